What follows belongs to an exercise in optimizing a design on an open flow for small area, a short achievable clock period and few clock cycles; a production flow would make more cautious choices. RTL that was checked went through simulation tests only; none was proved equivalent to the original. Order is by start time. A run may have started before the one above it ended, and the first run may already hold edits. Not every run is shown, and edits may drop behaviour that the tests do not exercise. Only the layout flow was run in runs 2 to 4, 7, 9 and 10; the RTL was not checked for function there. No activity file was given, so power comes from the tool's default toggle rates.

==> flow/design.v <==
module ALU(
    input  [31:0] A, B,
    input  [3:0]  ALUControl,
    output reg [31:0] Result,
    output Zero,
    output Less,
    output LessU
);
    assign Zero  = (Result == 32'b0);
    assign Less  = ($signed(A) < $signed(B));
    assign LessU = (A < B);
    always @(*) begin
        case (ALUControl)
            4'b0010: Result = A + B;                      
            4'b0110: Result = A - B;                      
            4'b0000: Result = A & B;                      
            4'b0001: Result = A | B;                      
            4'b0011: Result = A ^ B;                      
            4'b0100: Result = A << B[4:0];                
            4'b0101: Result = A >> B[4:0];                
            4'b0111: Result = $signed(A) >>> B[4:0];      
            4'b1000: Result = {31'b0, Less};              
            4'b1001: Result = {31'b0, LessU};             
            default: Result = 32'b0;
        endcase
    end
endmodule
module Control_Unit(
    input  [6:0] opcode,
    input  [2:0] funct3,
    input  [6:0] funct7,
    output reg RegWrite,
    output reg ALUSrc,
    output reg [1:0] ALUSrcA,
    output reg MemWrite,
    output reg MemRead,
    output reg [1:0] ResultSrc,
    output reg Branch,
    output reg Jump,
    output reg JumpReg,
    output reg [3:0] ALUControl,
    output reg [2:0] ImmSrc
);
    always @(*) begin
        RegWrite   = 1'b0;
        ALUSrc     = 1'b0;
        ALUSrcA    = 2'b00;
        MemWrite   = 1'b0;
        MemRead    = 1'b0;
        ResultSrc  = 2'b00;
        Branch     = 1'b0;
        Jump       = 1'b0;
        JumpReg    = 1'b0;
        ALUControl = 4'b0010;
        ImmSrc     = 3'b000;
        case (opcode)
            7'b0110011: begin  
                RegWrite = 1'b1;
                case ({funct7, funct3})
                    10'b0000000_000: ALUControl = 4'b0010;  
                    10'b0100000_000: ALUControl = 4'b0110;  
                    10'b0000000_111: ALUControl = 4'b0000;  
                    10'b0000000_110: ALUControl = 4'b0001;  
                    10'b0000000_100: ALUControl = 4'b0011;  
                    10'b0000000_001: ALUControl = 4'b0100;  
                    10'b0000000_101: ALUControl = 4'b0101;  
                    10'b0100000_101: ALUControl = 4'b0111;  
                    10'b0000000_010: ALUControl = 4'b1000;  
                    10'b0000000_011: ALUControl = 4'b1001;  
                    default:         ALUControl = 4'b0000;
                endcase
            end
            7'b0010011: begin  
                RegWrite = 1'b1;
                ALUSrc   = 1'b1;
                case (funct3)
                    3'b000: ALUControl = 4'b0010;  
                    3'b111: ALUControl = 4'b0000;  
                    3'b110: ALUControl = 4'b0001;  
                    3'b100: ALUControl = 4'b0011;  
                    3'b001: ALUControl = 4'b0100;  
                    3'b101: ALUControl = (funct7 == 7'b0000000) ? 4'b0101 : 4'b0111;  
                    3'b010: ALUControl = 4'b1000;  
                    3'b011: ALUControl = 4'b1001;  
                    default: ALUControl = 4'b0000;
                endcase
            end
            7'b0000011: begin  
                RegWrite  = 1'b1;
                ALUSrc    = 1'b1;
                MemRead   = 1'b1;
                ResultSrc = 2'b01;
            end
            7'b0100011: begin  
                ALUSrc   = 1'b1;
                MemWrite = 1'b1;
                ImmSrc   = 3'b001;
            end
            7'b1100011: begin  
                Branch     = 1'b1;
                ALUControl = 4'b0110;
                ImmSrc     = 3'b010;
            end
            7'b0110111: begin  
                RegWrite = 1'b1;
                ALUSrc   = 1'b1;
                ALUSrcA  = 2'b10;
                ImmSrc   = 3'b011;
            end
            7'b0010111: begin  
                RegWrite = 1'b1;
                ALUSrc   = 1'b1;
                ALUSrcA  = 2'b01;
                ImmSrc   = 3'b011;
            end
            7'b1101111: begin  
                RegWrite  = 1'b1;
                ResultSrc = 2'b10;
                Jump      = 1'b1;
                ImmSrc    = 3'b100;
            end
            7'b1100111: begin  
                RegWrite  = 1'b1;
                ALUSrc    = 1'b1;
                ResultSrc = 2'b10;
                Jump      = 1'b1;
                JumpReg   = 1'b1;
            end
            default: ;
        endcase
    end
endmodule
module Extend(In, ImmSrc, Imm_Ext);
    input  [31:0] In;
    input  [2:0]  ImmSrc;
    output reg [31:0] Imm_Ext;
    always @(*) begin
        case (ImmSrc)
            3'b000: Imm_Ext = {{20{In[31]}}, In[31:20]};                                 
            3'b001: Imm_Ext = {{20{In[31]}}, In[31:25], In[11:7]};                       
            3'b010: Imm_Ext = {{19{In[31]}}, In[31], In[7], In[30:25], In[11:8], 1'b0};  
            3'b011: Imm_Ext = {In[31:12], 12'b0};                                        
            3'b100: Imm_Ext = {{11{In[31]}}, In[31], In[19:12], In[20], In[30:21], 1'b0};  
            default: Imm_Ext = 32'h00000000;
        endcase
    end
endmodule
module Register_file(clk, WE3, WD3, A1, A2, A3, RD1, RD2);
    input clk, WE3;
    input  [4:0]  A1, A2, A3;
    input  [31:0] WD3;
    output [31:0] RD1, RD2;
    reg [31:0] Register [1:31];
    always @(posedge clk) begin
        if (WE3 & (A3 != 5'h00))
            Register[A3] <= WD3;
    end
    assign RD1 = (A1 == 5'h00) ? 32'd0 :
                 (WE3 && (A3 == A1)) ? WD3 : Register[A1];
    assign RD2 = (A2 == 5'h00) ? 32'd0 :
                 (WE3 && (A3 == A2)) ? WD3 : Register[A2];
endmodule
module Hazard_unit(
    input  [4:0] Rs1_D, Rs2_D,
    input  [4:0] Rs1_E, Rs2_E, Rd_E,
    input        MemReadE, PCSrcE,
    input        RegWriteM, RegWriteW,
    input  [4:0] Rd_M, Rd_W,
    output reg [1:0] ForwardAE,
    output reg [1:0] ForwardBE,
    output StallF, StallD, FlushD, FlushE
);
    wire lwStall = MemReadE && (Rd_E != 5'h00) && ((Rd_E == Rs1_D) || (Rd_E == Rs2_D));
    assign StallF = lwStall;
    assign StallD = lwStall;
    assign FlushD = PCSrcE;
    assign FlushE = lwStall | PCSrcE;
    always @(*) begin
        if (RegWriteM && (Rd_M != 5'h00) && (Rd_M == Rs1_E))
            ForwardAE = 2'b10;
        else if (RegWriteW && (Rd_W != 5'h00) && (Rd_W == Rs1_E))
            ForwardAE = 2'b01;
        else
            ForwardAE = 2'b00;
        if (RegWriteM && (Rd_M != 5'h00) && (Rd_M == Rs2_E))
            ForwardBE = 2'b10;
        else if (RegWriteW && (Rd_W != 5'h00) && (Rd_W == Rs2_E))
            ForwardBE = 2'b01;
        else
            ForwardBE = 2'b00;
    end
endmodule
module Branch_Jump_Control(
    input Branch, Jump,
    input Zero, Less, LessU,
    input [2:0] funct3,
    output reg PCSrc
);
    always @(*) begin
        PCSrc = 1'b0;
        if (Jump)
            PCSrc = 1'b1;
        else if (Branch) begin
            case (funct3)
                3'b000: PCSrc = Zero;     
                3'b001: PCSrc = ~Zero;    
                3'b100: PCSrc = Less;     
                3'b101: PCSrc = ~Less;    
                3'b110: PCSrc = LessU;    
                3'b111: PCSrc = ~LessU;   
                default: PCSrc = 1'b0;
            endcase
        end
    end
endmodule
module RV32I_Processor(
    input         clk,
    input         rst,
    output [31:0] imem_addr,
    input  [31:0] imem_rdata,
    output [31:0] dmem_addr,
    output [31:0] dmem_wdata,
    output        dmem_we,
    input  [31:0] dmem_rdata
);
    localparam [31:0] NOP = 32'h00000013;
    reg  [31:0] PCF;
    wire [31:0] PCPlus4F = PCF + 32'd4;
    wire [31:0] PCTargetE;
    wire PCSrcE;
    wire StallF, StallD, FlushD, FlushE;
    always @(posedge clk or posedge rst) begin
        if (rst)
            PCF <= 32'h00000000;
        else if (!StallF)
            PCF <= PCSrcE ? PCTargetE : PCPlus4F;
    end
    assign imem_addr = PCF;
    reg [31:0] InstrD, PCD, PCPlus4D;
    always @(posedge clk or posedge rst) begin
        if (rst) begin
            InstrD   <= NOP;
            PCD      <= 32'h0;
            PCPlus4D <= 32'h0;
        end else if (FlushD) begin
            InstrD   <= NOP;
            PCD      <= 32'h0;
            PCPlus4D <= 32'h0;
        end else if (!StallD) begin
            InstrD   <= imem_rdata;
            PCD      <= PCF;
            PCPlus4D <= PCPlus4F;
        end
    end
    wire RegWriteD, ALUSrcD, MemWriteD, MemReadD, BranchD, JumpD, JumpRegD;
    wire [1:0] ALUSrcAD, ResultSrcD;
    wire [3:0] ALUControlD;
    wire [2:0] ImmSrcD;
    wire [31:0] RD1D, RD2D, ImmExtD;
    wire [4:0] Rs1D = InstrD[19:15];
    wire [4:0] Rs2D = InstrD[24:20];
    wire [4:0] RdD  = InstrD[11:7];
    wire        RegWriteW;
    wire [4:0]  RdW;
    wire [31:0] ResultW;
    Control_Unit control (
        .opcode(InstrD[6:0]),
        .funct3(InstrD[14:12]),
        .funct7(InstrD[31:25]),
        .RegWrite(RegWriteD),
        .ALUSrc(ALUSrcD),
        .ALUSrcA(ALUSrcAD),
        .MemWrite(MemWriteD),
        .MemRead(MemReadD),
        .ResultSrc(ResultSrcD),
        .Branch(BranchD),
        .Jump(JumpD),
        .JumpReg(JumpRegD),
        .ALUControl(ALUControlD),
        .ImmSrc(ImmSrcD)
    );
    Register_file rf (
        .clk(clk),
        .WE3(RegWriteW),
        .WD3(ResultW),
        .A1(Rs1D),
        .A2(Rs2D),
        .A3(RdW),
        .RD1(RD1D),
        .RD2(RD2D)
    );
    Extend extension (
        .In(InstrD),
        .ImmSrc(ImmSrcD),
        .Imm_Ext(ImmExtD)
    );
    reg RegWriteE, ALUSrcE, MemWriteE, MemReadE, BranchE, JumpE, JumpRegE;
    reg [1:0] ALUSrcAE, ResultSrcE;
    reg [3:0] ALUControlE;
    reg [31:0] RD1E, RD2E, ImmExtE, PCE, PCPlus4E;
    reg [4:0] Rs1E, Rs2E, RdE;
    reg [2:0] funct3E;
    always @(posedge clk or posedge rst) begin
        if (rst) begin
            RegWriteE   <= 1'b0;
            ALUSrcE     <= 1'b0;
            MemWriteE   <= 1'b0;
            MemReadE    <= 1'b0;
            BranchE     <= 1'b0;
            JumpE       <= 1'b0;
            JumpRegE    <= 1'b0;
            ALUSrcAE    <= 2'b00;
            ResultSrcE  <= 2'b00;
            ALUControlE <= 4'b0000;
            RD1E        <= 32'h0;
            RD2E        <= 32'h0;
            ImmExtE     <= 32'h0;
            PCE         <= 32'h0;
            PCPlus4E    <= 32'h0;
            Rs1E        <= 5'h0;
            Rs2E        <= 5'h0;
            RdE         <= 5'h0;
            funct3E     <= 3'b000;
        end else if (FlushE) begin
            RegWriteE   <= 1'b0;
            ALUSrcE     <= 1'b0;
            MemWriteE   <= 1'b0;
            MemReadE    <= 1'b0;
            BranchE     <= 1'b0;
            JumpE       <= 1'b0;
            JumpRegE    <= 1'b0;
            ALUSrcAE    <= 2'b00;
            ResultSrcE  <= 2'b00;
            ALUControlE <= 4'b0000;
            RD1E        <= 32'h0;
            RD2E        <= 32'h0;
            ImmExtE     <= 32'h0;
            PCE         <= 32'h0;
            PCPlus4E    <= 32'h0;
            Rs1E        <= 5'h0;
            Rs2E        <= 5'h0;
            RdE         <= 5'h0;
            funct3E     <= 3'b000;
        end else begin
            RegWriteE   <= RegWriteD;
            ALUSrcE     <= ALUSrcD;
            MemWriteE   <= MemWriteD;
            MemReadE    <= MemReadD;
            BranchE     <= BranchD;
            JumpE       <= JumpD;
            JumpRegE    <= JumpRegD;
            ALUSrcAE    <= ALUSrcAD;
            ResultSrcE  <= ResultSrcD;
            ALUControlE <= ALUControlD;
            RD1E        <= RD1D;
            RD2E        <= RD2D;
            ImmExtE     <= ImmExtD;
            PCE         <= PCD;
            PCPlus4E    <= PCPlus4D;
            Rs1E        <= Rs1D;
            Rs2E        <= Rs2D;
            RdE         <= RdD;
            funct3E     <= InstrD[14:12];
        end
    end
    wire [1:0] ForwardAE, ForwardBE;
    reg  [31:0] ALUResultM;
    reg         RegWriteM;
    reg  [4:0]  RdM;
    wire [31:0] FwdAE = (ForwardAE == 2'b10) ? ALUResultM :
                        (ForwardAE == 2'b01) ? ResultW : RD1E;
    wire [31:0] FwdBE = (ForwardBE == 2'b10) ? ALUResultM :
                        (ForwardBE == 2'b01) ? ResultW : RD2E;
    wire [31:0] SrcAE = (ALUSrcAE == 2'b01) ? PCE :
                        (ALUSrcAE == 2'b10) ? 32'h0 : FwdAE;
    wire [31:0] SrcBE = ALUSrcE ? ImmExtE : FwdBE;
    wire [31:0] ALUResultE;
    wire ZeroE, LessE, LessUE;
    ALU alu (
        .A(SrcAE),
        .B(SrcBE),
        .ALUControl(ALUControlE),
        .Result(ALUResultE),
        .Zero(ZeroE),
        .Less(LessE),
        .LessU(LessUE)
    );
    Branch_Jump_Control branch_jump_control (
        .Branch(BranchE),
        .Jump(JumpE),
        .Zero(ZeroE),
        .Less(LessE),
        .LessU(LessUE),
        .funct3(funct3E),
        .PCSrc(PCSrcE)
    );
    assign PCTargetE = JumpRegE ? ((FwdAE + ImmExtE) & 32'hFFFFFFFE) : (PCE + ImmExtE);
    Hazard_unit hazard_unit_inst (
        .Rs1_D(Rs1D),
        .Rs2_D(Rs2D),
        .Rs1_E(Rs1E),
        .Rs2_E(Rs2E),
        .Rd_E(RdE),
        .MemReadE(MemReadE),
        .PCSrcE(PCSrcE),
        .RegWriteM(RegWriteM),
        .RegWriteW(RegWriteW),
        .Rd_M(RdM),
        .Rd_W(RdW),
        .ForwardAE(ForwardAE),
        .ForwardBE(ForwardBE),
        .StallF(StallF),
        .StallD(StallD),
        .FlushD(FlushD),
        .FlushE(FlushE)
    );
    reg        MemWriteM;
    reg [1:0]  ResultSrcM;
    reg [31:0] WriteDataM, PCPlus4M;
    always @(posedge clk or posedge rst) begin
        if (rst) begin
            RegWriteM  <= 1'b0;
            MemWriteM  <= 1'b0;
            ResultSrcM <= 2'b00;
            ALUResultM <= 32'h0;
            WriteDataM <= 32'h0;
            PCPlus4M   <= 32'h0;
            RdM        <= 5'h0;
        end else begin
            RegWriteM  <= RegWriteE;
            MemWriteM  <= MemWriteE;
            ResultSrcM <= ResultSrcE;
            ALUResultM <= ALUResultE;
            WriteDataM <= FwdBE;
            PCPlus4M   <= PCPlus4E;
            RdM        <= RdE;
        end
    end
    assign dmem_addr  = ALUResultM;
    assign dmem_wdata = WriteDataM;
    assign dmem_we    = MemWriteM;
    reg        RegWriteWr;
    reg [1:0]  ResultSrcW;
    reg [31:0] ALUResultW, ReadDataW, PCPlus4W;
    reg [4:0]  RdWr;
    always @(posedge clk or posedge rst) begin
        if (rst) begin
            RegWriteWr <= 1'b0;
            ResultSrcW <= 2'b00;
            ALUResultW <= 32'h0;
            ReadDataW  <= 32'h0;
            PCPlus4W   <= 32'h0;
            RdWr       <= 5'h0;
        end else begin
            RegWriteWr <= RegWriteM;
            ResultSrcW <= ResultSrcM;
            ALUResultW <= ALUResultM;
            ReadDataW  <= dmem_rdata;
            PCPlus4W   <= PCPlus4M;
            RdWr       <= RdM;
        end
    end
    assign RegWriteW = RegWriteWr;
    assign RdW       = RdWr;
    assign ResultW   = (ResultSrcW == 2'b01) ? ReadDataW :
                       (ResultSrcW == 2'b10) ? PCPlus4W : ALUResultW;
endmodule
==> flow/run.sh <==
#!/bin/bash
# synth_recipe.tcl (not shown) runs the flow's synth.tcl, then flattens the netlist and writes it again
# the make line also repeats each setting of config.mk as NAME=value (left out here)
make -C /OpenROAD-flow-scripts/flow DESIGN_CONFIG=/design/flow/config.mk WORK_HOME=/design/flow/orfs CLKGATE_MAP_FILE= SYNTH_SCRIPT=/design/flow/synth_recipe.tcl finish
==> flow/config.mk <==
export PLATFORM = sky130hd
export DESIGN_NAME = RV32I_Processor
export DESIGN_NICKNAME = RV32I_Processor
export VERILOG_FILES = /design/flow/design.v
export SDC_FILE = /design/flow/constraint.sdc
export NUM_CORES = 4
export LEC_CHECK = 0
export CAP_MARGIN = 20
export CORE_MARGIN = 2
export CORE_UTILIZATION = 40
export PLACE_DENSITY = 0.6
export SLEW_MARGIN = 20
==> flow/constraint.sdc <==
create_clock -name core_clock -period 11.0 [get_ports {clk}]
set_input_delay 2.2000 -clock core_clock [delete_from_list [all_inputs] [get_ports {clk}]]
set_output_delay 2.2000 -clock core_clock [all_outputs]
set_load 0.01 [all_outputs]
==> notes.md, run 1 <==
The number of slew-limit violations in the final report is 0. The average detailed-routed wire length per instance is between 30 and 40 µm. For this run, the detailed router's first-pass iteration total came to 7. The layout overhead on the synthesized area came out at 14.2%. In the synthesized netlist the dominant register cell turns out to be sky130_fd_sc_hd__edfxtp_1. The largest area contributor in the netlist is sky130_fd_sc_hd__edfxtp_1. The share of post-route cells with drive strength above 1 came out at around 19%. The number of global-route vias before repair came out at roughly 57k. The areal power density over the cells is around 210 nW/µm². The data required time at the worst endpoint is ~12 ns. The final-report hold violation count was 0. For this run, design rule violations remaining after detail routing come to 0. The post-synthesis cell count is 6132. The proportion of register bits with asynchronous set or reset after synthesis is 34.6%. The clock sink total is between 1.5k and 2k. The post-layout utilization of the core is between 40 and 50%. At the pin with the least slew margin, the transition time is ~1.3 ns.

The startpoint identified for the worst hold timing path is PCPlus4E[21]. Entering global routing, the biggest net connects between 150 and 200 pins. The number of hold-repair buffers added at the cts stage came out at 0.

The post-CTS clock slew at the launch and capture registers of the worst setup and hold paths is 0.06 ns. The area of the die came out at 204000 µm². The hold-critical path depth is 0.

The total of warnings raised by yosys came out at 7. The endpoint of the most critical register-to-register path is PCF[7]. The overall via count from detail_route is 59.0k. The number of gates resized after cts is 0.

The number of clock buffers inserted by TritonCTS came out at about 170. The worst relative slew slack came out at ~12%. The worst IR drop on VDD is roughly 0.18 mV. The depth of the worst register-to-register path is 25. The share of the yosys chip area belonging to registers is between 50% and 60%. The later pin in the worst-skew pair is clocked with a latency of around 0.84 ns. Of all nets on the critical path, the largest fanout is roughly 50. The final net count is roughly 6.5k. The count of endpoints failing setup in the final report came out at 0.

The reported leakage power is 32.5 nW. Data on the critical path arrives at its endpoint at 11.16 ns. The kind of start point of the critical path is a flip-flop. Static timing analysis puts the maximum clock frequency at roughly 0.096 GHz. The number of flip-flops under the largest register name is 992. The post-detailed-route count of antenna-violating nets came out at 0. The total length of routed wires is around 320000 µm. The weighted congestion reported at the end of routability-driven placement came out at ~1.

The first-pass GRT wire length is ~450000 µm. The number of antenna violations at the first check in global routing was 20. The number of placement rows came out at between 150 and 200.

The count of H-tree levels built during CTS is 4. Across the run, the number of max-cap violations was 0. The fraction of post-synthesis cell area in the top cell type by area is between 30% and 40%. Each instance of the synthesized netlist takes up on average between 10 and 15 µm². Counting I/O delays and the setup requirement, the final critical path takes between 10 and 15 ns. The total grt overflow is 0.

For this run, the total global-route usage over all layers was measured as between 30 and 40%. The detail-routed via count per cell is 6.52. The worst setup skew after layout came out at between 0.05 and 0.06 ns.

The sum of negative setup slack is 0 ns. Setup repair after global routing left no endpoint under its margin. The cell area after synthesis is 80000 µm². In this run the post-CTS setup repair buffer count came out at 0.

Counting flops per register, the top entry is rf.Register. The reg-to-reg setup timing slack came out at 0.54 ns. After layout, the worst path uses 95.1% of the clock period. Overall power consumption after layout is estimated at 19.1 mW. The count of buffers from port buffering came out at between 150 and 200. Synthesis inferred roughly 1.5k register bits.

The worst hold path terminates at PCPlus4M[21]. The initial cell density of the core came out at 40.1%. The buffer cell driving the clock tree root is sky130_fd_sc_hd__clkbuf_16. The critical path in this run is classified as flip-flop to flip-flop. By area the synthesized netlist is led by sky130_fd_sc_hd__edfxtp_1 (37%), sky130_fd_sc_hd__dfrtp_1 (16%), sky130_fd_sc_hd__mux4_2 (14%). The number of distinct library cells after synthesis came out at around 100. The startpoint of the lowest-slack register-to-register path is RdWr[3]. The number of violations reported at the end of detailed-routing iteration 0 is slightly below 9k.

The die extent in x came out at around 450 µm. STA classifies the critical path endpoint as a flip-flop. Measured along the y axis, the die boundary spans approximately 450 µm. In this run the worst hold path is classified as flip-flop to flip-flop.

The run finished with no timing, DRC or antenna violations. The TritonCTS clock tree is yes. The number of ports placed on the die boundary came out at 163. Counting the fill cells in the layout gives approximately 18k. Yosys mapped a number of flops with a built-in enable equal to 992. The clock passes through at most 3 buffers. The detailed placer's ending HPWL came out at 213000 µm. The floorplan core area came out at around 200000 µm².
==> cells by family after synthesis <==
logic type,count (synthesis),synth area share [%]
adders and majority gates,166,2.63
AOI/OAI and AO/OA,1403,11.9
muxes,894,19.3
xor gates and xnor gates,113,1.24
DFF,1517,53.7
and+or+nand+nor,1430,8.25
buffers and inverters,609,3.02
==> cell usage after synthesis, drive strengths merged, types with 46 or more instances <==
| cell | count |
|---|---|
| nand3 | 125 |
| nor3 | 91 |
| xnor2 | 74 |
| dfrtp | 522 |
| nand2 | 405 |
| nor2 | 468 |
| clkbuf | 306 |
| edfxtp | 992 |
| ha | 162 |
| and2 | 95 |
| o21ai | 244 |
| mux4 | 514 |
| a21oi | 320 |
| mux2i | 352 |
| a31oi | 60 |
| o211ai | 46 |
| buf | 150 |
| inv | 152 |
| a211oi | 275 |
| a22oi | 72 |
| and3 | 46 |
==> through the flow <==
stage	setup WS, ns	instances	hold WS, ns	cell area (µm²)
3_5_place_dp	0.979	8721	0.335	85700
2_1_floorplan	1.67	6132	0.331	80000
5_1_grt	0.369	9033	0.348	91300
4_1_cts	0.933	9024	0.345	91200
6_report	0.541	9050	0.340	91300
3_3_place_gp	1.18	8720	0.331	85700
==> per-layer routing <==
| layer | wire [µm] | share of wire, % | up-vias | GRT usage [%] |
|---|---|---|---|---|
| met5 | 15 | 0.0047 | - | 0 |
| met4 | 20900 | 6.5 | 2 | 17.5 |
| met3 | 30900 | 9.6 | 787 | 6.53 |
| li1 | - | - | 24200 | - |
| met2 | 146000 | 46 | 3626 | 47.7 |
| met1 | 123000 | 38 | 30300 | 41.0 |
==> final cells by class <==
class,instances,area (µm²),share of cell area [%]
clock buffers,225,4610,5.04
well taps,2656,3320,3.64
multi-input cells,4006,35400,38.7
flip-flops and latches,1517,43000,47.1
repair buffers,390,3460,3.79
clock inverters,78,932,1.02
diodes,25,62.6,0.0685
inverters,153,578,0.633
==> worst max-delay path, cell delays in order (launching register included) <==
cell                        delay [ns]
sky130_fd_sc_hd__dfrtp_1          0.53
sky130_fd_sc_hd__or3_1            0.64
sky130_fd_sc_hd__o311ai_2         0.51
sky130_fd_sc_hd__nor2_4           0.06
sky130_fd_sc_hd__buf_4            0.32
sky130_fd_sc_hd__mux2i_1          0.72
sky130_fd_sc_hd__o21ai_0          0.22
sky130_fd_sc_hd__mux2_2           0.39
sky130_fd_sc_hd__ha_1             0.44
sky130_fd_sc_hd__or4_1            0.55
sky130_fd_sc_hd__o31ai_1          0.47
sky130_fd_sc_hd__a221o_1          0.56
sky130_fd_sc_hd__nand3_1          0.18
sky130_fd_sc_hd__a2111oi_0        0.66
sky130_fd_sc_hd__nor2_1           0.12
sky130_fd_sc_hd__a21oi_1          0.42
sky130_fd_sc_hd__a2111oi_0        0.22
sky130_fd_sc_hd__or3_1            0.35
sky130_fd_sc_hd__or4_1            0.52
sky130_fd_sc_hd__nor4_1           0.27
sky130_fd_sc_hd__nand3_1          0.33
sky130_fd_sc_hd__a221o_1          0.47
sky130_fd_sc_hd__or2_4            0.49
sky130_fd_sc_hd__buf_4            0.33
sky130_fd_sc_hd__o211a_1          0.15
sky130_fd_sc_hd__o32ai_1          0.32
==> layout by cell type (no fill, tap or decap), drive strengths merged, types with 39 or more instances in the layout <==
cell type      netlist  routed
a2111oi             39      39
a211oi             275     275
a21o                43      43
a21oi              320     320
a22oi               72      72
a31oi               60      60
and2                95      95
and3                46      46
buf                150     228
clkbuf             306     225
clkdlybuf4s50        0     162
clkinv               1      52
dfrtp              522     522
edfxtp             992     992
ha                 162     162
inv                152     160
mux2i              352     352
mux4               514     514
nand2              405     405
nand2b              44      44
nand3              125     125
nor2               468     468
nor3                91      91
o211ai              46      46
o21ai              244     244
xnor2               74      74
xor2                39      39
==> worst max path at each step <==
stage / start / end / depth (start not counted)
4_1_cts: RdWr[3] / PCF[7] / 25
3_3_place_gp: RdWr[3] / PCF[7] / 25
5_1_grt: RdWr[3] / PCF[7] / 25
6_report: RdWr[3] / PCF[7] / 25
2_1_floorplan: rst / ALUControlE[0] / 1
3_5_place_dp: RdWr[3] / PCF[7] / 25
==> report_power, final <==
group | total (mW) | switching, mW | leakage (nW) | internal, mW
registers | 8.08 | 0.859 | 15.2 | 7.22
logic | 5.39 | 3.62 | 14.5 | 1.77
clock network | 5.67 | 2.42 | 2.70 | 3.25
total | 19.1 | 6.90 | 32.5 | 12.2
Testbench counts, summed over its fixed seeds: cycles 67,204.
==> inputs of run 2 (changes only) <==
==> flow/design.v (replaced) <==
module ALU(
    input  [31:0] A, B,
    input         Sub, Add, Xor, Or, And, ShiftL, ShiftR, Sra, Slt, Sltu,
    output [31:0] Result,
    output        Eq, Lt, Ltu
);
    wire [31:0] Bx  = Sub ? ~B : B;
    wire [32:0] Sum = {1'b0, A} + {1'b0, Bx} + {32'd0, Sub};
    assign Ltu = ~Sum[32];
    assign Lt  = (A[31] ^ B[31]) ? A[31] : Sum[31];
    assign Eq  = (A == B);
    function [31:0] rev(input [31:0] x);
        integer i;
        for (i = 0; i < 32; i = i + 1) rev[i] = x[31 - i];
    endfunction
    wire [31:0] ShIn  = ShiftL ? rev(A) : A;
    wire        Fill  = Sra & A[31] & ~ShiftL;
    wire [32:0] ShTmp = $signed({Fill, ShIn}) >>> B[4:0];
    wire [31:0] ShOut = ShiftL ? rev(ShTmp[31:0]) : ShTmp[31:0];
    assign Result = ({32{Add}} & Sum[31:0]) |
                    ({32{Xor}} & (A ^ B)) |
                    ({32{Or}}  & (A | B)) |
                    ({32{And}} & (A & B)) |
                    ({32{ShiftL | ShiftR}} & ShOut) |
                    {31'd0, (Slt & Lt) | (Sltu & Ltu)};
endmodule
module Control_Unit(
    input  [6:0] opcode,
    output isR, isI, isLoad, isStore, isBranch, isLUI, isAUIPC, isJAL, isJALR
);
    assign isR      = (opcode == 7'b0110011);
    assign isI      = (opcode == 7'b0010011);
    assign isLoad   = (opcode == 7'b0000011);
    assign isStore  = (opcode == 7'b0100011);
    assign isBranch = (opcode == 7'b1100011);
    assign isLUI    = (opcode == 7'b0110111);
    assign isAUIPC  = (opcode == 7'b0010111);
    assign isJAL    = (opcode == 7'b1101111);
    assign isJALR   = (opcode == 7'b1100111);
endmodule
module Extend(In, Imm_Ext);
    input  [31:0] In;
    output reg [31:0] Imm_Ext;
    wire [6:0] op = In[6:0];
    always @(*) begin
        case (op)
            7'b0100011: Imm_Ext = {{20{In[31]}}, In[31:25], In[11:7]};                       
            7'b1100011: Imm_Ext = {{19{In[31]}}, In[31], In[7], In[30:25], In[11:8], 1'b0};  
            7'b0110111,
            7'b0010111: Imm_Ext = {In[31:12], 12'b0};                                        
            7'b1101111: Imm_Ext = {{11{In[31]}}, In[31], In[19:12], In[20], In[30:21], 1'b0};  
            default:    Imm_Ext = {{20{In[31]}}, In[31:20]};                                 
        endcase
    end
endmodule
module Register_file(clk, WE3, WD3, A1, A2, A3, RD1, RD2);
    input clk, WE3;
    input  [4:0]  A1, A2, A3;
    input  [31:0] WD3;
    output [31:0] RD1, RD2;
    reg [31:0] Register [1:31];
    always @(posedge clk) begin
        if (WE3 & (A3 != 5'h00))
            Register[A3] <= WD3;
    end
    assign RD1 = Register[A1];
    assign RD2 = Register[A2];
endmodule
module Hazard_unit(
    input  [4:0] Rs1_D, Rs2_D,
    input  [4:0] Rs1_E, Rs2_E, Rd_E,
    input        MemReadE, PCSrcE,
    input        RegWriteM, RegWriteW,
    input  [4:0] Rd_M, Rd_W,
    output reg [1:0] ForwardAE,
    output reg [1:0] ForwardBE,
    output StallF, StallD, FlushD, FlushE
);
    wire lwStall = MemReadE && (Rd_E != 5'h00) && ((Rd_E == Rs1_D) || (Rd_E == Rs2_D));
    assign StallF = lwStall;
    assign StallD = lwStall;
    assign FlushD = PCSrcE;
    assign FlushE = lwStall | PCSrcE;
    always @(*) begin
        if (RegWriteM && (Rd_M != 5'h00) && (Rd_M == Rs1_E))
            ForwardAE = 2'b10;
        else if (RegWriteW && (Rd_W != 5'h00) && (Rd_W == Rs1_E))
            ForwardAE = 2'b01;
        else
            ForwardAE = 2'b00;
        if (RegWriteM && (Rd_M != 5'h00) && (Rd_M == Rs2_E))
            ForwardBE = 2'b10;
        else if (RegWriteW && (Rd_W != 5'h00) && (Rd_W == Rs2_E))
            ForwardBE = 2'b01;
        else
            ForwardBE = 2'b00;
    end
endmodule
module Branch_Jump_Control(
    input  [2:0] funct3,
    input        Eq, Lt, Ltu,
    output reg   Taken
);
    always @(*) begin
        case (funct3)
            3'b000:  Taken = Eq;
            3'b001:  Taken = ~Eq;
            3'b100:  Taken = Lt;
            3'b101:  Taken = ~Lt;
            3'b110:  Taken = Ltu;
            3'b111:  Taken = ~Ltu;
            default: Taken = 1'b0;
        endcase
    end
endmodule
module RV32I_Processor(
    input         clk,
    input         rst,
    output [31:0] imem_addr,
    input  [31:0] imem_rdata,
    output [31:0] dmem_addr,
    output [31:0] dmem_wdata,
    output        dmem_we,
    input  [31:0] dmem_rdata
);
    reg        RegWriteW, LoadW, MemWriteW;
    reg [4:0]  RdW;
    reg [31:0] ResultW, WriteDataW;
    wire [31:0] WBDataW = LoadW ? dmem_rdata : ResultW;
    reg  [31:2] PCF;
    wire [31:2] PCPlus4F = PCF + 30'd1;
    assign imem_addr = {PCF, 2'b00};
    reg         ValidD;
    reg  [31:0] InstrD;
    reg  [31:2] PCD;
    wire [6:0] opD = InstrD[6:0];
    wire [2:0] f3D = InstrD[14:12];
    wire [4:0] Rs1D = InstrD[19:15];
    wire [4:0] Rs2D = InstrD[24:20];
    wire [4:0] RdD  = InstrD[11:7];
    wire [14:0] dec;
    wire isRD, isID, isLoadD, isStoreD, isBranchD, isLUID, isAUIPCD, isJALD, isJALRD;
    Control_Unit control (
        .opcode(opD),
        .isR(isRD), .isI(isID), .isLoad(isLoadD), .isStore(isStoreD),
        .isBranch(isBranchD), .isLUI(isLUID), .isAUIPC(isAUIPCD),
        .isJAL(isJALD), .isJALR(isJALRD)
    );
    wire usesRs1D = isRD | isID | isLoadD | isStoreD | isBranchD | isJALRD;
    wire usesRs2D = isRD | isStoreD | isBranchD;
    wire RegWriteD = ValidD & (isRD | isID | isLoadD | isLUID | isAUIPCD | isJALD | isJALRD)
                     & (RdD != 5'd0);
    wire [31:0] ImmD;
    Extend extension (.In(InstrD), .Imm_Ext(ImmD));
    wire [31:0] RD1D, RD2D;
    Register_file rf (
        .clk(clk), .WE3(RegWriteW), .WD3(WBDataW),
        .A1(Rs1D), .A2(Rs2D), .A3(RdW),
        .RD1(RD1D), .RD2(RD2D)
    );
    reg         ValidE, RegWriteE, LoadE, StoreE, BranchE, JumpLinkE, JALRE, PredTakenE;
    reg  [4:0]  RdE;
    wire StallD = ValidE & LoadE & RegWriteE &
                  ((usesRs1D & (RdE == Rs1D)) | (usesRs2D & (RdE == Rs2D)));
    wire PredTakenD = isJALD | (isBranchD & InstrD[31]);
    wire [31:2] TargetD = PCD + ImmD[31:2];
    wire [31:2] PCPlus4D = PCD + 30'd1;
    wire RedirectD = ValidD & PredTakenD & ~StallD;
    wire RedirectE;
    wire [31:2] TargetE;
    always @(posedge clk or posedge rst) begin
        if (rst)
            PCF <= 30'd0;
        else if (RedirectE)
            PCF <= TargetE;
        else if (!StallD)
            PCF <= RedirectD ? TargetD : PCPlus4F;
    end
    always @(posedge clk or posedge rst) begin
        if (rst)
            ValidD <= 1'b0;
        else if (RedirectE | RedirectD)
            ValidD <= 1'b0;
        else if (!StallD)
            ValidD <= 1'b1;
    end
    always @(posedge clk) begin
        if (!StallD) begin
            InstrD <= imem_rdata;
            PCD    <= PCF;
        end
    end
    wire [31:0] Rs1ValD = (Rs1D == 5'd0) ? 32'd0 :
                          (RegWriteW && RdW == Rs1D) ? WBDataW : RD1D;
    wire [31:0] Rs2ValD = (Rs2D == 5'd0) ? 32'd0 :
                          (RegWriteW && RdW == Rs2D) ? WBDataW : RD2D;
    wire [31:0] OpAD = isAUIPCD ? {PCD, 2'b00} : isLUID ? 32'd0 : Rs1ValD;
    wire        BImmD = ~(isRD | isBranchD);
    wire [31:0] OpBD = BImmD ? ImmD : Rs2ValD;
    wire FwdHitE1 = ValidE & RegWriteE & (RdE == Rs1D);
    wire FwdHitE2 = ValidE & RegWriteE & (RdE == Rs2D);
    reg  [31:0] OpAE, OpBE, StoreDataE;
    reg  [31:2] AltE;
    reg         FwdAE, FwdBE, FwdSE;
    reg  [2:0]  f3E;
    reg         SubE, SraE, ShiftLE, ShiftRE, SltE, SltuE, XorE, OrE, AndE, AddE;
    always @(posedge clk or posedge rst) begin
        if (rst) begin
            ValidE    <= 1'b0;
            RegWriteE <= 1'b0;
            LoadE     <= 1'b0;
            StoreE    <= 1'b0;
            BranchE   <= 1'b0;
            JALRE     <= 1'b0;
        end else begin
            ValidE    <= ValidD & ~StallD & ~RedirectE;
            RegWriteE <= RegWriteD & ~StallD & ~RedirectE;
            LoadE     <= ValidD & isLoadD;
            StoreE    <= ValidD & isStoreD & ~StallD & ~RedirectE;
            BranchE   <= ValidD & isBranchD & ~StallD & ~RedirectE;
            JALRE     <= ValidD & isJALRD & ~StallD & ~RedirectE;
        end
    end
    wire isOpD = isRD | isID;
    always @(posedge clk) begin
        RdE        <= RdD;
        OpAE       <= OpAD;
        OpBE       <= OpBD;
        StoreDataE <= Rs2ValD;
        AltE       <= (isBranchD & ~InstrD[31]) ? TargetD : PCPlus4D;
        FwdAE      <= FwdHitE1 & usesRs1D;
        FwdBE      <= FwdHitE2 & ~BImmD;
        FwdSE      <= FwdHitE2;
        f3E        <= f3D;
        PredTakenE <= InstrD[31];
        JumpLinkE  <= isJALD | isJALRD;
        SubE    <= isBranchD | (isOpD & (f3D == 3'b010 | f3D == 3'b011)) | (isRD & f3D == 3'b000 & InstrD[30]);
        AddE    <= ~isOpD | (f3D == 3'b000);
        XorE    <= isOpD & (f3D == 3'b100);
        OrE     <= isOpD & (f3D == 3'b110);
        AndE    <= isOpD & (f3D == 3'b111);
        ShiftLE <= isOpD & (f3D == 3'b001);
        ShiftRE <= isOpD & (f3D == 3'b101);
        SraE    <= InstrD[30];
        SltE    <= isOpD & (f3D == 3'b010);
        SltuE   <= isOpD & (f3D == 3'b011);
    end
    wire [31:0] AE = FwdAE ? ResultW : OpAE;
    wire [31:0] BE = FwdBE ? ResultW : OpBE;
    wire [31:0] SE = FwdSE ? ResultW : StoreDataE;
    wire [31:0] ALUResultE;
    wire EqE, LtE, LtuE;
    ALU alu (
        .A(AE), .B(BE),
        .Sub(SubE), .Add(AddE), .Xor(XorE), .Or(OrE), .And(AndE),
        .ShiftL(ShiftLE), .ShiftR(ShiftRE), .Sra(SraE), .Slt(SltE), .Sltu(SltuE),
        .Result(ALUResultE), .Eq(EqE), .Lt(LtE), .Ltu(LtuE)
    );
    wire TakenE;
    Branch_Jump_Control bjc (
        .funct3(f3E), .Eq(EqE), .Lt(LtE), .Ltu(LtuE), .Taken(TakenE)
    );
    assign RedirectE = (BranchE & (TakenE ^ PredTakenE)) | JALRE;
    assign TargetE   = JALRE ? ALUResultE[31:2] : AltE;
    always @(posedge clk or posedge rst) begin
        if (rst) begin
            RegWriteW <= 1'b0;
            MemWriteW <= 1'b0;
        end else begin
            RegWriteW <= RegWriteE;
            MemWriteW <= StoreE;
        end
    end
    always @(posedge clk) begin
        LoadW      <= LoadE;
        RdW        <= RdE;
        ResultW    <= JumpLinkE ? {AltE, 2'b00} : ALUResultE;
        WriteDataW <= SE;
    end
    assign dmem_addr  = ResultW;
    assign dmem_wdata = WriteDataW;
    assign dmem_we    = MemWriteW;
endmodule
==> notes.md, run 2 <==
The overall fraction of global-route tracks in use is 27.7% (-3.3 points). The post-synthesis cell count is 4607 (-25%). The synthesized area divided by synthesized cell count came out at 14.7 µm² (+13%).

The post-detailed-route count of antenna-violating nets came out at 0 (unchanged). The clock latency on the worst-skew pair is 0.80 ns (-0.04 ns). The total grt overflow is 0 (unchanged). The post-CTS clock slew at the launch and capture registers of the worst setup and hold paths came to 0.06 ns (about the same). The final worst-path cycle share is 57.4% (-38 points). The worst register-to-register path begins at FwdBE. The share of post-route cells with drive strength above 1 came out at 23.1% (+4.5 points). The worst hold slack came out at 0.364 ns (+0.0238 ns). The data required time at the worst endpoint was 11.68 ns (-0.02 ns). The weighted congestion reported at the end of routability-driven placement is 1.01 (-0.95%).

The number of placement rows came to 150 (-8.5%). The overall via count from detail_route came out at 44.9k (-24%). The area of the die is 173000 µm² (-15%).

The count of endpoints failing setup in the final report is 0 (unchanged). The number of violations reported at the end of detailed-routing iteration 0 is 6092 (-30%). The post-CTS repair timing setup buffer count came out at 0 (unchanged).

The reported leakage power was 25.9 nW (-20%). The buffer cell driving the clock tree root is sky130_fd_sc_hd__clkbuf_16. The max capacitance violation total is 0 (unchanged). The detail-routed via count per cell came out at 6.38 (-2.0%). In the layout the commonest cells are sky130_fd_sc_hd__edfxtp_1 (1054), sky130_fd_sc_hd__mux4_2 (579), sky130_fd_sc_hd__nand2_1 (287). The total chip power is 14.8 mW (-22%). The number of global-route vias before repair is 43.4k (-24%). The DRC violation count after routing was 0 (unchanged). The worst-path maximum fanout came out at 40 (-18%). The number of hold-repair buffers added at the cts stage was 0 (unchanged). The detailed placer's ending HPWL is 155000 µm (-27%).

The first-pass GRT wire length is 338000 µm (-24%). The number of distinct library cells after synthesis is 91 (-11%). The maximum root-to-sink buffer count was 3 (unchanged). The total of warnings raised by yosys is 5 (-2). The launching instance or port of the critical path is FwdBE. The share of the yosys chip area belonging to registers is 55.0% (+1.3 points). The worst register-to-register path ends at PCF[31]. The number of clock buffers inserted by TritonCTS is 142 (-14%). The commonest cells after synthesis are sky130_fd_sc_hd__edfxtp_1 (1054), sky130_fd_sc_hd__mux4_2 (579), sky130_fd_sc_hd__nand2_1 (287). The number of slew-limit violations in the final report is 0 (unchanged). Sorting the synthesized cells by area gives the leading types as sky130_fd_sc_hd__edfxtp_1 (47%), sky130_fd_sc_hd__mux4_2 (19%), sky130_fd_sc_hd__dfxtp_1 (6.8%). The average detailed-routed wire length per instance is 34.5 µm (-2.6%).

The highest attainable clock frequency is 0.158 GHz (+66%). The number of enable flip-flop cells after synthesis came out at 1054 (+6.3%). The number of antenna violations at the first check in global routing came out at 8 (-60%). The slew at the pin closest to its max-slew limit is 1.30 ns (-0.00711 ns).

The critical path class is flip-flop to flip-flop. The post-layout utilization of the core is 45.8% (-0.048 points). The worst relative slew slack is 12.7% (+0.27 points). The worst IR drop on VDD is 0.166 mV (-7.5%).

The reg-to-reg setup timing slack is 4.68 ns (+4.14 ns). The worst setup skew after layout came out at 0.0270 ns (-0.0272 ns). The TritonCTS clock tree is yes. The run finished with no timing, DRC or antenna violations. The number of storage elements in the synthesis netlist is 1322 (-13%). The post-route minimum period is 6.32 ns (-4.14 ns). The number of flip-flops under the largest register name is 992 (unchanged). The register with the most flip-flops in the final layout is rf.Register. The standard cell area after detailed placement is 72100 µm² (-16%). Setup repair after global routing left no endpoint under its margin. The final-report hold violation count came to 0 (unchanged). The final net count came out at 4906 (-24%).

The data arrival time of the critical path is 6.99 ns (-4.17 ns). For this run, the leading register cell type out of synthesis is sky130_fd_sc_hd__edfxtp_1. The largest area contributor in the netlist is sky130_fd_sc_hd__edfxtp_1. In this run the worst hold path is classified as flip-flop to flip-flop. The post-route cell area is 76700 µm² (-16%).

The proportion of register bits with asynchronous set or reset after synthesis came out at 2.95% (-32 points). The kind of start point of the critical path is a flip-flop. The cell area after synthesis came out at 67700 µm² (-15%). STA classifies the critical path endpoint as a flip-flop. The count of buffers from port buffering came out at 160 (-1.2%). The largest net degree at the start of global routing was 91 (-40%). The initial cell density of the core came out at 40.4% (+0.25 points). The critical path ends at PCF[31]. The floorplan core area came out at 168000 µm² (-16%). The layout overhead on the synthesized area came out at 13.4%. The depth of the worst register-to-register path came to 16 (-36%). The count of H-tree levels built during CTS came out at 4 (unchanged). The cell with the most instances after synthesis is sky130_fd_sc_hd__edfxtp_1. The sum of negative setup slack came out at 0 ns (unchanged).

The iteration count of the initial detailed-routing pass came out at 6 (-1). The clock sink total is 1322 (-13%). Leaving out fill and tap cells, the most frequent cell in the layout is sky130_fd_sc_hd__edfxtp_1. The areal power density over the cells was 193 nW/µm² (-7.7%).

The fraction of post-synthesis cell area in the top cell type by area is 46.8% (+9.5 points). The die extent in x came to 415 µm (-7.9%). The die outline height is 415 µm (-7.9%). The total length of routed wires was 243000 µm (-24%). The number of ports placed on the die boundary is 163 (unchanged).

The number of gates resized after cts is 0 (unchanged).
run 2: cell count changes in the layout (fill, tap and decap cells not counted), moves of 98 or more:
| cell | delta |
|---|---|
| sky130_fd_sc_hd__a21oi_1 | -112 |
| sky130_fd_sc_hd__a211oi_1 | -118 |
| sky130_fd_sc_hd__dfxtp_1 | +212 |
| sky130_fd_sc_hd__nor2_1 | -203 |
| sky130_fd_sc_hd__buf_4 | -98 |
| sky130_fd_sc_hd__dfrtp_1 | -468 |
| sky130_fd_sc_hd__nand2_1 | -118 |
run 2: area by class of cell:
type | instances | area, µm²
clock buffer | 188 | 3870
antenna | 2 | 5.00
inverter | 122 | 460
clock inverter | 71 | 767
sequential | 1322 | 37300
multi-input combinational | 2841 | 29100
tap | 2204 | 2760
fill | 14500 | 90900
timing repair buffer | 283 | 2560
run 2: per-layer routing:
metal / global-route usage (%) / up-vias / share of wire, %
met5: 0 / - / 0
met4: 17.5 / 0 / 7.3
met3: 4.61 / 548 / 7.9
met2: 44.1 / 2418 / 47
met1: 35.4 / 23300 / 38
li1: - / 18600 / -
run 2: kinds of logic after synthesis:
kind of cell / count (synthesis) / synth area share [%]
AO/OA/AOI/OAI: 798 / 7.60
XOR/XNOR: 136 / 1.76
adder cells (fa/ha/maj): 128 / 2.39
buffers and inverters: 445 / 2.61
flip-flops: 1322 / 55.0
multiplexers: 973 / 25.4
other: 1 / 0.00554
AND/OR/NAND/NOR: 804 / 5.32
run 2: report_power, final:
group          switching (mW)  leakage (nW)  internal [mW]  total [mW]
Sequential              0.629          12.0           6.15        6.78
Combinational            2.04          11.6           1.17        3.22
Clock                    2.05          2.25           2.79        4.84
run 2: critical path: stages, from the launching register on:
cell and delay, ns:
sky130_fd_sc_hd__dfxtp_2 0.31, sky130_fd_sc_hd__buf_4 0.57, sky130_fd_sc_hd__mux2i_4 0.90, sky130_fd_sc_hd__inv_2 0.52
sky130_fd_sc_hd__a21boi_0 0.45, sky130_fd_sc_hd__fa_1 0.32, sky130_fd_sc_hd__a211oi_1 0.13, sky130_fd_sc_hd__o211a_1 0.30
sky130_fd_sc_hd__or3b_1 0.50, sky130_fd_sc_hd__a211oi_2 0.33, sky130_fd_sc_hd__o21a_1 0.17, sky130_fd_sc_hd__o211ai_1 0.12
sky130_fd_sc_hd__nor4_1 0.18, sky130_fd_sc_hd__and3b_2 0.24, sky130_fd_sc_hd__buf_4 0.30, sky130_fd_sc_hd__or3_1 0.50
sky130_fd_sc_hd__o221a_1 0.28
run 2: stage by stage:
| step | setup slack [ns] | instances |
|---|---|---|
| 4_1_cts | 4.76 | 7030 |
| 5_1_grt | 4.44 | 7031 |
| 6_report | 4.68 | 7033 |
| 2_1_floorplan | 6.16 | 4608 |
| 3_5_place_dp | 4.78 | 6771 |
| 3_3_place_gp | 4.86 | 6771 |
run 2: how the worst min path moves through the flow:
stage / from / slack (ns) / endpoint / cells past startpoint
2_1_floorplan: StoreE / 0.33 / MemWriteW / 0
3_3_place_gp: LoadE / 0.35 / LoadW / 0
3_5_place_dp: LoadE / 0.36 / LoadW / 0
4_1_cts: LoadE / 0.37 / LoadW / 0
5_1_grt: LoadE / 0.38 / LoadW / 0
6_report: LoadE / 0.36 / LoadW / 0
==> inputs of run 3 (changes only) <==
--- a/flow/design.v
+++ b/flow/design.v
@@ -130,7 +130,10 @@
     reg  [31:2] PCF;
     wire [31:2] PCPlus4F = PCF + 30'd1;
     assign imem_addr = {PCF, 2'b00};
-    reg         ValidD;
+    reg         BtbValid;
+    reg  [11:2] BtbTag, BtbTarget;
+    wire        BtbHitF = BtbValid & (PCF[31:12] == 20'd0) & (PCF[11:2] == BtbTag);
+    reg         ValidD, BtbHitD;
     reg  [31:0] InstrD;
     reg  [31:2] PCD;
     wire [6:0] opD = InstrD[6:0];
@@ -165,7 +168,9 @@
     wire PredTakenD = isJALD | (isBranchD & InstrD[31]);
     wire [31:2] TargetD = PCD + ImmD[31:2];
     wire [31:2] PCPlus4D = PCD + 30'd1;
-    wire RedirectD = ValidD & PredTakenD & ~StallD;
+    wire RedirectD = ValidD & PredTakenD & ~BtbHitD & ~StallD;
+    wire BtbAlloc  = ValidD & isBranchD & InstrD[31] & ~BtbHitD &
+                     (PCD[31:12] == 20'd0) & (TargetD[31:12] == 20'd0);
     wire RedirectE;
     wire [31:2] TargetE;
     always @(posedge clk or posedge rst) begin
@@ -174,7 +179,19 @@
         else if (RedirectE)
             PCF <= TargetE;
         else if (!StallD)
-            PCF <= RedirectD ? TargetD : PCPlus4F;
+            PCF <= RedirectD ? TargetD : BtbHitF ? {20'd0, BtbTarget} : PCPlus4F;
+    end
+    always @(posedge clk or posedge rst) begin
+        if (rst)
+            BtbValid <= 1'b0;
+        else if (BtbAlloc)
+            BtbValid <= 1'b1;
+    end
+    always @(posedge clk) begin
+        if (BtbAlloc) begin
+            BtbTag    <= PCD[11:2];
+            BtbTarget <= TargetD[11:2];
+        end
     end
     always @(posedge clk or posedge rst) begin
         if (rst)
@@ -186,8 +203,9 @@
     end
     always @(posedge clk) begin
         if (!StallD) begin
-            InstrD <= imem_rdata;
-            PCD    <= PCF;
+            InstrD  <= imem_rdata;
+            PCD     <= PCF;
+            BtbHitD <= BtbHitF;
         end
     end
     wire [31:0] Rs1ValD = (Rs1D == 5'd0) ? 32'd0 :
--- a/flow/config.mk
+++ b/flow/config.mk
@@ -5,8 +5,10 @@
 export SDC_FILE = /design/flow/constraint.sdc
 export NUM_CORES = 4
 export LEC_CHECK = 0
+export ABC_CLOCK_PERIOD_IN_PS = 3000
 export CAP_MARGIN = 20
 export CORE_MARGIN = 2
 export CORE_UTILIZATION = 40
 export PLACE_DENSITY = 0.6
+export SETUP_SLACK_MARGIN = 5
 export SLEW_MARGIN = 20
==> notes.md, run 3 <==
The flow ran to the end and the layout has no timing, DRC or antenna violations. The number of enable flip-flop cells after synthesis is 1075 (+2.0%). The most used flip-flop cell after synthesis is sky130_fd_sc_hd__edfxtp_1. The critical path goes through nand4bb_2 > nor3b_1 > buf_4 > o21ai_0 > ha_1 > fa_1 > a211oi_1 > o21ai_1 > and3_1 > or3_1 > a21oi_1 > or4b_1 > or4b_1 > nor4b_4 > and4b_4. The count of endpoints failing setup in the final report came out at 0 (unchanged).

The count of buffers from port buffering is 160 (unchanged). The share of the yosys chip area belonging to registers came out at 54.7% (-0.26 points). The die outline height came out at 420 µm (+1.1%). The sum of negative setup slack is 0 ns (unchanged). The worst setup skew after layout came out at 0.0723 ns (+0.0453 ns). The final-report hold violation count is 0 (unchanged). The proportion of register bits with asynchronous set or reset after synthesis is 2.98% (+0.026 points). The worst IR drop on VDD is 0.157 mV (-5.0%). The final-layout fill cell count is 15.0k (+3.0%). The final net count is 5035 (+2.6%).

The total of warnings raised by yosys is 5 (unchanged). The biggest cell delay along the critical path came out at 0.56 ns (-0.34 ns). The post-route minimum period came out at 5.87 ns (-0.448 ns). The synthesized area divided by synthesized cell count came out at 14.6 µm² (-0.88%). The area of the die is 176000 µm² (+2.2%). The average detailed-routed wire length per instance was 34.6 µm (+0.24%). The clock sink total was 1344 (+1.7%). The floorplan core area is 172000 µm² (+2.5%). The post-synthesis cell count is 4752 (+3.1%). The post-layout utilization of the core is 45.8% (about the same). The fraction of post-synthesis cell area in the top cell type by area was 46.6% (-0.11 points). In the synthesized netlist, the cells that appear most often are sky130_fd_sc_hd__edfxtp_1 (1075), sky130_fd_sc_hd__mux4_2 (592), sky130_fd_sc_hd__nand2_1 (310). The number of antenna violations at the first check in global routing is 20 (+12).

The cell with the most instances after synthesis is sky130_fd_sc_hd__edfxtp_1. Setup repair after global routing left no endpoint under its margin. For this design, the slowest cell found on the critical path is sky130_fd_sc_hd__or4b_1. The initial cell density of the core came out at 40.3% (-0.090 points). The share of post-route cells with drive strength above 1 is 23.4% (+0.32 points). The number of slew-limit violations in the final report came out at 0 (unchanged).

The total length of routed wires came out at 252000 µm (+3.8%). The die extent in x came out at 420 µm (+1.1%). The number of distinct library cells after synthesis came out at 91 (unchanged).

The max capacitance violation total is 0 (unchanged). STA classifies the critical path endpoint as a flip-flop. Among the stages of the critical path, the cell type that occurs most often is sky130_fd_sc_hd__or4b_1. The number of hold-repair buffers added at the cts stage is 0 (unchanged). The overall via count from detail_route is 46.5k (+3.6%). The DRC violation count after routing came to 0 (unchanged). The worst-path maximum fanout came out at 13 (-68%).

The total chip power came to 15.6 mW (+5.3%). STA classifies the critical path startpoint as a flip-flop. The detail-routed via count per cell was 6.38 (about the same).

In the layout the commonest cells are sky130_fd_sc_hd__edfxtp_1 (1075), sky130_fd_sc_hd__mux4_2 (592), sky130_fd_sc_hd__nand2_1 (309). Relative to the synthesized area, the layout overhead comes to 13.6%. The number of violations reported at the end of detailed-routing iteration 0 is 5994 (-1.6%). The path class of the lowest-slack min-delay path is flip-flop to flip-flop. The sum of buffers and inverters on the critical path is 1 (-2). The category of cells accounting for the largest share of critical-path delay is simple AND/OR/NAND/NOR gates.

The first-pass GRT wire length came out at 350000 µm (+3.4%). The library cell used most frequently in the layout, excluding fill and tap cells, is sky130_fd_sc_hd__edfxtp_1. The post-placement cell count came to 7001 (+3.4%). The total grt overflow came out at 0 (unchanged). The post-route non-filler standard cell count came out at 7285 (+3.6%). The largest net degree at the start of global routing came to 121 (+33%). The data arrival time of the critical path is 6.32 ns (-0.67 ns). The slew at the pin closest to its max-slew limit was 1.26 ns (-0.0418 ns). The highest attainable clock frequency came out at 0.170 GHz (+7.6%). The count of H-tree levels built during CTS was 4 (unchanged). The cell area after synthesis came out at 69200 µm² (+2.2%).

The detailed placer's ending HPWL came out at 165000 µm (+6.5%). The post-detailed-route count of antenna-violating nets is 0 (unchanged). The number of storage elements in the synthesis netlist is 1344 (+1.7%).

The number of placement rows is 152 (+1.3%). The reported leakage power was 26.3 nW (+1.9%). TritonCTS built the clock tree. The final worst-path cycle share came out at 53.4% (-4.1 points). The overall fraction of global-route tracks in use is 28.4% (+0.67 points). The number of ports placed on the die boundary was 163 (unchanged). The largest area contributor in the netlist is sky130_fd_sc_hd__edfxtp_1. Yosys attributes the largest share of cell area to sky130_fd_sc_hd__edfxtp_1 (47%), sky130_fd_sc_hd__mux4_2 (19%), sky130_fd_sc_hd__dfxtp_1 (6.6%).

The critical path is of the flip-flop to flip-flop type. The weighted congestion reported at the end of routability-driven placement was 1.02 (+0.63%). The number of global-route vias before repair is 45.4k (+4.6%).

The data required time at the worst endpoint came out at 11.45 ns (-0.23 ns). The post-CTS clock slew at the launch and capture registers of the worst setup and hold paths is 0.06 ns (about the same). The number of clock buffers inserted by TritonCTS is 145 (+2.1%). The maximum root-to-sink buffer count came out at 3 (unchanged).

The worst relative slew slack was 15.5% (+2.8 points). The areal power density over the cells is 199 nW/µm² (+2.7%). The reg-to-reg setup timing slack came out at 5.13 ns (+0.45 ns). Ranked by flip-flop count, first place goes to rf.Register. The number of flip-flops under the largest register name was 992 (unchanged). The clock latency on the worst-skew pair came to 0.82 ns (+0.02 ns). The buffer cell driving the clock tree root is sky130_fd_sc_hd__clkbuf_16.

The iteration count of the initial detailed-routing pass is 5 (-1).
## run 3: changes by cell type in the layout (fill, tap and decap cells not counted), moves of 12 or more
cell,delta
sky130_fd_sc_hd__diode_2,+12
sky130_fd_sc_hd__edfxtp_1,+21
sky130_fd_sc_hd__xnor2_1,+19
sky130_fd_sc_hd__mux2i_1,-21
sky130_fd_sc_hd__a211oi_1,-19
sky130_fd_sc_hd__nor2_1,+17
sky130_fd_sc_hd__a21o_1,-13
sky130_fd_sc_hd__nand2_1,+22
sky130_fd_sc_hd__o21ai_0,+36
sky130_fd_sc_hd__nand2b_1,+12
sky130_fd_sc_hd__mux4_2,+13
sky130_fd_sc_hd__mux2_2,+14
## run 3: kinds of logic (layout without fill, tap and decap cells)
logic type / after synthesis / count (layout) / share of synthesized area (%)
compound gates: 808 / 808 / 7.55
xor+xnor: 150 / 150 / 1.90
fa+ha+maj: 128 / 128 / 2.34
buf+inv: 466 / 672 / 2.60
flops: 1344 / 1344 / 54.7
mux: 976 / 976 / 25.1
other cells: 1 / 16 / 0.00542
simple gates: 879 / 881 / 5.82
## run 3: per-layer routing
metal,vias up,global-route usage (%),part of all wire (%)
met4,14,17.0,6.8
met3,645,6.24,9.0
li1,19200,-,-
met2,2549,44.0,46
met5,-,0,0.037
met1,24100,36.5,38
## run 3: timing repair
action,CTS,global route
setup buffers,0,0
cloned,0,2
gates resized for setup,2,11
setup endpoints to repair,21,50
pin swaps,0,1
hold endpoints to repair,0,0
## run 3: layout make-up
class | count | area [µm²] | area share [%]
Clock buffer | 186 | 3860 | 4.91
Inverter | 126 | 480 | 0.611
Sequential cell | 1344 | 37900 | 48.2
Clock inverter | 81 | 972 | 1.24
Tap cell | 2310 | 2890 | 3.67
Timing Repair Buffer | 279 | 2550 | 3.25
Antenna cell | 14 | 35.0 | 0.0445
Multi-Input combinational cell | 2945 | 29900 | 38.1
## run 3: power breakdown
part | leakage, nW | internal [mW] | switching, mW | total, mW
combinational | 11.8 | 1.29 | 2.28 | 3.57
sequential | 12.2 | 6.28 | 0.758 | 7.04
clock | 2.34 | 2.85 | 2.15 | 5.00
## run 3: through the flow
stage / hold slack (ns) / setup WS, ns / instance area (µm²)
4_1_cts: 0.333 / 5.03 / 78500
3_3_place_gp: 0.345 / 4.66 / 73700
5_1_grt: 0.355 / 4.94 / 78600
2_1_floorplan: 0.331 / 5.70 / 69200
6_report: 0.331 / 5.13 / 78600
3_5_place_dp: 0.340 / 4.65 / 73700
## run 3: path summary, 6_finish.rpt
path                       startpoint      endpoint  cells after the start
max                         InstrD[2]  BtbTarget[6]                     15
min                             LoadE         LoadW                      0
max reg2reg                 InstrD[2]  BtbTarget[6]                     15
min reg2reg                     LoadE         LoadW                      0
max in group asynchronous         rst         JALRE                      2
min in group asynchronous         rst       PCF[25]                      2
==> inputs of run 4 (changes only) <==
==> flow/flow/run.sh (new file) <==
#!/bin/bash
# Standard layout, with timing repair aiming for a larger setup slack.
set -euo pipefail
bash standard.sh SETUP_SLACK_MARGIN=7.8 finish > standard_flow.log 2>&1
==> flow/standard.sh (new file) <==
#!/bin/bash
# synth_recipe.tcl (not shown) runs the flow's synth.tcl, then flattens the netlist and writes it again
# the make line also repeats each setting of config.mk as NAME=value (left out here)
make -C /OpenROAD-flow-scripts/flow DESIGN_CONFIG=/design/flow/config.mk WORK_HOME=/design/flow/orfs CLKGATE_MAP_FILE= SYNTH_SCRIPT=/design/flow/synth_recipe.tcl "${@:-finish}"
--- a/flow/config.mk
+++ b/flow/config.mk
@@ -10,5 +10,4 @@
 export CORE_MARGIN = 2
 export CORE_UTILIZATION = 40
 export PLACE_DENSITY = 0.6
-export SETUP_SLACK_MARGIN = 5
 export SLEW_MARGIN = 20
removed: flow/run.sh
==> notes.md, run 4 <==
The overall fraction of global-route tracks in use came out at 31.2% (+2.9 points). The endpoint of the worst hold path is MemWriteW. Sorting the synthesized cells by area gives the leading types as sky130_fd_sc_hd__edfxtp_1 (47%), sky130_fd_sc_hd__mux4_2 (19%), sky130_fd_sc_hd__dfxtp_1 (6.6%). The run finished with no timing, DRC or antenna violations.

The detailed placer's ending HPWL is 163000 µm (-1.3%). The number of storage elements in the synthesis netlist is 1344 (unchanged). The die extent in x is 420 µm (unchanged). In this run the critical register-to-register path is captured at BtbTag[3].

The biggest cell delay along the critical path is 0.51 ns (-0.05 ns). The first-pass GRT wire length is 381000 µm (+9.0%). The worst-path maximum fanout came out at 6 (-7). The tightest min-delay check is of the flip-flop to flip-flop type. The detail-routed via count per cell came out at 6.51 (+2.0%). The post-route minimum period came out at 4.99 ns (-0.877 ns).

The hold-critical path depth is 0 (unchanged). The clock latency on the worst-skew pair came out at 0.81 ns (about the same). The post-detailed-route count of antenna-violating nets was 0 (unchanged).

The total length of routed wires came out at 281000 µm (+12%). The maximum root-to-sink buffer count came out at 3 (unchanged). The total of warnings raised by yosys is 5 (unchanged). The slew at the pin closest to its max-slew limit was 1.39 ns (+0.128 ns).

The data arrival time of the critical path is 5.45 ns (-0.87 ns). On the critical path the largest part of the delay comes from simple AND/OR/NAND/NOR gates. The overall via count from detail_route came out at 50.0k (+7.5%). The share of the yosys chip area belonging to registers is 54.7% (unchanged).

The setup slack of the critical path after layout is 6.01 ns (+0.877 ns). The most used flip-flop cell after synthesis is sky130_fd_sc_hd__edfxtp_1. CTS placed an instance of sky130_fd_sc_hd__clkbuf_16 at the clock tree root. The cell type of the slowest stage on the worst timing path is sky130_fd_sc_hd__or4b_4. The proportion of register bits with asynchronous set or reset after synthesis came to 2.98% (unchanged).

The area of the die is 176000 µm² (unchanged). The layout overhead on the synthesized area is 26.4%. The number of violations reported at the end of detailed-routing iteration 0 is 6948 (+16%).

By count the netlist is led by sky130_fd_sc_hd__edfxtp_1 (1075), sky130_fd_sc_hd__mux4_2 (592), sky130_fd_sc_hd__nand2_1 (310). The worst relative slew slack is 7.48% (-8.0 points). The reported leakage power is 30.0 nW (+14%).

The max capacitance violation total came out at 0 (unchanged). The largest total area in the synthesized netlist belongs to sky130_fd_sc_hd__edfxtp_1. The count of endpoints failing setup in the final report came to 0 (unchanged). The cell area after synthesis is 69200 µm² (unchanged). The final-report hold violation count is 0 (unchanged). The total grt overflow is 0 (unchanged). In this run the most critical hold path is launched from StoreE. The number of hold-repair buffers added at the cts stage came to 0 (unchanged).

The largest net degree at the start of global routing is 68 (-44%). The count of buffers from port buffering came out at 160 (unchanged). The data required time at the worst endpoint is 11.46 ns (about the same). The weighted congestion reported at the end of routability-driven placement came out at 1.00 (-1.4%). The post-CTS clock slew at the launch and capture registers of the worst setup and hold paths came out at 0.06 ns (about the same). The most repeated library cell on the critical path is sky130_fd_sc_hd__or4b_4. The worst setup path is launched from a flip-flop. The number of distinct library cells after synthesis came out at 91 (unchanged). The highest attainable clock frequency is 0.200 GHz (+18%).

The reg-to-reg setup timing slack came out at 6.01 ns (+0.88 ns). The sum of buffers and inverters on the critical path is 2 (+1). The number of clock buffers inserted by TritonCTS came out at 143 (-1.4%). The type of destination of the critical path is a flip-flop. The cell with the most instances after synthesis is sky130_fd_sc_hd__edfxtp_1. The worst IR drop on VDD came out at 0.153 mV (-3.0%). The iteration count of the initial detailed-routing pass is 8 (+3). The depth of the worst register-to-register path came out at 17 (+2). The number of placement rows is 152 (unchanged). The number of ports placed on the die boundary is 163 (unchanged). The largest register by flop count is rf.Register.

The number of slew-limit violations in the final report came out at 0 (unchanged). Setup repair after global routing could not meet its margin everywhere. The floorplan core area is 172000 µm² (unchanged). The clock sink total was 1344 (unchanged). The number of enable flip-flop cells after synthesis came out at 1075 (unchanged).

The synthesized area divided by synthesized cell count came to 14.6 µm² (unchanged). The share of post-route cells with drive strength above 1 came out at 41.0% (+18 points). The DRC violation count after routing is 0 (unchanged). The worst setup slack before clock tree synthesis is 4.88 ns (+0.232 ns).

The sum of negative setup slack came to 0 ns (unchanged). The average detailed-routed wire length per instance is 36.6 µm (+5.7%). The startpoint identified for the worst register-to-register timing path is InstrD[3].

The number of global-route vias before repair was 48.1k (+5.9%). The worst setup skew after layout came out at 0.0499 ns (-0.0225 ns). TritonCTS built the clock tree. The final net count was 5439 (+8.0%).

Leaving out fill and tap cells, the most frequent cell in the layout is sky130_fd_sc_hd__edfxtp_1. The final worst-path cycle share came out at 45.4% (-8.0 points). The worst setup path is of the flip-flop to flip-flop kind.

The initial cell density of the core came to 40.3% (unchanged). The fraction of post-synthesis cell area in the top cell type by area came out at 46.6% (unchanged). The areal power density over the cells is 200 nW/µm² (+0.96%). The count of H-tree levels built during CTS came out at 4 (unchanged). The signal on the critical path passes through nand4bb_4 > nor3b_4 > buf_4 > mux2i_1 > nand2_1 > nand2_2 > ha_4 > a21oi_4 > o21ai_4 > a221o_1 > or3_4 > a21oi_2 > or4b_4 > or4b_4 > nor4b_4 > buf_6 > and4b_4. The number of antenna violations at the first check in global routing is 22 (+10%). The number of flip-flops under the largest register name came out at 992 (unchanged). The die outline height is 420 µm (unchanged). The post-synthesis cell count is 4752 (unchanged).

The library cells used most frequently in the layout, excluding fill and tap cells, are sky130_fd_sc_hd__edfxtp_1 (1075), sky130_fd_sc_hd__mux4_2 (592), sky130_fd_sc_hd__buf_4 (325).
[run 4: how the worst max path moves through the flow]
stage,cells after the start,to,startpoint
5_1_grt,17,BtbTag[3],InstrD[3]
4_1_cts,17,BtbTag[3],InstrD[3]
3_5_place_dp,15,PCF[30],FwdBE
2_1_floorplan,17,BtbTag[10],InstrD[4]
6_report,17,BtbTag[3],InstrD[3]
3_3_place_gp,15,PCF[30],FwdBE
[run 4: cells by family (layout without fill, tap and decap cells)]
family / Yosys count / in the layout / share of synthesized area, %
xor gates and xnor gates: 150 / 150 / 1.90
and+or+nand+nor: 879 / 885 / 5.82
other: 1 / 15 / 0.00542
AOI/OAI and AO/OA: 808 / 809 / 7.55
buffers and inverters: 466 / 1045 / 2.60
DFF: 1344 / 1344 / 54.7
adders and majority gates: 128 / 128 / 2.34
muxes: 976 / 997 / 25.1
[run 4: repair_timing]
item                                    4_1_cts  5_1_grt
pin swaps                                    98       94
cloned                                       53        8
resized for setup                          1232      218
endpoints found under the setup margin      352      308
setup buffers                               269       90
hold endpoints to repair                      0        0
[run 4: final cells by class]
class	count	area (µm²)
clock buffers	188	3870
inverters	126	493
clock inverters	72	918
multi-input cells	2971	34000
repair inverters	2	23.8
fillers	14200	84300
diodes	13	32.5
flip-flops and latches	1344	38100
well taps	2310	2890
repair buffers	657	7180
[run 4: metal layers]
metal	routed length [µm]	GRT usage (%)	vias up
li1	-	-	20000
met1	102000	39.3	25800
met2	129000	48.4	3282
met3	28500	7.16	849
met4	21500	20.6	26
met5	187	0	-
[run 4: metrics by stage]
stage	util, %	total power [mW]	cell area (µm²)	std cells	hold WS (ns)
finish	50.9	17.5	87500	7683	0.363
global route	50.9	17.9	87400	7672	0.382
CTS	49.7	17.0	85400	7571	0.369
detailed placement	43.2	10.7	74300	6989	0.356
global placement	43.2	10.7	74200	6988	0.342
floorplan	-	8.82	70200	4753	0.331
[run 4: worst register-to-register path, cell delays in order (launching register included)]
cell and delay [ns]:
sky130_fd_sc_hd__edfxtp_1 0.39, sky130_fd_sc_hd__nand4bb_4 0.26, sky130_fd_sc_hd__nor3b_4 0.33, sky130_fd_sc_hd__buf_4 0.18, sky130_fd_sc_hd__mux2i_1 0.19, sky130_fd_sc_hd__nand2_1 0.08, sky130_fd_sc_hd__nand2_2 0.14, sky130_fd_sc_hd__ha_4 0.24
sky130_fd_sc_hd__a21oi_4 0.18, sky130_fd_sc_hd__o21ai_4 0.09, sky130_fd_sc_hd__a221o_1 0.35, sky130_fd_sc_hd__or3_4 0.35, sky130_fd_sc_hd__a21oi_2 0.11, sky130_fd_sc_hd__or4b_4 0.46, sky130_fd_sc_hd__or4b_4 0.51, sky130_fd_sc_hd__nor4b_4 0.27
sky130_fd_sc_hd__buf_6 0.18, sky130_fd_sc_hd__and4b_4 0.35
[run 4: report_power, final]
group | switching [mW] | internal, mW | total [mW] | leakage (nW)
Clock | 2.18 | 2.80 | 4.98 | 2.31
Combinational | 3.40 | 2.33 | 5.73 | 15.5
Sequential | 0.507 | 6.32 | 6.83 | 12.2
Total | 6.08 | 11.5 | 17.5 | 30.0
==> inputs of run 5 (changes only) <==
==> flow/design.v (replaced) <==
module ALU(
    input  [31:0] A, B,
    input         Sub, Add, Xor, Or, And, ShiftL, ShiftR, Sra, Slt, Sltu,
    output [31:0] Result, Sum,
    output        Eq, Lt, Ltu
);
    assign Sum = A + B + {31'd0, Sub};
    assign Ltu = A < B;
    assign Lt  = $signed(A) < $signed(B);
    assign Eq  = (A == B);
    function [31:0] rev(input [31:0] x);
        integer i;
        for (i = 0; i < 32; i = i + 1) rev[i] = x[31 - i];
    endfunction
    wire [31:0] ShIn  = ShiftL ? rev(A) : A;
    wire        Fill  = Sra & A[31] & ~ShiftL;
    wire [32:0] ShTmp = $signed({Fill, ShIn}) >>> B[4:0];
    wire [31:0] ShOut = ShiftL ? rev(ShTmp[31:0]) : ShTmp[31:0];
    assign Result = ({32{Add}} & Sum) |
                    ({32{Xor}} & (A ^ B)) |
                    ({32{Or}}  & (A | B)) |
                    ({32{And}} & (A & B)) |
                    ({32{ShiftL | ShiftR}} & ShOut) |
                    {31'd0, (Slt & Lt) | (Sltu & Ltu)};
endmodule
module Control_Unit(
    input  [6:0] opcode,
    output isR, isI, isLoad, isStore, isLUI, isAUIPC, isJALR
);
    assign isR      = (opcode == 7'b0110011);
    assign isI      = (opcode == 7'b0010011);
    assign isLoad   = (opcode == 7'b0000011);
    assign isStore  = (opcode == 7'b0100011);
    assign isLUI    = (opcode == 7'b0110111);
    assign isAUIPC  = (opcode == 7'b0010111);
    assign isJALR   = (opcode == 7'b1100111);
endmodule
module Extend(In, Imm_Ext);
    input  [31:0] In;
    output [31:0] Imm_Ext;
    wire isS = (In[6:0] == 7'b0100011);
    wire isU = (In[4:0] == 5'b10111);    
    assign Imm_Ext = isU ? {In[31:12], 12'b0} :
                     isS ? {{20{In[31]}}, In[31:25], In[11:7]} :
                           {{20{In[31]}}, In[31:20]};
endmodule
module Register_file(clk, WE3, WD3, A1, A2, A3, RD1, RD2);
    input clk, WE3;
    input  [4:0]  A1, A2, A3;
    input  [31:0] WD3;
    output [31:0] RD1, RD2;
    reg [31:0] Register [1:31];
    always @(posedge clk) begin
        if (WE3 & (A3 != 5'h00))
            Register[A3] <= WD3;
    end
    assign RD1 = Register[A1];
    assign RD2 = Register[A2];
endmodule
module Hazard_unit(
    input        ValidD,
    input  [4:0] Rs1D, Rs2D,
    input        UsesRs1D, UsesRs2D, OpAIsRs1D, OpBIsRs2D,
    input        RegWriteE, LoadE,
    input  [4:0] RdE,
    output       StallD, FwdA, FwdB, FwdS
);
    wire hit1 = RegWriteE & (RdE == Rs1D);
    wire hit2 = RegWriteE & (RdE == Rs2D);
    assign StallD = ValidD & LoadE & ((UsesRs1D & hit1) | (UsesRs2D & hit2));
    assign FwdA   = hit1 & OpAIsRs1D;
    assign FwdB   = hit2 & OpBIsRs2D;
    assign FwdS   = hit2;
endmodule
module Branch_Jump_Control(
    input  rEq, rNe, rLt, rGe, rLtu, rGeu,
    input  Eq, Lt, Ltu,
    output Redirect
);
    assign Redirect = (rEq & Eq) | (rNe & ~Eq) | (rLt & Lt) | (rGe & ~Lt) |
                      (rLtu & Ltu) | (rGeu & ~Ltu);
endmodule
module RV32I_Processor(
    input         clk,
    input         rst,
    output [31:0] imem_addr,
    input  [31:0] imem_rdata,
    output [31:0] dmem_addr,
    output [31:0] dmem_wdata,
    output        dmem_we,
    input  [31:0] dmem_rdata
);
    reg        RegWriteW, LoadW, MemWriteW;
    reg [4:0]  RdW;
    reg [31:0] ResultW, WriteDataW;
    wire [31:0] WBDataW = LoadW ? dmem_rdata : ResultW;
    reg FlushR;
    reg  [31:2] PCF;
    wire [31:2] PCPlus4F = PCF + 30'd1;
    assign imem_addr = {PCF, 2'b00};
    reg         BtbValid;
    reg  [11:2] BtbTag, BtbTarget;
    wire        BtbHitF = BtbValid & (PCF[31:12] == 20'd0) & (PCF[11:2] == BtbTag);
    wire        pdJAL = (imem_rdata[6:0] == 7'b1101111);
    wire        pdBr  = (imem_rdata[6:0] == 7'b1100011);
    wire [31:0] pdImmJ = {{12{imem_rdata[31]}}, imem_rdata[19:12], imem_rdata[20], imem_rdata[30:21], 1'b0};
    wire [31:0] pdImmB = {{20{imem_rdata[31]}}, imem_rdata[7], imem_rdata[30:25], imem_rdata[11:8], 1'b0};
    wire [31:2] pdImmBJ = pdJAL ? pdImmJ[31:2] : pdImmB[31:2];
    reg         ValidDr, BtbHitD, isJALD, isBrD;
    reg  [31:0] InstrD;
    reg  [31:2] PCD, ImmBJD;
    wire        ValidD = ValidDr & ~FlushR;
    wire [2:0] f3D  = InstrD[14:12];
    wire [4:0] Rs1D = InstrD[19:15];
    wire [4:0] Rs2D = InstrD[24:20];
    wire [4:0] RdD  = InstrD[11:7];
    wire       PredTakenD = isJALD | (isBrD & InstrD[31]);
    wire isRD, isID, isLoadD, isStoreD, isLUID, isAUIPCD, isJALRD;
    Control_Unit control (
        .opcode(InstrD[6:0]),
        .isR(isRD), .isI(isID), .isLoad(isLoadD), .isStore(isStoreD),
        .isLUI(isLUID), .isAUIPC(isAUIPCD), .isJALR(isJALRD)
    );
    wire usesRs1D = isRD | isID | isLoadD | isStoreD | isBrD | isJALRD;
    wire usesRs2D = isRD | isStoreD | isBrD;
    wire WritesD  = (isRD | isID | isLoadD | isLUID | isAUIPCD | isJALD | isJALRD) & (RdD != 5'd0);
    wire [31:0] ImmD;
    Extend extension (.In(InstrD), .Imm_Ext(ImmD));
    wire [31:0] RD1D, RD2D;
    Register_file rf (
        .clk(clk), .WE3(RegWriteW), .WD3(WBDataW),
        .A1(Rs1D), .A2(Rs2D), .A3(RdW),
        .RD1(RD1D), .RD2(RD2D)
    );
    reg         RegWriteEr, LoadEr, StoreEr, JALREr;
    reg         rEq, rNe, rLt, rGe, rLtu, rGeu;
    reg  [4:0]  RdE;
    wire        RegWriteE = RegWriteEr;
    wire        LoadE     = LoadEr;
    wire StallD, FwdAD, FwdBD, FwdSD;
    Hazard_unit hazard (
        .ValidD(ValidD), .Rs1D(Rs1D), .Rs2D(Rs2D),
        .UsesRs1D(usesRs1D), .UsesRs2D(usesRs2D),
        .OpAIsRs1D(~(isLUID | isAUIPCD)), .OpBIsRs2D(isRD | isBrD),
        .RegWriteE(RegWriteE), .LoadE(LoadE), .RdE(RdE),
        .StallD(StallD), .FwdA(FwdAD), .FwdB(FwdBD), .FwdS(FwdSD)
    );
    wire [31:2] TargetD  = PCD + ImmBJD;
    wire [31:2] PCPlus4D = PCD + 30'd1;
    wire        RedirectD = ValidD & PredTakenD & ~BtbHitD & ~StallD;
    wire [12:2] BtbSumD = {1'b0, PCD[11:2]} + {ImmBJD[12], ImmBJD[11:2]};
    wire        BtbAlloc = ValidD & isBrD & InstrD[31] & ~BtbHitD &
                           (PCD[31:12] == 20'd0) & ~BtbSumD[12];
    wire        RedirectE;
    wire [31:2] TargetE;
    always @(posedge clk or posedge rst) begin
        if (rst)
            PCF <= 30'd0;
        else if (RedirectE)
            PCF <= TargetE;
        else if (!StallD)
            PCF <= RedirectD ? TargetD : BtbHitF ? {20'd0, BtbTarget} : PCPlus4F;
    end
    always @(posedge clk or posedge rst) begin
        if (rst) begin
            ValidDr  <= 1'b0;
            FlushR   <= 1'b0;
            BtbValid <= 1'b0;
        end else begin
            ValidDr <= ~RedirectD;
            FlushR  <= RedirectE;
            if (BtbAlloc)
                BtbValid <= 1'b1;
        end
    end
    always @(posedge clk) begin
        if (BtbAlloc) begin
            BtbTag    <= PCD[11:2];
            BtbTarget <= BtbSumD[11:2];
        end
    end
    always @(posedge clk) begin
        if (!StallD) begin
            InstrD  <= imem_rdata;
            PCD     <= PCF;
            BtbHitD <= BtbHitF;
            isJALD  <= pdJAL;
            isBrD   <= pdBr;
            ImmBJD  <= pdImmBJ;
        end
    end
    wire [31:0] Rs1ValD = (RegWriteW && RdW == Rs1D) ? WBDataW : RD1D;
    wire [31:0] Rs2ValD = (Rs2D == 5'd0) ? 32'd0 :
                          (RegWriteW && RdW == Rs2D) ? WBDataW : RD2D;
    wire [31:0] OpAD = isAUIPCD ? {PCD, 2'b00} :
                       (isLUID | (Rs1D == 5'd0)) ? 32'd0 : Rs1ValD;
    wire        SubD = isRD & (f3D == 3'b000) & InstrD[30];
    wire [31:0] OpBD = (isRD | isBrD) ? (Rs2ValD ^ {32{SubD}}) : ImmD;
    wire        IssueD = ValidD & ~StallD;
    wire        PredD  = InstrD[31];
    wire        isOpD  = isRD | isID;
    reg  [31:0] OpAE, OpBE, StoreDataE;
    reg  [31:2] AltE;
    reg         FwdAE, FwdBE, FwdSE, JumpLinkE;
    reg         SubE, SraE, ShiftLE, ShiftRE, SltE, SltuE, XorE, OrE, AndE, AddE;
    wire        IssueE = IssueD & ~RedirectE;
    always @(posedge clk or posedge rst) begin
        if (rst) begin
            RegWriteEr <= 1'b0;
            LoadEr     <= 1'b0;
            StoreEr    <= 1'b0;
            JALREr     <= 1'b0;
            rEq        <= 1'b0;
            rNe        <= 1'b0;
            rLt        <= 1'b0;
            rGe        <= 1'b0;
            rLtu       <= 1'b0;
            rGeu       <= 1'b0;
        end else begin
            RegWriteEr <= IssueE & WritesD;
            LoadEr     <= IssueE & WritesD & isLoadD;
            StoreEr    <= IssueE & isStoreD;
            JALREr     <= IssueE & isJALRD;
            rEq  <= IssueE & isBrD & ((f3D == 3'b000 & ~PredD) | (f3D == 3'b001 & PredD));
            rNe  <= IssueE & isBrD & ((f3D == 3'b001 & ~PredD) | (f3D == 3'b000 & PredD));
            rLt  <= IssueE & isBrD & ((f3D == 3'b100 & ~PredD) | (f3D == 3'b101 & PredD));
            rGe  <= IssueE & isBrD & ((f3D == 3'b101 & ~PredD) | (f3D == 3'b100 & PredD));
            rLtu <= IssueE & isBrD & ((f3D == 3'b110 & ~PredD) | (f3D == 3'b111 & PredD));
            rGeu <= IssueE & isBrD & ((f3D == 3'b111 & ~PredD) | (f3D == 3'b110 & PredD));
        end
    end
    always @(posedge clk) begin
        RdE        <= RdD;
        OpAE       <= OpAD;
        OpBE       <= OpBD;
        StoreDataE <= Rs2ValD;
        AltE       <= (isBrD & ~PredD) ? TargetD : PCPlus4D;
        FwdAE      <= FwdAD;
        FwdBE      <= FwdBD;
        FwdSE      <= FwdSD;
        JumpLinkE  <= isJALD | isJALRD;
        AddE    <= ~(isOpD | isJALD | isJALRD) | (isOpD & f3D == 3'b000);
        SubE    <= SubD;
        XorE    <= isOpD & (f3D == 3'b100);
        OrE     <= isOpD & (f3D == 3'b110);
        AndE    <= isOpD & (f3D == 3'b111);
        ShiftLE <= isOpD & (f3D == 3'b001);
        ShiftRE <= isOpD & (f3D == 3'b101);
        SraE    <= InstrD[30];
        SltE    <= isOpD & (f3D == 3'b010);
        SltuE   <= isOpD & (f3D == 3'b011);
    end
    wire [31:0] AE = FwdAE ? ResultW : OpAE;
    wire [31:0] BE = FwdBE ? (ResultW ^ {32{SubE}}) : OpBE;
    wire [31:0] SE = FwdSE ? ResultW : StoreDataE;
    wire [31:0] ALUResultE, SumE;
    wire EqE, LtE, LtuE;
    ALU alu (
        .A(AE), .B(BE),
        .Sub(SubE), .Add(AddE), .Xor(XorE), .Or(OrE), .And(AndE),
        .ShiftL(ShiftLE), .ShiftR(ShiftRE), .Sra(SraE), .Slt(SltE), .Sltu(SltuE),
        .Result(ALUResultE), .Sum(SumE), .Eq(EqE), .Lt(LtE), .Ltu(LtuE)
    );
    wire BranchRedirectE;
    Branch_Jump_Control bjc (
        .rEq(rEq), .rNe(rNe), .rLt(rLt), .rGe(rGe), .rLtu(rLtu), .rGeu(rGeu),
        .Eq(EqE), .Lt(LtE), .Ltu(LtuE), .Redirect(BranchRedirectE)
    );
    assign RedirectE = BranchRedirectE | JALREr;
    assign TargetE   = JALREr ? SumE[31:2] : AltE;
    always @(posedge clk or posedge rst) begin
        if (rst) begin
            RegWriteW <= 1'b0;
            MemWriteW <= 1'b0;
        end else begin
            RegWriteW <= RegWriteE;
            MemWriteW <= StoreEr;
        end
    end
    always @(posedge clk) begin
        LoadW      <= LoadEr;
        RdW        <= RdE;
        ResultW    <= ALUResultE | ({32{JumpLinkE}} & {AltE, 2'b00});
        WriteDataW <= SE;
    end
    assign dmem_addr  = ResultW;
    assign dmem_wdata = WriteDataW;
    assign dmem_we    = MemWriteW;
endmodule
--- a/flow/config.mk
+++ b/flow/config.mk
@@ -5,7 +5,6 @@
 export SDC_FILE = /design/flow/constraint.sdc
 export NUM_CORES = 4
 export LEC_CHECK = 0
-export ABC_CLOCK_PERIOD_IN_PS = 3000
 export CAP_MARGIN = 20
 export CORE_MARGIN = 2
 export CORE_UTILIZATION = 40
==> notes.md, run 5 <==
The flow ran to the end and the layout has no timing, DRC or antenna violations. The final net count is 5383 (-1.0%). The worst hold path begins at RdE[4]. The final worst-path cycle share was 37.6% (-7.8 points). The largest net degree at the start of global routing came out at 78 (+15%). The post-detailed-route count of antenna-violating nets came out at 0 (unchanged). The startpoint of the lowest-slack register-to-register path is FwdBE. The worst setup skew after layout is 0.0350 ns (-0.0149 ns).

The areal power density over the cells is 192 nW/µm² (-4.2%). The clock latency on the worst-skew pair came out at 0.83 ns (+0.02 ns). The largest total area in the synthesized netlist belongs to sky130_fd_sc_hd__edfxtp_1. The slew at the pin closest to its max-slew limit was 1.24 ns (-0.147 ns). The layout overhead on the synthesized area came out at 21.3%.

The footprint of the multi-input gates came out at 32300 µm² (-5.0%). In this run the worst hold path is classified as flip-flop to flip-flop. The floorplan core area came to 174000 µm² (+1.1%). TritonCTS built the clock tree. The total grt overflow came out at 0 (unchanged).

The number of global-route vias before repair came out at 47.7k (-0.89%). The reg-to-reg setup timing slack was 6.86 ns (+0.86 ns). The proportion of register bits with asynchronous set or reset after synthesis is 3.31% (+0.34 points). The number of clock buffers inserted by TritonCTS came out at 147 (+2.8%).

The number of hold-repair buffers added at the cts stage is 0 (unchanged). Setup repair after global routing could not meet its margin everywhere. The data required time at the worst endpoint came out at 11.71 ns (+0.25 ns). The post-route minimum period came out at 4.14 ns (-0.855 ns).

In the layout the commonest cells are sky130_fd_sc_hd__edfxtp_1 (1089), sky130_fd_sc_hd__mux4_2 (580), sky130_fd_sc_hd__nor2_1 (344). The worst hold slack is 0.397 ns (+0.0345 ns). The total of warnings raised by yosys is 3 (-2).

In the post-synthesis netlist, the biggest area contributors are sky130_fd_sc_hd__edfxtp_1 (47%), sky130_fd_sc_hd__mux4_2 (19%), sky130_fd_sc_hd__dfxtp_1 (6.4%). The buffer cell driving the clock tree root is sky130_fd_sc_hd__clkbuf_16. The worst-path maximum fanout came out at 27 (+21). The worst IR drop on VDD is 0.185 mV (+21%). The worst setup slack before clock tree synthesis was 5.71 ns (+0.832 ns). The overall via count from detail_route came to 49.7k (-0.70%). The worst setup path is captured at a flip-flop. The sequential cell area in the final layout came to 38600 µm² (+1.3%). The weighted congestion reported at the end of routability-driven placement is 0.983 (-1.8%).

The overall fraction of global-route tracks in use was 29.5% (-1.7 points). The post-placement cell count came to 7072 (+1.2%). The maximum root-to-sink buffer count came out at 3 (unchanged).

The number of slew-limit violations in the final report came to 0 (unchanged). The die extent in x is 422 µm (+0.47%). The number of placement rows is 153 (+0.66%). The final-layout fill cell count is 14.8k (+3.8%). The initial cell density of the core is 40.2% (-0.065 points).

The setup slack of the critical path after layout is 6.86 ns (+0.855 ns). The die outline height came out at 422 µm (+0.47%). The highest attainable clock frequency is 0.242 GHz (+21%).

The data arrival time of the critical path was 4.85 ns (-0.60 ns). The clock sink total is 1359 (+1.1%). The share of the yosys chip area belonging to registers came to 54.9% (+0.16 points). The count of buffers from port buffering came out at 160 (unchanged). The number of antenna violations at the first check in global routing came out at 24 (+9.1%).

The reported leakage power is 29.3 nW (-2.3%). The kind of start point of the critical path is a flip-flop. The detailed placer's ending HPWL came out at 162000 µm (-0.74%). The leading cell type in the layout, fill and taps excluded is sky130_fd_sc_hd__edfxtp_1. The number of ports placed on the die boundary is 163 (unchanged). The cell area after synthesis was 69900 µm² (+0.94%). The average detailed-routed wire length per instance is 35.9 µm (-1.8%). The number of violations reported at the end of detailed-routing iteration 0 was 7328 (+5.5%). The number of enable flip-flop cells after synthesis is 1089 (+1.3%). The worst setup path is of the flip-flop to flip-flop kind. The worst relative slew slack came out at 17.3% (+9.8 points). The critical path starts at FwdBE. The detail-routed via count per cell was 6.50 (-0.15%). The fraction of post-synthesis cell area in the top cell type by area is 46.8% (+0.17 points).

The post-synthesis cell count is 4840 (+1.9%). The count of H-tree levels built during CTS is 4 (unchanged). The sum of negative setup slack is 0 ns (unchanged). The commonest cells after synthesis are sky130_fd_sc_hd__edfxtp_1 (1089), sky130_fd_sc_hd__mux4_2 (580), sky130_fd_sc_hd__nor2_1 (374). The final-report hold violation count came out at 0 (unchanged).

The area of the die came out at 178000 µm² (+0.93%). The post-route non-filler standard cell count is 7641 (-0.55%). The register with the most flip-flops in the final layout is rf.Register.

The number of flip-flops under the largest register name is 992 (unchanged). The DRC violation count after routing is 0 (unchanged). The count of endpoints failing setup in the final report is 0 (unchanged). The post-CTS clock slew at the launch and capture registers of the worst setup and hold paths came to 0.06 ns (about the same). The iteration count of the initial detailed-routing pass is 7 (-1). The max capacitance violation total is 0 (unchanged).

In the synthesized netlist the dominant register cell turns out to be sky130_fd_sc_hd__edfxtp_1. The share of post-route cells with drive strength above 1 was 34.9% (-6.1 points). The number of distinct library cells after synthesis is 94 (+3.3%). The number of storage elements in the synthesis netlist was 1359 (+1.1%). The synthesized area divided by synthesized cell count is 14.4 µm² (-0.89%). The most common cell in the synthesized netlist is sky130_fd_sc_hd__edfxtp_1. The first-pass GRT wire length came to 370000 µm (-3.0%). The total length of routed wires came out at 274000 µm (-2.3%).
## run 5: changes by cell type after synthesis, sizes merged, moves of 17 or more
| cell | delta |
|---|---|
| inv | -21 |
| o21ai | -24 |
| nand2 | -71 |
| nor2b | +20 |
| a21oi | +42 |
| mux2i | -34 |
| nand3 | -19 |
| buf | +50 |
| nor2 | +108 |
| a221o | +17 |
| clkbuf | -29 |
## run 5: metal layers
layer	up-vias	track usage [%]	wire, µm
met3	719	6.13	27800
met2	3169	47.0	128000
met1	25700	37.2	100000
met5	-	0	136
li1	20000	-	-
met4	22	17.7	18300
## run 5: what timing repair did
action / in CTS / in global routing
cloned: 34 / 19
setup endpoints to repair: 280 / 278
pin swaps: 54 / 66
endpoints found under the hold margin: 0 / 0
resized for setup: 838 / 188
buffers inserted: 166 / 71
## run 5: logic make-up (layout without fill, tap and decap cells)
group                      count (synthesis)  count (layout)  synth area share [%]
buffers and inverters                    466             898                  2.67
xor gates and xnor gates                 156             156                  1.96
AOI/OAI and AO/OA                        894             894                  8.34
muxes                                    925             956                  23.9
and+or+nand+nor                          908             908                  5.90
adders and majority gates                131             131                  2.38
other                                      1              14               0.00537
DFF                                     1359            1359                  54.9
## run 5: critical path: stages (launching register included)
cell                      delay, ns
sky130_fd_sc_hd__dfxtp_4       0.41
sky130_fd_sc_hd__buf_12        0.23
sky130_fd_sc_hd__nor2_1        0.14
sky130_fd_sc_hd__a21oi_1       0.35
sky130_fd_sc_hd__ha_1          0.40
sky130_fd_sc_hd__inv_1         0.18
sky130_fd_sc_hd__nand4_1       0.15
sky130_fd_sc_hd__nor2_1        0.16
sky130_fd_sc_hd__nand4_2       0.13
sky130_fd_sc_hd__mux2_4        0.33
sky130_fd_sc_hd__or4b_4        0.54
sky130_fd_sc_hd__a22oi_4       0.26
sky130_fd_sc_hd__buf_12        0.17
sky130_fd_sc_hd__mux2_4        0.29
sky130_fd_sc_hd__mux2_4        0.25
## run 5: report_power, final
part           switching [mW]  internal, mW
Combinational            2.69          1.79
Clock                    2.13          2.89
Sequential              0.450          6.31
## run 5: final cells by class
| class | count | area share [%] |
|---|---|---|
| timing repair buffer | 526 | 6.75 |
| antenna | 12 | 0.0354 |
| clock buffer | 203 | 4.95 |
| sequential | 1359 | 45.5 |
| inverter | 105 | 0.500 |
| tap | 2325 | 3.43 |
| clock inverter | 64 | 0.756 |
| multi-input combinational | 3047 | 38.1 |
## run 5: metrics by stage
step                util (%)  power [mW]  cell area (µm²)
floorplan                  -        8.66            70700
global placement        43.0        10.2            74700
detailed placement      43.0        10.2            74700
CTS                     47.8        15.9            83100
global route            48.8        16.7            84700
finish                  48.8        16.3            84800
## run 5: final timing paths
kind,cells after the start,endpoint
min in group asynchronous,3,BtbValid
max in group asynchronous,3,PCF[13]
worst max register to register,14,PCF[7]
worst min-delay path,0,RdW[4]
worst max-delay path,14,PCF[7]
worst min register to register,0,RdW[4]
Testbench counts for the RTL of run 5, summed over its fixed seeds: cycles 61,321.
==> inputs of run 6 (changes only) <==
==> flow/flow/run.sh (replaced) <==
#!/bin/bash
# Standard layout, with timing repair aiming for a larger setup slack.
set -euo pipefail
bash standard.sh SETUP_SLACK_MARGIN=7.0 finish > standard_flow.log 2>&1
==> notes.md, run 6 <==
The die extent in x is 422 µm (unchanged). The compound-cell area share of the yosys netlist is 8.34% (unchanged). The data required time at the worst endpoint was 11.67 ns (-0.04 ns).

The number of violations reported at the end of detailed-routing iteration 0 was 6132 (-16%). The post-route minimum period came out at 4.08 ns (-0.0612 ns). The endpoint of the worst hold path is RdW[1]. The total of warnings raised by yosys is 3 (unchanged).

The maximum root-to-sink buffer count came to 3 (unchanged). The number of flip-flops under the largest register name is 992 (unchanged). The number of global-route vias before repair came out at 46.8k (-1.9%). The multiplexer fraction of the synthesized cell area came out at 23.9% (unchanged).

The total length of routed wires came to 259000 µm (-5.7%). The post-synthesis cell count came out at 4840 (unchanged). The flow ran to the end and the layout has no timing, DRC or antenna violations. The area of the die is 178000 µm² (unchanged). The critical path class is flip-flop to flip-flop. The number of distinct library cells after synthesis came out at 94 (unchanged). The data arrival time of the critical path came out at 4.75 ns (-0.10 ns). The main flop type after synthesis is sky130_fd_sc_hd__edfxtp_1.

The slew at the pin closest to its max-slew limit is 1.14 ns (-0.0961 ns). The buffer cell driving the clock tree root is sky130_fd_sc_hd__clkbuf_16. The hold-critical path depth came out at 0 (unchanged). The worst IR drop on VDD is 0.174 mV (-5.8%). The iteration count of the initial detailed-routing pass is 6 (-1). The post-CTS clock slew at the launch and capture registers of the worst setup and hold paths is 0.06 ns (about the same). The start point of the worst hold path is RdE[1].

Sorting the synthesized cells by area gives the leading types as sky130_fd_sc_hd__edfxtp_1 (47%), sky130_fd_sc_hd__mux4_2 (19%), sky130_fd_sc_hd__dfxtp_1 (6.4%). Leaving out fill and tap cells, the most frequent cells in the layout are sky130_fd_sc_hd__edfxtp_1 (1089), sky130_fd_sc_hd__mux4_2 (580), sky130_fd_sc_hd__nor2_1 (349). The number of enable flip-flop cells after synthesis is 1089 (unchanged).

The cell with the most instances after synthesis is sky130_fd_sc_hd__edfxtp_1. The floorplan core area is 174000 µm² (unchanged). The reg-to-reg setup timing slack is 6.92 ns (+0.06 ns). The proportion of register bits with asynchronous set or reset after synthesis is 3.31% (unchanged). The average detailed-routed wire length per instance is 34.6 µm (-3.7%). The number of placement rows is 153 (unchanged).

The DRC violation count after routing came to 0 (unchanged). The count of buffers from port buffering is 160 (unchanged). The final net count came to 5225 (-2.9%). The reported leakage power came out at 27.6 nW (-5.7%). The worst setup path is captured at a flip-flop. The library cell used most frequently in the layout, excluding fill and tap cells, is sky130_fd_sc_hd__edfxtp_1.

The number of clock buffers inserted by TritonCTS is 147 (unchanged). The synthesized area divided by synthesized cell count came out at 14.4 µm² (unchanged). The biggest cell delay along the critical path is 0.52 ns (-0.02 ns). The areal power density over the cells came out at 189 nW/µm² (-1.5%). Walking the worst path, the cells encountered are buf_16 > mux2_2 > ha_4 > inv_1 > a21oi_1 > a21oi_2 > o31ai_2 > a21boi_2 > or4b_4 > a22oi_4 > buf_12 > mux2_4 > mux2_2. The final worst-path cycle share is 37.1% (-0.56 points).

The number of ports placed on the die boundary is 163 (unchanged). The commonest cells after synthesis are sky130_fd_sc_hd__edfxtp_1 (1089), sky130_fd_sc_hd__mux4_2 (580), sky130_fd_sc_hd__nor2_1 (374). The standard cell area after detailed placement is 74200 µm² (-0.74%). The number of antenna violations at the first check in global routing is 7 (-71%).

The category of cells accounting for the largest share of critical-path delay is compound AO/OA/AOI/OAI gates. The overall fraction of global-route tracks in use is 28.4% (-1.1 points). The combinational family with the most area after synthesis is multiplexers. The fraction of post-synthesis cell area in the top cell type by area is 46.8% (unchanged). The worst hold slack came out at 0.387 ns (-0.0100 ns). The worst relative slew slack came out at 23.7% (+6.4 points).

The die outline height came out at 422 µm (unchanged). The share of the yosys chip area belonging to registers came out at 54.9% (unchanged). The clock sink total is 1359 (unchanged).

The total grt overflow came out at 0 (unchanged). The synthesized design spends more area on one cell type than any other, namely sky130_fd_sc_hd__edfxtp_1. The post-route cell area is 81500 µm² (-3.8%). The number of storage elements in the synthesis netlist is 1359 (unchanged). The count of endpoints failing setup in the final report came out at 0 (unchanged). The max capacitance violation total came to 0 (unchanged). The path class of the tightest hold or removal check is flip-flop to flip-flop. The depth of the worst register-to-register path came out at 13 (-1).

The share of post-route cells with drive strength above 1 came to 27.8% (-7.1 points). The TritonCTS clock tree is yes. The highest attainable clock frequency is 0.245 GHz (+1.5%). The number of slew-limit violations in the final report came out at 0 (unchanged). The detail-routed via count per cell came out at 6.44 (-0.90%). The weighted congestion reported at the end of routability-driven placement was 1.00 (+1.7%). The clock latency on the worst-skew pair came to 0.80 ns (-0.03 ns). The final-report hold violation count came out at 0 (unchanged).

The detailed placer's ending HPWL came to 160000 µm (-1.5%). The cell area after synthesis was 69900 µm² (unchanged). The layout overhead on the synthesized area is 16.7%. The worst-path maximum fanout is 11 (-59%).

The overall via count from detail_route came out at 48.2k (-3.0%). The most repeated library cell on the critical path is sky130_fd_sc_hd__mux2_2. The count of H-tree levels built during CTS came out at 4 (unchanged).

The first-pass GRT wire length came out at 359000 µm (-3.0%). rf.Register holds more flip-flops than any other register. The worst register-to-register path begins at FwdAE. The kind of start point of the critical path is a flip-flop.

The endpoint identified for the worst register-to-register timing path is PCF[7]. The simple-gate share of the synthesized area is 5.90% (unchanged). The post-layout utilization of the core is 46.9% (-1.9 points). Setup repair after global routing could not meet its margin everywhere.

The sum of buffers and inverters on the critical path came out at 3 (unchanged). The final-layout fill cell count is 15.0k (+2.0%). The sum of negative setup slack is 0 ns (unchanged).

The XOR/XNOR share of the synthesized area is 1.96% (unchanged). The adder and majority cell fraction of the synthesized area is 2.38% (unchanged). The worst setup skew after layout is 0.0284 ns (-0.00659 ns). The post-detailed-route count of antenna-violating nets was 0 (unchanged). The largest net degree at the start of global routing is 104 (+33%). The initial cell density of the core came out at 40.2% (unchanged). The cell type of the slowest stage on the worst timing path is sky130_fd_sc_hd__or4b_4.
-- run 6: metrics by stage --
step | std cells | total power [mW] | setup slack (ns)
after floorplan | 4841 | 8.59 | 6.88
after global placement | 7067 | 10.1 | 5.16
after detailed placement | 7067 | 10.1 | 5.12
after CTS | 7433 | 15.3 | 6.98
after global routing | 7475 | 15.9 | 6.89
final | 7481 | 15.4 | 6.92
-- run 6: kinds of logic after synthesis --
group	after synthesis
AO/OA/AOI/OAI	894
XOR/XNOR	156
adder cells (fa/ha/maj)	131
buffers and inverters	466
flip-flops	1359
multiplexers	925
other	1
AND/OR/NAND/NOR	908
-- run 6: area by class of cell --
class                      instances  area, µm²  share of cell area (%)
clock inverter                    65        631                   0.774
inverter                         105        407                   0.499
clock buffer                     205       4130                    5.07
sequential                      1359      38500                    47.3
antenna                            7       17.5                  0.0215
multi-input combinational       3017      30800                    37.8
timing repair buffer             397       4040                    4.95
timing repair inverter             1       5.00                 0.00614
tap                             2325       2910                    3.57
-- run 6: metal layers --
metal / GRT usage, % / routed length, µm / vias to the layer above
met3: 5.41 / 23300 / 712
met4: 18.1 / 18900 / 4
met2: 44.5 / 120000 / 2845
met5: 0 / 31 / -
met1: 36.4 / 96100 / 24900
li1: - / - / 19700
-- run 6: timing repair --
item,in CTS,in global routing
hold buffers,0,0
buffers inserted,85,36
gates resized for setup,267,92
gates cloned,11,5
endpoints found under the setup margin,184,58
pin swaps,15,31
-- run 6: where the power goes --
group	internal, mW	total [mW]	switching [mW]	leakage (nW)
Sequential	6.32	6.84	0.523	12.3
Combinational	1.36	3.63	2.27	13.0
Clock	2.84	4.95	2.11	2.31
Total	10.5	15.4	4.89	27.6
-- run 6: worst max-delay path by stage --
stage | slack (ns) | depth (start not counted) | start | end
after floorplan | 6.88 | 17 | FwdAE | PCF[7]
after global placement | 5.16 | 12 | FwdBE | PCF[24]
after detailed placement | 5.12 | 12 | FwdBE | PCF[24]
after CTS | 6.98 | 17 | FwdBE | ResultW[16]
after global routing | 6.89 | 15 | FwdBE | PCF[7]
final | 6.92 | 13 | FwdAE | PCF[7]
==> inputs of run 7 (changes only) <==
--- a/flow/design.v
+++ b/flow/design.v
@@ -1,13 +1,11 @@
 module ALU(
     input  [31:0] A, B,
     input         Sub, Add, Xor, Or, And, ShiftL, ShiftR, Sra, Slt, Sltu,
-    output [31:0] Result, Sum,
-    output        Eq, Lt, Ltu
-);
-    assign Sum = A + B + {31'd0, Sub};
-    assign Ltu = A < B;
-    assign Lt  = $signed(A) < $signed(B);
-    assign Eq  = (A == B);
+    input         Lt, Ltu,
+    output [31:0] Result, Sum
+);
+    wire [32:0] SumC = {A, 1'b1} + {B, Sub};
+    assign Sum = SumC[32:1];
     function [31:0] rev(input [31:0] x);
         integer i;
         for (i = 0; i < 32; i = i + 1) rev[i] = x[31 - i];
@@ -189,13 +187,28 @@
             ImmBJD  <= pdImmBJ;
         end
     end
-    wire [31:0] Rs1ValD = (RegWriteW && RdW == Rs1D) ? WBDataW : RD1D;
-    wire [31:0] Rs2ValD = (Rs2D == 5'd0) ? 32'd0 :
-                          (RegWriteW && RdW == Rs2D) ? WBDataW : RD2D;
-    wire [31:0] OpAD = isAUIPCD ? {PCD, 2'b00} :
-                       (isLUID | (Rs1D == 5'd0)) ? 32'd0 : Rs1ValD;
-    wire        SubD = isRD & (f3D == 3'b000) & InstrD[30];
-    wire [31:0] OpBD = (isRD | isBrD) ? (Rs2ValD ^ {32{SubD}}) : ImmD;
+    wire        WbHit1 = RegWriteW & (RdW == Rs1D);
+    wire        WbHit2 = RegWriteW & (RdW == Rs2D);
+    wire        Rs1Live = ~(isLUID | isAUIPCD) & (Rs1D != 5'd0);
+    wire        Rs2Live = (Rs2D != 5'd0);
+    wire        SubD    = isRD & (f3D == 3'b000) & InstrD[30];
+    wire        BRs2D   = isRD | isBrD;
+    wire a_rf = Rs1Live & ~WbHit1;
+    wire a_ld = Rs1Live & WbHit1 & LoadW;
+    wire a_rw = Rs1Live & WbHit1 & ~LoadW;
+    wire s_rf = Rs2Live & ~WbHit2;
+    wire s_ld = Rs2Live & WbHit2 & LoadW;
+    wire s_rw = Rs2Live & WbHit2 & ~LoadW;
+    wire [31:0] SubMask = {32{SubD}};
+    wire [31:0] OpAD = ({32{a_rf}} & RD1D) | ({32{a_ld}} & dmem_rdata) |
+                       ({32{a_rw}} & ResultW) | ({32{isAUIPCD}} & {PCD, 2'b00});
+    wire [31:0] Rs2ValD = ({32{s_rf}} & RD2D) | ({32{s_ld}} & dmem_rdata) |
+                          ({32{s_rw}} & ResultW);
+    wire [31:0] OpBD = ({32{s_rf & BRs2D}} & (RD2D ^ SubMask)) |
+                       ({32{s_ld & BRs2D}} & (dmem_rdata ^ SubMask)) |
+                       ({32{s_rw & BRs2D}} & (ResultW ^ SubMask)) |
+                       ({32{~Rs2Live & SubD}}) |
+                       ({32{~BRs2D}} & ImmD);
     wire        IssueD = ValidD & ~StallD;
     wire        PredD  = InstrD[31];
     wire        isOpD  = isRD | isID;
@@ -253,13 +266,20 @@
     wire [31:0] AE = FwdAE ? ResultW : OpAE;
     wire [31:0] BE = FwdBE ? (ResultW ^ {32{SubE}}) : OpBE;
     wire [31:0] SE = FwdSE ? ResultW : StoreDataE;
+    wire eqAB = (OpAE == OpBE),    ltuAB = (OpAE < OpBE);
+    wire eqRB = (ResultW == OpBE), ltuRB = (ResultW < OpBE);
+    wire eqAR = (OpAE == ResultW), ltuAR = (OpAE < ResultW);
+    wire EqE  = FwdAE ? (FwdBE | eqRB) : (FwdBE ? eqAR : eqAB);
+    wire LtuE = FwdAE ? (~FwdBE & ltuRB) : (FwdBE ? ltuAR : ltuAB);
+    wire A31  = FwdAE ? ResultW[31] : OpAE[31];
+    wire B31  = FwdBE ? ResultW[31] : OpBE[31];
+    wire LtE  = (A31 ^ B31) ? A31 : LtuE;
     wire [31:0] ALUResultE, SumE;
-    wire EqE, LtE, LtuE;
     ALU alu (
-        .A(AE), .B(BE),
+        .A(AE), .B(BE), .Lt(LtE), .Ltu(LtuE),
         .Sub(SubE), .Add(AddE), .Xor(XorE), .Or(OrE), .And(AndE),
         .ShiftL(ShiftLE), .ShiftR(ShiftRE), .Sra(SraE), .Slt(SltE), .Sltu(SltuE),
-        .Result(ALUResultE), .Sum(SumE), .Eq(EqE), .Lt(LtE), .Ltu(LtuE)
+        .Result(ALUResultE), .Sum(SumE)
     );
     wire BranchRedirectE;
     Branch_Jump_Control bjc (
==> flow/flow/run.sh (replaced) <==
#!/bin/bash
# Standard layout, with timing repair aiming for a larger setup slack.
set -euo pipefail
bash standard.sh SETUP_SLACK_MARGIN=7.5 finish > standard_flow.log 2>&1
==> notes.md, run 7 <==
The worst setup skew after layout was 0.0484 ns (+0.0200 ns). The number of enable flip-flop cells after synthesis came out at 1089 (unchanged). The flow ran to the end and the layout has no timing, DRC or antenna violations.

The die outline height came out at 427 µm (+1.3%). The share of post-route cells with drive strength above 1 came to 32.5% (+4.8 points). The number of global-route vias before repair is 49.0k (+4.9%). The area of the die came out at 183000 µm² (+2.6%). The root buffer cell chosen for the clock tree is sky130_fd_sc_hd__clkbuf_16.

The detail-routed via count per cell is 6.44 (about the same). The number of distinct library cells after synthesis came to 102 (+8.5%). The worst relative slew slack came out at 30.3% (+6.6 points). The largest net degree at the start of global routing is 80 (-23%). The most repeated library cell on the critical path is sky130_fd_sc_hd__buf_12.

The worst IR drop on VDD came out at 0.213 mV (+23%). The count of H-tree levels built during CTS was 4 (unchanged). rf.Register holds more flip-flops than any other register. The clock sink total is 1359 (unchanged). The maximum root-to-sink buffer count is 3 (unchanged). The setup slack of the critical path after layout came to 7.29 ns (+0.368 ns).

The clock latency on the worst-skew pair is 0.83 ns (+0.03 ns). Leaving out fill and tap cells, the most frequent cells in the layout are sky130_fd_sc_hd__edfxtp_1 (1089), sky130_fd_sc_hd__mux4_2 (601), sky130_fd_sc_hd__nand2_1 (366). The count of buffers from port buffering was 160 (unchanged). The number of placement rows is 155 (+1.3%).

The cell family contributing the most delay on the critical path is buffers and inverters. For hold timing, the worst endpoint is LoadW. In the synthesized netlist the dominant register cell turns out to be sky130_fd_sc_hd__edfxtp_1. The number of flip-flops under the largest register name came out at 992 (unchanged). The detailed placer's ending HPWL came out at 162000 µm (+1.7%). The initial cell density of the core was 40.2% (about the same). The fraction of post-synthesis cell area in the top cell type by area is 45.6% (-1.2 points). The post-detailed-route count of antenna-violating nets is 0 (unchanged).

The weighted congestion reported at the end of routability-driven placement came out at 1.01 (+1.4%). The average detailed-routed wire length per instance came out at 34.4 µm (-0.42%). The floorplan core area was 178000 µm² (+2.6%). The reported leakage power was 30.3 nW (+9.7%). The share of the yosys chip area belonging to registers is 53.5% (-1.4 points). The depth of the worst register-to-register path is 16 (+3).

The overall via count from detail_route is 50.7k (+5.2%). The number of slew-limit violations in the final report is 0 (unchanged). The post-route minimum period is 3.71 ns (-0.368 ns). The post-CTS clock slew at the launch and capture registers of the worst setup and hold paths came out at 0.06 ns (about the same). The areal power density over the cells is 199 nW/µm² (+5.1%). The data arrival time of the critical path came to 4.43 ns (-0.32 ns). The iteration count of the initial detailed-routing pass is 8 (+2). The proportion of register bits with asynchronous set or reset after synthesis came out at 3.31% (unchanged).

The startpoint of the lowest-slack register-to-register path is ResultW[30]. The number of hold-repair buffers added at the cts stage came to 0 (unchanged). The number of ports placed on the die boundary is 163 (unchanged). The highest attainable clock frequency came out at 0.270 GHz (+9.9%). The final-report hold violation count is 0 (unchanged). The hold-critical path depth is 0 (unchanged).

Setup repair after global routing could not meet its margin everywhere. The count of endpoints failing setup in the final report came to 0 (unchanged). The biggest cell delay along the critical path came out at 0.37 ns (-0.15 ns).

The overall fraction of global-route tracks in use came out at 29.2% (+0.78 points). The number of violations reported at the end of detailed-routing iteration 0 is 6851 (+12%). The path class of the tightest hold or removal check is flip-flop to flip-flop. The post-layout utilization of the core came out at 48.5% (+1.6 points).

The reg-to-reg setup timing slack came out at 7.29 ns (+0.37 ns). The synthesized area divided by synthesized cell count is 14.2 µm² (-1.4%). STA classifies the critical path startpoint as a flip-flop. The startpoint identified for the worst hold timing path is LoadEr. The slew at the pin closest to its max-slew limit is 1.05 ns (-0.0989 ns). The total length of routed wires came out at 271000 µm (+4.8%). The endpoint identified for the worst register-to-register timing path is PCF[14]. Yosys attributes the largest share of cell area to sky130_fd_sc_hd__edfxtp_1 (46%), sky130_fd_sc_hd__mux4_2 (19%), sky130_fd_sc_hd__dfxtp_1 (6.3%). The number of storage elements in the synthesis netlist is 1359 (unchanged). Ranked by instance count, the synthesized netlist is headed by sky130_fd_sc_hd__edfxtp_1 (1089), sky130_fd_sc_hd__mux4_2 (601), sky130_fd_sc_hd__nand2_1 (371). The sum of negative setup slack is 0 ns (unchanged).

The number of antenna violations at the first check in global routing came out at 8 (+1). The worst-path maximum fanout was 6 (-5). The die extent in x is 427 µm (+1.3%).

The worst setup path is captured at a flip-flop. The DRC violation count after routing is 0 (unchanged). The max capacitance violation total is 0 (unchanged). The TritonCTS clock tree is yes. The library cell used most frequently in the layout, excluding fill and tap cells, is sky130_fd_sc_hd__edfxtp_1. Walking the worst path, the cells encountered are buf_12 > clkinvlp_4 > ha_4 > nand4_1 > nor4_4 > buf_6 > nand2_8 > a211oi_4 > o22a_1 > mux2_4 > o221ai_4 > nor2_4 > buf_12 > clkinv_16 > buf_12 > mux2i_1. The final worst-path cycle share came out at 33.7% (-3.3 points). The cell area after synthesis is 71700 µm² (+2.7%). The total of warnings raised by yosys is 3 (unchanged). The total grt overflow is 0 (unchanged).

The biggest area contributor in the post-synthesis netlist is sky130_fd_sc_hd__edfxtp_1. The first-pass GRT wire length is 375000 µm (+4.6%). In the post-synthesis netlist, the cell with the most instances is sky130_fd_sc_hd__edfxtp_1.

The number of clock buffers inserted by TritonCTS was 151 (+2.7%). The layout overhead on the synthesized area came out at 20.6%. For this design, the slowest cell found on the critical path is sky130_fd_sc_hd__dfxtp_4. The sum of buffers and inverters on the critical path is 6 (+3). The critical path class is flip-flop to flip-flop. The post-synthesis cell count is 5038 (+4.1%). The worst setup slack before clock tree synthesis is 5.25 ns (+0.131 ns). The data required time at the worst endpoint came out at 11.72 ns (+0.05 ns). The final net count is 5646 (+8.1%).
## run 7: worst max-delay path by stage
stage	start	end	slack (ns)	cells past startpoint
2_1_floorplan	dmem_rdata[0]	OpBE[0]	7.35	6
3_3_place_gp	ResultW[31]	PCF[30]	5.24	12
3_5_place_dp	ResultW[31]	PCF[28]	5.25	12
4_1_cts	ResultW[30]	dmem_addr[30]	7.30	2
5_1_grt	ResultW[30]	PCF[13]	7.30	16
6_report	ResultW[30]	PCF[14]	7.29	16
## run 7: layout make-up
class	instances	area (µm²)
diodes	1	2.50
clock buffers	192	4250
clock inverters	92	1140
fillers	15100	91700
inverters	180	737
multi-input cells	3158	33300
flip-flops and latches	1359	38500
well taps	2355	2950
repair buffers	536	5630
repair inverters	1	8.76
## run 7: metrics by stage
stage | hold WS, ns | instance area, µm² | power, mW | instances
after floorplan | 0.331 | 71900 | 8.90 | 5039
after global placement | 0.361 | 76300 | 10.7 | 7338
after detailed placement | 0.364 | 76400 | 10.7 | 7339
after CTS | 0.378 | 84600 | 16.8 | 7796
after global routing | 0.385 | 86500 | 17.7 | 7873
final | 0.373 | 86500 | 17.2 | 7874
## run 7: what timing repair did
| item | 4_1_cts | 5_1_grt |
|---|---|---|
| cloned | 11 | 6 |
| endpoints found under the hold margin | 0 | 0 |
| resized for setup | 764 | 236 |
| pin swaps | 27 | 71 |
| setup endpoints to repair | 322 | 210 |
| buffers inserted | 162 | 71 |
## run 7: cell families after synthesis
logic type,share of synthesized area [%]
XOR/XNOR,2.11
flip-flops,53.5
AO/OA/AOI/OAI,7.98
multiplexers,23.9
adder cells (fa/ha/maj),3.40
AND/OR/NAND/NOR,6.13
other,0.00523
buffers and inverters,3.01
## run 7: where the power goes
group          switching [mW]  internal [mW]  total [mW]
Combinational            2.92           1.96        4.88
Clock                    2.24           3.25        5.49
Sequential              0.483           6.35        6.84
Total                    5.64           11.6        17.2
## run 7: layer usage
layer	part of all wire, %	track usage [%]	wire length, µm	vias to the layer above
met2	46	46.2	126000	3205
met1	36	36.2	97800	25900
met5	0.020	0	55	-
met3	9.5	6.24	25700	840
met4	8.0	19.1	21600	8
li1	-	-	-	20700
==> inputs of run 8 (changes only) <==
--- a/flow/design.v
+++ b/flow/design.v
@@ -25,19 +25,20 @@
     input  [6:0] opcode,
     output isR, isI, isLoad, isStore, isLUI, isAUIPC, isJALR
 );
-    assign isR      = (opcode == 7'b0110011);
-    assign isI      = (opcode == 7'b0010011);
-    assign isLoad   = (opcode == 7'b0000011);
-    assign isStore  = (opcode == 7'b0100011);
-    assign isLUI    = (opcode == 7'b0110111);
-    assign isAUIPC  = (opcode == 7'b0010111);
-    assign isJALR   = (opcode == 7'b1100111);
+    wire [6:0] o = opcode;
+    assign isR      = ~o[6] &  o[5] &  o[4] & ~o[2];    
+    assign isI      = ~o[6] & ~o[5] &  o[4] & ~o[2];    
+    assign isLoad   = ~o[6] & ~o[5] & ~o[4];            
+    assign isStore  = ~o[6] &  o[5] & ~o[4];            
+    assign isLUI    = ~o[6] &  o[5] &  o[4] &  o[2];    
+    assign isAUIPC  = ~o[6] & ~o[5] &  o[4] &  o[2];    
+    assign isJALR   =  o[6] & ~o[3] &  o[2];            
 endmodule
 module Extend(In, Imm_Ext);
     input  [31:0] In;
     output [31:0] Imm_Ext;
-    wire isS = (In[6:0] == 7'b0100011);
-    wire isU = (In[4:0] == 5'b10111);    
+    wire isS = ~In[6] & In[5] & ~In[4];    
+    wire isU = ~In[6] & In[4] & In[2];     
     assign Imm_Ext = isU ? {In[31:12], 12'b0} :
                      isS ? {{20{In[31]}}, In[31:25], In[11:7]} :
                            {{20{In[31]}}, In[31:20]};
@@ -71,12 +72,21 @@
     assign FwdS   = hit2;
 endmodule
 module Branch_Jump_Control(
-    input  rEq, rNe, rLt, rGe, rLtu, rGeu,
-    input  Eq, Lt, Ltu,
-    output Redirect
+    input  [17:0] rCond,
+    input         rRR,
+    input  [2:0]  Eq, Lt, Ltu,
+    output        Redirect
 );
-    assign Redirect = (rEq & Eq) | (rNe & ~Eq) | (rLt & Lt) | (rGe & ~Lt) |
-                      (rLtu & Ltu) | (rGeu & ~Ltu);
+    wire [2:0] hit;
+    genvar k;
+    generate
+        for (k = 0; k < 3; k = k + 1) begin : cases
+            wire [5:0] r = rCond[6*k +: 6];
+            assign hit[k] = (r[0] & Eq[k]) | (r[1] & ~Eq[k]) | (r[2] & Lt[k]) |
+                            (r[3] & ~Lt[k]) | (r[4] & Ltu[k]) | (r[5] & ~Ltu[k]);
+        end
+    endgenerate
+    assign Redirect = rRR | (|hit);
 endmodule
 module RV32I_Processor(
     input         clk,
@@ -92,6 +102,9 @@
     reg [4:0]  RdW;
     reg [31:0] ResultW, WriteDataW;
     wire [31:0] WBDataW = LoadW ? dmem_rdata : ResultW;
+    reg        RegWriteR;
+    reg [4:0]  RdR;
+    reg [31:0] WBDataR;
     reg FlushR;
     reg  [31:2] PCF;
     wire [31:2] PCPlus4F = PCF + 30'd1;
@@ -99,14 +112,15 @@
     reg         BtbValid;
     reg  [11:2] BtbTag, BtbTarget;
     wire        BtbHitF = BtbValid & (PCF[31:12] == 20'd0) & (PCF[11:2] == BtbTag);
-    wire        pdJAL = (imem_rdata[6:0] == 7'b1101111);
-    wire        pdBr  = (imem_rdata[6:0] == 7'b1100011);
-    wire [31:0] pdImmJ = {{12{imem_rdata[31]}}, imem_rdata[19:12], imem_rdata[20], imem_rdata[30:21], 1'b0};
-    wire [31:0] pdImmB = {{20{imem_rdata[31]}}, imem_rdata[7], imem_rdata[30:25], imem_rdata[11:8], 1'b0};
-    wire [31:2] pdImmBJ = pdJAL ? pdImmJ[31:2] : pdImmB[31:2];
+    wire        pdJAL = imem_rdata[6] & imem_rdata[3];
+    wire        pdBr  = imem_rdata[6] & ~imem_rdata[2];
+    wire [20:0] pdImmJ = {imem_rdata[31], imem_rdata[19:12], imem_rdata[20], imem_rdata[30:21], 1'b0};
+    wire [20:0] pdImmB = {{9{imem_rdata[31]}}, imem_rdata[7], imem_rdata[30:25], imem_rdata[11:8], 1'b0};
+    wire [20:2] pdImmBJ = imem_rdata[3] ? pdImmJ[20:2] : pdImmB[20:2];
     reg         ValidDr, BtbHitD, isJALD, isBrD;
     reg  [31:0] InstrD;
-    reg  [31:2] PCD, ImmBJD;
+    reg  [31:2] PCD;
+    reg  [20:2] ImmBJD;    
     wire        ValidD = ValidDr & ~FlushR;
     wire [2:0] f3D  = InstrD[14:12];
     wire [4:0] Rs1D = InstrD[19:15];
@@ -126,12 +140,13 @@
     Extend extension (.In(InstrD), .Imm_Ext(ImmD));
     wire [31:0] RD1D, RD2D;
     Register_file rf (
-        .clk(clk), .WE3(RegWriteW), .WD3(WBDataW),
-        .A1(Rs1D), .A2(Rs2D), .A3(RdW),
+        .clk(clk), .WE3(RegWriteR), .WD3(WBDataR),
+        .A1(Rs1D), .A2(Rs2D), .A3(RdR),
         .RD1(RD1D), .RD2(RD2D)
     );
     reg         RegWriteEr, LoadEr, StoreEr, JALREr;
-    reg         rEq, rNe, rLt, rGe, rLtu, rGeu;
+    reg  [17:0] rCond;    
+    reg         rRR;
     reg  [4:0]  RdE;
     wire        RegWriteE = RegWriteEr;
     wire        LoadE     = LoadEr;
@@ -143,10 +158,10 @@
         .RegWriteE(RegWriteE), .LoadE(LoadE), .RdE(RdE),
         .StallD(StallD), .FwdA(FwdAD), .FwdB(FwdBD), .FwdS(FwdSD)
     );
-    wire [31:2] TargetD  = PCD + ImmBJD;
+    wire [31:2] TargetD  = PCD + {{11{ImmBJD[20]}}, ImmBJD};
     wire [31:2] PCPlus4D = PCD + 30'd1;
     wire        RedirectD = ValidD & PredTakenD & ~BtbHitD & ~StallD;
-    wire [12:2] BtbSumD = {1'b0, PCD[11:2]} + {ImmBJD[12], ImmBJD[11:2]};
+    wire [12:2] BtbSumD = {1'b0, PCD[11:2]} + {ImmBJD[20], ImmBJD[11:2]};
     wire        BtbAlloc = ValidD & isBrD & InstrD[31] & ~BtbHitD &
                            (PCD[31:12] == 20'd0) & ~BtbSumD[12];
     wire        RedirectE;
@@ -193,18 +208,23 @@
     wire        Rs2Live = (Rs2D != 5'd0);
     wire        SubD    = isRD & (f3D == 3'b000) & InstrD[30];
     wire        BRs2D   = isRD | isBrD;
-    wire a_rf = Rs1Live & ~WbHit1;
+    wire        RfHit1 = RegWriteR & (RdR == Rs1D);
+    wire        RfHit2 = RegWriteR & (RdR == Rs2D);
+    wire a_rf = Rs1Live & ~WbHit1 & ~RfHit1;
+    wire a_wr = Rs1Live & ~WbHit1 & RfHit1;
     wire a_ld = Rs1Live & WbHit1 & LoadW;
     wire a_rw = Rs1Live & WbHit1 & ~LoadW;
-    wire s_rf = Rs2Live & ~WbHit2;
+    wire s_rf = Rs2Live & ~WbHit2 & ~RfHit2;
+    wire s_wr = Rs2Live & ~WbHit2 & RfHit2;
     wire s_ld = Rs2Live & WbHit2 & LoadW;
     wire s_rw = Rs2Live & WbHit2 & ~LoadW;
     wire [31:0] SubMask = {32{SubD}};
-    wire [31:0] OpAD = ({32{a_rf}} & RD1D) | ({32{a_ld}} & dmem_rdata) |
+    wire [31:0] OpAD = ({32{a_rf}} & RD1D) | ({32{a_ld}} & dmem_rdata) | ({32{a_wr}} & WBDataR) |
                        ({32{a_rw}} & ResultW) | ({32{isAUIPCD}} & {PCD, 2'b00});
-    wire [31:0] Rs2ValD = ({32{s_rf}} & RD2D) | ({32{s_ld}} & dmem_rdata) |
+    wire [31:0] Rs2ValD = ({32{s_rf}} & RD2D) | ({32{s_ld}} & dmem_rdata) | ({32{s_wr}} & WBDataR) |
                           ({32{s_rw}} & ResultW);
     wire [31:0] OpBD = ({32{s_rf & BRs2D}} & (RD2D ^ SubMask)) |
+                       ({32{s_wr & BRs2D}} & (WBDataR ^ SubMask)) |
                        ({32{s_ld & BRs2D}} & (dmem_rdata ^ SubMask)) |
                        ({32{s_rw & BRs2D}} & (ResultW ^ SubMask)) |
                        ({32{~Rs2Live & SubD}}) |
@@ -217,29 +237,32 @@
     reg         FwdAE, FwdBE, FwdSE, JumpLinkE;
     reg         SubE, SraE, ShiftLE, ShiftRE, SltE, SltuE, XorE, OrE, AndE, AddE;
     wire        IssueE = IssueD & ~RedirectE;
+    wire brD  = IssueE & isBrD;
+    wire cEq  = brD & ((f3D == 3'b000 & ~PredD) | (f3D == 3'b001 & PredD));
+    wire cNe  = brD & ((f3D == 3'b001 & ~PredD) | (f3D == 3'b000 & PredD));
+    wire cLt  = brD & ((f3D == 3'b100 & ~PredD) | (f3D == 3'b101 & PredD));
+    wire cGe  = brD & ((f3D == 3'b101 & ~PredD) | (f3D == 3'b100 & PredD));
+    wire cLtu = brD & ((f3D == 3'b110 & ~PredD) | (f3D == 3'b111 & PredD));
+    wire cGeu = brD & ((f3D == 3'b111 & ~PredD) | (f3D == 3'b110 & PredD));
+    wire [5:0] cAll = {cGeu, cLtu, cGe, cLt, cNe, cEq};
+    wire kAB = ~FwdAD & ~FwdBD, kRB = FwdAD & ~FwdBD, kAR = ~FwdAD & FwdBD;
+    wire [17:0] BrSelD = {cAll & {6{kAR}}, cAll & {6{kRB}}, cAll & {6{kAB}}};
+    wire        BrRRD  = (cEq | cGe | cGeu) & FwdAD & FwdBD;
     always @(posedge clk or posedge rst) begin
         if (rst) begin
             RegWriteEr <= 1'b0;
             LoadEr     <= 1'b0;
             StoreEr    <= 1'b0;
             JALREr     <= 1'b0;
-            rEq        <= 1'b0;
-            rNe        <= 1'b0;
-            rLt        <= 1'b0;
-            rGe        <= 1'b0;
-            rLtu       <= 1'b0;
-            rGeu       <= 1'b0;
+            rCond      <= 18'd0;
+            rRR        <= 1'b0;
         end else begin
             RegWriteEr <= IssueE & WritesD;
             LoadEr     <= IssueE & WritesD & isLoadD;
             StoreEr    <= IssueE & isStoreD;
             JALREr     <= IssueE & isJALRD;
-            rEq  <= IssueE & isBrD & ((f3D == 3'b000 & ~PredD) | (f3D == 3'b001 & PredD));
-            rNe  <= IssueE & isBrD & ((f3D == 3'b001 & ~PredD) | (f3D == 3'b000 & PredD));
-            rLt  <= IssueE & isBrD & ((f3D == 3'b100 & ~PredD) | (f3D == 3'b101 & PredD));
-            rGe  <= IssueE & isBrD & ((f3D == 3'b101 & ~PredD) | (f3D == 3'b100 & PredD));
-            rLtu <= IssueE & isBrD & ((f3D == 3'b110 & ~PredD) | (f3D == 3'b111 & PredD));
-            rGeu <= IssueE & isBrD & ((f3D == 3'b111 & ~PredD) | (f3D == 3'b110 & PredD));
+            rCond      <= BrSelD;
+            rRR        <= BrRRD;
         end
     end
     always @(posedge clk) begin
@@ -269,11 +292,11 @@
     wire eqAB = (OpAE == OpBE),    ltuAB = (OpAE < OpBE);
     wire eqRB = (ResultW == OpBE), ltuRB = (ResultW < OpBE);
     wire eqAR = (OpAE == ResultW), ltuAR = (OpAE < ResultW);
-    wire EqE  = FwdAE ? (FwdBE | eqRB) : (FwdBE ? eqAR : eqAB);
+    wire ltAB = (OpAE[31] ^ OpBE[31]) ? OpAE[31] : ltuAB;
+    wire ltRB = (ResultW[31] ^ OpBE[31]) ? ResultW[31] : ltuRB;
+    wire ltAR = (OpAE[31] ^ ResultW[31]) ? OpAE[31] : ltuAR;
     wire LtuE = FwdAE ? (~FwdBE & ltuRB) : (FwdBE ? ltuAR : ltuAB);
-    wire A31  = FwdAE ? ResultW[31] : OpAE[31];
-    wire B31  = FwdBE ? ResultW[31] : OpBE[31];
-    wire LtE  = (A31 ^ B31) ? A31 : LtuE;
+    wire LtE  = FwdAE ? (~FwdBE & ltRB) : (FwdBE ? ltAR : ltAB);
     wire [31:0] ALUResultE, SumE;
     ALU alu (
         .A(AE), .B(BE), .Lt(LtE), .Ltu(LtuE),
@@ -283,22 +306,27 @@
     );
     wire BranchRedirectE;
     Branch_Jump_Control bjc (
-        .rEq(rEq), .rNe(rNe), .rLt(rLt), .rGe(rGe), .rLtu(rLtu), .rGeu(rGeu),
-        .Eq(EqE), .Lt(LtE), .Ltu(LtuE), .Redirect(BranchRedirectE)
+        .rCond(rCond), .rRR(rRR),
+        .Eq({eqAR, eqRB, eqAB}), .Lt({ltAR, ltRB, ltAB}), .Ltu({ltuAR, ltuRB, ltuAB}),
+        .Redirect(BranchRedirectE)
     );
     assign RedirectE = BranchRedirectE | JALREr;
     assign TargetE   = JALREr ? SumE[31:2] : AltE;
     always @(posedge clk or posedge rst) begin
         if (rst) begin
             RegWriteW <= 1'b0;
+            RegWriteR <= 1'b0;
             MemWriteW <= 1'b0;
         end else begin
             RegWriteW <= RegWriteE;
+            RegWriteR <= RegWriteW;
             MemWriteW <= StoreEr;
         end
     end
     always @(posedge clk) begin
         LoadW      <= LoadEr;
+        RdR        <= RdW;
+        WBDataR    <= WBDataW;
         RdW        <= RdE;
         ResultW    <= ALUResultE | ({32{JumpLinkE}} & {AltE, 2'b00});
         WriteDataW <= SE;
--- a/flow/config.mk
+++ b/flow/config.mk
@@ -7,6 +7,8 @@
 export LEC_CHECK = 0
 export CAP_MARGIN = 20
 export CORE_MARGIN = 2
-export CORE_UTILIZATION = 40
-export PLACE_DENSITY = 0.6
+export CORE_UTILIZATION = 55
+export CTS_CLUSTER_DIAMETER = 100
+export CTS_CLUSTER_SIZE = 25
+export PLACE_DENSITY = 0.7
 export SLEW_MARGIN = 20
==> notes.md, run 8 <==
In the layout the commonest cells are sky130_fd_sc_hd__edfxtp_1 (1087), sky130_fd_sc_hd__mux4_2 (608), sky130_fd_sc_hd__nor2_1 (349). The number of storage elements in the synthesis netlist came out at 1408 (+3.6%). The total chip power is 16.3 mW (-5.2%).

The count of endpoints failing setup in the final report is 0 (unchanged). The overall via count from detail_route came to 51.2k (+0.97%). The proportion of register bits with asynchronous set or reset after synthesis is 4.19% (+0.88 points). The type of destination of the critical path is a flip-flop. The final worst-path cycle share is 32.9% (-0.81 points). The number of global-route vias before repair is 49.7k (+1.3%).

The data required time at the worst endpoint is 11.58 ns (-0.14 ns). The number of slew-limit violations in the final report is 0 (unchanged). The total length of routed wires is 255000 µm (-5.8%). TritonCTS built the clock tree.

The sum of negative setup slack came out at 0 ns (unchanged). The worst IR drop on VDD came out at 0.153 mV (-28%). The number of placement rows is 134 (-14%). The post-detailed-route count of antenna-violating nets came to 0 (unchanged). The count of buffers from port buffering is 158 (-1.3%). By area the synthesized netlist is led by sky130_fd_sc_hd__edfxtp_1 (44%), sky130_fd_sc_hd__mux4_2 (19%), sky130_fd_sc_hd__dfxtp_1 (7.1%). The detail-routed via count per cell came out at 7.04 (+9.4%).

The detailed placer's ending HPWL is 158000 µm (-2.7%). The worst-path maximum fanout is 18 (+12). The synthesized area divided by synthesized cell count came out at 13.9 µm² (-2.3%).

In this run the critical register-to-register path is launched from SubE. The share of post-route cells with drive strength above 1 came to 27.9% (-4.6 points). The floorplan core area is 133000 µm² (-25%). The largest net degree at the start of global routing is 84 (+5.0%). The data arrival time of the critical path is 4.20 ns (-0.23 ns).

The number of violations reported at the end of detailed-routing iteration 0 is 7290 (+6.4%). The critical path is of the flip-flop to flip-flop type. The worst relative slew slack was 23.4% (-6.9 points). The number of flip-flops under the largest register name is 992 (unchanged). The final net count came out at 5721 (+1.3%). The post-synthesis cell count is 5302 (+5.2%). The highest attainable clock frequency came out at 0.276 GHz (+2.5%).

The run finished with no timing, DRC or antenna violations. The number of hold-repair buffers added at the cts stage came out at 0 (unchanged). The start point of the worst hold path is LoadEr. The worst setup skew after layout is 0.0334 ns (-0.0150 ns).

The slew at the pin closest to its max-slew limit came out at 1.14 ns (+0.0908 ns). The main flop type after synthesis is sky130_fd_sc_hd__edfxtp_1. The number of enable flip-flop cells after synthesis came to 1087 (-0.18%). The clock latency on the worst-skew pair came out at 0.72 ns (-0.11 ns).

The reported leakage power is 29.1 nW (-3.9%). The cell area after synthesis is 73700 µm² (+2.8%). In the post-synthesis netlist, the cell with the most instances is sky130_fd_sc_hd__edfxtp_1. The final-report hold violation count came out at 0 (unchanged). The count of H-tree levels built during CTS came out at 3 (-1).

The number of distinct library cells after synthesis is 92 (-9.8%). In this run the clock root is driven by a sky130_fd_sc_hd__clkbuf_16. The average detailed-routed wire length per instance was 35.1 µm (+2.0%). The DRC violation count after routing came to 0 (unchanged).

The reg-to-reg setup timing slack is 7.38 ns (+0.09 ns). The number of ports placed on the die boundary came out at 163 (unchanged). The area of the die came out at 137000 µm² (-25%). The fraction of post-synthesis cell area in the top cell type by area was 44.3% (-1.3 points). In this run the worst hold path is classified as flip-flop to flip-flop. The worst setup path is launched from a flip-flop. The die extent in x came to 370 µm (-13%). The max capacitance violation total came out at 0 (unchanged). The number of clock buffers inserted by TritonCTS came out at 70 (-54%). The overall fraction of global-route tracks in use came to 36.9% (+7.7 points). More flip-flops sit in one register than any other, and that register is rf.Register. The library cell used most frequently in the layout, excluding fill and tap cells, is sky130_fd_sc_hd__edfxtp_1. The launching instance or port of the critical path is SubE.

The post-route minimum period is 3.62 ns (-0.0891 ns). The total grt overflow is 0 (unchanged). The largest total area in the synthesized netlist belongs to sky130_fd_sc_hd__edfxtp_1. The total of warnings raised by yosys came out at 3 (unchanged).

The number of antenna violations at the first check in global routing came out at 6 (-2). The iteration count of the initial detailed-routing pass came to 7 (-1). The clock sink total came out at 1408 (+3.6%). The die outline height came out at 370 µm (-13%). The final-layout fill cell count is 9960 (-34%). The post-CTS clock slew at the launch and capture registers of the worst setup and hold paths was 0.11 ns (+0.05 ns).

Compared with the post-synthesis result, the final layout area differs by 12.8%. The share of the yosys chip area belonging to registers came to 53.4% (-0.063 points). The initial cell density of the core is 55.3% (+15 points). The weighted congestion reported at the end of routability-driven placement came out at 1.03 (+1.4%).

The post-layout utilization of the core came to 62.4% (+14 points). The maximum root-to-sink buffer count is 3 (unchanged). Setup repair after global routing could not meet its margin everywhere. Counting instances in the post-synthesis netlist gives the leading cell types as sky130_fd_sc_hd__edfxtp_1 (1087), sky130_fd_sc_hd__mux4_2 (608), sky130_fd_sc_hd__nor2_1 (376). The areal power density over the cells came to 196 nW/µm² (-1.5%). The first-pass GRT wire length is 358000 µm (-4.4%).
[run 8: worst paths after layout]
| kind | endpoint | cells after the start |
|---|---|---|
| setup / recovery | ResultW[19] | 14 |
| hold / removal | LoadW | 0 |
| setup reg to reg | ResultW[19] | 14 |
| hold reg to reg | LoadW | 0 |
| max in group asynchronous | PCF[18] | 3 |
| min in group asynchronous | PCF[30] | 3 |
[run 8: critical path, cell delays in order (launching register included)]
cell and delay, ns:
sky130_fd_sc_hd__dfxtp_4 0.43, sky130_fd_sc_hd__bufbuf_16 0.38, sky130_fd_sc_hd__xnor2_1 0.10, sky130_fd_sc_hd__a21oi_1 0.32, sky130_fd_sc_hd__ha_2 0.37, sky130_fd_sc_hd__a21oi_1 0.19
sky130_fd_sc_hd__o21ai_2 0.11, sky130_fd_sc_hd__o31ai_4 0.27, sky130_fd_sc_hd__a31oi_4 0.08, sky130_fd_sc_hd__buf_4 0.17, sky130_fd_sc_hd__buf_4 0.14, sky130_fd_sc_hd__a21o_1 0.21
sky130_fd_sc_hd__a21oi_4 0.18, sky130_fd_sc_hd__xnor2_4 0.15, sky130_fd_sc_hd__a221o_1 0.38
[run 8: per-layer routing]
metal	global-route usage (%)	wire [µm]
met4	24.1	20600
met1	46.5	89700
met2	58.8	120000
met5	0	93
met3	7.02	25200
[run 8: cells by family (layout without fill, tap and decap cells)]
logic type / Yosys count / after routing / synth area share, %
flops: 1408 / 1408 / 53.4
simple gates: 1050 / 1050 / 6.45
compound gates: 974 / 974 / 8.36
mux: 952 / 952 / 23.4
buf+inv: 545 / 743 / 2.95
fa+ha+maj: 193 / 193 / 3.30
xor+xnor: 179 / 179 / 2.14
other cells: 1 / 3 / 0.00509
[run 8: report_power, final]
group / total [mW] / switching (mW) / leakage (nW) / internal, mW
logic: 5.34 / 3.23 / 15.2 / 2.11
registers: 7.90 / 1.11 / 12.9 / 6.79
clock network: 3.06 / 1.78 / 1.03 / 1.28
[run 8: metrics by stage]
stage	hold WS, ns	instance area, µm²	worst slack, ns	cells
floorplan	0.331	73900	7.49	5303
global placement	0.357	77300	6.04	6969
detailed placement	0.365	77300	5.97	6969
CTS	0.390	82100	7.45	7230
global route	0.405	83200	7.34	7269
finish	0.386	83200	7.38	7270
[run 8: layout make-up]
type	count	area [µm²]	share of cell area, %
clock buffer	97	1910	2.29
timing repair inverter	1	6.26	0.00752
multi-input combinational	3350	34000	40.9
inverter	178	712	0.856
tap	1768	2210	2.66
sequential	1408	39600	47.6
timing repair buffer	453	4510	5.42
antenna	1	2.50	0.00301
clock inverter	14	218	0.262
[run 8: repair_timing]
action,in CTS,in global routing
setup endpoints to repair,277,171
setup buffers,134,35
gates resized for setup,654,196
gates cloned,16,4
pin swaps,29,50
Testbench counts for the RTL of run 8, summed over its fixed seeds: cycles 61,321.
==> inputs of run 9 (changes only) <==
--- a/flow/design.v
+++ b/flow/design.v
@@ -49,12 +49,22 @@
     input  [31:0] WD3;
     output [31:0] RD1, RD2;
     reg [31:0] Register [1:31];
-    always @(posedge clk) begin
-        if (WE3 & (A3 != 5'h00))
-            Register[A3] <= WD3;
+    integer i;
+    always @(posedge clk)
+        for (i = 1; i < 32; i = i + 1)
+            if (WE3 && A3 == i)
+                Register[i] <= WD3;
+    reg [31:0] o1, o2;
+    always @(*) begin
+        o1 = 32'd0;
+        o2 = 32'd0;
+        for (i = 1; i < 32; i = i + 1) begin
+            o1 = o1 | ({32{A1 == i}} & Register[i]);
+            o2 = o2 | ({32{A2 == i}} & Register[i]);
+        end
     end
-    assign RD1 = Register[A1];
-    assign RD2 = Register[A2];
+    assign RD1 = o1;
+    assign RD2 = o2;
 endmodule
 module Hazard_unit(
     input        ValidD,
@@ -102,9 +112,6 @@
     reg [4:0]  RdW;
     reg [31:0] ResultW, WriteDataW;
     wire [31:0] WBDataW = LoadW ? dmem_rdata : ResultW;
-    reg        RegWriteR;
-    reg [4:0]  RdR;
-    reg [31:0] WBDataR;
     reg FlushR;
     reg  [31:2] PCF;
     wire [31:2] PCPlus4F = PCF + 30'd1;
@@ -140,8 +147,8 @@
     Extend extension (.In(InstrD), .Imm_Ext(ImmD));
     wire [31:0] RD1D, RD2D;
     Register_file rf (
-        .clk(clk), .WE3(RegWriteR), .WD3(WBDataR),
-        .A1(Rs1D), .A2(Rs2D), .A3(RdR),
+        .clk(clk), .WE3(RegWriteW), .WD3(WBDataW),
+        .A1(Rs1D), .A2(Rs2D), .A3(RdW),
         .RD1(RD1D), .RD2(RD2D)
     );
     reg         RegWriteEr, LoadEr, StoreEr, JALREr;
@@ -208,23 +215,18 @@
     wire        Rs2Live = (Rs2D != 5'd0);
     wire        SubD    = isRD & (f3D == 3'b000) & InstrD[30];
     wire        BRs2D   = isRD | isBrD;
-    wire        RfHit1 = RegWriteR & (RdR == Rs1D);
-    wire        RfHit2 = RegWriteR & (RdR == Rs2D);
-    wire a_rf = Rs1Live & ~WbHit1 & ~RfHit1;
-    wire a_wr = Rs1Live & ~WbHit1 & RfHit1;
+    wire a_rf = Rs1Live & ~WbHit1;
     wire a_ld = Rs1Live & WbHit1 & LoadW;
     wire a_rw = Rs1Live & WbHit1 & ~LoadW;
-    wire s_rf = Rs2Live & ~WbHit2 & ~RfHit2;
-    wire s_wr = Rs2Live & ~WbHit2 & RfHit2;
+    wire s_rf = Rs2Live & ~WbHit2;
     wire s_ld = Rs2Live & WbHit2 & LoadW;
     wire s_rw = Rs2Live & WbHit2 & ~LoadW;
     wire [31:0] SubMask = {32{SubD}};
-    wire [31:0] OpAD = ({32{a_rf}} & RD1D) | ({32{a_ld}} & dmem_rdata) | ({32{a_wr}} & WBDataR) |
+    wire [31:0] OpAD = ({32{a_rf}} & RD1D) | ({32{a_ld}} & dmem_rdata) |
                        ({32{a_rw}} & ResultW) | ({32{isAUIPCD}} & {PCD, 2'b00});
-    wire [31:0] Rs2ValD = ({32{s_rf}} & RD2D) | ({32{s_ld}} & dmem_rdata) | ({32{s_wr}} & WBDataR) |
+    wire [31:0] Rs2ValD = ({32{s_rf}} & RD2D) | ({32{s_ld}} & dmem_rdata) |
                           ({32{s_rw}} & ResultW);
     wire [31:0] OpBD = ({32{s_rf & BRs2D}} & (RD2D ^ SubMask)) |
-                       ({32{s_wr & BRs2D}} & (WBDataR ^ SubMask)) |
                        ({32{s_ld & BRs2D}} & (dmem_rdata ^ SubMask)) |
                        ({32{s_rw & BRs2D}} & (ResultW ^ SubMask)) |
                        ({32{~Rs2Live & SubD}}) |
@@ -315,18 +317,14 @@
     always @(posedge clk or posedge rst) begin
         if (rst) begin
             RegWriteW <= 1'b0;
-            RegWriteR <= 1'b0;
             MemWriteW <= 1'b0;
         end else begin
             RegWriteW <= RegWriteE;
-            RegWriteR <= RegWriteW;
             MemWriteW <= StoreEr;
         end
     end
     always @(posedge clk) begin
         LoadW      <= LoadEr;
-        RdR        <= RdW;
-        WBDataR    <= WBDataW;
         RdW        <= RdE;
         ResultW    <= ALUResultE | ({32{JumpLinkE}} & {AltE, 2'b00});
         WriteDataW <= SE;
==> notes.md, run 9 <==
The area of the die came out at 122000 µm² (-11%). The switching part of the total power came to 37.5% (-0.092 points). More flip-flops sit in one register than any other, and that register is rf.Register.

The kind of start point of the critical path is a flip-flop. The start point of the worst hold path is StoreEr. The data arrival time of the critical path is 4.63 ns (+0.43 ns). The number of placement rows came out at 126 (-6.0%). The hold-critical path depth came out at 0 (unchanged). The part of the total power dissipated in sequential elements is 45.5% (-3.0 points). The fraction of post-synthesis cell area in the top cell type by area is 49.6% (+5.4 points). In the layout the commonest cells are sky130_fd_sc_hd__edfxtp_1 (1087), sky130_fd_sc_hd__a22oi_1 (400), sky130_fd_sc_hd__buf_4 (346). Among all flip-flop cells after synthesis, the most frequent one is sky130_fd_sc_hd__edfxtp_1. The clock latency on the worst-skew pair is 0.73 ns (about the same). The final net count came to 6010 (+5.1%).

The post-route minimum period came to 4.02 ns (+0.404 ns). The maximum root-to-sink buffer count came to 3 (unchanged). The total chip power is 15.7 mW (-3.8%). The total grt overflow was 0 (unchanged). The average detailed-routed wire length per instance came out at 42.4 µm (+21%). The most numerous cell type found on the critical path is sky130_fd_sc_hd__o211ai_1.

The iteration count of the initial detailed-routing pass came to 11 (+4). The die outline height is 350 µm (-5.5%). The design internal power came to 9.81 mW (-3.6%). The run finished with no timing, DRC or antenna violations. The synthesized area divided by synthesized cell count was 12.1 µm² (-13%). The number of hold-repair buffers added at the cts stage is 0 (unchanged). The count of H-tree levels built during CTS came out at 3 (unchanged).

The final worst-path cycle share is 36.6% (+3.7 points). The initial cell density of the core came to 55.6% (+0.24 points). The worst relative slew slack came out at 25.2% (+1.7 points). The share of the yosys chip area belonging to registers is 58.4% (+5.0 points).

The count of endpoints failing setup in the final report is 0 (unchanged). The detail-routed via count per cell is 7.99 (+13%). The slew at the pin closest to its max-slew limit came out at 1.12 ns (-0.0142 ns). The number of storage elements in the synthesis netlist came out at 1360 (-3.4%). For hold timing, the worst endpoint is MemWriteW.

The clock sink total came out at 1360 (-3.4%). The number of ports placed on the die boundary came out at 163 (unchanged). In this run the critical register-to-register path is captured at PCF[30]. Sorting the synthesized cells by area gives the leading types as sky130_fd_sc_hd__edfxtp_1 (50%), sky130_fd_sc_hd__dfxtp_1 (6.5%), sky130_fd_sc_hd__a22oi_1 (4.6%). The worst setup skew after layout came out at 0.0415 ns (+0.00804 ns). The die extent in x came out at 350 µm (-5.5%).

The leading cell type in the layout, fill and taps excluded is sky130_fd_sc_hd__edfxtp_1. The first-pass GRT wire length came out at 423000 µm (+18%). Setup repair after global routing could not meet its margin everywhere. The weighted congestion reported at the end of routability-driven placement came out at 1.05 (+2.3%). The worst setup path is captured at a flip-flop.

By count the netlist is led by sky130_fd_sc_hd__edfxtp_1 (1087), sky130_fd_sc_hd__a22oi_1 (400), sky130_fd_sc_hd__nor2_1 (333). The areal power density over the cells came out at 203 nW/µm² (+3.8%). The overall via count from detail_route came out at 59.0k (+15%). sky130_fd_sc_hd__edfxtp_1 is the most common cell in the netlist. The cell area after synthesis is 65800 µm² (-11%). The worst-path maximum fanout is 16 (-2).

The number of distinct library cells after synthesis is 85 (-7.6%). The number of flip-flops under the largest register name was 992 (unchanged). The reg-to-reg setup timing slack came out at 6.98 ns (-0.40 ns). The worst register-to-register path begins at FwdBE. The depth of the worst register-to-register path came to 15 (+1). The overall fraction of global-route tracks in use came out at 49.8% (+13 points). Clock tree synthesis selected as its root buffer the cell sky130_fd_sc_hd__clkbuf_16.

The clock share of power came out at 18.8% (about the same). The share of post-route cells with drive strength above 1 came out at 20.3% (-7.6 points). The data required time at the worst endpoint is 11.60 ns (+0.02 ns). By startpoint and endpoint, the worst setup path is classified as flip-flop to flip-flop.

The count of buffers from port buffering is 158 (unchanged). The total of warnings raised by yosys is 4 (+1). The number of global-route vias before repair is 54.7k (+10%). The footprint of the multi-input gates came to 28200 µm² (-17%). The number of slew-limit violations in the final report is 0 (unchanged). The post-detailed-route count of antenna-violating nets came out at 0 (unchanged).

TritonCTS built the clock tree. The floorplan core area was 118000 µm² (-11%). The path class of the tightest hold or removal check is flip-flop to flip-flop. The post-layout utilization of the core came to 65.1% (+2.7 points). The sequential cell area in the final layout is 38600 µm² (-2.6%). The power dissipated by switching net loads is 5.88 mW (-4.0%). The post-synthesis cell count is 5451 (+2.8%). The post-CTS clock slew at the launch and capture registers of the worst setup and hold paths came out at 0.10 ns (about the same).

The total length of routed wires is 313000 µm (+22%). The proportion of register bits with asynchronous set or reset after synthesis came to 4.26% (+0.074 points). The largest area contributor in the netlist is sky130_fd_sc_hd__edfxtp_1. The biggest cell delay along the critical path came out at 0.53 ns (+0.10 ns). Traced cell by cell, the critical path runs through buf_12 > mux2i_4 > buf_12 > clkinvlp_4 > ha_4 > o211ai_1 > o211ai_1 > a21oi_2 > a211oi_2 > nor3_2 > nor3_4 > or4b_4 > a31oi_4 > xor2_4 > o211ai_1. The sum of negative setup slack is 0 ns (unchanged).

The detailed placer's ending HPWL is 181000 µm (+15%). The worst IR drop on VDD came out at 0.172 mV (+12%). From synthesis to final layout, the design area changed by 17.3%. The final-report hold violation count is 0 (unchanged). The largest net degree at the start of global routing is 63 (-25%). The number of violations reported at the end of detailed-routing iteration 0 is 13.4k (+84%). The highest attainable clock frequency is 0.249 GHz (-10%). The worst hold slack is 0.367 ns (-0.0187 ns). The max capacitance violation total was 0 (unchanged). The reported leakage power came out at 26.8 nW (-8.0%). The number of antenna violations at the first check in global routing was 6 (unchanged).

The number of clock buffers inserted by TritonCTS is 67 (-4.3%). On the critical path, the stage with the largest delay is an instance of sky130_fd_sc_hd__or4b_4. The proportion of power drawn by combinational gates is 35.7% (+3.0 points).

The number of enable flip-flop cells after synthesis came to 1087 (unchanged). The final-layout fill cell count is 8885 (-11%). The DRC violation count after routing came out at 0 (unchanged).
-- run 9: critical path, delay by kind of cell, from the launching register on --
family | cells | cell delay [ns]
XOR/XNOR | 1 | 0.25
buffers and inverters | 3 | 0.47
adder cells (fa/ha/maj) | 1 | 0.26
AO/OA/AOI/OAI | 6 | 1.29
flip-flops | 1 | 0.43
multiplexers | 1 | 0.29
AND/OR/NAND/NOR | 3 | 0.91
-- run 9: routing by layer --
layer	global-route usage [%]	vias up	part of all wire (%)
met2	70.5	6571	40
li1	-	22300	-
met3	22.6	2185	17
met4	41.8	11	12
met5	0.392	-	0.045
met1	57.7	27900	31
-- run 9: cell families after synthesis --
| logic type | after synthesis | share of synthesized area [%] |
|---|---|---|
| adder cells (fa/ha/maj) | 193 | 3.69 |
| AO/OA/AOI/OAI | 1756 | 19.9 |
| buffers and inverters | 546 | 3.15 |
| multiplexers | 187 | 3.51 |
| AND/OR/NAND/NOR | 1234 | 9.05 |
| XOR/XNOR | 174 | 2.32 |
| other | 1 | 0.00570 |
| flip-flops | 1360 | 58.4 |
-- run 9: cell type report --
class / count / area share [%]
timing repair buffer: 602 / 7.31
timing repair inverter: 1 / 0.00649
sequential: 1360 / 50.0
tap: 1600 / 2.60
multi-input combinational: 3547 / 36.6
clock inverter: 13 / 0.271
antenna: 11 / 0.0357
clock buffer: 82 / 2.33
inverter: 172 / 0.868
-- run 9: worst max-delay path by stage --
stage / start / to / slack, ns
2_1_floorplan: FwdAE / ResultW[30] / 7.41
3_3_place_gp: FwdBE / PCF[30] / 5.70
3_5_place_dp: FwdBE / PCF[30] / 5.66
4_1_cts: SubE / PCF[30] / 7.06
5_1_grt: SubE / PCF[30] / 6.96
6_report: FwdBE / PCF[30] / 6.98
-- run 9: power by group through the flow --
stage | sequential, mW | clock [mW] | combinational [mW]
global route | 7.14 | 3.06 | 5.79
global placement | 7.40 | 0 | 4.07
detailed placement | 7.40 | 0 | 4.13
CTS | 7.11 | 2.90 | 5.05
finish | 7.14 | 2.95 | 5.60
floorplan | 6.99 | 0 | 2.41
-- run 9: metrics by stage --
| step | area [µm²] | instances | setup WS, ns |
|---|---|---|---|
| CTS | 75900 | 7315 | 7.06 |
| global placement | 70300 | 7016 | 5.70 |
| floorplan | 66000 | 5452 | 7.41 |
| finish | 77100 | 7388 | 6.98 |
| global route | 77100 | 7377 | 6.96 |
| detailed placement | 70300 | 7016 | 5.66 |
-- run 9: what timing repair did --
item,CTS,global route
endpoints found under the setup margin,353,199
gates resized for setup,717,209
setup buffers,188,60
hold endpoints to repair,0,0
pin swaps,98,62
cloned,16,1
==> inputs of run 10 (changes only) <==
--- a/flow/design.v
+++ b/flow/design.v
@@ -111,6 +111,7 @@
     reg        RegWriteW, LoadW, MemWriteW;
     reg [4:0]  RdW;
     reg [31:0] ResultW, WriteDataW;
+    reg [31:0] MemAddrW;
     wire [31:0] WBDataW = LoadW ? dmem_rdata : ResultW;
     reg FlushR;
     reg  [31:2] PCF;
@@ -328,8 +329,10 @@
         RdW        <= RdE;
         ResultW    <= ALUResultE | ({32{JumpLinkE}} & {AltE, 2'b00});
         WriteDataW <= SE;
+        if (LoadEr | StoreEr)
+            MemAddrW <= ALUResultE;
     end
-    assign dmem_addr  = ResultW;
+    assign dmem_addr  = MemAddrW;
     assign dmem_wdata = WriteDataW;
     assign dmem_we    = MemWriteW;
 endmodule
--- a/flow/config.mk
+++ b/flow/config.mk
@@ -7,8 +7,8 @@
 export LEC_CHECK = 0
 export CAP_MARGIN = 20
 export CORE_MARGIN = 2
-export CORE_UTILIZATION = 55
+export CORE_UTILIZATION = 45
 export CTS_CLUSTER_DIAMETER = 100
 export CTS_CLUSTER_SIZE = 25
-export PLACE_DENSITY = 0.7
+export PLACE_DENSITY = 0.65
 export SLEW_MARGIN = 20
==> notes.md, run 10 <==
The final net count is 6280 (+4.5%). The count of buffers from port buffering is 158 (unchanged). The worst hold slack is 0.401 ns (+0.0337 ns).

The highest attainable clock frequency was 0.262 GHz (+5.6%). The type of destination of the critical path is a flip-flop. The worst-path maximum fanout is 7 (-9). In the synthesized netlist, the cells that appear most often are sky130_fd_sc_hd__edfxtp_1 (1119), sky130_fd_sc_hd__a22oi_1 (655), sky130_fd_sc_hd__nand2_1 (348). The data required time at the worst endpoint is 11.62 ns (+0.02 ns). The run finished with no timing, DRC or antenna violations.

Among all cell types in the netlist, the one instantiated most often is sky130_fd_sc_hd__edfxtp_1. The total grt overflow came out at 0 (unchanged). The number of slew-limit violations in the final report is 0 (unchanged). The worst setup skew after layout is 0.0654 ns (+0.0239 ns). TritonCTS built the clock tree.

The areal power density over the cells is 211 nW/µm² (+3.7%). For this run, the leading register cell type out of synthesis is sky130_fd_sc_hd__edfxtp_1. The setup path with the least slack is of type flip-flop to flip-flop. The area of the die is 154000 µm² (+26%). The worst IR drop on VDD is 0.142 mV (-17%). The post-detailed-route count of antenna-violating nets is 0 (unchanged). The cell area after synthesis came out at 67800 µm² (+3.1%).

The overall fraction of global-route tracks in use came out at 41.2% (-8.6 points). The sum of negative setup slack came out at 0 ns (unchanged). The launching instance or port of the critical path is ResultW[9]. The maximum root-to-sink buffer count came to 3 (unchanged). The die outline height was 392 µm (+12%). The iteration count of the initial detailed-routing pass is 12 (+1). The slew at the pin closest to its max-slew limit is 1.16 ns (+0.0338 ns). The die extent in x is 392 µm (+12%). The number of clock buffers inserted by TritonCTS came out at 68 (+1.5%). The number of hold-repair buffers added at the cts stage was 0 (unchanged). The post-synthesis cell count is 5741 (+5.3%).

The data arrival time of the critical path is 4.43 ns (-0.20 ns). The floorplan core area is 150000 µm² (+27%). The number of antenna violations at the first check in global routing came to 16 (+10).

The synthesized area divided by synthesized cell count came out at 11.8 µm² (-2.1%). The final-report hold violation count came out at 0 (unchanged). Ranked by flip-flop count, first place goes to rf.Register. The share of the yosys chip area belonging to registers came out at 58.0% (-0.34 points). The overall via count from detail_route is 60.7k (+2.8%). The number of ports placed on the die boundary was 163 (unchanged). The post-route minimum period is 3.81 ns (-0.212 ns). The worst relative slew slack came out at 22.9% (-2.3 points).

The max capacitance violation total came out at 0 (unchanged). The count of endpoints failing setup in the final report is 0 (unchanged). The initial cell density of the core is 45.3% (-10 points). The number of distinct library cells after synthesis came out at 84 (-1.2%). The buffer cell driving the clock tree root is sky130_fd_sc_hd__clkbuf_16. The detailed placer's ending HPWL came out at 189000 µm (+4.2%). The number of flip-flops under the largest register name was 992 (unchanged). The number of storage elements in the synthesis netlist came to 1392 (+2.4%). The detail-routed via count per cell came out at 7.51 (-6.0%).

The average detailed-routed wire length per instance is 40.7 µm (-3.9%). The layout overhead on the synthesized area came out at 18.1%. The count of H-tree levels built during CTS was 3 (unchanged). The largest area contributor in the netlist is sky130_fd_sc_hd__edfxtp_1. The reported leakage power was 27.7 nW (+3.3%).

The number of enable flip-flop cells after synthesis is 1119 (+2.9%). The number of placement rows came out at 142 (+13%). The clock latency on the worst-skew pair was 0.76 ns (+0.03 ns). STA classifies the critical path startpoint as a flip-flop.

The start point of the worst hold path is RdE[0]. The library cell used most frequently in the layout, excluding fill and tap cells, is sky130_fd_sc_hd__edfxtp_1. The post-CTS clock slew at the launch and capture registers of the worst setup and hold paths came out at 0.10 ns (about the same).

The path class of the lowest-slack min-delay path is flip-flop to flip-flop. The first-pass GRT wire length is 439000 µm (+3.9%). The startpoint of the lowest-slack register-to-register path is ResultW[9].

The clock sink total is 1392 (+2.4%). The library cells used most frequently in the layout, excluding fill and tap cells, are sky130_fd_sc_hd__edfxtp_1 (1119), sky130_fd_sc_hd__a22oi_1 (652), sky130_fd_sc_hd__nand2_1 (334). The largest net degree at the start of global routing is 59 (-6.3%). The DRC violation count after routing is 0 (unchanged). The weighted congestion reported at the end of routability-driven placement is 1.02 (-3.4%). The total of warnings raised by yosys was 4 (unchanged). The number of global-route vias before repair came out at 55.8k (+2.1%). The share of post-route cells with drive strength above 1 came out at 20.6% (+0.23 points). Sorting the synthesized cells by area gives the leading types as sky130_fd_sc_hd__edfxtp_1 (50%), sky130_fd_sc_hd__a22oi_1 (7.2%), sky130_fd_sc_hd__dfxtp_1 (6.3%). Setup repair after global routing could not meet its margin everywhere.

The fraction of post-synthesis cell area in the top cell type by area is 49.5% (-0.081 points). The proportion of register bits with asynchronous set or reset after synthesis is 4.17% (-0.098 points). The total length of routed wires is 329000 µm (+5.1%). The number of violations reported at the end of detailed-routing iteration 0 is 13.2k (-1.6%). The final worst-path cycle share is 34.6% (-1.9 points).
-- run 10: routing by layer --
| layer | vias up | share of wire (%) | track usage [%] |
|---|---|---|---|
| met5 | - | 0.10 | 1.21 |
| met4 | 14 | 11 | 33.0 |
| met3 | 2108 | 17 | 17.8 |
| met2 | 6417 | 41 | 59.0 |
| met1 | 28900 | 32 | 48.1 |
| li1 | 23300 | - | - |
-- run 10: layout make-up --
type	count	area (µm²)
clock buffer	91	1800
inverter	195	786
sequential	1392	39500
multi-input combinational	3774	29500
timing repair inverter	3	18.8
antenna	12	30.0
fill	12600	69700
clock inverter	12	184
tap	2016	2520
timing repair buffer	587	5790
-- run 10: final timing paths --
check | to | slack, ns | depth (start not counted)
hold reg to reg | RdW[0] | 0.40 | 0
setup reg to reg | PCF[2] | 7.19 | 18
min in group asynchronous | PCF[6] | 2.08 | 3
max in group asynchronous | PCF[2] | 8.23 | 3
hold / removal | RdW[0] | 0.40 | 0
setup / recovery | PCF[2] | 7.19 | 18
-- run 10: repair_timing --
| action | 4_1_cts | 5_1_grt |
|---|---|---|
| gates resized for setup | 823 | 212 |
| gates cloned | 23 | 4 |
| setup buffers | 168 | 58 |
| endpoints found under the setup margin | 366 | 178 |
| pin swaps | 86 | 86 |
-- run 10: logic make-up after synthesis --
group | Yosys count | share of synthesized area [%]
AO/OA/AOI/OAI | 1876 | 19.9
XOR/XNOR | 174 | 2.25
adder cells (fa/ha/maj) | 193 | 3.58
buffers and inverters | 577 | 3.25
flip-flops | 1392 | 58.0
multiplexers | 188 | 3.49
other | 1 | 0.00553
AND/OR/NAND/NOR | 1340 | 9.47
-- run 10: stage by stage --
step	cell area (µm²)	std cells	utilization, %	worst slack [ns]	total power [mW]
2_1_floorplan	68100	5742	-	7.37	9.91
3_3_place_gp	72800	7714	48.6	6.06	12.1
3_5_place_dp	72800	7714	48.6	6.02	12.2
4_1_cts	78400	8008	52.3	7.33	16.1
5_1_grt	80000	8070	53.4	7.08	17.2
6_report	80100	8082	53.5	7.19	16.9
-- run 10: worst max-delay path, cell delays in order (launching register included) --
cell	delay, ns
sky130_fd_sc_hd__dfxtp_2	0.50
sky130_fd_sc_hd__inv_1	0.14
sky130_fd_sc_hd__ha_1	0.33
sky130_fd_sc_hd__nand4_1	0.16
sky130_fd_sc_hd__or2_2	0.36
sky130_fd_sc_hd__a311oi_4	0.37
sky130_fd_sc_hd__o41a_1	0.30
sky130_fd_sc_hd__buf_4	0.15
sky130_fd_sc_hd__o21ai_1	0.10
sky130_fd_sc_hd__a21oi_4	0.16
sky130_fd_sc_hd__nor4_4	0.06
sky130_fd_sc_hd__buf_6	0.13
sky130_fd_sc_hd__buf_12	0.12
sky130_fd_sc_hd__buf_16	0.13
sky130_fd_sc_hd__buf_12	0.12
sky130_fd_sc_hd__buf_12	0.12
sky130_fd_sc_hd__buf_6	0.11
sky130_fd_sc_hd__a221oi_4	0.25
sky130_fd_sc_hd__a21oi_1	0.07
-- run 10: report_power, final --
group | switching [mW] | internal (mW) | leakage (nW) | total (mW)
clock | 1.79 | 1.19 | 0.956 | 2.98
sequential | 0.686 | 6.76 | 12.8 | 7.45
combinational | 4.04 | 2.41 | 13.9 | 6.45
total | 6.52 | 10.4 | 27.7 | 16.9
==> inputs of run 11 (changes only) <==
--- a/flow/design.v
+++ b/flow/design.v
@@ -49,22 +49,12 @@
     input  [31:0] WD3;
     output [31:0] RD1, RD2;
     reg [31:0] Register [1:31];
-    integer i;
-    always @(posedge clk)
-        for (i = 1; i < 32; i = i + 1)
-            if (WE3 && A3 == i)
-                Register[i] <= WD3;
-    reg [31:0] o1, o2;
-    always @(*) begin
-        o1 = 32'd0;
-        o2 = 32'd0;
-        for (i = 1; i < 32; i = i + 1) begin
-            o1 = o1 | ({32{A1 == i}} & Register[i]);
-            o2 = o2 | ({32{A2 == i}} & Register[i]);
-        end
+    always @(posedge clk) begin
+        if (WE3 & (A3 != 5'h00))
+            Register[A3] <= WD3;
     end
-    assign RD1 = o1;
-    assign RD2 = o2;
+    assign RD1 = Register[A1];
+    assign RD2 = Register[A2];
 endmodule
 module Hazard_unit(
     input        ValidD,
@@ -111,7 +101,6 @@
     reg        RegWriteW, LoadW, MemWriteW;
     reg [4:0]  RdW;
     reg [31:0] ResultW, WriteDataW;
-    reg [31:0] MemAddrW;
     wire [31:0] WBDataW = LoadW ? dmem_rdata : ResultW;
     reg FlushR;
     reg  [31:2] PCF;
@@ -329,10 +318,8 @@
         RdW        <= RdE;
         ResultW    <= ALUResultE | ({32{JumpLinkE}} & {AltE, 2'b00});
         WriteDataW <= SE;
-        if (LoadEr | StoreEr)
-            MemAddrW <= ALUResultE;
     end
-    assign dmem_addr  = MemAddrW;
+    assign dmem_addr  = ResultW;
     assign dmem_wdata = WriteDataW;
     assign dmem_we    = MemWriteW;
 endmodule
--- a/flow/config.mk
+++ b/flow/config.mk
@@ -7,8 +7,8 @@
 export LEC_CHECK = 0
 export CAP_MARGIN = 20
 export CORE_MARGIN = 2
-export CORE_UTILIZATION = 45
+export CORE_UTILIZATION = 55
 export CTS_CLUSTER_DIAMETER = 100
 export CTS_CLUSTER_SIZE = 25
-export PLACE_DENSITY = 0.65
+export PLACE_DENSITY = 0.7
 export SLEW_MARGIN = 20
==> notes.md, run 11 <==
The critical path goes through buf_4 > mux2i_4 > buf_4 > buf_4 > fa_2 > nor2b_4 > o31ai_4 > a22oi_2 > a21o_1 > o21ai_0 > xor2_1 > a21oi_1 > mux2_2. The floorplan core area is 130000 µm² (-13%). The largest net degree at the start of global routing is 122 (+110%). The type of destination of the critical path is a flip-flop. The proportion of power drawn by combinational gates came out at 38.1% (about the same). The post-placement cell count came out at 6762 (-12%). The worst relative slew slack came out at 28.2% (+5.3 points). The count of H-tree levels built during CTS is 3 (unchanged). The clock share of power is 17.4% (-0.3 points). The biggest cell delay along the critical path came out at 0.56 ns (+0.06 ns). The reported leakage power came out at 28.4 nW (+2.5%). The reg-to-reg setup timing slack is 7.32 ns (+0.13 ns).

The overall via count from detail_route came to 50.4k (-17%). The worst setup skew after layout came out at 0.0479 ns (-0.0175 ns). The number of distinct library cells after synthesis came out at 85 (+1.2%). The share of post-route cells with drive strength above 1 is 28.9% (+8.4 points). The power dissipated by switching net loads is 6.15 mW (-5.7%). The total length of routed wires was 253000 µm (-23%). The detail-routed via count per cell came to 7.12 (-5.1%).

The synthesized area divided by synthesized cell count is 14.2 µm² (+20%). The flow ran to the end and the layout has no timing, DRC or antenna violations. The iteration count of the initial detailed-routing pass came to 8 (-4). The library cell used most frequently in the layout, excluding fill and tap cells, is sky130_fd_sc_hd__edfxtp_1.

The die outline height came out at 366 µm (-6.7%). The number of global-route vias before repair was 48.3k (-13%). The post-route non-filler standard cell count came out at 7077 (-12%).

The die extent in x is 366 µm (-6.7%). In the layout the commonest cells are sky130_fd_sc_hd__edfxtp_1 (1087), sky130_fd_sc_hd__mux4_2 (608), sky130_fd_sc_hd__nand2_1 (334). After synthesis, the cell types taking the most area are sky130_fd_sc_hd__edfxtp_1 (45%), sky130_fd_sc_hd__mux4_2 (19%), sky130_fd_sc_hd__dfxtp_1 (6.3%). The cell with the most instances after synthesis is sky130_fd_sc_hd__edfxtp_1. The number of storage elements in the synthesis netlist is 1370 (-1.6%). The final net count came out at 5562 (-11%). The DRC violation count after routing came to 0 (unchanged). The number of enable flip-flop cells after synthesis came to 1087 (-2.9%). The number of placement rows came out at 132 (-7.0%).

The clock latency on the worst-skew pair came out at 0.70 ns (-0.06 ns). The part of the total power dissipated in sequential elements came to 44.5% (+0.4 points). The count of endpoints failing setup in the final report came out at 0 (unchanged). The share of the yosys chip area belonging to registers came out at 53.6% (-4.4 points). The post-route minimum period came out at 3.68 ns (-0.126 ns). The sum of negative setup slack came out at 0 ns (unchanged). The count of buffers from port buffering is 158 (unchanged).

The buffer cell driving the clock tree root is sky130_fd_sc_hd__clkbuf_16. By startpoint and endpoint, the worst setup path is classified as flip-flop to flip-flop. The post-synthesis cell count came out at 5072 (-12%).

The total grt overflow came to 0 (unchanged). Ranked by flip-flop count, first place goes to rf.Register. The first-pass GRT wire length is 353000 µm (-20%). The most numerous cell type found on the critical path is sky130_fd_sc_hd__buf_4.

The areal power density over the cells is 200 nW/µm² (-5.2%). The post-layout utilization of the core is 62.8% (+9.4 points). The proportion of register bits with asynchronous set or reset after synthesis is 4.23% (+0.067 points).

The initial cell density of the core is 55.5% (+10 points). The data arrival time of the critical path came out at 4.28 ns (-0.15 ns). The total of warnings raised by yosys came to 3 (-1). The overall fraction of global-route tracks in use came out at 37.1% (-4.2 points). The post-detailed-route count of antenna-violating nets is 0 (unchanged).

The post-CTS clock slew at the launch and capture registers of the worst setup and hold paths came out at 0.12 ns (+0.02 ns). The clock sink total came to 1370 (-1.6%). The slew at the pin closest to its max-slew limit is 1.06 ns (-0.0930 ns). The maximum root-to-sink buffer count is 3 (unchanged). The final worst-path cycle share came out at 33.5% (-1.1 points).

The fraction of post-synthesis cell area in the top cell type by area came out at 45.3% (-4.2 points). The worst setup path is launched from a flip-flop. Counting instances in the post-synthesis netlist gives the leading cell types as sky130_fd_sc_hd__edfxtp_1 (1087), sky130_fd_sc_hd__mux4_2 (608), sky130_fd_sc_hd__nand2_1 (337).

The average detailed-routed wire length per instance came out at 35.7 µm (-12%). sky130_fd_sc_hd__edfxtp_1 takes more of the synthesized area than any other cell. The highest attainable clock frequency came out at 0.271 GHz (+3.4%). The sum of buffers and inverters on the critical path came out at 3 (-5). The max capacitance violation total is 0 (unchanged). The worst-path maximum fanout came out at 4 (-3). The number of ports placed on the die boundary is 163 (unchanged). The design internal power came out at 10.1 mW (-2.1%).

The detailed placer's ending HPWL is 153000 µm (-19%). The weighted congestion reported at the end of routability-driven placement was 0.992 (-2.4%). Grouping stages by cell kind, the critical path spends the most delay in compound AO/OA/AOI/OAI gates. TritonCTS built the clock tree. The number of antenna violations at the first check in global routing was 13 (-3). The number of clock buffers inserted by TritonCTS came to 67 (-1.5%). The switching part of the total power is 37.8% (-0.88 points).

The area of the die came to 134000 µm² (-13%). The data required time at the worst endpoint came out at 11.60 ns (-0.02 ns). The path class of the lowest-slack min-delay path is flip-flop to flip-flop.

Among all stages on the critical path, the largest delay is contributed by sky130_fd_sc_hd__xor2_1. The layout overhead on the synthesized area came out at 13.2%. The number of hold-repair buffers added at the cts stage came out at 0 (unchanged). The final-report hold violation count came to 0 (unchanged). The cell area after synthesis came to 72000 µm² (+6.2%). The worst IR drop on VDD is 0.121 mV (-15%).

Setup repair after global routing could not meet its margin everywhere. The most used flip-flop cell after synthesis is sky130_fd_sc_hd__edfxtp_1. The number of violations reported at the end of detailed-routing iteration 0 is 8169 (-38%). The number of slew-limit violations in the final report is 0 (unchanged).

The number of flip-flops under the largest register name came out at 992 (unchanged).
run 11: cell count changes in the layout (fill, tap and decap cells not counted), sizes merged, moves of 88 or more:
cell	change
mux4	+576
mux2i	+186
nand4	-88
buf	-118
a22o	-144
a221oi	-136
nand3	-125
a22oi	-628
run 11: per-layer routing:
metal  share of wire [%]  track usage (%)
met1                  35             47.7
met2                  46             57.1
met3                  11             7.72
met4                 8.7             24.9
met5               0.029                0
run 11: final timing paths:
kind / start / to / depth (start not counted)
max: FwdAE / PCF[19] / 13
min: RdE[0] / RdW[0] / 0
max reg2reg: FwdAE / PCF[19] / 13
min reg2reg: RdE[0] / RdW[0] / 0
max in group asynchronous: rst / PCF[30] / 3
min in group asynchronous: rst / BtbValid / 3
run 11: repair_timing:
item,4_1_cts,5_1_grt
endpoints found under the setup margin,272,160
cloned,13,7
pin swaps,32,32
buffers inserted,143,51
gates resized for setup,614,188
run 11: cell families (layout without fill, tap and decap cells):
family | after synthesis | in the layout | share of synthesized area, %
buffers and inverters | 502 | 753 | 2.76
adders and majority gates | 193 | 193 | 3.37
muxes | 968 | 968 | 24.2
other | 1 | 10 | 0.00521
AOI/OAI and AO/OA | 900 | 903 | 7.80
xor gates and xnor gates | 173 | 173 | 2.10
and+or+nand+nor | 965 | 965 | 6.18
DFF | 1370 | 1370 | 53.6
run 11: cell type report:
type	instances	area [µm²]
diodes	8	20.0
clock buffers	82	1730
clock inverters	11	144
fillers	9583	48200
inverters	169	697
multi-input cells	3204	33100
flip-flops and latches	1370	38800
well taps	1742	2180
repair buffers	488	4770
repair inverters	3	45.0
run 11: worst register-to-register path, stage by stage, from the launching register on:
cell and delay, ns:
sky130_fd_sc_hd__dfxtp_4 0.44, sky130_fd_sc_hd__buf_4 0.17, sky130_fd_sc_hd__mux2i_4 0.40, sky130_fd_sc_hd__buf_4 0.18
sky130_fd_sc_hd__buf_4 0.11, sky130_fd_sc_hd__fa_2 0.28, sky130_fd_sc_hd__nor2b_4 0.07, sky130_fd_sc_hd__o31ai_4 0.28
sky130_fd_sc_hd__a22oi_2 0.13, sky130_fd_sc_hd__a21o_1 0.22, sky130_fd_sc_hd__o21ai_0 0.21, sky130_fd_sc_hd__xor2_1 0.56
sky130_fd_sc_hd__a21oi_1 0.23, sky130_fd_sc_hd__mux2_2 0.31
run 11: stage by stage:
| stage | area [µm²] | hold WS (ns) | power, mW | worst slack [ns] |
|---|---|---|---|---|
| after CTS | 80200 | 0.394 | 15.8 | 7.33 |
| after global routing | 81500 | 0.405 | 16.7 | 7.29 |
| after detailed placement | 75900 | 0.370 | 12.3 | 5.75 |
| after global placement | 75800 | 0.377 | 12.2 | 5.81 |
| after floorplan | 72100 | 0.331 | 10.0 | 7.35 |
| final | 81500 | 0.397 | 16.3 | 7.32 |
run 11: power groups by stage:
stage	clock network, mW	logic, mW	registers (mW)
after floorplan	0	2.91	7.10
after global placement	0	4.75	7.49
after detailed placement	0	4.81	7.48
after CTS	2.85	5.70	7.23
after global routing	3.02	6.47	7.26
final	2.83	6.20	7.26
Testbench counts for the RTL of run 11, summed over its fixed seeds: cycles 61,321.
==> inputs of run 12 (changes only) <==
==> flow/design.v: back to that of run 8 <==
==> flow/flow/run.sh (replaced) <==
#!/bin/bash
# Standard layout, with timing repair aiming for a larger setup slack.
set -euo pipefail
bash standard.sh SETUP_SLACK_MARGIN=7.6 finish > standard_flow.log 2>&1
--- a/flow/config.mk
+++ b/flow/config.mk
@@ -7,7 +7,7 @@
 export LEC_CHECK = 0
 export CAP_MARGIN = 20
 export CORE_MARGIN = 2
-export CORE_UTILIZATION = 55
+export CORE_UTILIZATION = 50
 export CTS_CLUSTER_DIAMETER = 100
 export CTS_CLUSTER_SIZE = 25
 export PLACE_DENSITY = 0.7
==> notes.md, run 12 <==
The flow ran to the end and the layout has no timing, DRC or antenna violations. The endpoint of the worst hold path is LoadW. The area of the die came to 151000 µm² (+13%). The overall fraction of global-route tracks in use was 33.8% (-3.3 points). The post-CTS clock slew at the launch and capture registers of the worst setup and hold paths is 0.10 ns (-0.02 ns). The cell area after synthesis came out at 73700 µm² (+2.4%).

The critical path class is flip-flop to flip-flop. The number of distinct library cells after synthesis came out at 92 (+8.2%). The DRC violation count after routing came out at 0 (unchanged). The kind of start point of the critical path is a flip-flop.

The die extent in x came out at 388 µm (+6.1%). The data required time at the worst endpoint is 11.65 ns (+0.05 ns). The initial cell density of the core came out at 50.5% (-5.1 points). The clock sink total is 1408 (+2.8%). The final-layout fill cell count came out at 11.3k (+18%).

The worst register-to-register path ends at PCF[31]. The average detailed-routed wire length per instance is 35.1 µm (-1.5%). The reg-to-reg setup timing slack came to 7.39 ns (+0.08 ns).

The final-report hold violation count came out at 0 (unchanged). The TritonCTS clock tree is yes. The post-detailed-route count of antenna-violating nets was 0 (unchanged). The library cell used most frequently in the layout, excluding fill and tap cells, is sky130_fd_sc_hd__edfxtp_1. Counting flops per register, the top entry is rf.Register.

The share of the yosys chip area belonging to registers is 53.4% (-0.22 points). The total length of routed wires came to 263000 µm (+4.2%). The worst-path maximum fanout is 7 (+3).

Of all cell types, the one taking the most synthesized area is sky130_fd_sc_hd__edfxtp_1. The hold-critical path depth is 0 (unchanged). The start point of the worst hold path is LoadEr. The floorplan core area came out at 146000 µm² (+13%). The worst setup skew after layout is 0.0447 ns (-0.00318 ns). The worst hold slack is 0.398 ns (+0.000432 ns). The count of endpoints failing setup in the final report was 0 (unchanged). The slew at the pin closest to its max-slew limit was 1.18 ns (+0.113 ns). The proportion of register bits with asynchronous set or reset after synthesis is 4.19% (-0.043 points). The detailed placer's ending HPWL was 161000 µm (+5.0%).

In the synthesized netlist the dominant register cell turns out to be sky130_fd_sc_hd__edfxtp_1. The sum of negative setup slack is 0 ns (unchanged). The number of slew-limit violations in the final report came out at 0 (unchanged). Setup repair after global routing could not meet its margin everywhere.

The number of clock buffers inserted by TritonCTS is 68 (+1.5%). The largest net degree at the start of global routing is 83 (-32%). The number of antenna violations at the first check in global routing is 3 (-10). The areal power density over the cells is 196 nW/µm² (-2.0%).

The weighted congestion reported at the end of routability-driven placement is 1.04 (+4.7%). The worst IR drop on VDD was 0.128 mV (+5.6%). The post-placement cell count is 7117 (+5.2%). The buffer cell driving the clock tree root is sky130_fd_sc_hd__clkbuf_16. The detail-routed via count per cell came to 7.01 (-1.6%).

The reported leakage power is 29.8 nW (+4.9%). The layout overhead on the synthesized area came out at 15.4%. The number of global-route vias before repair is 49.3k (+1.9%). The count of H-tree levels built during CTS is 3 (unchanged). In the layout the commonest cells are sky130_fd_sc_hd__edfxtp_1 (1087), sky130_fd_sc_hd__mux4_2 (608), sky130_fd_sc_hd__nor2_1 (346). The number of ports placed on the die boundary came out at 163 (unchanged). The worst relative slew slack is 21.1% (-7.1 points). The fraction of post-synthesis cell area in the top cell type by area was 44.3% (-1.1 points). Tracing the worst setup path back leads to its startpoint at SubE. The total grt overflow is 0 (unchanged). The post-route minimum period was 3.61 ns (-0.0769 ns). The number of placement rows came out at 140 (+6.1%). The post-layout utilization of the core is 58.2% (-4.6 points). The die outline height was 388 µm (+6.1%). The sequential cell area in the final layout came out at 39600 µm² (+2.1%). The iteration count of the initial detailed-routing pass came out at 6 (-2). In the post-synthesis netlist, the biggest area contributors are sky130_fd_sc_hd__edfxtp_1 (44%), sky130_fd_sc_hd__mux4_2 (19%), sky130_fd_sc_hd__dfxtp_1 (7.1%). The post-synthesis cell count is 5302 (+4.5%). The final worst-path cycle share came out at 32.8% (-0.70 points). sky130_fd_sc_hd__edfxtp_1 is the most common cell in the netlist. The share of post-route cells with drive strength above 1 is 30.8% (+1.9 points). The synthesized area divided by synthesized cell count came to 13.9 µm² (-2.0%).

In this run the worst hold path is classified as flip-flop to flip-flop. The data arrival time of the critical path came to 4.26 ns (-0.02 ns). Ranked by instance count, the synthesized netlist is headed by sky130_fd_sc_hd__edfxtp_1 (1087), sky130_fd_sc_hd__mux4_2 (608), sky130_fd_sc_hd__nor2_1 (376). The count of buffers from port buffering was 158 (unchanged).

The final net count is 5806 (+4.4%). The first-pass GRT wire length came out at 362000 µm (+2.6%). The overall via count from detail_route came out at 52.5k (+4.1%). The max capacitance violation total is 0 (unchanged). The maximum root-to-sink buffer count is 3 (unchanged). The number of hold-repair buffers added at the cts stage came out at 0 (unchanged). The footprint of the multi-input gates is 34600 µm² (+4.6%). The clock latency on the worst-skew pair came out at 0.73 ns (+0.03 ns).

The number of flip-flops under the largest register name came to 992 (unchanged). The highest attainable clock frequency is 0.277 GHz (+2.1%). In this run the critical register-to-register path is launched from SubE. The depth of the worst register-to-register path came out at 15 (+2).

The number of violations reported at the end of detailed-routing iteration 0 is 7667 (-6.1%). The number of enable flip-flop cells after synthesis came out at 1087 (unchanged). STA classifies the critical path endpoint as a flip-flop. The total of warnings raised by yosys came out at 3 (unchanged). The post-route non-filler standard cell count is 7490 (+5.8%). The number of storage elements in the synthesis netlist is 1408 (+2.8%).
[run 12: cell types whose count changed after synthesis, sizes merged, moves of 27 or more]
cell    previous run  this run
o21ai            278       249
dfxtp            225       262
a22o               3        37
nor2             273       376
nand2            337       310
a211oi            26        54
a21oi            267       318
[run 12: critical path, stage by stage (launching register included)]
cell and delay (ns):
sky130_fd_sc_hd__dfxtp_4 0.37, sky130_fd_sc_hd__buf_12 0.15, sky130_fd_sc_hd__clkbuf_4 0.18, sky130_fd_sc_hd__buf_4 0.14
sky130_fd_sc_hd__xnor2_1 0.20, sky130_fd_sc_hd__a21oi_2 0.12, sky130_fd_sc_hd__ha_2 0.39, sky130_fd_sc_hd__a21oi_1 0.12
sky130_fd_sc_hd__o21ai_2 0.21, sky130_fd_sc_hd__nor2_2 0.09, sky130_fd_sc_hd__a31oi_4 0.33, sky130_fd_sc_hd__a31oi_4 0.17
sky130_fd_sc_hd__a2111oi_4 0.37, sky130_fd_sc_hd__a32oi_2 0.24, sky130_fd_sc_hd__a32o_2 0.34, sky130_fd_sc_hd__a31oi_1 0.13
[run 12: area by class of cell]
type | count | share of cell area, %
repair inverters | 3 | 0.0338
well taps | 1917 | 2.82
clock inverters | 11 | 0.229
clock buffers | 84 | 2.16
diodes | 1 | 0.00294
inverters | 178 | 0.862
flip-flops and latches | 1408 | 46.6
multi-input cells | 3351 | 40.7
repair buffers | 537 | 6.62
[run 12: worst max path at each step]
stage,endpoint,slack [ns],cells past startpoint
floorplan,ResultW[31],7.50,16
global placement,PCF[29],5.88,13
detailed placement,PCF[29],5.84,13
CTS,imem_addr[25],7.42,1
global route,PCF[31],7.38,15
finish,PCF[31],7.39,15
[run 12: cells by family (layout without fill, tap and decap cells)]
logic type,after synthesis,count (layout),synth area share [%]
flops,1408,1408,53.4
xor+xnor,179,179,2.14
simple gates,1050,1051,6.45
mux,952,952,23.4
buf+inv,545,813,2.95
fa+ha+maj,193,193,3.30
compound gates,974,974,8.36
other cells,1,3,0.00509
[run 12: what timing repair did]
item,4_1_cts,5_1_grt
pin swaps,45,80
cloned,14,11
setup buffers,161,90
endpoints found under the setup margin,300,220
resized for setup,821,280
hold endpoints to repair,0,0
[run 12: layer usage]
layer  wire length, µm  vias up  track usage (%)
li1                  -    21200                -
met1             93900    26600             44.0
met2            120000     3810             52.8
met3             28500      818             6.65
met4             20700        2             20.0
met5                13        -                0
[run 12: where the power goes]
group	total, mW	internal [mW]	switching (mW)
logic	5.76	2.40	3.36
clock network	3.01	1.24	1.77
registers	7.91	6.78	1.12
[run 12: metrics by stage]
stage                     cell area (µm²)  power, mW  setup slack [ns]
after floorplan                     73900       10.1              7.50
after global placement              77400       12.3              5.88
after detailed placement            77400       12.3              5.84
after CTS                           82600       16.0              7.42
after global routing                85100       17.1              7.38
final                               85100       16.7              7.39
Testbench counts for the RTL of run 12, summed over its fixed seeds: cycles 61,321.
==> inputs of run 13 (changes only) <==
==> flow/design.v: back to that of run 11 <==
==> flow/flow/run.sh (replaced) <==
#!/bin/bash
# Standard layout, with timing repair aiming for a larger setup slack.
set -euo pipefail
bash standard.sh SETUP_SLACK_MARGIN=7.5 finish > standard_flow.log 2>&1
--- a/flow/config.mk
+++ b/flow/config.mk
@@ -5,10 +5,10 @@
 export SDC_FILE = /design/flow/constraint.sdc
 export NUM_CORES = 4
 export LEC_CHECK = 0
-export CAP_MARGIN = 20
+export CAP_MARGIN = 5
 export CORE_MARGIN = 2
-export CORE_UTILIZATION = 50
+export CORE_UTILIZATION = 55
 export CTS_CLUSTER_DIAMETER = 100
 export CTS_CLUSTER_SIZE = 25
 export PLACE_DENSITY = 0.7
-export SLEW_MARGIN = 20
+export SLEW_MARGIN = 5
==> notes.md, run 13 <==
The number of global-route vias before repair is 48.7k (-1.2%). The met3 track demand over resource in global routing is 8.05% (+1.4 points). The cell area after synthesis came to 72000 µm² (-2.3%). The average detailed-routed wire length per instance came out at 35.8 µm (+1.9%). The DRC violation count after routing came out at 0 (unchanged). The floorplan core area came out at 130000 µm² (-11%). For this run, the leading register cell type out of synthesis is sky130_fd_sc_hd__edfxtp_1. The total grt overflow came out at 0 (unchanged). The worst relative slew slack came out at 20.6% (-0.58 points). The largest net degree at the start of global routing is 122 (+47%).

The critical path class is flip-flop to flip-flop. TritonCTS built the clock tree. The number of distinct library cells after synthesis is 85 (-7.6%). The final worst-path cycle share was 34.4% (+1.6 points).

The largest register by flop count is rf.Register. The run finished with no timing, DRC or antenna violations. The layout overhead on the synthesized area came out at 13.7%. The maximum root-to-sink buffer count came out at 3 (unchanged). The proportion of register bits with asynchronous set or reset after synthesis is 4.23% (+0.043 points).

The area of the die is 134000 µm² (-11%). The areal power density over the cells came to 201 nW/µm² (+2.4%). The number of slew-limit violations in the final report is 0 (unchanged).

The total of warnings raised by yosys came out at 3 (unchanged). The clock latency on the worst-skew pair came out at 0.73 ns (about the same). The post-synthesis cell count came to 5072 (-4.3%). The count of endpoints failing setup in the final report is 0 (unchanged).

The worst setup slack before clock tree synthesis came out at 5.73 ns (-0.107 ns). The post-route non-filler standard cell count came out at 7095 (-5.3%). The post-layout utilization of the core is 63.2% (+4.9 points). The setup slack of the critical path after layout is 7.21 ns (-0.178 ns). The worst setup path is captured at a flip-flop. By area the synthesized netlist is led by sky130_fd_sc_hd__edfxtp_1 (45%), sky130_fd_sc_hd__mux4_2 (19%), sky130_fd_sc_hd__dfxtp_1 (6.3%). The total chip power came out at 16.4 mW (-1.4%). The data required time at the worst endpoint was 11.63 ns (-0.02 ns). The overall fraction of global-route tracks in use came out at 37.2% (+3.4 points). The startpoint of the lowest-slack register-to-register path is FwdBE. The peak-usage layer in the global routing report is met2. The number of flip-flops under the largest register name is 992 (unchanged).

The die outline height came out at 366 µm (-5.7%). In this run the critical register-to-register path is captured at PCF[9]. The max capacitance violation total is 0 (unchanged).

The final net count is 5580 (-3.9%). The count of H-tree levels built during CTS came out at 3 (unchanged). The total length of routed wires is 254000 µm (-3.5%). The post-CTS clock slew at the launch and capture registers of the worst setup and hold paths is 0.11 ns (about the same). The buffer cell driving the clock tree root is sky130_fd_sc_hd__clkbuf_16. The slew at the pin closest to its max-slew limit was 1.19 ns (+0.0126 ns). The count of buffers from port buffering came out at 158 (unchanged). Leaving out fill and tap cells, the most frequent cell in the layout is sky130_fd_sc_hd__edfxtp_1. The iteration count of the initial detailed-routing pass came to 9 (+3). The final-report hold violation count is 0 (unchanged). The worst IR drop on VDD was 0.117 mV (-8.4%).

The largest area contributor in the netlist is sky130_fd_sc_hd__edfxtp_1. Following the worst setup path forward leads to its endpoint at PCF[9]. The final-layout fill cell count is 9549 (-15%).

The die extent in x came out at 366 µm (-5.7%). The first-pass GRT wire length came to 353000 µm (-2.4%). The number of storage elements in the synthesis netlist came out at 1370 (-2.7%). The path class of the lowest-slack min-delay path is flip-flop to flip-flop. The weighted congestion reported at the end of routability-driven placement is 0.992 (-4.5%). The worst setup skew after layout was 0.0524 ns (+0.00766 ns). The detailed placer's ending HPWL is 153000 µm (-4.7%).

The commonest cells after synthesis are sky130_fd_sc_hd__edfxtp_1 (1087), sky130_fd_sc_hd__mux4_2 (608), sky130_fd_sc_hd__nand2_1 (337). The initial cell density of the core came out at 55.5% (+5.1 points). The clock sink total came out at 1370 (-2.7%). The launching instance or port of the critical path is FwdBE. The depth of the worst register-to-register path was 15 (unchanged). The worst-path maximum fanout came out at 5 (-2). The number of antenna violations at the first check in global routing is 8 (+5). The number of ports placed on the die boundary came out at 163 (unchanged). The post-placement cell count is 6762 (-5.0%). The library cells used most frequently in the layout, excluding fill and tap cells, are sky130_fd_sc_hd__edfxtp_1 (1087), sky130_fd_sc_hd__mux4_2 (608), sky130_fd_sc_hd__nand2_1 (335). The detail-routed via count per cell came out at 7.11 (+1.5%). The post-route minimum period is 3.79 ns (+0.178 ns). The share of the yosys chip area belonging to registers is 53.6% (+0.22 points). The met1 track utilization from global routing came out at 47.3% (+3.3 points). The reg-to-reg setup timing slack came out at 7.21 ns (-0.18 ns).

STA classifies the critical path startpoint as a flip-flop. In the post-synthesis netlist, the cell with the most instances is sky130_fd_sc_hd__edfxtp_1. The share of post-route cells with drive strength above 1 is 29.6% (-1.2 points). The overall via count from detail_route is 50.5k (-3.8%). The fraction of met2 tracks used by global routing came out at 57.5% (+4.7 points). The synthesized area divided by synthesized cell count is 14.2 µm² (+2.1%). The reported leakage power came to 28.6 nW (-4.0%). The number of enable flip-flop cells after synthesis is 1087 (unchanged). The number of placement rows is 132 (-5.7%). The number of hold-repair buffers added at the cts stage was 0 (unchanged). The post-detailed-route count of antenna-violating nets was 0 (unchanged). The highest attainable clock frequency is 0.264 GHz (-4.7%). The number of violations reported at the end of detailed-routing iteration 0 is 7647 (-0.26%). The fraction of post-synthesis cell area in the top cell type by area is 45.3% (+1.1 points). The data arrival time of the critical path came to 4.41 ns (+0.15 ns). The sum of negative setup slack is 0 ns (unchanged). The number of clock buffers inserted by TritonCTS came out at 68 (unchanged). Setup repair after global routing could not meet its margin everywhere.
## run 13: cell types whose count changed after synthesis, sizes merged, moves of 27 or more
| cell | change |
|---|---|
| nand2 | +27 |
| dfxtp | -37 |
| a211oi | -28 |
| a22o | -34 |
| o21ai | +29 |
| a21oi | -51 |
| nor2 | -103 |
## run 13: logic make-up (layout without fill, tap and decap cells)
kind of cell	Yosys count	after routing	synth area share, %
adders and majority gates	193	193	3.37
buffers and inverters	502	776	2.76
muxes	968	968	24.2
and+or+nand+nor	965	965	6.18
xor gates and xnor gates	173	173	2.10
DFF	1370	1370	53.6
other	1	6	0.00521
AOI/OAI and AO/OA	900	902	7.80
## run 13: worst min path at each step
stage	startpoint	end	slack (ns)	cells after the start
after floorplan	StoreEr	MemWriteW	0.33	0
final	LoadEr	LoadW	0.39	0
after detailed placement	LoadEr	LoadW	0.37	0
after global placement	LoadEr	LoadW	0.38	0
after CTS	LoadEr	LoadW	0.39	0
after global routing	LoadEr	LoadW	0.40	0
## run 13: cell type report
| type | count | area (µm²) | area share, % |
|---|---|---|---|
| Antenna cell | 4 | 10.0 | 0.0122 |
| Clock inverter | 16 | 190 | 0.232 |
| Clock buffer | 82 | 1780 | 2.17 |
| Sequential cell | 1370 | 38800 | 47.4 |
| Timing Repair Buffer | 506 | 5060 | 6.18 |
| Timing Repair inverter | 3 | 38.8 | 0.0474 |
| Multi-Input combinational cell | 3203 | 33100 | 40.4 |
| Tap cell | 1742 | 2180 | 2.66 |
| Inverter | 169 | 711 | 0.868 |
## run 13: repair_timing
item / CTS / global route
setup buffers: 142 / 66
cloned: 14 / 9
setup endpoints to repair: 273 / 174
gates resized for setup: 641 / 235
hold endpoints to repair: 0 / 0
pin swaps: 27 / 40
## run 13: stage by stage
| stage | hold WS, ns | area [µm²] |
|---|---|---|
| 2_1_floorplan | 0.331 | 72100 |
| 3_3_place_gp | 0.377 | 75800 |
| 3_5_place_dp | 0.370 | 75800 |
| 4_1_cts | 0.393 | 80300 |
| 5_1_grt | 0.400 | 81900 |
| 6_report | 0.394 | 81900 |
## run 13: routing by layer
metal / routed length (µm) / vias to the layer above
met2: 116000 / 3587
met1: 88700 / 25500
met4: 21700 / 6
li1: - / 20500
met3: 28100 / 865
met5: 44 / -
## run 13: power breakdown
| group | switching [mW] | internal [mW] |
|---|---|---|
| clock | 1.72 | 1.19 |
| sequential | 0.666 | 6.62 |
| combinational | 3.85 | 2.40 |
| total | 6.23 | 10.2 |
## run 13: critical path, cell delays in order (launching register included)
cell and delay, ns:
sky130_fd_sc_hd__dfxtp_4 0.48, sky130_fd_sc_hd__clkinvlp_4 0.25, sky130_fd_sc_hd__o21ai_4 0.24, sky130_fd_sc_hd__buf_12 0.15
sky130_fd_sc_hd__clkinv_16 0.05, sky130_fd_sc_hd__fa_2 0.42, sky130_fd_sc_hd__nor2b_4 0.17, sky130_fd_sc_hd__o31ai_4 0.08
sky130_fd_sc_hd__a22oi_2 0.17, sky130_fd_sc_hd__buf_4 0.14, sky130_fd_sc_hd__buf_4 0.10, sky130_fd_sc_hd__a21o_1 0.10
sky130_fd_sc_hd__a21oi_1 0.07, sky130_fd_sc_hd__xnor2_1 0.71, sky130_fd_sc_hd__mux2i_1 0.33, sky130_fd_sc_hd__mux2i_1 0.21
Testbench counts for the RTL of run 13, summed over its fixed seeds: cycles 61,321.
==> inputs of run 14 (changes only) <==
==> flow/flow/run.sh (replaced) <==
#!/bin/bash
# Standard layout, with timing repair aiming for a larger setup slack.
set -euo pipefail
bash standard.sh SETUP_SLACK_MARGIN=7.4 finish > standard_flow.log 2>&1
--- a/flow/config.mk
+++ b/flow/config.mk
@@ -5,10 +5,10 @@
 export SDC_FILE = /design/flow/constraint.sdc
 export NUM_CORES = 4
 export LEC_CHECK = 0
-export CAP_MARGIN = 5
+export CAP_MARGIN = 20
 export CORE_MARGIN = 2
 export CORE_UTILIZATION = 55
 export CTS_CLUSTER_DIAMETER = 100
 export CTS_CLUSTER_SIZE = 25
 export PLACE_DENSITY = 0.7
-export SLEW_MARGIN = 5
+export SLEW_MARGIN = 20
==> notes.md, run 14 <==
The data required time at the worst endpoint is 11.58 ns (-0.05 ns). The library cell used most frequently in the layout, excluding fill and tap cells, is sky130_fd_sc_hd__edfxtp_1. The count of endpoints failing setup in the final report came out at 0 (unchanged). The TritonCTS clock tree is yes. The sum of buffers and inverters on the critical path is 7 (+2).

The iteration count of the initial detailed-routing pass is 6 (-3). The detailed placer's ending HPWL is 157000 µm (+2.7%). The area of the die was 134000 µm² (unchanged). The maximum root-to-sink buffer count came out at 3 (unchanged). The worst setup slack before clock tree synthesis came out at 5.49 ns (-0.243 ns). The worst relative slew slack came to 18.0% (-2.6 points). The proportion of register bits with asynchronous set or reset after synthesis came to 4.23% (unchanged). The reported leakage power was 28.5 nW (-0.28%). The highest attainable clock frequency was 0.267 GHz (+1.2%). Relative to the synthesized area, the layout overhead comes to 13.2%. The fraction of met2 tracks used by global routing came to 58.1% (+0.59 points). The number of placement rows is 132 (unchanged).

STA classifies the critical path startpoint as a flip-flop. The clock latency on the worst-skew pair is 0.73 ns (about the same). The worst-path maximum fanout is 13 (+8). The detail-routed via count per cell is 7.08 (-0.46%). The slew at the pin closest to its max-slew limit is 1.21 ns (+0.0254 ns). The post-detailed-route count of antenna-violating nets is 0 (unchanged). The number of storage elements in the synthesis netlist came out at 1370 (unchanged). The worst setup skew after layout came out at 0.0431 ns (-0.00932 ns). Counting flops per register, the top entry is rf.Register.

The depth of the worst register-to-register path is 16 (+1). The worst register-to-register path begins at ResultW[9]. The number of clock buffers inserted by TritonCTS is 68 (unchanged). The die extent in x was 366 µm (unchanged). The biggest cell delay along the critical path came out at 0.34 ns (-0.37 ns).

The count of H-tree levels built during CTS is 3 (unchanged). Yosys instantiated no cell more often than sky130_fd_sc_hd__edfxtp_1. The fraction of post-synthesis cell area in the top cell type by area came out at 45.3% (unchanged). In this run the critical register-to-register path is captured at PCF[2]. The tightest min-delay check is of the flip-flop to flip-flop type. The number of distinct library cells after synthesis came out at 85 (unchanged). The number of enable flip-flop cells after synthesis came out at 1087 (unchanged). The number of slew-limit violations in the final report came out at 0 (unchanged). The die outline height was 366 µm (unchanged).

Clock tree synthesis selected as its root buffer the cell sky130_fd_sc_hd__clkbuf_16. The critical path depth in cells is 16 (+1). The post-synthesis cell count is 5072 (unchanged). The clock sink total came to 1370 (unchanged). By count the netlist is led by sky130_fd_sc_hd__edfxtp_1 (1087), sky130_fd_sc_hd__mux4_2 (608), sky130_fd_sc_hd__nand2_1 (337).

The category of cells accounting for the largest share of critical-path delay is compound AO/OA/AOI/OAI gates. The cell area after synthesis came out at 72000 µm² (unchanged). The synthesized area divided by synthesized cell count is 14.2 µm² (unchanged). The max capacitance violation total came out at 0 (unchanged).

The count of buffers from port buffering came out at 158 (unchanged). The number of violations reported at the end of detailed-routing iteration 0 came out at 7367 (-3.7%). Walking the worst path, the cells encountered are buf_6 > buf_12 > inv_1 > ha_1 > and4_1 > a221o_1 > a211o_1 > buf_4 > a21oi_2 > o211ai_1 > a2111oi_4 > and2_4 > buf_12 > buf_4 > inv_6 > mux2i_1.

The reg-to-reg setup timing slack came out at 7.26 ns (+0.04 ns). In the synthesized netlist the dominant register cell turns out to be sky130_fd_sc_hd__edfxtp_1. The run finished with no timing, DRC or antenna violations. Ranked by total cell area, the synthesized netlist is headed by sky130_fd_sc_hd__edfxtp_1 (45%), sky130_fd_sc_hd__mux4_2 (19%), sky130_fd_sc_hd__dfxtp_1 (6.3%). The post-layout utilization of the core is 62.9% (-0.30 points).

The number of flip-flops under the largest register name is 992 (unchanged). The number of ports placed on the die boundary was 163 (unchanged). The number of global-route vias before repair is 47.7k (-2.0%).

The average detailed-routed wire length per instance was 35.7 µm (-0.38%). The met3 track demand over resource in global routing is 6.16% (-1.9 points). The number of antenna violations at the first check in global routing is 9 (+1). The setup slack of the critical path after layout came out at 7.26 ns (+0.0431 ns). The launching instance or port of the critical path is ResultW[9]. The overall via count from detail_route is 50.1k (-0.71%). The sum of negative setup slack is 0 ns (unchanged).

The DRC violation count after routing is 0 (unchanged). The final net count was 5552 (-0.50%). By startpoint and endpoint, the worst setup path is classified as flip-flop to flip-flop.

In the layout the commonest cells are sky130_fd_sc_hd__edfxtp_1 (1087), sky130_fd_sc_hd__mux4_2 (608), sky130_fd_sc_hd__nand2_1 (336). The standard cell area after detailed placement is 75900 µm² (about the same). The worst IR drop on VDD came out at 0.140 mV (+20%).

The slowest stage of the critical path belongs to the cell sky130_fd_sc_hd__a221o_1. The share of post-route cells with drive strength above 1 is 27.9% (-1.7 points). The post-route minimum period is 3.74 ns (-0.0431 ns). The worst setup path is captured at a flip-flop.

The met1 track utilization from global routing came to 47.5% (+0.27 points). The floorplan core area came out at 130000 µm² (unchanged). The total length of routed wires came out at 252000 µm (-0.63%). The overall fraction of global-route tracks in use came out at 36.8% (-0.31 points). The data arrival time of the critical path came out at 4.32 ns (-0.09 ns). The areal power density over the cells is 200 nW/µm² (-0.24%).

The post-CTS clock slew at the launch and capture registers of the worst setup and hold paths is 0.10 ns (about the same). The peak-usage layer in the global routing report is met2. The worst hold slack is 0.356 ns (-0.0378 ns). The largest total area in the synthesized netlist belongs to sky130_fd_sc_hd__edfxtp_1. The post-route cell area was 81500 µm² (-0.47%). The final-report hold violation count came out at 0 (unchanged). The share of the yosys chip area belonging to registers came out at 53.6% (unchanged). The total grt overflow came out at 0 (unchanged). The final worst-path cycle share came out at 34.0% (-0.39 points). The first-pass GRT wire length is 351000 µm (-0.72%). The total of warnings raised by yosys came out at 3 (unchanged). The largest net degree at the start of global routing came out at 146 (+20%).

The weighted congestion reported at the end of routability-driven placement came out at 1.03 (+3.5%). Following the worst setup path forward leads to its endpoint at PCF[2]. The initial cell density of the core came out at 55.5% (unchanged). Setup repair after global routing could not meet its margin everywhere.
run 14: metal layers:
layer  up-vias  wire length, µm
met5         -               42
met4         6            20800
met3       812            24900
met2      3395           117000
met1     25400            89500
li1      20400                -
run 14: worst min path at each step:
stage             from   endpoint  slack, ns  depth (start not counted)
3_5_place_dp   StoreEr  MemWriteW       0.33                          0
4_1_cts        StoreEr  MemWriteW       0.36                          0
2_1_floorplan  StoreEr  MemWriteW       0.33                          0
3_3_place_gp   StoreEr  MemWriteW       0.34                          0
6_report       StoreEr  MemWriteW       0.36                          0
5_1_grt        StoreEr  MemWriteW       0.38                          0
run 14: where the power goes:
group          switching [mW]  internal (mW)  leakage, nW
logic                    3.82           2.29         14.9
clock network            1.74           1.26         1.01
registers               0.598           6.62         12.6
total                    6.16           10.2         28.5
run 14: area by class of cell:
cell class                 instances  area [µm²]
fill                            9539       48100
clock buffer                      97        1870
multi-input combinational       3202       33000
timing repair inverter             4        35.0
antenna                            2        5.00
inverter                         169         672
tap                             1742        2180
timing repair buffer             478        4740
clock inverter                    13         219
sequential                      1370       38800
run 14: per-stage QoR:
stage | std cells | power (mW)
floorplan | 5073 | 10.0
global placement | 6763 | 12.3
detailed placement | 6763 | 12.3
CTS | 7016 | 15.8
global route | 7075 | 16.8
finish | 7077 | 16.3
run 14: kinds of logic (layout without fill, tap and decap cells):
kind of cell,Yosys count,count (layout),synth area share (%)
other,1,4,0.00521
adder cells (fa/ha/maj),193,193,3.37
AND/OR/NAND/NOR,965,965,6.18
multiplexers,968,968,24.2
flip-flops,1370,1370,53.6
XOR/XNOR,173,173,2.10
buffers and inverters,502,761,2.76
AO/OA/AOI/OAI,900,901,7.80
run 14: repair_timing:
action	in CTS	in global routing
buffers inserted	131	51
resized for setup	508	153
setup endpoints to repair	274	136
pin swaps	24	42
gates cloned	12	8
hold buffers	0	0
==> inputs of run 15 (changes only) <==
--- a/flow/design.v
+++ b/flow/design.v
@@ -101,6 +101,7 @@
     reg        RegWriteW, LoadW, MemWriteW;
     reg [4:0]  RdW;
     reg [31:0] ResultW, WriteDataW;
+    reg [31:0] MemAddrW;
     wire [31:0] WBDataW = LoadW ? dmem_rdata : ResultW;
     reg FlushR;
     reg  [31:2] PCF;
@@ -318,8 +319,9 @@
         RdW        <= RdE;
         ResultW    <= ALUResultE | ({32{JumpLinkE}} & {AltE, 2'b00});
         WriteDataW <= SE;
+        MemAddrW   <= ALUResultE;
     end
-    assign dmem_addr  = ResultW;
+    assign dmem_addr  = MemAddrW;
     assign dmem_wdata = WriteDataW;
     assign dmem_we    = MemWriteW;
 endmodule
==> flow/flow/run.sh (replaced) <==
#!/bin/bash
# Standard layout, with timing repair aiming for a larger setup slack.
set -euo pipefail
bash standard.sh SETUP_SLACK_MARGIN=7.5 finish > standard_flow.log 2>&1
==> notes.md, run 15 <==
The max capacitance violation total came to 0 (unchanged). After detailed routing, no signal wire sits above met5. The power dissipated by switching net loads came to 5.76 mW (-6.5%).

By area the synthesized netlist is led by sky130_fd_sc_hd__edfxtp_1 (45%), sky130_fd_sc_hd__mux4_2 (19%), sky130_fd_sc_hd__dfxtp_1 (7.0%). The clock sink total was 1400 (+2.2%). The number of slew-limit violations in the final report was 0 (unchanged). The worst-path maximum fanout is 6 (-7). The detail-routed via count per cell came out at 7.02 (-0.82%). The total chip power was 15.7 mW (-3.7%). The reported leakage power came out at 28.9 nW (+1.5%).

The clock share of power came to 19.1% (+0.7 points). The detailed placer's ending HPWL is 154000 µm (-1.8%). The area of the die came out at 135000 µm² (+1.1%). The number of violations reported at the end of detailed-routing iteration 0 is 7180 (-2.5%). The routed length on met2 came out at 116000 µm (-0.66%). The number of global-route vias before repair came out at 48.2k (+0.94%). The proportion of register bits with asynchronous set or reset after synthesis came out at 4.14% (-0.091 points). The floorplan core area is 131000 µm² (+1.4%).

The synthesized area divided by synthesized cell count came out at 14.1 µm² (-0.61%). The part of the total power dissipated in sequential elements came to 47.4% (+3.2 points). The share of post-route cells with drive strength above 1 is 28.9% (+0.94 points). The areal power density over the cells is 191 nW/µm² (-4.8%). The setup slack of the critical path after layout is 7.43 ns (+0.175 ns). The leading cell type in the layout, fill and taps excluded is sky130_fd_sc_hd__edfxtp_1. The sequential cell area in the final layout is 39400 µm² (+1.6%). TritonCTS built the clock tree.

The post-CTS clock slew at the launch and capture registers of the worst setup and hold paths came out at 0.11 ns (about the same). The first-pass GRT wire length came out at 352000 µm (+0.27%). The number of placement rows came out at 133 (+0.76%). The cell area after synthesis is 72800 µm² (+1.1%). The path class of the lowest-slack min-delay path is flip-flop to flip-flop. The number of flip-flops under the largest register name was 992 (unchanged). The worst setup slack before clock tree synthesis came to 5.75 ns (+0.255 ns).

In the synthesized netlist the dominant register cell turns out to be sky130_fd_sc_hd__edfxtp_1. The total length of routed wires came out at 252000 µm (-0.36%). The post-route minimum period is 3.57 ns (-0.175 ns).

The number of enable flip-flop cells after synthesis came to 1087 (unchanged). The count of buffers from port buffering came to 158 (unchanged). The flow ran to the end and the layout has no timing, DRC or antenna violations.

The proportion of power drawn by combinational gates came out at 33.6% (-3.8 points). The overall fraction of global-route tracks in use came out at 36.7% (-0.18 points). The sum of negative setup slack is 0 ns (unchanged). The kind of start point of the critical path is a flip-flop. The worst relative slew slack is 27.0% (+9.0 points). The largest area contributor in the netlist is sky130_fd_sc_hd__edfxtp_1. The register with the most flip-flops in the final layout is rf.Register. The data arrival time of the critical path came to 4.18 ns (-0.14 ns). The clock latency on the worst-skew pair came out at 0.74 ns (about the same). The highest attainable clock frequency came out at 0.280 GHz (+4.9%). The iteration count of the initial detailed-routing pass came out at 6 (unchanged). The final-layout fill cell count was 9675 (+1.4%). The type of destination of the critical path is a flip-flop. The total of warnings raised by yosys came out at 3 (unchanged). The initial cell density of the core came out at 55.4% (-0.16 points).

The count of endpoints failing setup in the final report came out at 0 (unchanged). The footprint of the multi-input gates is 33600 µm² (+1.8%). The count of H-tree levels built during CTS came out at 3 (unchanged). The weighted congestion reported at the end of routability-driven placement is 1.04 (+0.94%).

The final worst-path cycle share was 32.4% (-1.6 points). After synthesis, the most frequently instantiated cells are sky130_fd_sc_hd__edfxtp_1 (1087), sky130_fd_sc_hd__mux4_2 (604), sky130_fd_sc_hd__nand2_1 (386). The layout overhead on the synthesized area came out at 13.3% (about the same). The data required time at the worst endpoint was 11.61 ns (+0.03 ns). The met3 wire length came to 24900 µm (about the same).

The design internal power is 9.95 mW (-2.1%). The number of distinct library cells after synthesis came to 89 (+4.7%). The number of antenna violations at the first check in global routing came out at 9 (unchanged). By startpoint and endpoint, the worst setup path is classified as flip-flop to flip-flop.

The number of hold-repair buffers added at the cts stage is 0 (unchanged). The number of clock buffers inserted by TritonCTS came out at 68 (unchanged). The final net count is 5587 (+0.63%). The die outline height is 368 µm (+0.55%). The largest net degree at the start of global routing came out at 109 (-25%). The fraction of post-synthesis cell area in the top cell type by area is 44.8% (-0.50 points). The DRC violation count after routing is 0 (unchanged). The average detailed-routed wire length per instance came to 35.3 µm (-0.92%). The post-synthesis cell count was 5160 (+1.7%).

Clock tree synthesis selected as its root buffer the cell sky130_fd_sc_hd__clkbuf_16. The slew at the pin closest to its max-slew limit came to 1.09 ns (-0.121 ns). The post-route met1 wirelength is 89500 µm (about the same). The die extent in x was 368 µm (+0.55%). In the post-synthesis netlist, the cell with the most instances is sky130_fd_sc_hd__edfxtp_1.

The maximum root-to-sink buffer count is 3 (unchanged). The switching part of the total power came to 36.7% (-1.1 points). The number of storage elements in the synthesis netlist came out at 1400 (+2.2%). The share of the yosys chip area belonging to registers came out at 53.8% (+0.24 points). The final-report hold violation count came out at 0 (unchanged). The worst setup skew after layout came out at 0.0377 ns (-0.00539 ns). Setup repair after global routing could not meet its margin everywhere. The post-detailed-route count of antenna-violating nets came out at 0 (unchanged). The total grt overflow is 0 (unchanged). In the layout the commonest cells are sky130_fd_sc_hd__edfxtp_1 (1087), sky130_fd_sc_hd__mux4_2 (604), sky130_fd_sc_hd__nand2_1 (380). The number of ports placed on the die boundary was 163 (unchanged). The overall via count from detail_route is 50.0k (-0.26%). The worst IR drop on VDD came out at 0.132 mV (-6.1%).
==> run 15: cell types whose count changed after synthesis, sizes merged, moves of 16 or more <==
cell	delta
nand2	+50
nor2	-31
dfxtp	+30
a21o	+26
a21oi	-26
o211ai	+22
a22oi	-19
inv	+16
nor3	-16
==> run 15: critical path: stages, from the launching register on <==
cell	delay, ns
sky130_fd_sc_hd__dfxtp_4	0.45
sky130_fd_sc_hd__buf_6	0.14
sky130_fd_sc_hd__buf_16	0.15
sky130_fd_sc_hd__mux2i_4	0.29
sky130_fd_sc_hd__inv_2	0.07
sky130_fd_sc_hd__ha_4	0.30
sky130_fd_sc_hd__and2_4	0.19
sky130_fd_sc_hd__nand3_4	0.09
sky130_fd_sc_hd__or4_4	0.61
sky130_fd_sc_hd__nand2_4	0.14
sky130_fd_sc_hd__or2_4	0.22
sky130_fd_sc_hd__a31oi_4	0.14
sky130_fd_sc_hd__xnor2_4	0.17
sky130_fd_sc_hd__mux2i_4	0.34
sky130_fd_sc_hd__mux2i_1	0.14
==> run 15: final cells by class <==
| class | count | area share [%] |
|---|---|---|
| antenna | 1 | 0.00304 |
| tap | 1755 | 2.66 |
| clock buffer | 88 | 2.23 |
| inverter | 184 | 0.912 |
| clock inverter | 15 | 0.249 |
| timing repair buffer | 439 | 5.41 |
| multi-input combinational | 3235 | 40.8 |
| sequential | 1400 | 47.8 |
==> run 15: final timing paths <==
check                      startpoint  slack [ns]  depth (start not counted)   endpoint
setup / recovery                FwdAE        7.43                         14    PCF[16]
hold / removal                StoreEr        0.36                          0  MemWriteW
setup reg to reg                FwdAE        7.43                         14    PCF[16]
hold reg to reg               StoreEr        0.36                          0  MemWriteW
max in group asynchronous         rst        8.21                          3     JALREr
min in group asynchronous         rst        2.11                          3    PCF[12]
==> run 15: cell families after synthesis <==
logic type               count (synthesis)  synth area share [%]
buffers and inverters                  527                  2.91
adder cells (fa/ha/maj)                193                  3.34
multiplexers                           950                  23.6
AND/OR/NAND/NOR                       1010                  6.45
flip-flops                            1400                  53.8
other                                    1               0.00515
XOR/XNOR                               170                  2.05
AO/OA/AOI/OAI                          909                  7.84
==> run 15: power groups by stage <==
stage | sequential [mW] | combinational [mW] | clock (mW)
final | 7.45 | 5.27 | 2.99
after detailed placement | 7.53 | 4.39 | 0
after global routing | 7.46 | 5.56 | 3.18
after floorplan | 7.15 | 2.71 | 0
after global placement | 7.53 | 4.32 | 0
after CTS | 7.40 | 4.88 | 3.00
==> run 15: layer usage <==
layer / up-vias / GRT usage, %
met5: - / 0
met4: 6 / 23.8
met3: 720 / 6.21
met2: 3274 / 56.9
met1: 25400 / 48.1
li1: 20500 / -
==> run 15: through the flow <==
step	instance area, µm²	util (%)	cells	hold WS (ns)
after floorplan	73100	-	5161	0.331
after global placement	76600	58.2	6838	0.342
after detailed placement	76600	58.3	6840	0.344
after CTS	81200	61.8	7048	0.367
after global routing	82400	62.7	7116	0.380
final	82500	62.7	7117	0.364
==> run 15: repair_timing <==
item | CTS | global route
setup buffers | 94 | 58
setup endpoints to repair | 304 | 204
gates resized for setup | 722 | 184
pin swaps | 50 | 48
gates cloned | 11 | 9
Testbench counts for the RTL of run 15, summed over its fixed seeds: cycles 61,321.
==> inputs of run 16 (changes only) <==
--- a/flow/design.v
+++ b/flow/design.v
@@ -146,8 +146,8 @@
     reg  [17:0] rCond;    
     reg         rRR;
     reg  [4:0]  RdE;
-    wire        RegWriteE = RegWriteEr;
-    wire        LoadE     = LoadEr;
+    wire        RegWriteE = RegWriteEr & ~FlushR;
+    wire        LoadE     = LoadEr & ~FlushR;
     wire StallD, FwdAD, FwdBD, FwdSD;
     Hazard_unit hazard (
         .ValidD(ValidD), .Rs1D(Rs1D), .Rs2D(Rs2D),
@@ -250,9 +250,9 @@
             rCond      <= 18'd0;
             rRR        <= 1'b0;
         end else begin
-            RegWriteEr <= IssueE & WritesD;
-            LoadEr     <= IssueE & WritesD & isLoadD;
-            StoreEr    <= IssueE & isStoreD;
+            RegWriteEr <= IssueD & WritesD;
+            LoadEr     <= IssueD & WritesD & isLoadD;
+            StoreEr    <= IssueD & isStoreD;
             JALREr     <= IssueE & isJALRD;
             rCond      <= BrSelD;
             rRR        <= BrRRD;
@@ -311,7 +311,7 @@
             MemWriteW <= 1'b0;
         end else begin
             RegWriteW <= RegWriteE;
-            MemWriteW <= StoreEr;
+            MemWriteW <= StoreEr & ~FlushR;
         end
     end
     always @(posedge clk) begin
==> notes.md, run 16 <==
The share of post-route cells with drive strength above 1 was 31.5% (+2.6 points). The average detailed-routed wire length per instance came to 34.5 µm (-2.4%). The cell type of the slowest stage on the worst timing path is sky130_fd_sc_hd__or4_1.

The number of hold-repair buffers added at the cts stage came out at 0 (unchanged). The number of enable flip-flop cells after synthesis came out at 1087 (unchanged). The proportion of power drawn by combinational gates came out at 36.2% (+2.6 points).

The number of slew-limit violations in the final report came out at 0 (unchanged). The setup slack of the critical path after layout came to 7.23 ns (-0.204 ns). The tightest min-delay check is of the flip-flop to flip-flop type.

The weighted congestion reported at the end of routability-driven placement is 1.05 (+1.2%). The number of distinct library cells after synthesis is 96 (+7.9%). The switching part of the total power is 36.5% (-0.16 points).

The clock share of power is 18.0% (-1.1 points). The first-pass GRT wire length came out at 344000 µm (-2.2%). The cell area after synthesis is 72400 µm² (-0.52%). The design internal power is 10.3 mW (+3.8%). The maximum root-to-sink buffer count came out at 3 (unchanged). The final net count came out at 5658 (+1.3%). The critical path in this run is classified as flip-flop to flip-flop. The number of clock buffers inserted by TritonCTS is 68 (unchanged). The total length of routed wires came to 248000 µm (-1.4%).

The area of the die came out at 135000 µm² (-0.51%). The proportion of register bits with asynchronous set or reset after synthesis is 4.14% (unchanged). The library cell used most frequently in the layout, excluding fill and tap cells, is sky130_fd_sc_hd__edfxtp_1.

The reg-to-reg setup timing slack is 7.23 ns (-0.20 ns). The largest register by flop count is rf.Register. The worst-path maximum fanout came to 7 (+1).

The part of the total power dissipated in sequential elements came out at 45.7% (-1.7 points). Yosys attributes the largest share of cell area to sky130_fd_sc_hd__edfxtp_1 (45%), sky130_fd_sc_hd__mux4_2 (19%), sky130_fd_sc_hd__dfxtp_1 (7.0%). The count of endpoints failing setup in the final report came out at 0 (unchanged). The DRC violation count after routing is 0 (unchanged). The flow ran to the end and the layout has no timing, DRC or antenna violations. The largest total area in the synthesized netlist belongs to sky130_fd_sc_hd__edfxtp_1.

The post-CTS clock slew at the launch and capture registers of the worst setup and hold paths is 0.11 ns (about the same). The biggest cell delay along the critical path is 0.49 ns (-0.12 ns). The overall via count from detail_route came to 49.8k (-0.26%). The fraction of post-synthesis cell area in the top cell type by area came out at 45.1% (+0.23 points). The power dissipated by switching net loads came to 5.94 mW (+3.0%). The total grt overflow was 0 (unchanged). The final-layout fill cell count came out at 9529 (-1.5%). The layout overhead on the synthesized area is 15.4%. The final worst-path cycle share came to 34.3% (+1.9 points). The count of buffers from port buffering came to 158 (unchanged). The detail-routed via count per cell is 6.94 (-1.2%).

The largest net degree at the start of global routing is 82 (-25%). The worst setup slack before clock tree synthesis came to 5.99 ns (+0.244 ns). The number of antenna violations at the first check in global routing is 5 (-4). STA classifies the critical path startpoint as a flip-flop. The cell with the most instances after synthesis is sky130_fd_sc_hd__edfxtp_1. The max capacitance violation total came to 0 (unchanged). The worst setup skew after layout came out at 0.0578 ns (+0.0201 ns). The post-route minimum period is 3.77 ns (+0.204 ns).

The total of warnings raised by yosys was 3 (unchanged). The die extent in x came out at 367 µm (-0.26%). The total chip power is 16.3 mW (+3.5%). The worst relative slew slack is 17.7% (-9.3 points). The worst setup path is captured at a flip-flop. The depth of the worst register-to-register path came out at 14 (unchanged). The sum of negative setup slack came out at 0 ns (unchanged). The number of global-route vias before repair is 47.5k (-1.4%). The floorplan core area was 131000 µm² (-0.25%). The clock sink total came out at 1400 (unchanged). The data arrival time of the critical path came to 4.39 ns (+0.21 ns). The number of storage elements in the synthesis netlist is 1400 (unchanged). The highest attainable clock frequency is 0.265 GHz (-5.4%). The number of violations reported at the end of detailed-routing iteration 0 is 7650 (+6.5%).

The detailed placer's ending HPWL is 151000 µm (-2.2%). The number of placement rows came to 133 (unchanged). The reported leakage power came out at 29.2 nW (+0.92%). The clock latency on the worst-skew pair was 0.72 ns (-0.02 ns). The post-detailed-route count of antenna-violating nets is 0 (unchanged). The initial cell density of the core came to 55.2% (-0.15 points). Setup repair after global routing could not meet its margin everywhere. The iteration count of the initial detailed-routing pass was 9 (+3). TritonCTS built the clock tree. The overall fraction of global-route tracks in use is 36.0% (-0.70 points). The post-synthesis cell count is 5130 (-0.58%). The count of H-tree levels built during CTS is 3 (unchanged). The number of ports placed on the die boundary is 163 (unchanged). The areal power density over the cells is 195 nW/µm² (+2.1%). The hold-critical path depth came out at 0 (unchanged).

The number of flip-flops under the largest register name was 992 (unchanged). The data required time at the worst endpoint came out at 11.62 ns (about the same). The final-report hold violation count is 0 (unchanged).

The slew at the pin closest to its max-slew limit came out at 1.23 ns (+0.140 ns). The most used flip-flop cell after synthesis is sky130_fd_sc_hd__edfxtp_1. The share of the yosys chip area belonging to registers came out at 54.1% (+0.28 points). The synthesized area divided by synthesized cell count was 14.1 µm² (about the same). The worst IR drop on VDD came out at 0.144 mV (+9.1%). Traced cell by cell, the critical path runs through buf_12 > buf_16 > mux2i_4 > inv_2 > ha_4 > or4_4 > o211ai_1 > nand2_2 > o2bb2ai_4 > o21ai_4 > or4_1 > nand4_1 > nand2_1 > a32oi_1. Ranked by instance count, the synthesized netlist is headed by sky130_fd_sc_hd__edfxtp_1 (1087), sky130_fd_sc_hd__mux4_2 (605), sky130_fd_sc_hd__nand2_1 (394).

The library cells used most frequently in the layout, excluding fill and tap cells, are sky130_fd_sc_hd__edfxtp_1 (1087), sky130_fd_sc_hd__mux4_2 (605), sky130_fd_sc_hd__nand2_1 (390). The root buffer cell chosen for the clock tree is sky130_fd_sc_hd__clkbuf_16. The die outline height is 367 µm (-0.26%).
run 16: cell count changes after synthesis, moves of 10 or more:
cell                       change
sky130_fd_sc_hd__and2_1       -14
sky130_fd_sc_hd__mux2i_1      -15
sky130_fd_sc_hd__a21o_1       -16
sky130_fd_sc_hd__o22ai_1      -10
sky130_fd_sc_hd__a21oi_1      +34
sky130_fd_sc_hd__nor2_1       +44
sky130_fd_sc_hd__nor4_1       -21
sky130_fd_sc_hd__o211ai_1     -24
run 16: final cells by class:
class | count | area, µm² | area share, %
flip-flops and latches | 1400 | 39500 | 47.2
multi-input cells | 3216 | 33800 | 40.5
repair buffers | 532 | 5330 | 6.38
well taps | 1755 | 2200 | 2.63
clock buffers | 90 | 1830 | 2.18
inverters | 178 | 744 | 0.890
clock inverters | 12 | 153 | 0.183
repair inverters | 3 | 33.8 | 0.0404
diodes | 1 | 2.50 | 0.00299
run 16: worst paths after layout:
check,start,end
hold / removal,LoadEr,LoadW
min in group asynchronous,rst,PCF[15]
setup / recovery,FwdAE,PCF[28]
max in group asynchronous,rst,PCF[30]
hold reg to reg,LoadEr,LoadW
setup reg to reg,FwdAE,PCF[28]
run 16: logic make-up after synthesis:
logic type | synth area share, %
buffers and inverters | 2.89
other | 0.00518
AO/OA/AOI/OAI | 7.52
AND/OR/NAND/NOR | 6.47
flip-flops | 54.1
XOR/XNOR | 2.11
multiplexers | 23.5
adder cells (fa/ha/maj) | 3.36
run 16: through the flow:
| stage | hold WS (ns) | std cells | util, % | cell area (µm²) |
|---|---|---|---|---|
| finish | 0.402 | 7187 | 63.8 | 83600 |
| detailed placement | 0.374 | 6817 | 58.0 | 76100 |
| global route | 0.413 | 7186 | 63.8 | 83600 |
| CTS | 0.398 | 7062 | 62.0 | 81300 |
| global placement | 0.374 | 6817 | 58.0 | 76100 |
| floorplan | 0.347 | 5131 | - | 72600 |
run 16: worst max-delay path: cells and delay by family, from the launching register on:
| family | cells | cell delay, ns |
|---|---|---|
| AND/OR/NAND/NOR | 5 | 1.41 |
| AO/OA/AOI/OAI | 4 | 0.92 |
| flip-flops | 1 | 0.47 |
| buffers and inverters | 3 | 0.40 |
| multiplexers | 1 | 0.30 |
| adder cells (fa/ha/maj) | 1 | 0.16 |
run 16: what timing repair did:
item,4_1_cts,5_1_grt
endpoints found under the setup margin,369,208
gates resized for setup,680,323
gates cloned,15,7
pin swaps,74,103
setup buffers,128,116
run 16: metal layers:
metal  up-vias  share of wire [%]  GRT usage (%)
li1      20500                  -              -
met1     25300                 36           46.6
met2      3357                 46           56.3
met3       687                 10           6.93
met4         0                7.8           22.4
met5         -                  0              0
run 16: power groups by stage:
stage	clock network, mW	registers (mW)	logic [mW]
finish	2.94	7.44	5.89
detailed placement	0	7.57	4.50
CTS	2.95	7.41	5.15
global route	3.12	7.46	6.20
global placement	0	7.57	4.43
floorplan	0	7.21	2.79
Testbench counts for the RTL of run 16, summed over its fixed seeds: cycles 61,321.
==> inputs of run 17 (changes only) <==
--- a/flow/design.v
+++ b/flow/design.v
@@ -146,8 +146,8 @@
     reg  [17:0] rCond;    
     reg         rRR;
     reg  [4:0]  RdE;
-    wire        RegWriteE = RegWriteEr & ~FlushR;
-    wire        LoadE     = LoadEr & ~FlushR;
+    wire        RegWriteE = RegWriteEr;
+    wire        LoadE     = LoadEr;
     wire StallD, FwdAD, FwdBD, FwdSD;
     Hazard_unit hazard (
         .ValidD(ValidD), .Rs1D(Rs1D), .Rs2D(Rs2D),
@@ -250,9 +250,9 @@
             rCond      <= 18'd0;
             rRR        <= 1'b0;
         end else begin
-            RegWriteEr <= IssueD & WritesD;
-            LoadEr     <= IssueD & WritesD & isLoadD;
-            StoreEr    <= IssueD & isStoreD;
+            RegWriteEr <= IssueE & WritesD;
+            LoadEr     <= IssueE & WritesD & isLoadD;
+            StoreEr    <= IssueE & isStoreD;
             JALREr     <= IssueE & isJALRD;
             rCond      <= BrSelD;
             rRR        <= BrRRD;
@@ -311,7 +311,7 @@
             MemWriteW <= 1'b0;
         end else begin
             RegWriteW <= RegWriteE;
-            MemWriteW <= StoreEr & ~FlushR;
+            MemWriteW <= StoreEr;
         end
     end
     always @(posedge clk) begin
--- a/flow/config.mk
+++ b/flow/config.mk
@@ -7,7 +7,7 @@
 export LEC_CHECK = 0
 export CAP_MARGIN = 20
 export CORE_MARGIN = 2
-export CORE_UTILIZATION = 55
+export CORE_UTILIZATION = 50
 export CTS_CLUSTER_DIAMETER = 100
 export CTS_CLUSTER_SIZE = 25
 export PLACE_DENSITY = 0.7
==> notes.md, run 17 <==
The critical path in this run is classified as flip-flop to flip-flop. The clock sink total came out at 1400 (unchanged). The sum of buffers and inverters on the critical path came out at 6 (+3). The detail-routed via count per cell is 6.82 (-1.7%). The TritonCTS clock tree is yes. In this run the worst setup path begins at FwdBE. The layout overhead on the synthesized area came out at 14.5%. The iteration count of the initial detailed-routing pass is 5 (-4). The worst IR drop on VDD was 0.160 mV (+12%). The highest attainable clock frequency came to 0.271 GHz (+2.1%). The worst setup skew after layout came to 0.0372 ns (-0.0206 ns). The post-route minimum period is 3.69 ns (-0.0786 ns). The path class of the lowest-slack min-delay path is flip-flop to flip-flop. The count of endpoints failing setup in the final report is 0 (unchanged). The total grt overflow came out at 0 (unchanged). Setup repair after global routing could not meet its margin everywhere.

The share of the yosys chip area belonging to registers is 53.8% (-0.28 points). The weighted congestion reported at the end of routability-driven placement is 1.06 (+0.70%). The reported leakage power came to 29.2 nW (about the same). The setup slack of the critical path after layout was 7.31 ns (+0.0786 ns). The number of storage elements in the synthesis netlist is 1400 (unchanged). The proportion of register bits with asynchronous set or reset after synthesis came to 4.14% (unchanged). The number of global-route vias before repair came to 48.3k (+1.7%). The maximum root-to-sink buffer count is 3 (unchanged).

After synthesis, the cell types taking the most area are sky130_fd_sc_hd__edfxtp_1 (45%), sky130_fd_sc_hd__mux4_2 (19%), sky130_fd_sc_hd__dfxtp_1 (7.0%). The hold-critical path depth came out at 0 (unchanged). The count of buffers from port buffering is 158 (unchanged). The worst-path maximum fanout is 6 (-1). STA classifies the critical path startpoint as a flip-flop. The synthesized area divided by synthesized cell count came to 14.1 µm² (about the same).

The average detailed-routed wire length per instance came out at 34.4 µm (-0.38%). The overall fraction of global-route tracks in use is 33.3% (-2.6 points). The number of enable flip-flop cells after synthesis came out at 1087 (unchanged). For this run, the leading register cell type out of synthesis is sky130_fd_sc_hd__edfxtp_1.

Among all cell types in the netlist, the one instantiated most often is sky130_fd_sc_hd__edfxtp_1. The cell area after synthesis came out at 72800 µm² (+0.52%). The post-CTS clock slew at the launch and capture registers of the worst setup and hold paths is 0.10 ns (about the same). The leading cell type in the layout, fill and taps excluded is sky130_fd_sc_hd__edfxtp_1. The die extent in x is 386 µm (+5.1%). The number of antenna violations at the first check in global routing came out at 3 (-2).

The number of clock buffers inserted by TritonCTS is 69 (+1.5%). The depth of the worst register-to-register path is 15 (+1). The max capacitance violation total was 0 (unchanged).

The post-synthesis cell count is 5160 (+0.58%). The areal power density over the cells came to 189 nW/µm² (-2.6%). The number of slew-limit violations in the final report is 0 (unchanged). The footprint of the multi-input gates was 33800 µm² (about the same). The number of flip-flops under the largest register name was 992 (unchanged).

STA classifies the critical path endpoint as a flip-flop. The signal on the critical path passes through buf_6 > buf_12 > nand2b_4 > buf_6 > o21ai_4 > inv_8 > buf_4 > buf_4 > o21ai_0 > o211ai_1 > o21ai_1 > mux2i_1 > mux2i_1 > a21o_1 > a21o_1. The largest net degree at the start of global routing came to 112 (+37%). The post-layout utilization of the core is 57.5% (-6.3 points). The post-detailed-route count of antenna-violating nets is 0 (unchanged).

The total of warnings raised by yosys came out at 3 (unchanged). The die outline height came to 386 µm (+5.1%). The initial cell density of the core came out at 50.2% (-5.0 points). The worst relative slew slack is 8.62% (-9.1 points). The slew at the pin closest to its max-slew limit is 1.36 ns (+0.122 ns). The total chip power came to 15.8 mW (-2.9%).

The first-pass GRT wire length was 350000 µm (+1.6%). The path with the worst hold slack has its endpoint at MemWriteW. The run finished with no timing, DRC or antenna violations. The fraction of post-synthesis cell area in the top cell type by area came out at 44.8% (-0.23 points).

The count of H-tree levels built during CTS came out at 3 (unchanged). After synthesis, the most frequently instantiated cells are sky130_fd_sc_hd__edfxtp_1 (1087), sky130_fd_sc_hd__mux4_2 (604), sky130_fd_sc_hd__nand2_1 (386). The slowest stage of the critical path is the sky130_fd_sc_hd__mux2i_1 cell. The DRC violation count after routing was 0 (unchanged). The sum of negative setup slack is 0 ns (unchanged). The endpoint of the most critical register-to-register path is ResultW[2].

The worst hold slack was 0.365 ns (-0.0362 ns). Grouping stages by cell kind, the critical path spends the most delay in compound AO/OA/AOI/OAI gates. The number of violations reported at the end of detailed-routing iteration 0 came out at 6802 (-11%). The startpoint identified for the worst register-to-register timing path is FwdBE. The final net count was 5638 (-0.35%). The sequential cell area in the final layout is 39400 µm² (-0.27%).

The buffer cell driving the clock tree root is sky130_fd_sc_hd__clkbuf_16. The total length of routed wires came out at 252000 µm (+1.5%). The number of placement rows was 140 (+5.3%). The number of hold-repair buffers added at the cts stage came out at 0 (unchanged). The final-report hold violation count is 0 (unchanged). The overall via count from detail_route came out at 50.0k (+0.21%). More flip-flops sit in one register than any other, and that register is rf.Register. The worst setup slack before clock tree synthesis came out at 5.60 ns (-0.395 ns).

Summed over all instances, the cell type with the most area after synthesis is sky130_fd_sc_hd__edfxtp_1. The detailed placer's ending HPWL came out at 156000 µm (+3.4%). The clock latency on the worst-skew pair was 0.74 ns (+0.02 ns). The biggest cell delay along the critical path is 0.65 ns (+0.16 ns). The reg-to-reg setup timing slack came out at 7.31 ns (+0.08 ns).

The final-layout fill cell count was 11.3k (+19%). The number of distinct library cells after synthesis came to 89 (-7.3%). The final worst-path cycle share is 33.6% (-0.71 points). The floorplan core area is 145000 µm² (+11%). The area of the die is 149000 µm² (+10%). The share of post-route cells with drive strength above 1 is 30.3% (-1.2 points).

The worst hold path begins at StoreEr. The data required time at the worst endpoint came out at 11.68 ns (+0.06 ns). The number of ports placed on the die boundary is 163 (unchanged). The data arrival time of the critical path is 4.37 ns (-0.02 ns). Leaving out fill and tap cells, the most frequent cells in the layout are sky130_fd_sc_hd__edfxtp_1 (1087), sky130_fd_sc_hd__mux4_2 (604), sky130_fd_sc_hd__nand2_1 (376).
-- run 17: changes by cell type in the layout (fill, tap and decap cells not counted), sizes merged, moves of 10 or more --
cell / delta
and2: +13
mux2i: +15
xnor2: -10
a21o: +16
nor4: +21
dlygate4sd2: -15
o211ai: +24
clkdlybuf4s15: -14
buf: -20
a21oi: -34
nor2: -43
o22ai: +10
-- run 17: worst max path at each step --
stage                              end  cells after the start
after floorplan                OpBE[2]                      6
final                       ResultW[2]                     15
after global routing       ResultW[28]                     16
after detailed placement       PCF[19]                     13
after global placement         PCF[19]                     13
after CTS                 MemAddrW[29]                     16
-- run 17: cell type report --
class | instances | area share, %
diodes | 4 | 0.0120
clock buffers | 78 | 2.12
clock inverters | 17 | 0.258
inverters | 184 | 0.964
multi-input cells | 3236 | 40.6
flip-flops and latches | 1400 | 47.3
well taps | 1917 | 2.88
repair buffers | 487 | 5.90
repair inverters | 1 | 0.00751
-- run 17: stage by stage --
stage / cell area (µm²) / cells
4_1_cts: 81900 / 7239
2_1_floorplan: 73100 / 5161
6_report: 83300 / 7324
5_1_grt: 83300 / 7320
3_5_place_dp: 76800 / 7005
3_3_place_gp: 76800 / 7002
-- run 17: logic make-up after synthesis --
kind of cell               synth area share (%)
DFF                                        53.8
and+or+nand+nor                            6.45
muxes                                      23.6
AOI/OAI and AO/OA                          7.84
buffers and inverters                      2.91
adders and majority gates                  3.34
xor gates and xnor gates                   2.05
other                                   0.00515
-- run 17: metal layers --
metal | part of all wire (%) | vias up | wire [µm] | global-route usage [%]
met5 | 0.0044 | - | 11 | 0
met4 | 7.7 | 2 | 19400 | 21.7
met3 | 11 | 727 | 27000 | 7.41
met2 | 46 | 3254 | 115000 | 51.3
met1 | 36 | 25300 | 90400 | 42.8
li1 | - | 20700 | - | -
-- run 17: what timing repair did --
action | in CTS | in global routing
gates cloned | 14 | 6
resized for setup | 736 | 240
endpoints found under the setup margin | 327 | 225
pin swaps | 62 | 67
endpoints found under the hold margin | 0 | 0
buffers inserted | 125 | 74
-- run 17: report_power, final --
| group | internal, mW | switching (mW) |
|---|---|---|
| combinational | 2.14 | 3.28 |
| sequential | 6.69 | 0.722 |
| clock | 1.19 | 1.76 |
Testbench counts for the RTL of run 17, summed over its fixed seeds: cycles 61,321.
==> inputs of run 18 (changes only) <==
==> flow/flow/run.sh (replaced) <==
#!/bin/bash
# Standard layout, with timing repair aiming for a larger setup slack.
set -euo pipefail
bash standard.sh SETUP_SLACK_MARGIN=7.6 finish > standard_flow.log 2>&1
--- a/flow/config.mk
+++ b/flow/config.mk
@@ -7,7 +7,7 @@
 export LEC_CHECK = 0
 export CAP_MARGIN = 20
 export CORE_MARGIN = 2
-export CORE_UTILIZATION = 50
+export CORE_UTILIZATION = 55
 export CTS_CLUSTER_DIAMETER = 100
 export CTS_CLUSTER_SIZE = 25
 export PLACE_DENSITY = 0.7
==> notes.md, run 18 <==
The run finished with no timing, DRC or antenna violations. The post-synthesis cell count came to 5160 (unchanged). The number of flip-flops under the largest register name came to 992 (unchanged).

The type of destination of the critical path is a flip-flop. The worst relative slew slack is 21.7% (+13 points). The total length of routed wires was 254000 µm (+0.71%). The count of H-tree levels built during CTS came out at 3 (unchanged). The setup slack of the critical path after layout came to 7.34 ns (+0.0301 ns). The post-route minimum period is 3.66 ns (-0.0301 ns). The reported leakage power is 29.5 nW (+0.94%). The overall via count from detail_route came out at 50.5k (+1.1%). On the critical path, the stage with the largest delay is an instance of sky130_fd_sc_hd__or4_4. The tree is rooted in a sky130_fd_sc_hd__clkbuf_16. The die extent in x came out at 368 µm (-4.6%). The share of post-route cells with drive strength above 1 came out at 31.3% (+1.1 points).

The synthesized area divided by synthesized cell count came out at 14.1 µm² (unchanged). The count of buffers from port buffering is 158 (unchanged). The total of warnings raised by yosys is 3 (unchanged). The number of clock buffers inserted by TritonCTS is 68 (-1.4%). The category of cells accounting for the largest share of critical-path delay is compound AO/OA/AOI/OAI gates. By instance count, the cell type seen most on the critical path is sky130_fd_sc_hd__a21oi_4. The fraction of post-synthesis cell area in the top cell type by area is 44.8% (unchanged). The data required time at the worst endpoint came out at 11.59 ns (-0.09 ns). The number of slew-limit violations in the final report is 0 (unchanged). The number of antenna violations at the first check in global routing is 11 (+8). The weighted congestion reported at the end of routability-driven placement came out at 1.03 (-2.5%).

Yosys instantiated no cell more often than sky130_fd_sc_hd__edfxtp_1. The post-placement cell count came out at 6852 (-2.2%). The cell area after synthesis is 72800 µm² (unchanged).

The highest attainable clock frequency is 0.273 GHz (+0.82%). The die outline height is 368 µm (-4.6%). The worst hold slack was 0.366 ns (+0.000915 ns). The largest register by flop count is rf.Register.

The TritonCTS clock tree is yes. The worst setup skew after layout came out at 0.0305 ns (-0.00669 ns). The number of violations reported at the end of detailed-routing iteration 0 is 6855 (+0.78%).

The data arrival time of the critical path came to 4.26 ns (-0.11 ns). The critical path goes through buf_12 > buf_16 > buf_6 > xnor2_2 > a21oi_2 > ha_4 > buf_4 > a21o_1 > a21oi_4 > a21oi_4 > o21ai_4 > buf_6 > a21oi_4 > or4_4 > and2_4 > a221o_1. The number of storage elements in the synthesis netlist came to 1400 (unchanged). The detailed placer's ending HPWL is 157000 µm (+0.33%).

The number of distinct library cells after synthesis is 89 (unchanged). The post-layout utilization of the core is 63.8% (+6.3 points). The count of endpoints failing setup in the final report came out at 0 (unchanged). The areal power density over the cells came out at 191 nW/µm² (+0.79%). The worst IR drop on VDD is 0.130 mV (-19%). The final-report hold violation count came out at 0 (unchanged). The post-CTS clock slew at the launch and capture registers of the worst setup and hold paths came out at 0.11 ns (about the same). The sum of negative setup slack came out at 0 ns (unchanged). The final net count came out at 5648 (+0.18%). The library cell used most frequently in the layout, excluding fill and tap cells, is sky130_fd_sc_hd__edfxtp_1.

The proportion of register bits with asynchronous set or reset after synthesis is 4.14% (unchanged). Setup repair after global routing could not meet its margin everywhere. The clock sink total is 1400 (unchanged).

The worst-path maximum fanout came out at 5 (-1). The share of the yosys chip area belonging to registers is 53.8% (unchanged). sky130_fd_sc_hd__edfxtp_1 takes more of the synthesized area than any other cell. The overall fraction of global-route tracks in use came out at 37.0% (+3.7 points). The slew at the pin closest to its max-slew limit is 1.17 ns (-0.186 ns). The floorplan core area is 131000 µm² (-9.4%).

The average detailed-routed wire length per instance came out at 35.3 µm (+2.7%). For this run, the leading register cell type out of synthesis is sky130_fd_sc_hd__edfxtp_1. The worst setup slack before clock tree synthesis is 5.69 ns (+0.0938 ns). The post-detailed-route count of antenna-violating nets is 0 (unchanged). The worst setup path is launched from a flip-flop. The number of global-route vias before repair is 48.7k (+0.90%). The final worst-path cycle share is 33.3% (-0.27 points).

The number of enable flip-flop cells after synthesis is 1087 (unchanged). The post-route non-filler standard cell count was 7182 (-1.9%). The initial cell density of the core came out at 55.4% (+5.2 points). The first-pass GRT wire length is 354000 µm (+1.3%). The iteration count of the initial detailed-routing pass is 9 (+4).

The library cells used most frequently in the layout, excluding fill and tap cells, are sky130_fd_sc_hd__edfxtp_1 (1087), sky130_fd_sc_hd__mux4_2 (604), sky130_fd_sc_hd__nand2_1 (377). By count the netlist is led by sky130_fd_sc_hd__edfxtp_1 (1087), sky130_fd_sc_hd__mux4_2 (604), sky130_fd_sc_hd__nand2_1 (386). The critical path class is flip-flop to flip-flop. The biggest cell delay along the critical path came to 0.48 ns (-0.17 ns). The layout overhead on the synthesized area is 15.1%.

The number of placement rows was 133 (-5.0%). The sum of buffers and inverters on the critical path is 5 (-1). The clock latency on the worst-skew pair is 0.72 ns (-0.02 ns). The largest net degree at the start of global routing came out at 76 (-32%). Yosys attributes the largest share of cell area to sky130_fd_sc_hd__edfxtp_1 (45%), sky130_fd_sc_hd__mux4_2 (19%), sky130_fd_sc_hd__dfxtp_1 (7.0%). The area of the die came out at 135000 µm² (-9.0%).

The number of ports placed on the die boundary is 163 (unchanged). The total grt overflow came to 0 (unchanged). The DRC violation count after routing is 0 (unchanged).

The max capacitance violation total is 0 (unchanged). The number of hold-repair buffers added at the cts stage came out at 0 (unchanged). The worst hold path belongs to the class flip-flop to flip-flop.

The maximum root-to-sink buffer count came to 3 (unchanged). The detail-routed via count per cell came to 7.03 (+3.1%).
run 18: cell counts after synthesis:
Identical to the previous run, type by type.
run 18: metrics by stage:
| step | power [mW] | cell area, µm² |
|---|---|---|
| floorplan | 9.88 | 73300 |
| global placement | 11.9 | 76700 |
| detailed placement | 12.0 | 76800 |
| CTS | 15.5 | 82000 |
| global route | 16.5 | 83800 |
| finish | 16.0 | 83800 |
run 18: power breakdown:
part,internal [mW],total [mW],switching [mW]
Combinational,2.25,5.63,3.38
Clock,1.21,2.95,1.74
Sequential,6.69,7.42,0.728
run 18: cell families after synthesis:
group | share of synthesized area [%]
buf+inv | 2.91
fa+ha+maj | 3.34
compound gates | 7.84
flops | 53.8
simple gates | 6.45
other cells | 0.00515
xor+xnor | 2.05
mux | 23.6
run 18: area by class of cell:
| type | count | area [µm²] |
|---|---|---|
| Fill cell | 9518 | 47600 |
| Sequential cell | 1400 | 39400 |
| Multi-Input combinational cell | 3234 | 34300 |
| Timing Repair Buffer | 500 | 5150 |
| Tap cell | 1755 | 2200 |
| Clock buffer | 90 | 1820 |
| Inverter | 184 | 766 |
| Clock inverter | 14 | 203 |
| Antenna cell | 4 | 10.0 |
| Timing Repair inverter | 1 | 6.26 |
run 18: metal layers:
layer | global-route usage, % | wire length [µm]
met5 | 0 | 68
met3 | 7.00 | 25700
met4 | 24.1 | 20500
met1 | 47.7 | 90100
met2 | 57.9 | 117000
run 18: path summary, 6_finish.rpt:
| check | to | cells after the start | slack (ns) | from |
|---|---|---|---|---|
| min in group asynchronous | PCF[26] | 3 | 2.13 | rst |
| worst min-delay path | MemWriteW | 0 | 0.37 | StoreEr |
| worst max register to register | MemAddrW[29] | 16 | 7.34 | SubE |
| worst min register to register | MemWriteW | 0 | 0.37 | StoreEr |
| max in group asynchronous | PCF[31] | 3 | 8.18 | rst |
| worst max-delay path | MemAddrW[29] | 16 | 7.34 | SubE |
run 18: what timing repair did:
action	in CTS	in global routing
endpoints found under the setup margin	315	189
gates cloned	14	3
resized for setup	880	227
pin swaps	63	85
setup buffers	133	71

## port drivers added, routing unchanged
How much do the figures lean on ideal ports? The routed layouts below were timed once more, with nothing changed but the port constraints. Step 1 sets driving cells, clkbuf_16 on the clock port and buf_2 on the other inputs (assumed; they add their load-dependent delay and slew). Step 2 adds t to the input delays and takes it off the output delays; t is the mean of the earliest and latest rising clock arrival at the registers after step 1. Input paths then give back, and output paths get back, about the clock's delay inside the block. a / b / c = ideal / step 1 / step 2; a / b = the first two.
run | t (ns) | setup WS [ns] | hold slack, ns
run 1 | 0.885 | 0.541 / 0.541 / 0.541 | 0.340 / 0.340 / 0.340
run 2 | 0.874 | 4.682 / 4.682 / 4.682 | 0.364 / 0.364 / 0.364
run 3 | 0.862 | 5.130 / 5.130 / 5.130 | 0.331 / 0.331 / 0.331
run 4 | 0.865 | 6.007 / 6.007 / 6.007 | 0.363 / 0.363 / 0.363
run 5 | 0.888 | 6.862 / 6.862 / 6.862 | 0.397 / 0.397 / 0.397
run 6 | 0.875 | 6.923 / 6.923 / 6.360 | 0.387 / 0.387 / 0.387
run 7 | 0.904 | 7.292 / 7.225 / 6.649 | 0.373 / 0.373 / 0.373
run 8 | 0.791 | 7.381 / 7.381 / 6.763 | 0.386 / 0.386 / 0.386
run 9 | 0.789 | 6.977 / 6.977 / 6.810 | 0.367 / 0.367 / 0.367
run 10 | 0.808 | 7.189 / 7.189 / 6.736 | 0.401 / 0.401 / 0.401
run 11 | 0.758 | 7.315 / 7.251 / 6.759 | 0.397 / 0.397 / 0.397
run 12 | 0.783 | 7.392 / 7.359 / 6.875 | 0.398 / 0.398 / 0.398
run 13 | 0.785 | 7.214 / 7.214 / 6.768 | 0.394 / 0.394 / 0.394
run 14 | 0.790 | 7.257 / 7.257 / 6.652 | 0.356 / 0.356 / 0.356
run 15 | 0.798 | 7.432 / 7.357 / 6.718 | 0.364 / 0.364 / 0.364
run 16 | 0.768 | 7.227 / 7.227 / 6.741 | 0.402 / 0.402 / 0.402
run 17 | 0.809 | 7.306 / 7.306 / 6.741 | 0.365 / 0.365 / 0.365
run 18 | 0.789 | 7.336 / 7.336 / 6.796 | 0.366 / 0.366 / 0.366
After both steps every run listed still meets setup and hold. The setup slack of run 15, which loses most, moves by -0.075 ns with the drivers and by -0.714 ns with both steps.
